Source: an optimization exercise on an open RTL-to-GDS flow (aim: small area). Production flows keep margins and buffers that such runs may drop. Where RTL was checked, it was by simulation tests only, not by an equivalence proof against the original. The runs stand in the order in which they began. Some may have run side by side, so a run need not build on the results above it, and the first need not be the original design. Not every run is shown, and edits may drop behaviour that the tests do not exercise. No functional check of the RTL was part of runs 3 to 5 and 15. No activity file was given, so power comes from the tool's default toggle rates.

## flow/design.v

```verilog
module collisionPipe(evaluateCollision, xBird, yBird, xPipe, yPipe, resetLow, clk, height, width, collisionHappen);
	input evaluateCollision;
	input [7:0] xBird;
	input [6:0] yBird;
	input [7:0] xPipe;
	input [6:0] yPipe;
	input resetLow;
	input [7:0] height;
	input [4:0] width;
	input clk;
	output reg collisionHappen;
	always@(posedge clk)
	if (!resetLow)
		collisionHappen <= 1'b0;
	else
	begin
		if (evaluateCollision)
		begin
			if (collisionHappen == 0)  
			begin
				if (xPipe - 4 <= xBird && xBird <= xPipe + width && yBird <= yPipe + 1)
					collisionHappen <= 1'b1;
				else if (xPipe - 4 <= xBird && xBird <= xPipe + width && yBird >= yPipe + height - 4)
					collisionHappen <= 1'b1;
				else
					collisionHappen <= 1'b0;  
			end
			else
				collisionHappen <= 1'b1;
		end
	end
endmodule
module collisionSurface(evaluateCollision, yBird, resetLow, clk, crashHappen);
	input evaluateCollision;
	input [6:0] yBird;
	input resetLow;
	input clk;
	output reg crashHappen;
	always@(posedge clk)
	if (!resetLow)
		crashHappen <= 1'b0;
	else
	begin
		if (evaluateCollision)
		begin
			if (crashHappen == 0)
			begin
				if (yBird >= 7'd116)
					crashHappen <= 1'b1;
				else
					crashHappen <= 1'b0;
			end
			else
				crashHappen <= 1'b1;
		end
	end
endmodule
module datapath(xInput, yInput, loadDatapath, xOut, yOut, clk, resetLow, colorOut, oldOrCurrent, 
		finishedPrintingSignal, collisionHappened, points);
	input [7:0] xInput;
	input [6:0] yInput;
	input loadDatapath;  
	input clk;
	input resetLow;
	input oldOrCurrent;
	output reg [7:0] points;  
	output reg [7:0] xOut;  
	output reg [6:0] yOut;  
	output reg [2:0] colorOut;
	output reg finishedPrintingSignal;
	output collisionHappened;
	reg [2:0] birdOrPipeOrCoin;  
	reg [7:0] x;
	reg [6:0] y;
	reg [3:0] count;
	reg [7:0] xPipe1;
	reg [6:0] yPipe1;
	reg [7:0] xPipe2;
	reg [6:0] yPipe2;
	reg [7:0] xPipe3;
	reg [6:0] yPipe3;
	reg [4:0] countWidth;
	reg [7:0] countHeight;
	reg checkUpperPipeFinish;  
	reg [2:0] colorBird;
	reg [2:0] colorPipe;
	reg [2:0] colorPoint;
	 reg [2:0] speed;
	wire [7:0] height;
	wire [4:0] width;
	assign height = 8'd40;  
	assign width = 5'd6;  
	reg [4:0] pipeHeightIncrease;
	wire collisionHappened1;
	wire collisionHappened2;
	wire collisionHappened3;
	wire collisionHappened4;
	always @(posedge clk)
	begin
		if (!resetLow)
		begin
			speed <= 3'd1;
		end
		else if (points >= 8'd20)
		begin
			speed <= 3'd3;
		end
		else if (points >= 8'd5)
		begin
			speed <= 3'd2;
		end
	end
	collisionPipe checkPipe1(
		.evaluateCollision(1'b1),
		.xBird(xInput), 
		.yBird(yInput), 
		.xPipe(xPipe1), 
		.yPipe(yPipe1), 
		.clk(clk),
		.resetLow(resetLow), 
		.height(height), 
		.width(width),
		.collisionHappen(collisionHappened1)
		);
	collisionPipe checkPipe2(
		.evaluateCollision(1'b1),
		.xBird(xInput),
		.yBird(yInput),
		.xPipe(xPipe2), 
		.yPipe(yPipe2), 
		.clk(clk),
		.resetLow(resetLow),
		.height(height), 
		.width(width),
		.collisionHappen(collisionHappened2)
		);
	collisionPipe checkPipe3(
		.evaluateCollision(1'b1),
		.xBird(xInput),
		.yBird(yInput),
		.xPipe(xPipe3), 
		.yPipe(yPipe3), 
		.clk(clk),
		.resetLow(resetLow), 
		.height(height),
		.width(width), 
		.collisionHappen(collisionHappened3)
		);
	collisionSurface checkSurface(
		.evaluateCollision(1'b1),
		.yBird(yInput),
		.resetLow(resetLow),
		.clk(clk),
		.crashHappen(collisionHappened_4)
		);
	assign collisionHappened4 = 1'b0;  
	assign collisionHappened = collisionHappened1 | collisionHappened2 | collisionHappened3 | collisionHappened4;
	always @(posedge clk)
	begin
		if (resetLow == 1'b0)
		begin
			x <= 8'd78;
			y <= 7'd58;
			xOut <= 8'd0;
			yOut <= 7'd0;
			xPipe1 <= 8'd135;
			yPipe1 <= 7'd40;
			xPipe2 <= 8'd20;
			yPipe2 <= 7'd60;
			xPipe3 <= 8'd60;
			yPipe3 <= 7'd30;
			points <= 8'd0;
			countWidth <= 5'd0;
			countHeight <= 8'd0;
			checkUpperPipeFinish <= 1'd0;
			colorBird <= 3'd0;
			colorPipe <= 3'd0;
			colorPoint <= 3'd0;
			birdOrPipeOrCoin <= 3'd0;
			count <= 4'd0;  
			finishedPrintingSignal <= 1'd0;
			colorOut <= 3'd0;
		end
		else if (loadDatapath == 1'b1)
		begin
				x <= xInput;
				xOut <= xInput;
				y <= yInput;
				xOut <= yInput;
				count <= 4'b0000;
				finishedPrintingSignal <= 1'b0;
				birdOrPipeOrCoin <= 1'b0;
				if (oldOrCurrent == 1'b1)
					if (xPipe1 - speed >= 8'd160)  
					begin
						xPipe1 <= 8'd160 ;
						yPipe1 <= 7'd30 + pipeHeightIncrease;  
					end
					else
					begin
						if (!collisionHappened)  
						begin
							if (xPipe1 + width >= 8'd78 && xPipe1 + width - speed < 8'd78)  
								points <= points + 1;
							xPipe1 <= xPipe1 - speed;  
						end
						else
							xPipe1 <= xPipe1;  
					end
				else
					xPipe1 <= xPipe1;
				if (oldOrCurrent == 1'b1)
					if (xPipe2 - speed >= 8'd160)
					begin
						xPipe2 <= 8'd160;
						yPipe2 <= 7'd20 + pipeHeightIncrease;
					end
					else
					begin
						if (!collisionHappened)
						begin
							if (xPipe2 + width >= 8'd78 && xPipe2 + width - speed < 8'd78)
								points <= points + 1;
							xPipe2 <= xPipe2 - speed;
						end
						else
							xPipe2 <= xPipe2;
					end
				else
					xPipe2 <= xPipe2;
				if (oldOrCurrent == 1'b1)
					if (xPipe3 - speed >= 8'd160)
					begin
						xPipe3 <= 8'd160;
						yPipe3 <= 7'd40 + pipeHeightIncrease;
					end
					else
					begin
						if (!collisionHappened)
						begin
							if (xPipe3 + width >= 8'd78 && xPipe3 + width - speed < 8'd78)
								points <= points + 1;
							xPipe3 <= xPipe3 - speed;
						end
						else
							xPipe3 <= xPipe3;
					end
				else
					xPipe3 <= xPipe3;
				xOut <= 8'd0;  
				yOut <= 7'd0;  
				countWidth <= 5'd0;
				countHeight <= 8'd0;
				finishedPrintingSignal <= 1'b0;
				checkUpperPipeFinish <= 1'b0;
				if (oldOrCurrent == 1'b0)
				begin
					colorBird <= 3'b000;
					colorPipe <= 3'b000;
					colorPoint <= 3'b000;
				end
				else
				begin  
					colorBird <= 3'b100;
					colorPipe <= 3'b010;
					colorPoint <= 3'b110;
				end
		end
		else if (birdOrPipeOrCoin == 3'b0)
		begin
			colorOut <= colorBird;
			if (count != 4'b1111)
			begin
				xOut <= x + count[3:2];
				yOut <= y + count[1:0];
				count <= count + 1'b1;
			end
			else
			begin
				xOut <= x + count[3:2];
				yOut <= y + count[1:0];
				birdOrPipeOrCoin <= 3'd1;
			end
		end  
		else if (birdOrPipeOrCoin == 3'd1)
		begin
			colorOut <= colorPipe;
			if (!checkUpperPipeFinish)
			begin
				if (countWidth != (width - 1) || yOut != 0)  
				begin
					if (countWidth < width)
					begin  
						colorOut <= colorPipe;
						xOut <= xPipe1 + countWidth;
						countWidth <= countWidth + 1'b1;
						yOut <= yPipe1 - countHeight;
					end
					else
					begin  
						countWidth <= 0;
						countHeight <= countHeight + 1;
						xOut <= xPipe1;
						yOut <= yPipe1 - countHeight;
					end
				end
				else
				begin  
					xOut <= xPipe1 + countWidth;
					countWidth <= 0;
					countHeight <= height;
					checkUpperPipeFinish <= 1'b1;
				end
			end
			else
			begin
				if (countWidth != (width - 1) || yOut != 119)  
				begin
					if (countWidth < width)
					begin  
						xOut <= xPipe1 + countWidth;
						countWidth <= countWidth + 1'b1;
						yOut <= yPipe1 + countHeight;
					end
					else
					begin  
						countWidth <= 0;
						countHeight <= countHeight + 1;
						xOut <= xPipe1;
						yOut <= yPipe1 + countHeight;
					end
				end
				else
				begin  
					xOut <= xPipe1 + countWidth;
					checkUpperPipeFinish <= 1'b0;
					countWidth <= 5'd0;
					countHeight <= 8'd0;
					count <= 4'b0000;
					if (xPipe1 >= 8'd82)
						birdOrPipeOrCoin <= 3'd4;  
					else
						birdOrPipeOrCoin <= 3'd2;  
				end
			end
		end  
		else if (birdOrPipeOrCoin == 3'd4)
		begin  
			colorOut <= colorPoint;
			if (count != 4'b1111)
			begin
				xOut <= xPipe1 + count[3:2];
				yOut <= yPipe1 + 7'd19 + count[1:0];
				count <= count + 1'b1;
			end
			else
			begin
				xOut <= xPipe1 + count[3:2];
				yOut <= yPipe1 + 7'd19 + count[1:0];
				birdOrPipeOrCoin <= 3'd2;
			end
		end  
		else if (birdOrPipeOrCoin == 3'd2)
		begin
			colorOut <= colorPipe;
			if (!checkUpperPipeFinish)
			begin
				if (countWidth != (width - 1) || yOut != 0)  
				begin
					if (countWidth < width)
					begin  
						colorOut <= colorPipe;
						xOut <= xPipe2 + countWidth;
						countWidth <= countWidth + 1'b1;
						yOut <= yPipe2 - countHeight;
					end
					else
					begin  
						countWidth <= 0;
						countHeight <= countHeight + 1;
						xOut <= xPipe2;
						yOut <= yPipe2 - countHeight;
					end
				end
				else
				begin  
					xOut <= xPipe2 + countWidth;
					countWidth <= 0;
					countHeight <= height;
					checkUpperPipeFinish <= 1'b1;
				end
			end
			else
			begin
				if (countWidth != (width - 1) || yOut != 119)  
				begin
					if (countWidth < width)
					begin  
						xOut <= xPipe2 + countWidth;
						countWidth <= countWidth + 1'b1;
						yOut <= yPipe2 + countHeight;
					end
					else
					begin  
						countWidth <= 0;
						countHeight <= countHeight + 1;
						xOut <= xPipe2;
						yOut <= yPipe2 + countHeight;
					end
				end
				else
				begin  
					xOut <= xPipe2 + countWidth;	
					checkUpperPipeFinish <= 1'b0;
					countWidth <= 5'd0;
					countHeight <= 8'd0;
					count <= 4'b0000;
					if (xPipe2 >= 8'd82)
						birdOrPipeOrCoin <= 3'd5;
					else
						birdOrPipeOrCoin <= 3'd3;
				end
			end
		end 
		else if (birdOrPipeOrCoin == 3'd5)
		begin  
			colorOut <= colorPoint;
			if (count != 4'b1111)
			begin
				xOut <= xPipe2 + count[3:2];
				yOut <= yPipe2 + 7'd19 + count[1:0];
				count <= count + 1'b1;
			end
			else
			begin
				xOut <= xPipe2 + count[3:2];
				yOut <= yPipe2 + 7'd19 + count[1:0];
				birdOrPipeOrCoin <= 3'd3;
			end
		end 
		else if (birdOrPipeOrCoin == 3'd3)
		begin  
			colorOut <= colorPipe;
			if (!checkUpperPipeFinish)
			begin
				if (countWidth != (width - 1) || yOut != 0)  
				begin
					if (countWidth < width)
					begin  
						colorOut <= colorPipe;
						xOut <= xPipe3 + countWidth;
						countWidth <= countWidth + 1'b1;
						yOut <= yPipe3 - countHeight;
					end
					else
					begin  
						countWidth <= 0;
						countHeight <= countHeight + 1;
						xOut <= xPipe3;
						yOut <= yPipe3 - countHeight;
					end
				end
				else
				begin  
					xOut <= xPipe3 + countWidth;
					countWidth <= 0;
					countHeight <= height;
					checkUpperPipeFinish <= 1'b1;
				end
			end
			else
			begin
				if (countWidth != (width - 1) || yOut != 119)  
				begin
					if (countWidth < width)
					begin  
						xOut <= xPipe3 + countWidth;
						countWidth <= countWidth + 1'b1;
						yOut <= yPipe3 + countHeight;
					end
					else
					begin  
						countWidth <= 0;
						countHeight <= countHeight + 1;
						xOut <= xPipe3;
						yOut <= yPipe3 + countHeight;
					end
				end
				else
				begin  
					xOut <= xPipe3 + countWidth;	
					checkUpperPipeFinish <= 1'b0;
					countWidth <= 5'd0;
					countHeight <= 8'd0;
					count <= 4'b0000;
					if (xPipe3 >= 8'd82)
						birdOrPipeOrCoin <= 3'd6;
					else
						finishedPrintingSignal <= 1'b1;
				end
			end
		end  
		else if (birdOrPipeOrCoin == 3'd6)
		begin  
			colorOut <= colorPoint;
			if (count != 4'b1111)
			begin
				xOut <= xPipe3 + count[3:2];
				yOut <= yPipe3 + 7'd19 + count[1:0];
				count <= count + 1'b1;
			end
			else
			begin
				xOut <= xPipe3 + count[3:2];
				yOut <= yPipe3 + 7'd19 + count[1:0];
				finishedPrintingSignal <= 1'b1;
			end
		end  
	end  
	always @(posedge clk)
	begin
		if (!resetLow)
			pipeHeightIncrease <= 5'd0;
		else
			pipeHeightIncrease <= pipeHeightIncrease + 5'd15;
	end
endmodule
module controller(flap, clk, frameactive, resetLow, outputFinish, collisionOccurred, clrCanvasFinish, plotEnable, 
			oldOrCurrent, loadEnableDataPath, dropEnable, clrCanvasScreenEnable, clrCanvasXYOrRetainXYToVGA);
	input flap;
	input frameactive;
	input clk;
	input resetLow;
	input outputFinish;
	input collisionOccurred;
	input clrCanvasFinish;
	output reg plotEnable;
	output reg oldOrCurrent;
	output reg loadEnableDataPath;
	output reg dropEnable;
	output reg clrCanvasScreenEnable;
	output reg clrCanvasXYOrRetainXYToVGA;
   localparam  waitOnFrameDone = 4'd0,  
               eraseSetUp = 4'd1,
					erase = 4'd2,
					nextVisualSetUp = 4'd3,
					nextVisual = 4'd4,
					continuation = 4'd5,
					checkForCollision = 4'd6,
					collisionState = 4'd7,
					clrCanvas = 4'd8,  
					clrCanvasSetUp = 4'd9,  
					initialFrameSetUp = 4'd10,  
					initialFrame = 4'd11,
					waitForFlap = 4'd12;  
	reg [3:0] next_state;
	reg [3:0] current_state;
   always@(*)
   begin: state_table 
           case (current_state) 
					clrCanvasSetUp: 		next_state = clrCanvas;  
					clrCanvas:				next_state = clrCanvasFinish ? initialFrameSetUp : clrCanvas;  
					initialFrameSetUp: 	next_state = initialFrame;  
					initialFrame: 			next_state = outputFinish ? waitForFlap : initialFrame;  
					waitForFlap: 			next_state = flap ? waitForFlap : waitOnFrameDone;  
					waitOnFrameDone: 		next_state = frameactive ? eraseSetUp : waitOnFrameDone;  
					eraseSetUp: 			next_state = erase;  
					erase: 					next_state = outputFinish ? nextVisualSetUp: erase;  
					nextVisualSetUp: 		next_state = nextVisual;  
               nextVisual: 			next_state = outputFinish ? checkForCollision : nextVisual;  
					checkForCollision: 	next_state = collisionOccurred ? collisionState : continuation;  
					continuation: 			next_state = waitOnFrameDone;  
					collisionState: 		next_state = waitOnFrameDone;  
					default:     next_state = waitOnFrameDone;
       endcase
   end  
   always@(posedge clk)
   begin: state_FFs
		if(!resetLow)
			begin
				current_state <= clrCanvasSetUp;
			end
      else
           current_state <= next_state;
   end  
	always @(*)
	begin: enable_signals
		dropEnable = 1'b0;
		clrCanvasScreenEnable = 1'b0;
		clrCanvasXYOrRetainXYToVGA = 1'b1;
		plotEnable = 1'b0;
		loadEnableDataPath = 1'b0;
		oldOrCurrent = 1'b0;
		case (current_state)
			waitOnFrameDone:	plotEnable = 1'b0;
			eraseSetUp: begin  
				loadEnableDataPath = 1'b1; 
				oldOrCurrent = 1'b0;
			end
			erase: begin  
				loadEnableDataPath = 1'b0;
				plotEnable = 1'b1;
			end
			nextVisualSetUp: begin  
				loadEnableDataPath = 1'b1;
				oldOrCurrent = 1'b1;
			end
			nextVisual: begin  
				loadEnableDataPath = 1'b0;
				plotEnable = 1'b1;
			end
			continuation: begin
				dropEnable = 1'b1;  
			end
			collisionState: begin
				dropEnable = 1'b1;  
			end
			clrCanvasSetUp: begin
				clrCanvasScreenEnable = 1'b1;  
				clrCanvasXYOrRetainXYToVGA = 1'b0;  
			end
			clrCanvas: begin  
				clrCanvasScreenEnable = 1'b0;  
				clrCanvasXYOrRetainXYToVGA = 1'b0;
				plotEnable = 1'b1;  
			end
			initialFrameSetUp: begin
				loadEnableDataPath = 1'b1;  
				oldOrCurrent = 1'b1;  
			end
			initialFrame: begin
				loadEnableDataPath = 1'b0;  
				plotEnable = 1'b1;  
			end
		endcase
	end
endmodule
module flapController(flap, flapStateEnabled, clk, resetLow);
	input flap;
	input clk;
	input resetLow;
	output reg flapStateEnabled;  
	reg [4:0] currentState;
	reg [4:0] nextState;
	localparam flapState = 2'd0,  flapStateWait = 2'd1;
	always @(*)
	begin
		case (currentState)
			flapState:			nextState = flapStateWait;
			flapStateWait:  nextState = flap ? flapStateWait : flapState;
			default: 	nextState = flapStateWait;
		endcase
	end
	always @(posedge clk)
   begin: state_FFs
		if(!resetLow)
			begin
				currentState <= flapStateWait;
			end
      else
           currentState <= nextState;
   end
	always @(*)
	begin
		case (currentState)
			flapState: flapStateEnabled = 1'b1;
			flapStateWait: flapStateEnabled = 1'b0;
			default: flapStateEnabled = 1'b0;
		endcase
	end
endmodule
module downForce(dropActionSignal, flapActive, oldOrCurrent, yOut, clk, resetLow);
	input dropActionSignal;  
	input flapActive;
	input clk;
	input resetLow;
	input oldOrCurrent;
	output wire [6:0] yOut;
	reg signed [7:0] currentY;
	reg signed [7:0] oldY;
	reg signed [6:0] directionSpeed;  
	wire [3:0] gravity;
	assign gravity = 4'd1;
	wire [6:0] initialDirectiondirectionSpeed;
	assign yOut = oldOrCurrent ? currentY : oldY;  
	assign initialDirectiondirectionSpeed = 7'd2;
	always @(posedge clk)
	begin
		if (!resetLow)
		begin
			currentY <= 8'd58;
			oldY <= 8'd58;
			directionSpeed <= initialDirectiondirectionSpeed;
		end
		if (flapActive)  
		begin
			directionSpeed <= initialDirectiondirectionSpeed;
			if (dropActionSignal)
			begin
				oldY <= currentY;
				if (currentY - directionSpeed >= 0)
				begin
					currentY <= currentY - initialDirectiondirectionSpeed;
				end
			end
		end	
		else if (dropActionSignal)  
			begin
				if (currentY - directionSpeed >= 0 && currentY - directionSpeed <= 116)  
				begin
					oldY <= currentY;
					currentY <= currentY - directionSpeed;
					directionSpeed <= directionSpeed - gravity;
				end
				else if (currentY - directionSpeed < 0)  
				begin
					if (currentY == 8'd0)
						oldY <= 8'd0;
					else
						oldY <= currentY;
					currentY <= 8'd0;
					directionSpeed <= directionSpeed - gravity;
				end
				else if (currentY - directionSpeed > 116)  
				begin
					if (currentY == 8'd116)
						oldY <= 8'd116;
					else
						oldY <= currentY;
					currentY <= 116;
				end
			end
	end
endmodule
module frameClockCalculator(frameClock, resetLow, frameOut);
	input frameClock;
	input resetLow;
	output frameOut;
	reg [40:0] q;
	always @(posedge frameClock)
	begin
		if (resetLow == 1'b0)
			q <= 0;
		else
		begin
			if (q == 0)
					q <= 4999;  
			else
				q <= q - 1'b1;  
		end
	end
	assign frameOut = (q == 0) ? 1 : 0;
endmodule
module vgaFacilitatorForBlackOrNormalState(sendClearOrRegular, xClear, yClear, colorClear, xRegular, yRegular, colorRegular, xOut, yOut, colorOut);
	input sendClearOrRegular;  
	input [7:0] xClear;
	input [6:0] yClear;
	input [2:0] colorClear;
	input [7:0] xRegular;
	input [6:0] yRegular;
	input [2:0] colorRegular;
	output reg [7:0] xOut;
	output reg [6:0] yOut;
	output reg [2:0] colorOut;
	always @(*)
	begin
		case (sendClearOrRegular)
			1'b0:
			begin
				xOut = xClear;
				yOut = yClear;
				colorOut = colorClear;
			end
			1'b1:
			begin
				xOut = xRegular;
				yOut = yRegular;
				colorOut = colorRegular;
			end
		endcase
	end
endmodule
module blackScreenCalculator(colorIn, enableLoad, xOut, yOut, clk, resetLow, colorOut, signalClearFinish);
	input enableLoad;
	input clk;
	input resetLow;
	input [2:0] colorIn;
	output reg [7:0] xOut;
	output reg [6:0] yOut;
	output reg [2:0] colorOut;
	output reg signalClearFinish;
	reg [7:0] x;
	reg [6:0] y;
	reg [7:0] count_x;
	reg [6:0] count_y;
	always @(posedge clk)
	begin
		if (resetLow == 1'b0)
		begin
			x <= 8'd0;
			y <= 7'd0;
			colorOut <= 3'd0;
		end
		else if (enableLoad == 1'b1)
		begin
			xOut <= x;
			yOut <= y;
			count_x <= 8'd0;
			count_y <= 7'd0;
			signalClearFinish <= 1'b0;
		end
		else	
		begin
			if (count_y != 7'd120)
			begin
				if (count_x != 8'd160)
				begin
					xOut <= x + count_x;
					yOut <= y + count_y;
					count_x <= count_x + 1'd1;
					colorOut <= colorIn;
				end
				else if (count_x == 8'd160)
				begin
					count_x <= 8'd0;
					xOut <= x + count_x;
					yOut <= y + count_y;
					count_y <= count_y + 1'd1;
					colorOut <= colorIn;
				end
			end
			else
			begin
				xOut <= x + count_x;
				yOut <= y + count_y;
				colorOut <= colorOut;
				signalClearFinish <= 1'b1;
			end
		end
	end
endmodule
module flappyBird
	(
		clk,
		resetn,    
		flap_n,    
		x,
		y,
		colour,
		plot,
		HEX0,
		HEX1
	);
	input			clk;
	input			resetn;
	input			flap_n;
	output	[7:0]	x;
	output	[6:0]	y;
	output	[2:0]	colour;
	output			plot;
	output	[6:0]	HEX1;
	output	[6:0]	HEX0;
	wire writeEn;
	assign plot = writeEn;
	wire [7:0] points;  
	wire fm;  
	wire old_cur;  
	wire load_en;  
	wire [6:0] y_out;
	wire printEnd;  
	wire moveEn_ac;  
	wire jumpEn;  
	wire jump_state_achieved;  
	wire is_crash;  
	wire [2:0] colour_clear;
	wire [7:0] x_clear;
	wire [6:0] y_clear;
	wire [2:0] colour_go;
	wire [7:0] x_go;
	wire [6:0] y_go;
	wire clr_go;  
	wire clr_load_en;  
	wire clr_end_signal;  
	assign jumpEn = jump_state_achieved & !is_crash;  
	datapath data1(
		.xInput(8'd78),
		.yInput(y_out),
		.loadDatapath(load_en),
		.clk(clk),
		.resetLow(resetn),
		.oldOrCurrent(old_cur),
		.xOut(x_go),
		.yOut(y_go),
		.colorOut(colour_go),
		.finishedPrintingSignal(printEnd),
		.collisionHappened(is_crash),
		.points(points)
		);
	controller control1(
		.flap(flap_n),
		.frameactive(fm),
		.clk(clk),
		.resetLow(resetn),
		.outputFinish(printEnd),
		.collisionOccurred(is_crash),
		.clrCanvasFinish(clr_end_signal),
		.plotEnable(writeEn),
		.oldOrCurrent(old_cur),
		.loadEnableDataPath(load_en),
		.dropEnable(moveEn_ac),
		.clrCanvasScreenEnable(clr_load_en),
		.clrCanvasXYOrRetainXYToVGA(clr_go)
		);
	flapController control2(
		.flap(flap_n),
		.clk(clk),
		.resetLow(resetn),
		.flapStateEnabled(jump_state_achieved)
		);
	downForce gravity(
		.dropActionSignal(moveEn_ac),
		.flapActive(jumpEn),
		.oldOrCurrent(old_cur),
		.clk(clk),
		.resetLow(resetn),
		.yOut(y_out)
		);
	frameClockCalculator frames1(
		.frameClock(clk),
		.resetLow(resetn),
		.frameOut(fm)
		);
	vgaFacilitatorForBlackOrNormalState vgabOrN(
		.sendClearOrRegular(clr_go),
		.xClear(x_clear),
		.yClear(y_clear),
		.colorClear(colour_clear),
		.xRegular(x_go),
		.yRegular(y_go),
		.colorRegular(colour_go),
		.xOut(x),
		.yOut(y),
		.colorOut(colour)
		);
	blackScreenCalculator blkScreen(
		.colorIn(3'b000),
		.enableLoad(clr_load_en),
		.clk(clk),
		.resetLow(resetn),
		.xOut(x_clear),
		.yOut(y_clear),
		.colorOut(colour_clear),
		.signalClearFinish(clr_end_signal)
		);
	decoder dec0(
		.in(points[3:0]),
		.hex(HEX0)
		);
	decoder dec1(
		.in(points[7:4]),
		.hex(HEX1)
		);
endmodule
module decoder(in, hex);
	input [3:0] in;
   output [6:0] hex;
	assign hex[0] = ~((in[3] | in[2] | in[1] | ~in[0]) & (in[3] | ~in[2] | in[1] | in[0])
		& (~in[3] | ~in[2] | in[1] | ~in[0]) & (~in[3] | in[2] | ~in[1] | ~in[0]));
	assign hex[1] = ~((in[3] | ~in[2] | in[1] | ~in[0]) & (~in[3] | ~in[2] | in[1] | in[0])
		& (~in[3] | ~in[1] | ~in[0]) & (~in[2] | ~in[1] | in[0]));
	assign hex[2] = ~((~in[3] | ~in[2] | in[1] | in[0]) & (in[3] | in[2] | ~in[1] | in[0])
		& (~in[3] | ~in[2] | ~in[1]));
	assign hex[3] = ~((in[3] | ~in[2] | in[1] | in[0]) & (in[3] | in[2] | in[1] | ~in[0])
		& (~in[2] | ~in[1] | ~in[0]) & (~in[3] | in[2] | ~in[1] | in[0]));
	assign hex[4] = ~((in[3] | ~in[2] | in[1]) & (in[2] | in[1] | ~in[0]) & (in[3] | ~in[0]));
	assign hex[5] = ~((~in[3] | ~in[2] | in[1] | ~in[0]) & (in[3] | in[2] | ~in[0])
		& (in[3] | in[2] | ~in[1]) & (in[3] | ~in[1] | ~in[0]));
	assign hex[6] = ~((in[3] | in[2] | in[1]) & (in[3] | ~in[2] | ~in[1] | ~in[0])
		& (~in[3] | ~in[2] | in[1] | in[0]));
endmodule
```

## flow/run.sh

```bash
#!/bin/bash
# synth_recipe.tcl (not shown) runs the flow's synth.tcl, then flattens the netlist and writes it again
# the make line also repeats each setting of config.mk as NAME=value (left out here)
make -C /OpenROAD-flow-scripts/flow DESIGN_CONFIG=/design/flow/config.mk WORK_HOME=/design/flow/orfs CLKGATE_MAP_FILE= SYNTH_SCRIPT=/design/flow/synth_recipe.tcl finish
```

## flow/config.mk

```make
export PLATFORM = sky130hd
export DESIGN_NAME = flappyBird
export DESIGN_NICKNAME = flappyBird
export VERILOG_FILES = /design/flow/design.v
export SDC_FILE = /design/flow/constraint.sdc
export NUM_CORES = 4
export LEC_CHECK = 0
export CAP_MARGIN = 20
export CORE_MARGIN = 2
export CORE_UTILIZATION = 40
export SLEW_MARGIN = 20
```

## flow/constraint.sdc

```tcl
create_clock -name core_clock -period 10.0 [get_ports {clk}]
set_input_delay 2.0000 -clock core_clock [delete_from_list [all_inputs] [get_ports {clk}]]
set_output_delay 2.0000 -clock core_clock [all_outputs]
set_load 0.01 [all_outputs]
```

==> out/summary.txt, run 1 <==
run status: complete, no violations
Lkg Pwr: 7.40 nW
worst r2r src: data1.xPipe3[1]$_SDFFE_PN0P_
Post-Syn Area: 16,800 um^2
Overall Global Routing Usage: 21.6%
Final Skew: 0.00996 ns
crit path from: data1.points[1]$_SDFFE_PN0P_
IO buf count: 34
antenna violations before repair: 0
Max VDD drop: 216 uV
Worst slew margin: 34.3%
DRT Pass-1 Iters: 5
Num Clock Sinks: 212
synth top area cells: dfxtp_1, ha_1, edfxtp_1
CP Launch Type: flip-flop
largest net degree at the start of global routing: 44
Slew Limit Fails: 0
Netlist cell types: 86
Tcrit/Tclk final: 44.4%
core region area: 41,800 um^2
Clk pwr share: 38.1%
GRT overflow: 0
sequential group share of total power: 39.5%
Worst Setup End Kind: output port
Layout Nets: 2,253
Critical Path Max Stage Delay: 0.60 ns
DRT Wirelength: 47.9 mm
min-delay src: control2.currentState[0]$_SDFF_PN1_
Pwr Total: 2.71 mW
fraction of registers with async set/reset: 0%
cell count after synthesis: 2,094
slowest CP cell: dfxtp_1
Fin. Hold Viols: 0
Worst Path Required: 8.00 ns
CTS resizes: 0
WL/cell: 18.2 um
vias in the first global route: 14,400
first-pass GRT wire length: 77.4 mm
DP HPWL: 35.8 mm
Achievable Freq: 225 MHz
Pwr Density: 147 nW/um^2
commonest cells after routing, fill and taps aside: nor2_1, dfxtp_1, ha_1, nand2_1, a21oi_1
critical path arrival: 2.44 ns
commonest non-fill, non-tap cell in the layout: nor2_1
CTS tree: built
Min-Delay Path Class: flip-flop to flip-flop
ANT nets after route: 0
area leader, netlist: dfxtp_1
Post-route DRC: 0
Worst-path clk slew: 0.06 ns
syn_nets: 2,281
internal power: 1.87 mW
fin crit period: 4.44 ns
clock buffer depth: 3
unrepaired setup endpoints after global routing: false
maximum fanout along the worst path: 15
Post-Syn Area per Cell: 8.04 um^2
Layout fillers: 4,128
area grow syn2layout: 9.87%
total CTS buffers: 26
sw power: 0.847 mW
Hold Path Depth: 1
Post-synth top flop: dfxtp_1
diode count: 0
slew of the pin with the lowest slew margin: 0.980 ns
Logic pwr share: 22.5%
worst skew pair latency: 0.55 ns
vias per inst: 5.78
Die Outline Area: 43,800 um^2
row count: 75
Iteration-0 DRC Markers: 1,177
via count: 15,200
CTS root buf: clkbuf_16
synth warn: 10
CP Cell Sequence: inv_1 > maj3_1 > o32ai_1 > clkdlybuf4s50_1
switch share: 31.2%
Final GP Congestion: 0.928
path depth of the worst reg2reg path: 10
htree depth: 1
CP Class: flip-flop to output port
number of enable flip-flop cells after synthesis: 32
die height: 209 um
Final Setup Violations: 0
Yosys top cell area share: 21.4%
Synth Register Bits: 212
die width: 209 um
setup TNS: 0 ns
Post-CTS Setup Repair Bufs: 0
Max Cap Violations: 0
Initial Util: 40.3%
post-synthesis sequential area ratio: 27.1%
num ports: 36
fraction of layout cells with a size suffix above 1: 5.51%
CTS Hold Buffers Added: 0
## kinds of logic after synthesis
| family | Yosys count | share of synthesized area (%) |
|---|---|---|
| DFF | 212 | 27.1 |
| adders and majority gates | 186 | 14.7 |
| xor gates and xnor gates | 161 | 8.37 |
| buffers and inverters | 221 | 5.04 |
| AOI/OAI and AO/OA | 532 | 20.2 |
| muxes | 55 | 3.54 |
| and+or+nand+nor | 726 | 21.0 |
| other | 1 | 0.0223 |
## synth_stat cells (5+ instances only)
master and n:
dfxtp_1 180, a311oi_1 7, or3_1 16, a21o_1 22, o21ai_0 113, ha_1 164
o211ai_1 32, a21oi_1 158, nand2b_1 32, nand3_1 69, o221ai_1 8, edfxtp_1 32
and3_1 15, a221oi_1 7, clkbuf_1 87, o311ai_0 6, nand3b_1 8, nor2b_1 44
a211oi_1 24, mux2i_1 28, a41oi_1 5, a22oi_1 6, a21boi_0 7, xnor2_1 97
xor2_1 64, or2_2 7, nand4_1 18, nand2_1 158, o22ai_1 14, o21a_1 31
or4_1 10, inv_1 114, buf_1 8, nor4_1 18, o2111ai_1 5, nor3b_1 11
a31oi_1 16, mux2_2 26, nor3_1 55, fa_1 20, o21bai_1 16, nor2_1 232
buf_2 6, o31ai_1 10, and2_1 10
## per-layer routing
metal  vias up  part of all wire, %  global-route usage [%]  routed length [um]
li1       7397                    -                       -                   -
met1      7238                   45                    29.1               21700
met2       424                   46                    36.4               22300
met3       106                  5.1                    2.12                2430
met4         0                  3.1                    7.12                1500
met5         -                    0                       0                   0
## sequential cells by signal, summed over array words and instances (netlist names), 8 cells and up
register           count
frames1.q             41
blkScreen.count_x      8
blkScreen.xOut         8
data1.points           8
data1.xOut             8
data1.xPipe1           8
data1.xPipe2           8
data1.xPipe3           8
gravity.currentY       8
## final timing paths
path                                          to  slack (ns)
max                                      HEX0[5]        5.56
min          control2.currentState[0]$_SDFF_PN1_        0.43
max reg2reg         data1.points[6]$_SDFFE_PN0P_        6.03
min reg2reg  control2.currentState[0]$_SDFF_PN1_        0.43
## power groups by stage
stage / combinational (mW) / sequential (mW) / clock [mW]
after CTS: 0.614 / 1.07 / 1.05
final: 0.609 / 1.07 / 1.03
after floorplan: 0.502 / 1.05 / 0
after detailed placement: 0.608 / 1.09 / 0
after global routing: 0.694 / 1.09 / 1.08
after global placement: 0.594 / 1.08 / 0
## cell type report
class	count	area [um^2]	area share [%]
Timing Repair Buffer	47	435	2.35
Clock buffer	37	733	3.96
Clock inverter	11	210	1.14
Sequential cell	212	4560	24.7
Inverter	118	443	2.39
Tap cell	539	674	3.64
Multi-Input combinational cell	1661	11400	61.8
## worst max-delay path, delay by kind of cell (launching register included)
family	cells	cell delay, ns
buffers and inverters	2	0.78
adder cells (fa/ha/maj)	1	0.36
AO/OA/AOI/OAI	1	0.15
flip-flops	1	0.60
## per-stage QoR
step                std cells  utilization, %  setup WS [ns]  area [um^2]  hold slack, ns
floorplan                2094               -           6.19        16800           0.391
global placement         2577            42.0           5.67        17600           0.408
detailed placement       2577            42.1           5.61        17600           0.423
CTS                      2625            44.3           5.53        18500           0.439
global route             2625            44.3           5.38        18500           0.452
finish                   2625            44.3           5.56        18500           0.431
==> run 2: changes to the inputs <==
==> flow/design.v (replaced) <==
module flappyBird
	(
		clk,
		resetn,    
		flap_n,    
		x,
		y,
		colour,
		plot,
		HEX0,
		HEX1
	);
	input			clk;
	input			resetn;
	input			flap_n;
	output	[7:0]	x;
	output	[6:0]	y;
	output	[2:0]	colour;
	output			plot;
	output	[6:0]	HEX1;
	output	[6:0]	HEX0;
	localparam	S_WFRAME   = 4'd0,
				S_ERASESET = 4'd1,
				S_ERASE    = 4'd2,
				S_NVSET    = 4'd3,
				S_NV       = 4'd4,
				S_CONT     = 4'd5,
				S_CHECK    = 4'd6,
				S_CLR      = 4'd8,
				S_CLRSET   = 4'd9,
				S_INITSET  = 4'd10,
				S_INIT     = 4'd11,
				S_WFLAP    = 4'd12;
	localparam	P_FIRST = 3'd0,
				P_BIRD  = 3'd1,
				P_UP    = 3'd2,
				P_LO    = 3'd3,
				P_COIN  = 3'd4;
	reg [3:0] st;
	reg [2:0] ph;
	reg [1:0] k;         
	reg [7:0] c;         
	reg [6:0] r;         
	reg [7:0] xP1, xP2, xP3;
	reg [6:0] yP1, yP2, yP3;
	reg signed [7:0] curY;
	reg [6:0] oldY;
	reg signed [4:0] ds;
	reg [7:0] points;
	reg wrapped;         
	reg coll;
	reg fs;              
	reg [12:0] q;        
	reg [1:0] fk;        
	wire pass   = (st == S_INIT) | (st == S_ERASE) | (st == S_NV);
	wire cur    = (st == S_INIT) | (st == S_NV);
	wire oldcur = (st == S_INITSET) | (st == S_NVSET);
	wire setup  = (st == S_INITSET) | (st == S_ERASESET) | (st == S_NVSET);
	wire fm     = (q == 13'd0);
	wire [1:0] speed = (points >= 8'd20) ? 2'd3 :
	                   (points >= 8'd5)  ? 2'd2 :
	                   wrapped ? 2'd3 : 2'd1;
	wire [4:0] tmod = {fk, 3'b000} - q[4:0];
	wire [4:0] phi  = {tmod[0], 4'b0000} - tmod;
	wire [6:0] yB = oldcur ? curY[6:0] : oldY;
	function hit;
		input [7:0] xp;
		input [6:0] yp;
		input [6:0] yb;
		begin
			hit = (xp >= 8'd72) && (xp <= 8'd82) &&
			      (({1'b0, yb} <= {1'b0, yp} + 8'd1) || ({1'b0, yb} >= {1'b0, yp} + 8'd36));
		end
	endfunction
	wire collNow = hit(xP1, yP1, yB) | hit(xP2, yP2, yB) | hit(xP3, yP3, yB);
	wire flapActive = fs & ~coll;
	wire drop = (st == S_CONT);
	wire [7:0] xPk = (k == 2'd0) ? xP1 : (k == 2'd1) ? xP2 : xP3;
	wire [6:0] yPk = (k == 2'd0) ? yP1 : (k == 2'd1) ? yP2 : yP3;
	wire [6:0] yPn = (k == 2'd0) ? yP2 : yP3;    
	wire bc = (ph == P_BIRD) | (ph == P_COIN);
	wire rowEnd  = (c[2:0] == 3'd6);
	wire upEnd   = (c[2:0] == 3'd5) && (r == 7'd0);
	wire loEnd   = (c[2:0] == 3'd5) && (r == 7'd119);
	wire cnt15   = (c[3:0] == 4'd15);
	wire coinK   = (xPk >= 8'd82);
	wire lastPix = (k == 2'd2) && (((ph == P_LO) && loEnd && !coinK) || ((ph == P_COIN) && cnt15));
	wire clrEnd  = (r == 7'd120);
	wire [7:0] xbase = (ph == P_BIRD) ? 8'd78 : xPk;
	wire [2:0] xoff  = bc ? {1'b0, c[3:2]} : (rowEnd ? 3'd0 : c[2:0]);
	assign x = ((st == S_CLR) || (ph == P_FIRST)) ? c : xbase + {5'd0, xoff};
	assign y = r + (bc ? {5'd0, c[1:0]} : 7'd0);
	assign colour[0] = 1'b0;
	assign colour[1] = (ph == P_FIRST) ? (st == S_ERASE) : (cur & (ph != P_BIRD));
	assign colour[2] = (ph == P_FIRST) ? ((st == S_ERASE) & (xP3 >= 8'd82)) : (cur & bc);
	assign plot = pass | (st == S_CLR);
	always @(posedge clk) begin
		if (!resetn)
			st <= S_CLRSET;
		else
			case (st)
				S_CLRSET:   st <= S_CLR;
				S_CLR:      st <= clrEnd ? S_INITSET : S_CLR;
				S_INITSET:  st <= S_INIT;
				S_INIT:     st <= lastPix ? S_WFLAP : S_INIT;
				S_WFLAP:    st <= flap_n ? S_WFLAP : S_WFRAME;
				S_WFRAME:   st <= fm ? S_ERASESET : S_WFRAME;
				S_ERASESET: st <= S_ERASE;
				S_ERASE:    st <= lastPix ? S_NVSET : S_ERASE;
				S_NVSET:    st <= S_NV;
				S_NV:       st <= lastPix ? S_CHECK : S_NV;
				S_CHECK:    st <= S_CONT;
				default:    st <= S_WFRAME;
			endcase
	end
	always @(posedge clk) begin
		if (setup || (st == S_CLRSET)) begin
			ph <= P_FIRST;
			c <= 8'd0;
			r <= 7'd0;
			k <= 2'd0;
		end
		else if (st == S_CLR) begin
			if (ph == P_FIRST)
				ph <= P_UP;
			else if (c == 8'd160) begin
				c <= 8'd0;
				r <= r + 7'd1;
			end
			else
				c <= c + 8'd1;
		end
		else begin
			case (ph)
				P_FIRST: begin
					ph <= P_BIRD;
					c <= 8'd0;
					r <= cur ? curY[6:0] : oldY;
				end
				P_BIRD: begin
					c <= c + 8'd1;
					if (cnt15) begin
						ph <= P_UP;
						k <= 2'd0;
						c <= 8'd0;
						r <= yP1;
					end
				end
				P_UP: begin
					if (rowEnd) begin
						c <= 8'd0;
						r <= r - 7'd1;
					end
					else if (upEnd) begin
						ph <= P_LO;
						c <= 8'd0;
						r <= yPk + 7'd40;
					end
					else
						c <= c + 8'd1;
				end
				P_LO: begin
					if (rowEnd) begin
						c <= 8'd0;
						r <= r + 7'd1;
					end
					else if (loEnd) begin
						c <= 8'd0;
						if (coinK) begin
							ph <= P_COIN;
							r <= yPk + 7'd19;
						end
						else begin
							ph <= P_UP;
							k <= k + 2'd1;
							r <= yPn;
						end
					end
					else
						c <= c + 8'd1;
				end
				default: begin  
					c <= c + 8'd1;
					if (cnt15) begin
						ph <= P_UP;
						k <= k + 2'd1;
						c <= 8'd0;
						r <= yPn;
					end
				end
			endcase
		end
	end
	wire [7:0] sp8 = {6'd0, speed};
	wire w1 = xP1 < sp8;
	wire w2 = xP2 < sp8;
	wire w3 = xP3 < sp8;
	wire s1 = !w1 && (xP1 >= 8'd72) && (xP1 < 8'd72 + sp8);
	wire s2 = !w2 && (xP2 >= 8'd72) && (xP2 < 8'd72 + sp8);
	wire s3 = !w3 && (xP3 >= 8'd72) && (xP3 < 8'd72 + sp8);
	always @(posedge clk) begin
		if (!resetn) begin
			xP1 <= 8'd135; yP1 <= 7'd40;
			xP2 <= 8'd20;  yP2 <= 7'd60;
			xP3 <= 8'd60;  yP3 <= 7'd30;
			points <= 8'd0;
			wrapped <= 1'b0;
		end
		else if (oldcur) begin
			if (w1) begin
				xP1 <= 8'd160; yP1 <= 7'd30 + {2'd0, phi};
			end
			else if (!coll)
				xP1 <= xP1 - sp8;
			if (w2) begin
				xP2 <= 8'd160; yP2 <= 7'd20 + {2'd0, phi};
			end
			else if (!coll)
				xP2 <= xP2 - sp8;
			if (w3) begin
				xP3 <= 8'd160; yP3 <= 7'd40 + {2'd0, phi};
			end
			else if (!coll)
				xP3 <= xP3 - sp8;
			if (!coll && (s1 || s2 || s3)) begin
				points <= points + 8'd1;
				if (points == 8'd255)
					wrapped <= 1'b1;
			end
		end
	end
	always @(posedge clk) begin
		if (!resetn)
			coll <= 1'b0;
		else if (collNow)
			coll <= 1'b1;
	end
	always @(posedge clk) begin
		if (!resetn)
			fs <= 1'b0;
		else
			fs <= ~fs & ~flap_n;
	end
	wire signed [8:0] d = curY - ds;
	always @(posedge clk) begin
		if (!resetn) begin
			curY <= 8'sd58;
			oldY <= 7'd58;
			ds <= 5'sd2;
		end
		else begin
			if (drop)
				oldY <= curY[6:0];
			if (flapActive) begin
				ds <= 5'sd2;
				if (drop && d >= 0)
					curY <= curY - 8'sd2;
			end
			else if (drop) begin
				if (d < 0) begin
					curY <= 8'sd0;
					ds <= ds - 5'sd1;
				end
				else if (d > 116)
					curY <= 8'sd116;
				else begin
					curY <= d[7:0];
					ds <= ds - 5'sd1;
				end
			end
		end
	end
	always @(posedge clk) begin
		if (!resetn) begin
			q <= 13'd0;
			fk <= 2'd0;
		end
		else if (fm) begin
			q <= 13'd4999;
			fk <= fk + 2'd1;
		end
		else
			q <= q - 13'd1;
	end
	decoder dec0(
		.in(points[3:0]),
		.hex(HEX0)
		);
	decoder dec1(
		.in(points[7:4]),
		.hex(HEX1)
		);
endmodule
module decoder(in, hex);
	input [3:0] in;
	output [6:0] hex;
	assign hex[0] = ~((in[3] | in[2] | in[1] | ~in[0]) & (in[3] | ~in[2] | in[1] | in[0])
		& (~in[3] | ~in[2] | in[1] | ~in[0]) & (~in[3] | in[2] | ~in[1] | ~in[0]));
	assign hex[1] = ~((in[3] | ~in[2] | in[1] | ~in[0]) & (~in[3] | ~in[2] | in[1] | in[0])
		& (~in[3] | ~in[1] | ~in[0]) & (~in[2] | ~in[1] | in[0]));
	assign hex[2] = ~((~in[3] | ~in[2] | in[1] | in[0]) & (in[3] | in[2] | ~in[1] | in[0])
		& (~in[3] | ~in[2] | ~in[1]));
	assign hex[3] = ~((in[3] | ~in[2] | in[1] | in[0]) & (in[3] | in[2] | in[1] | ~in[0])
		& (~in[2] | ~in[1] | ~in[0]) & (~in[3] | in[2] | ~in[1] | in[0]));
	assign hex[4] = ~((in[3] | ~in[2] | in[1]) & (in[2] | in[1] | ~in[0]) & (in[3] | ~in[0]));
	assign hex[5] = ~((~in[3] | ~in[2] | in[1] | ~in[0]) & (in[3] | in[2] | ~in[0])
		& (in[3] | in[2] | ~in[1]) & (in[3] | ~in[1] | ~in[0]));
	assign hex[6] = ~((in[3] | in[2] | in[1]) & (in[3] | ~in[2] | ~in[1] | ~in[0])
		& (~in[3] | ~in[2] | in[1] | in[0]));
endmodule
==> run 2 against run 1 <==
Clock power shrank 43%; first-iteration DRC count shrank 50%; clock skew shrank 0.0013 ns; critical path type unchanged; largest power group is now clock.
==> out/summary.txt, run 2 <==
Synth top cells by count: nand2_1, nor2_1, dfxtp_1
Num Clock Sinks: 113
most frequent cell after synthesis: nand2_1
Fin. Hold Viols: 0
fraction of registers with async set/reset: 0%
Worst-path clk slew: 0.06 ns
synth warn: 1
commonest non-fill, non-tap cell in the layout: nand2_1
via count: 9,165
critical path arrival: 4.05 ns
DP HPWL: 19.7 mm
largest net degree at the start of global routing: 46
Post-CTS Setup Repair Bufs: 0
CP Cell Sequence: inv_1 > ha_1 > mux2_2 > mux2i_1 > nand2_1 > ha_1 > a21o_1 > a21oi_1 > nor3_1 > nand3_1 > o21a_1 > o21ai_0 > clkdlybuf4s50_1
CP Launch Type: flip-flop
ANT nets after route: 0
htree depth: 4
setup TNS: 0 ns
slew of the pin with the lowest slew margin: 1.06 ns
syn_nets: 1,414
antenna violations before repair: 0
Max VDD drop: 100 uV
GRT overflow: 0
cell mode on critical path: ha_1
synth top area cells: dfxtp_1, ha_1, nand2_1
fraction of layout cells with a size suffix above 1: 5.36%
Post-synth top flop: dfxtp_1
Pwr Total: 1.48 mW
Pwr Density: 136 nW/um^2
CTS Hold Buffers Added: 0
Critical Path Max Stage Delay: 0.64 ns
Post-Syn Area: 9790 um^2
Worst Path Required: 8.00 ns
cell count after synthesis: 1,311
Max Cap Violations: 0
vias per inst: 5.63
slowest CP cell: ha_1
Final Skew: 0.00863 ns
CTS root buf: clkbuf_16
Min-Delay Path Class: flip-flop to flip-flop
DRT Wirelength: 26.4 mm
IO buf count: 34
Post-Syn Area per Cell: 7.47 um^2
worst skew pair latency: 0.42 ns
CP Class: flip-flop to output port
CTS tree: built
post-synthesis sequential area ratio: 23.1%
number of enable flip-flop cells after synthesis: 0
unrepaired setup endpoints after global routing: false
CTS resizes: 0
run status: complete, no violations
Layout Nets: 1,395
Synth Register Bits: 113
Worst slew margin: 29.2%
max reg flops: 13
first-pass GRT wire length: 44.0 mm
Lkg Pwr: 4.15 nW
Final Setup Violations: 0
DRT Pass-1 Iters: 6
die width: 160 um
Overall Global Routing Usage: 20.8%
clock buffer depth: 2
Slew Limit Fails: 0
Yosys top cell area share: 23.1%
Worst Setup End Kind: output port
Initial Util: 40.5%
Final GP Congestion: 0.952
area grow syn2layout: 10.6%
Die Outline Area: 25,700 um^2
Biggest register: q
Tcrit/Tclk final: 60.5%
area leader, netlist: dfxtp_1
maximum fanout along the worst path: 16
WL/cell: 16.2 um
core region area: 24,200 um^2
Iteration-0 DRC Markers: 592
Achievable Freq: 165 MHz
diode count: 0
num ports: 36
die height: 160 um
commonest cells after routing, fill and taps aside: nand2_1, nor2_1, dfxtp_1, a21oi_1, ha_1
total CTS buffers: 17
Netlist cell types: 77
vias in the first global route: 8,593
reg2reg setup slack: 5.80 ns
final core utilization: 44.8%
fin crit period: 6.05 ns
hold_ws: 0.453 ns
row count: 57
Post-route DRC: 0
[run 2: cell types whose count changed after synthesis, moves of 28 or more]
cell      previous run  this run
o21ai_0            113        78
nor2b_1             44        16
dfxtp_1            180       113
edfxtp_1            32         0
ha_1               164        97
nor2_1             232       134
a21oi_1            158       105
xnor2_1             97        55
inv_1              114        65
[run 2: metal layers]
metal | track usage, % | wire length, um
met3 | 3.38 | 1210
met4 | 6.22 | 522
met2 | 33.9 | 12000
met5 | 0 | 0
met1 | 28.5 | 12600
[run 2: where the power goes]
part	total, mW	switching (mW)	internal, mW	leakage, nW
logic	0.371	0.213	0.158	2.97
clock network	0.582	0.234	0.348	0.263
registers	0.522	0.0426	0.479	0.917
[run 2: through the flow]
step	cells	setup slack, ns	cell area [um^2]
floorplan	1311	5.17	9790
global placement	1597	4.40	10300
detailed placement	1597	4.34	10300
CTS	1629	3.88	10800
global route	1629	3.65	10800
finish	1629	3.95	10800
[run 2: final cells by class]
| cell class | count | area, um^2 |
|---|---|---|
| Clock buffer | 20 | 447 |
| Fill cell | 2432 | 13300 |
| Tap cell | 324 | 405 |
| Inverter | 66 | 248 |
| Timing Repair Buffer | 39 | 378 |
| Sequential cell | 113 | 2260 |
| Clock inverter | 12 | 110 |
| Multi-Input combinational cell | 1055 | 6980 |
[run 2: kinds of logic after synthesis]
logic type / synth area share, %
DFF: 23.1
muxes: 4.56
xor gates and xnor gates: 8.68
and+or+nand+nor: 23.4
AOI/OAI and AO/OA: 21.3
buffers and inverters: 5.65
adders and majority gates: 13.3
other: 0.0383
[run 2: path summary, 6_finish.rpt]
check                              start                      to  depth (start not counted)
setup / recovery       k[1]$_SDFFE_PP0P_                    x[7]                         13
hold / removal          q[12]$_SDFF_PN0_        q[12]$_SDFF_PN0_                          2
setup reg to reg  points[1]$_SDFFE_PN0P_  points[7]$_SDFFE_PN0P_                         12
hold reg to reg         q[12]$_SDFF_PN0_        q[12]$_SDFF_PN0_                          2
[run 2: worst max-delay path: cells and delay by family, from the launching register on]
family          cells  cell delay, ns
fa+ha+maj           2            0.94
simple gates        3            0.56
mux                 2            0.60
buf+inv             2            0.64
flops               1            0.32
compound gates      4            0.57
==> run 3: changes to the inputs <==
==> flow/design.v (replaced) <==
module flappyBird
	(
		clk,
		resetn,    
		flap_n,    
		x,
		y,
		colour,
		plot,
		HEX0,
		HEX1
	);
	input			clk;
	input			resetn;
	input			flap_n;
	output	[7:0]	x;
	output	[6:0]	y;
	output	[2:0]	colour;
	output			plot;
	output	[6:0]	HEX1;
	output	[6:0]	HEX0;
	localparam	S_CLRSET   = 4'b0000,
				S_ERASESET = 4'b0001,
				S_INITSET  = 4'b0010,
				S_NVSET    = 4'b0011,
				S_WFRAME   = 4'b0100,
				S_CHECK    = 4'b0101,
				S_CONT     = 4'b0110,
				S_WFLAP    = 4'b0111,
				S_CLR      = 4'b1000,
				S_ERASE    = 4'b1001,
				S_INIT     = 4'b1010,
				S_NV       = 4'b1011;
	localparam	P_FIRST = 2'd0,
				P_BC    = 2'd1,    
				P_UP    = 2'd2,
				P_LO    = 2'd3;
	reg [3:0] st;
	reg [1:0] ph;
	reg [1:0] k;         
	reg [7:0] c;         
	reg [6:0] r;         
	reg [7:0] xP1, xP2, xP3;
	reg [6:0] yP1, yP2, yP3;
	reg signed [7:0] curY;
	reg [6:0] oldY;
	reg signed [4:0] ds;
	reg [7:0] points;
	reg wrapped;         
	reg coll;
	reg fs;              
	reg [12:0] lf;       
	reg [4:0] phi;       
	wire plotSt = st[3];
	wire clrSt  = (st == S_CLR);
	wire passSt = st[3] & (st[1] | st[0]);
	wire cur    = st[3] & st[1];                    
	wire oldcur = ~st[3] & ~st[2] & st[1];          
	wire setup  = ~st[3] & ~st[2];                  
	wire drop   = (st == S_CONT);
	wire fm     = (lf == 13'h0001);
	wire [1:0] speed = (points >= 8'd20) ? 2'd3 :
	                   (points >= 8'd5)  ? 2'd2 :
	                   wrapped ? 2'd3 : 2'd1;
	wire [6:0] yB = oldcur ? curY[6:0] : oldY;
	wire inX1 = (xP1 >= 8'd72) && (xP1 <= 8'd82);
	wire inX2 = (xP2 >= 8'd72) && (xP2 <= 8'd82);
	wire inX3 = (xP3 >= 8'd72) && (xP3 <= 8'd82);
	wire [6:0] yPx = ({7{inX1}} & yP1) | ({7{inX2}} & yP2) | ({7{inX3}} & yP3);
	wire [7:0] gd = {1'b0, yB} + {1'b1, ~yPx} - 8'd1;
	wire collNow = (inX1 | inX2 | inX3) & ~((gd[7:6] == 2'b00) && (gd[5:0] <= 6'd33));
	wire flapActive = fs & ~coll;
	wire first   = (ph == P_FIRST);
	wire bc      = (ph == P_BC);
	wire up      = (ph == P_UP);
	wire lo      = (ph == P_LO);
	wire game    = ~clrSt;                        
	wire bird    = (k == 2'd3);
	wire rowEnd  = (c[2:0] == 3'd6);
	wire at5     = (c[2:0] == 3'd5);
	wire upEnd   = up & at5 & (r == 7'd0);
	wire loEnd   = lo & at5 & (r == 7'd119);
	wire bcEnd   = bc & (c[3:0] == 4'd15);
	wire c160    = (c == 8'd160);
	wire [6:0] by = cur ? curY[6:0] : oldY;
	wire [7:0] xsel = (k == 2'd0) ? xP1 : (k == 2'd1) ? xP2 : (k == 2'd2) ? xP3 : 8'd78;
	wire coinK   = (xsel >= 8'd82);
	wire nextPipe = bcEnd | (loEnd & ~coinK);
	wire lastPix  = nextPipe & (k == 2'd2);
	wire [1:0] idx = nextPipe ? k + 2'd1 : k;
	wire [6:0] ysel = (idx == 2'd0) ? yP1 : (idx == 2'd1) ? yP2 : (idx == 2'd2) ? yP3 : by;
	wire rl = game & (first | (bc & (c[1:0] == 2'd3)) | upEnd | loEnd);
	wire ri = clrSt ? (c160 & ~first) : ((bc & (c[1:0] != 2'd3)) | (lo & rowEnd));
	wire rd = game & up & rowEnd;
	wire [6:0] kadd = nextPipe ? 7'd0 : up ? 7'd40 : (bird ? 7'd0 : 7'd19);
	wire [6:0] ra = rl ? ysel : r;
	wire [6:0] rb = rl ? kadd : {{6{rd}}, ri | rd};
	wire [6:0] rnext = ra + rb;
	wire cz = first | (clrSt ? c160 : (bcEnd | ((up | lo) & rowEnd) | upEnd | loEnd));
	wire [7:0] cnext = c + 8'd1;
	always @(posedge clk) begin
		if (setup) begin
			ph <= P_FIRST;
			k <= 2'd3;
		end
		else if (clrSt) begin
			if (first)
				ph <= P_UP;
		end
		else begin
			if (first)
				ph <= P_BC;
			if (bcEnd)
				ph <= P_UP;
			if (upEnd)
				ph <= P_LO;
			if (loEnd)
				ph <= coinK ? P_BC : P_UP;
			if (nextPipe)
				k <= idx;
		end
		r <= setup ? 7'd0 : rnext;
		c <= (setup | cz) ? 8'd0 : cnext;
	end
	wire [2:0] xoff  = bc ? {1'b0, c[3:2]} : {c[2] & ~c[1], c[1] & ~c[2], c[0]};
	assign x = (clrSt | first) ? c : xsel + {5'd0, xoff};
	assign y = r;
	assign colour[0] = 1'b0;
	assign colour[1] = first ? (st == S_ERASE) : (cur & ~(bc & bird));
	assign colour[2] = first ? ((st == S_ERASE) & (xP3 >= 8'd82)) : (cur & bc);
	assign plot = plotSt;
	always @(posedge clk) begin
		if (!resetn)
			st <= S_CLRSET;
		else
			case (st)
				S_CLR:      st <= (r == 7'd120) ? S_INITSET : S_CLR;
				S_INIT:     st <= lastPix ? S_WFLAP : S_INIT;
				S_ERASE:    st <= lastPix ? S_NVSET : S_ERASE;
				S_NV:       st <= lastPix ? S_CHECK : S_NV;
				S_WFLAP:    st <= flap_n ? S_WFLAP : S_WFRAME;
				S_WFRAME:   st <= fm ? S_ERASESET : S_WFRAME;
				S_CHECK:    st <= S_CONT;
				S_CONT:     st <= S_WFRAME;
				default:    st <= {2'b10, st[1:0]};    
			endcase
	end
	wire move = oldcur & ~coll;
	wire [1:0] amt = move ? speed : 2'd0;
	wire w1 = oldcur && (xP1 < {6'd0, speed});
	wire w2 = oldcur && (xP2 < {6'd0, speed});
	wire w3 = oldcur && (xP3 < {6'd0, speed});
	wire [7:0] xm1 = xP1 - {6'd0, amt};
	wire [7:0] xm2 = xP2 - {6'd0, amt};
	wire [7:0] xm3 = xP3 - {6'd0, amt};
	wire s1 = (xP1[7:3] == 5'b01001) && (xP1[2:0] < {1'b0, speed});
	wire s2 = (xP2[7:3] == 5'b01001) && (xP2[2:0] < {1'b0, speed});
	wire s3 = (xP3[7:3] == 5'b01001) && (xP3[2:0] < {1'b0, speed});
	wire inc = move & (s1 | s2 | s3);
	always @(posedge clk) begin
		if (!resetn) begin
			xP1 <= 8'd135; yP1 <= 7'd40;
			xP2 <= 8'd20;  yP2 <= 7'd60;
			xP3 <= 8'd60;  yP3 <= 7'd30;
			points <= 8'd0;
			wrapped <= 1'b0;
		end
		else begin
			xP1 <= w1 ? 8'd160 : xm1;
			xP2 <= w2 ? 8'd160 : xm2;
			xP3 <= w3 ? 8'd160 : xm3;
			if (w1) yP1 <= 7'd30 + {2'd0, phi};
			if (w2) yP2 <= 7'd20 + {2'd0, phi};
			if (w3) yP3 <= 7'd40 + {2'd0, phi};
			points <= points + {7'd0, inc};
			if (inc && (points == 8'd255))
				wrapped <= 1'b1;
		end
	end
	always @(posedge clk) begin
		if (!resetn)
			coll <= 1'b0;
		else if (collNow)
			coll <= 1'b1;
	end
	always @(posedge clk) begin
		if (!resetn)
			fs <= 1'b0;
		else
			fs <= ~fs & ~flap_n;
	end
	reg lt;
	always @(*)
		case ({curY[7], curY[1:0]})
			3'b001:  lt = (ds == 5'sd2);
			3'b000:  lt = (ds == 5'sd2) | (ds == 5'sd1);
			3'b111:  lt = (ds == 5'sd2) | (ds == 5'sd1) | (ds == 5'sd0);
			3'b110:  lt = (ds == 5'sd2) | (ds == 5'sd1) | (ds == 5'sd0) | (ds == -5'sd1);
			default: lt = 1'b0;
		endcase
	wire nearTop = (curY[7:1] == 7'd0) | (curY[7:1] == 7'h7f);
	wire fall = drop & ~flapActive;
	wire signed [4:0] rise = fall ? ds : (drop & ~(nearTop & lt)) ? 5'sd2 : 5'sd0;
	wire signed [8:0] e = curY - rise;
	wire low = (e > 116);
	wire dec = fall & ~low;
	always @(posedge clk) begin
		if (!resetn) begin
			curY <= 8'sd58;
			oldY <= 7'd58;
			ds <= 5'sd2;
		end
		else begin
			if (drop)
				oldY <= curY[6:0];
			ds <= flapActive ? 5'sd2 : ds + {5{dec}};
			curY <= (fall & e[8]) ? 8'sd0 : (fall & low) ? 8'sd116 : e[7:0];
		end
	end
	always @(posedge clk) begin
		if (!resetn) begin
			lf <= 13'h0001;
			phi <= 5'd0;
		end
		else begin
			phi <= phi + 5'd15;
			lf <= (lf == 13'h0b43) ? 13'h0001 : {lf[11:0], lf[12] ^ lf[3] ^ lf[2] ^ lf[0]};
		end
	end
	decoder dec0(
		.in(points[3:0]),
		.hex(HEX0)
		);
	decoder dec1(
		.in(points[7:4]),
		.hex(HEX1)
		);
endmodule
module decoder(in, hex);
	input [3:0] in;
	output [6:0] hex;
	assign hex[0] = ~((in[3] | in[2] | in[1] | ~in[0]) & (in[3] | ~in[2] | in[1] | in[0])
		& (~in[3] | ~in[2] | in[1] | ~in[0]) & (~in[3] | in[2] | ~in[1] | ~in[0]));
	assign hex[1] = ~((in[3] | ~in[2] | in[1] | ~in[0]) & (~in[3] | ~in[2] | in[1] | in[0])
		& (~in[3] | ~in[1] | ~in[0]) & (~in[2] | ~in[1] | in[0]));
	assign hex[2] = ~((~in[3] | ~in[2] | in[1] | in[0]) & (in[3] | in[2] | ~in[1] | in[0])
		& (~in[3] | ~in[2] | ~in[1]));
	assign hex[3] = ~((in[3] | ~in[2] | in[1] | in[0]) & (in[3] | in[2] | in[1] | ~in[0])
		& (~in[2] | ~in[1] | ~in[0]) & (~in[3] | in[2] | ~in[1] | in[0]));
	assign hex[4] = ~((in[3] | ~in[2] | in[1]) & (in[2] | in[1] | ~in[0]) & (in[3] | ~in[0]));
	assign hex[5] = ~((~in[3] | ~in[2] | in[1] | ~in[0]) & (in[3] | in[2] | ~in[0])
		& (in[3] | in[2] | ~in[1]) & (in[3] | ~in[1] | ~in[0]));
	assign hex[6] = ~((in[3] | in[2] | in[1]) & (in[3] | ~in[2] | ~in[1] | ~in[0])
		& (~in[3] | ~in[2] | in[1] | in[0]));
endmodule
--- a/flow/config.mk
+++ b/flow/config.mk
@@ -9,3 +9,4 @@
 export CORE_MARGIN = 2
 export CORE_UTILIZATION = 40
+export CTS_BUF_LIST = sky130_fd_sc_hd__clkbuf_4 sky130_fd_sc_hd__clkbuf_8
 export SLEW_MARGIN = 20
==> run 3 against run 2 <==
Die area is 17% lower; worst hold slack improved by 0.013 ns; critical path depth is 1 lower; sequential power shrank 4.0%; sequential share of layout area is 4.7 points higher; cell count decreased by 20%; total power is 25% lower; clock power down 23%; critical endpoint is now x[6]; combinational power down 57%; via count down 23%.
==> out/summary.txt, run 3 <==
Pwr Density: 124 nW/um^2
post-route setup slack: 3.69 ns
commonest non-fill, non-tap cell in the layout: nand2_1
cell mode on critical path: inv_1
max reg flops: 13
cell count after synthesis: 1,019
Post-synth top flop: dfxtp_1
Post-route DRC: 0
maximum fanout along the worst path: 18
vias in the first global route: 6,467
worst skew pair latency: 0.45 ns
CTS Hold Buffers Added: 0
synth warn: 1
CP Launch Type: flip-flop
run status: complete, no violations
Pwr Total: 1.11 mW
unrepaired setup endpoints after global routing: false
Fin. Hold Viols: 0
clock buffer depth: 2
num ports: 36
Min-Delay Path Class: flip-flop to flip-flop
worst r2r src: k[0]$_SDFFE_PP1P_
Place WS: 4.20 ns
dpl cell area: 8590 um^2
Initial Util: 40.4%
Overall Global Routing Usage: 18.7%
hold_ws: 0.466 ns
post-synthesis sequential area ratio: 28.4%
Iteration-0 DRC Markers: 373
CTS root buf: clkbuf_8
htree depth: 4
Final Skew: 0.0123 ns
Post-Syn Area per Cell: 7.95 um^2
most frequent cell after synthesis: nand2_1
commonest cells after routing, fill and taps aside: nand2_1, dfxtp_1, nor2_1, inv_1, o21ai_0
Synth Register Bits: 115
cell area after layout: 8980 um^2
fraction of registers with async set/reset: 0%
first-pass GRT wire length: 32.6 mm
Post-CTS Setup Repair Bufs: 0
via count: 7,033
IO buf count: 34
DRT Wirelength: 19.7 mm
Num Clock Sinks: 115
Yosys top cell area share: 28.4%
die height: 146 um
Worst-path clk slew: 0.08 ns
Final GP Congestion: 0.907
Tcrit/Tclk final: 63.1%
min-delay src: lf[7]$_SDFF_PP0_
ANT nets after route: 0
Max Cap Violations: 0
Layout Nets: 1,098
CP Cell Sequence: inv_1 > ha_1 > nor3b_1 > o31ai_2 > inv_1 > fa_1 > nor2b_1 > o21a_1 > nand3_1 > xor2_1 > o21ai_0 > clkdlybuf4s50_1
Post-Syn Area: 8100 um^2
die width: 146 um
slew of the pin with the lowest slew margin: 0.832 ns
WL/cell: 15.0 um
area leader, netlist: dfxtp_1
Critical Path Max Stage Delay: 0.71 ns
Achievable Freq: 158 MHz
number of enable flip-flop cells after synthesis: 0
Netlist cell types: 74
DRT Pass-1 Iters: 5
DP HPWL: 14.6 mm
Lkg Pwr: 3.54 nW
syn_nets: 1,088
GRT overflow: 0
total CTS buffers: 17
Biggest register: lf
Max VDD drop: 70.1 uV
largest net degree at the start of global routing: 79
row count: 52
CTS tree: built
antenna violations before repair: 0
fraction of layout cells with a size suffix above 1: 7.20%
Worst slew margin: 44.3%
vias per inst: 5.36
Worst Path Required: 8.00 ns
area grow syn2layout: 10.9%
diode count: 0
CP Class: flip-flop to output port
Slew Limit Fails: 0
fin crit period: 6.31 ns
slowest CP cell: dfxtp_1
setup TNS: 0 ns
core region area: 20,000 um^2
Die Outline Area: 21,400 um^2
critical path arrival: 4.31 ns
crit path from: k[0]$_SDFFE_PP1P_
synth top area cells: dfxtp_1, ha_1, nand2_1
Final Setup Violations: 0
CTS resizes: 0
Worst Setup End Kind: output port
Synth top cells by count: nand2_1, dfxtp_1, nor2_1
run 3: changes by cell type after synthesis, moves of 16 or more:
cell / delta
a21oi_1: -57
ha_1: -38
nand2_1: -18
xnor2_1: -19
nor2_1: -57
nor3_1: -25
and2_1: +16
clkbuf_1: -33
run 3: report_power, final:
| part | leakage (nW) | switching (mW) | internal (mW) |
|---|---|---|---|
| logic | 2.41 | 0.0894 | 0.0716 |
| clock network | 0.197 | 0.207 | 0.243 |
| registers | 0.934 | 0.0264 | 0.474 |
run 3: worst max-delay path: cells and delay by family, from the launching register on:
kind	cells	cell delay [ns]
AND/OR/NAND/NOR	3	0.41
flip-flops	1	0.71
buffers and inverters	3	1.05
AO/OA/AOI/OAI	3	0.65
adder cells (fa/ha/maj)	2	0.87
XOR/XNOR	1	0.15
run 3: final cells by class:
cell class / count / area (um^2)
clock inverters: 14 / 164
repair buffers: 40 / 380
flip-flops and latches: 115 / 2300
clock buffers: 17 / 234
fillers: 2054 / 11100
well taps: 270 / 338
multi-input cells: 791 / 5330
inverters: 64 / 240
run 3: final timing paths:
kind	end	slack, ns	depth (start not counted)
max reg2reg	r[6]$_SDFF_PP0_	4.47	19
min	lf[8]$_SDFF_PP0_	0.47	1
min reg2reg	lf[8]$_SDFF_PP0_	0.47	1
max	x[6]	3.69	12
run 3: through the flow:
stage               util, %  cells
floorplan                 -   1019
global placement       42.9   1280
detailed placement     42.9   1280
finish                 44.8   1311
global route           44.8   1311
CTS                    44.8   1311
run 3: cells by family after synthesis:
group | count (synthesis) | share of synthesized area, %
multiplexers | 31 | 4.03
AND/OR/NAND/NOR | 381 | 23.1
XOR/XNOR | 63 | 6.81
other | 1 | 0.0463
buffers and inverters | 113 | 5.93
adder cells (fa/ha/maj) | 66 | 10.8
flip-flops | 115 | 28.4
AO/OA/AOI/OAI | 249 | 20.9
run 3: layer usage:
metal	track usage, %	vias to the layer above	routed length (um)
li1	-	3585	-
met1	24.3	3319	9210
met2	31.3	110	9490
met3	3.66	19	733
met4	6.02	0	282
met5	0	-	0
==> run 4: changes to the inputs <==
--- a/flow/config.mk
+++ b/flow/config.mk
@@ -9,4 +9,5 @@
 export CORE_MARGIN = 2
 export CORE_UTILIZATION = 40
-export CTS_BUF_LIST = sky130_fd_sc_hd__clkbuf_4 sky130_fd_sc_hd__clkbuf_8
+export CTS_BUF_LIST = sky130_fd_sc_hd__clkbuf_4
+export CTS_CLUSTER_SIZE = 12
 export SLEW_MARGIN = 20
==> run 4 against run 3 <==
Cell count barely moved; fmax is 2.0% lower; sequential share of layout area is 0.30 points higher; die area unchanged; non-clock buffer count stayed put; core utilization is 0.52 points lower; wire length fell by 0.22%; combinational power about the same; clock power shrank 19%; first-iteration DRC count fell by 15%; critical path type unchanged.
==> out/summary.txt, run 4 <==
Worst-path clk slew: 0.12 ns
Post-Syn Area: 8100 um^2
run status: complete, no violations
antenna violations before repair: 1
fraction of layout cells with a size suffix above 1: 7.20%
Final Skew: 0.0179 ns
CTS root buf: clkbuf_4
Logic pwr share: 15.6%
DRT Pass-1 Iters: 5
die width: 146 um
cell count after synthesis: 1,019
first-pass GRT wire length: 32.4 mm
synth top area cells: dfxtp_1, ha_1, nand2_1
Initial Util: 40.4%
Post-Syn Area per Cell: 7.95 um^2
IO buf count: 34
Max Cap Violations: 0
Finished Layout Cells: 1,312
Yosys top cell area share: 28.4%
Worst Path Required: 8.00 ns
DP Cell Count: 1,280
commonest non-fill, non-tap cell in the layout: nand2_1
post-synthesis sequential area ratio: 28.4%
fin crit period: 6.44 ns
CTS resizes: 0
internal power: 0.716 mW
commonest cells after routing, fill and taps aside: nand2_1, dfxtp_1, nor2_1, inv_1, o21ai_0
Overall Global Routing Usage: 18.5%
DP HPWL: 14.6 mm
Layout fillers: 2,066
vias per inst: 5.37
row count: 52
largest net degree at the start of global routing: 79
Slew Limit Fails: 0
final core utilization: 44.3%
Post-route DRC: 0
Worst Setup End Kind: output port
Iteration-0 DRC Markers: 316
unrepaired setup endpoints after global routing: false
Final GP Congestion: 0.907
worst skew pair latency: 0.54 ns
critical path arrival: 4.44 ns
sequential group share of total power: 48.8%
Synth Register Bits: 115
CP Launch Type: flip-flop
area leader, netlist: dfxtp_1
sw power: 0.309 mW
CTS Hold Buffers Added: 0
fraction of registers with async set/reset: 0%
Die Outline Area: 21,400 um^2
Fin. Hold Viols: 0
Post-CTS Setup Repair Bufs: 0
Num Clock Sinks: 115
Pwr Density: 115 nW/um^2
Layout Nets: 1,098
Biggest register: lf
via count: 7,042
area grow syn2layout: 9.59%
Post-synth top flop: dfxtp_1
synth warn: 1
Lkg Pwr: 3.50 nW
die height: 146 um
clock buffer depth: 2
core region area: 20,000 um^2
total CTS buffers: 17
max reg flops: 13
syn_nets: 1,088
CP Class: flip-flop to output port
Synth top cells by count: nand2_1, dfxtp_1, nor2_1
vias in the first global route: 6,445
setup TNS: 0 ns
switch share: 30.1%
most frequent cell after synthesis: nand2_1
CTS tree: built
number of enable flip-flop cells after synthesis: 0
maximum fanout along the worst path: 18
Pwr Total: 1.02 mW
num ports: 36
ANT nets after route: 0
slew of the pin with the lowest slew margin: 0.855 ns
DRT Wirelength: 19.7 mm
Final Setup Violations: 0
GRT overflow: 0
Worst slew margin: 42.8%
Min-Delay Path Class: flip-flop to flip-flop
Clk pwr share: 35.6%
Tcrit/Tclk final: 64.4%
Achievable Freq: 155 MHz
WL/cell: 15.0 um
Netlist cell types: 74
Max VDD drop: 57.5 uV
htree depth: 4
## run 4: area by class of cell
| cell class | instances | area [um^2] | area share, % |
|---|---|---|---|
| sequential | 115 | 2300 | 25.9 |
| tap | 270 | 338 | 3.80 |
| antenna | 1 | 2.50 | 0.0282 |
| timing repair buffer | 40 | 380 | 4.28 |
| multi-input combinational | 791 | 5330 | 60.0 |
| inverter | 64 | 240 | 2.70 |
| clock buffer | 17 | 128 | 1.44 |
| clock inverter | 14 | 164 | 1.85 |
## run 4: through the flow
stage | hold WS [ns] | setup WS, ns | cell area, um^2
floorplan | 0.410 | 5.18 | 8100
global placement | 0.455 | 4.21 | 8590
detailed placement | 0.452 | 4.20 | 8590
CTS | 0.474 | 3.57 | 8880
global route | 0.501 | 3.30 | 8880
finish | 0.471 | 3.56 | 8880
## run 4: power by group through the flow
stage | clock network (mW) | registers, mW | logic [mW]
after floorplan | 0 | 0.501 | 0.120
after global placement | 0 | 0.511 | 0.159
after detailed placement | 0 | 0.511 | 0.160
after CTS | 0.374 | 0.501 | 0.161
after global routing | 0.395 | 0.504 | 0.181
final | 0.364 | 0.500 | 0.160
## run 4: kinds of logic (layout without fill, tap and decap cells)
group | Yosys count | in the layout | share of synthesized area (%)
AOI/OAI and AO/OA | 249 | 249 | 20.9
xor gates and xnor gates | 63 | 63 | 6.81
adders and majority gates | 66 | 66 | 10.8
buffers and inverters | 113 | 135 | 5.93
DFF | 115 | 115 | 28.4
muxes | 31 | 31 | 4.03
other | 1 | 2 | 0.0463
and+or+nand+nor | 381 | 381 | 23.1
## run 4: critical path: stages (launching register included)
cell             delay, ns
dfxtp_1               0.74
inv_1                 0.38
ha_1                  0.53
o31ai_2               0.43
inv_1                 0.11
fa_1                  0.46
nor2b_1               0.12
o21a_1                0.15
nand3_1               0.10
xor2_1                0.15
o21ai_0               0.16
clkdlybuf4s50_1       0.56
## run 4: worst paths after layout
check / startpoint / to / slack [ns] / cells after the start
setup / recovery: k[0]$_SDFFE_PP1P_ / x[6] / 3.56 / 11
hold reg to reg: lf[7]$_SDFF_PP0_ / lf[8]$_SDFF_PP0_ / 0.47 / 1
setup reg to reg: k[0]$_SDFFE_PP1P_ / r[6]$_SDFF_PP0_ / 4.46 / 18
hold / removal: lf[7]$_SDFF_PP0_ / lf[8]$_SDFF_PP0_ / 0.47 / 1
## run 4: layer usage
layer	track usage (%)	up-vias	wire (um)
li1	-	3599	-
met1	24.2	3322	9290
met2	31.3	99	9390
met3	3.50	22	663
met4	5.39	0	331
met5	0	-	0
==> run 5: changes to the inputs <==
==> flow/flow/run.sh (new file) <==
#!/bin/bash
# The standard layout (standard.sh), with two changes: the port buffers
# that global placement inserts are the smallest buffer (buf_1), and the
# clock tree is built from clkbuf_4 without dummy loads. Everything the
# flow prints goes to standard.log in the work folder.
set -euo pipefail
export BUFFER_PORTS_ARGS="-buffer_cell sky130_fd_sc_hd__buf_1"
export CTS_ARGS="-sink_clustering_enable -repair_clock_nets -buf_list sky130_fd_sc_hd__clkbuf_4 -dont_use_dummy_load"
bash standard.sh > standard.log 2>&1
==> flow/standard.sh (new file) <==
#!/bin/bash
# synth_recipe.tcl (not shown) runs the flow's synth.tcl, then flattens the netlist and writes it again
# the make line also repeats each setting of config.mk as NAME=value (left out here)
make -C /OpenROAD-flow-scripts/flow DESIGN_CONFIG=/design/flow/config.mk WORK_HOME=/design/flow/orfs CLKGATE_MAP_FILE= SYNTH_SCRIPT=/design/flow/synth_recipe.tcl "${@:-finish}"
--- a/flow/config.mk
+++ b/flow/config.mk
@@ -9,5 +9,3 @@
 export CORE_MARGIN = 2
 export CORE_UTILIZATION = 40
-export CTS_BUF_LIST = sky130_fd_sc_hd__clkbuf_4
-export CTS_CLUSTER_SIZE = 12
 export SLEW_MARGIN = 20
removed: flow/run.sh
==> run 5 against run 4 <==
Still clean; combinational power is 6% lower; design area fell by 4.1%; synthesized area did not move; register-to-register slack better by 0.25 ns; non-clock buffer count shrank 1; wire length shrank 1.6%; via count decreased by 1.2%; total power down 14%; global-route usage is 0.16 points lower; critical path depth did not move; cell count fell by 1.1%; critical path type unchanged; largest power group unchanged; highest routed layer unchanged.
==> out/summary.txt, run 5 <==
run status: complete, no violations
Num Clock Sinks: 115
Min-Delay Path Class: flip-flop to flip-flop
Final Skew: 0.0309 ns
largest net degree at the start of global routing: 79
CP endpoint: x[6]
Max Cap Violations: 0
Die Outline Area: 21,400 um^2
CTS root buf: clkbuf_4
DP HPWL: 14.4 mm
post-synthesis sequential area ratio: 28.4%
via count: 6,955
CP Class: flip-flop to output port
Synth top cells by count: nand2_1, dfxtp_1, nor2_1
clock buffer depth: 2
critical path arrival: 4.01 ns
GRT overflow: 0
path depth of the worst reg2reg path: 20
core region area: 20,000 um^2
most frequent cell after synthesis: nand2_1
WL/cell: 14.9 um
ANT nets after route: 0
worst r2r dst: r[6]$_SDFF_PP0_
die width: 146 um
Slew Limit Fails: 0
Post-Syn Area: 8100 um^2
max reg flops: 13
Lkg Pwr: 3.34 nW
dpl cell area: 8370 um^2
DRT Pass-1 Iters: 5
Layout fillers: 2,132
worst r2r src: k[0]$_SDFFE_PP1P_
Yosys top cell area share: 28.4%
Post-route DRC: 0
Worst-path clk slew: 0.12 ns
Worst Path Required: 8.00 ns
multi-input combinational cell area: 5340 um^2
Post-CTS Setup Repair Bufs: 0
Fin. Hold Viols: 0
Biggest register: lf
Post-Syn Area per Cell: 7.95 um^2
unrepaired setup endpoints after global routing: false
fin crit period: 6.01 ns
Post-synth top flop: dfxtp_1
number of enable flip-flop cells after synthesis: 0
crit path from: k[0]$_SDFFE_PP1P_
Final GP Congestion: 0.878
fraction of layout cells with a size suffix above 1: 6.04%
IO buf count: 34
synth warn: 1
final core utilization: 42.5%
total CTS buffers: 17
CP Launch Type: flip-flop
commonest cells after routing, fill and taps aside: nand2_1, dfxtp_1, nor2_1, inv_1, o21ai_0
antenna violations before repair: 1
Tcrit/Tclk final: 60.1%
Synth Register Bits: 115
maximum fanout along the worst path: 18
DP Cell Count: 1,279
area leader, netlist: dfxtp_1
vias per inst: 5.36
vias in the first global route: 6,461
first-pass GRT wire length: 32.2 mm
Layout Nets: 1,097
Worst Setup End Kind: output port
area grow syn2layout: 5.05%
Overall Global Routing Usage: 18.4%
cell area after layout: 8510 um^2
row count: 52
setup TNS: 0 ns
Finished Layout Cells: 1,297
fraction of registers with async set/reset: 0%
die height: 146 um
num ports: 36
Netlist cell types: 74
synth top area cells: dfxtp_1, ha_1, nand2_1
htree depth: 4
Iteration-0 DRC Markers: 328
worst skew pair latency: 0.53 ns
Final Setup Violations: 0
cell count after synthesis: 1,019
syn_nets: 1,088
CTS resizes: 0
slew of the pin with the lowest slew margin: 0.815 ns
CTS Hold Buffers Added: 0
Max VDD drop: 51.7 uV
Achievable Freq: 166 MHz
commonest non-fill, non-tap cell in the layout: nand2_1
DRT Wirelength: 19.4 mm
Worst slew margin: 45.1%
Initial Util: 40.4%
Pwr Density: 103 nW/um^2
register area: 2300 um^2
reg2reg setup slack: 4.71 ns
CTS tree: built
==> run 5: per-stage QoR <==
step	worst slack, ns	power [mW]	hold WS, ns
finish	3.99	0.880	0.478
floorplan	5.18	0.621	0.410
detailed placement	4.53	0.662	0.450
global route	3.65	0.936	0.490
CTS	3.94	0.891	0.478
global placement	4.63	0.661	0.450
==> run 5: power by group <==
part	total, mW	internal, mW	switching, mW
Sequential	0.500	0.474	0.0264
Clock	0.229	0.0774	0.152
Combinational	0.151	0.0624	0.0883
==> run 5: worst min path at each step <==
stage	start	to	slack, ns	cells past startpoint
4_1_cts	lf[6]$_SDFF_PP0_	lf[7]$_SDFF_PP0_	0.48	1
3_3_place_gp	lf[7]$_SDFF_PP0_	lf[8]$_SDFF_PP0_	0.45	1
3_5_place_dp	lf[4]$_SDFF_PP0_	lf[5]$_SDFF_PP0_	0.45	1
5_1_grt	lf[6]$_SDFF_PP0_	lf[7]$_SDFF_PP0_	0.49	1
6_report	lf[6]$_SDFF_PP0_	lf[7]$_SDFF_PP0_	0.48	1
2_1_floorplan	fs$_SDFF_PN0_	fs$_SDFF_PN0_	0.41	1
==> run 5: critical path, stage by stage, from the launching register on <==
cell	delay, ns
dfxtp_1	0.70
inv_1	0.36
ha_1	0.52
o31ai_2	0.43
inv_1	0.12
fa_1	0.48
nor2b_1	0.13
o21a_1	0.15
nand3_1	0.10
xor2_1	0.15
o21ai_0	0.18
buf_1	0.17
==> run 5: layout make-up <==
type / instances / area share, %
clock buffers: 17 / 1.50
flip-flops and latches: 115 / 27.0
diodes: 1 / 0.0294
repair buffers: 39 / 1.95
inverters: 64 / 2.82
multi-input cells: 791 / 62.7
well taps: 270 / 3.97
==> run 5: layer usage <==
metal | up-vias | part of all wire [%] | GRT usage, %
met3 | 22 | 3.2 | 3.28
met5 | - | 0 | 0
met4 | 0 | 1.3 | 5.00
met1 | 3252 | 47 | 24.4
li1 | 3567 | - | -
met2 | 114 | 48 | 30.8
==> run 5: kinds of logic after synthesis <==
| family | after synthesis | share of synthesized area (%) |
|---|---|---|
| buf+inv | 113 | 5.93 |
| flops | 115 | 28.4 |
| fa+ha+maj | 66 | 10.8 |
| mux | 31 | 4.03 |
| other cells | 1 | 0.0463 |
| xor+xnor | 63 | 6.81 |
| simple gates | 381 | 23.1 |
| compound gates | 249 | 20.9 |
==> run 6: changes to the inputs <==
--- a/flow/design.v
+++ b/flow/design.v
@@ -42,8 +42,13 @@
 	reg [6:0] r;         
 	reg [7:0] xP1, xP2, xP3;
-	reg [6:0] yP1, yP2, yP3;
-	reg signed [7:0] curY;
+	reg nw1, nw2, nw3;
+	reg [1:0] m1, m2, m3;
+	wire [6:0] yP1 = nw1 ? 7'd40 : {2'b01, m1, 3'b100};
+	wire [6:0] yP2 = nw2 ? 7'd60 : {4'd3 + {2'b00, m2}, 3'b010};
+	wire [6:0] yP3 = nw3 ? 7'd30 : {4'd5 + {2'b00, m3}, 3'b110};
+	reg [6:0] cy7;       
+	wire signed [7:0] curY = {&cy7[6:1], cy7};
 	reg [6:0] oldY;
-	reg signed [4:0] ds;
+	reg signed [4:0] v;   
 	reg [7:0] points;
 	reg wrapped;         
@@ -51,5 +56,5 @@
 	reg fs;              
 	reg [12:0] lf;       
-	reg [4:0] phi;       
+	reg [1:0] j;         
 	wire plotSt = st[3];
 	wire clrSt  = (st == S_CLR);
@@ -68,6 +73,6 @@
 	wire inX3 = (xP3 >= 8'd72) && (xP3 <= 8'd82);
 	wire [6:0] yPx = ({7{inX1}} & yP1) | ({7{inX2}} & yP2) | ({7{inX3}} & yP3);
-	wire [7:0] gd = {1'b0, yB} + {1'b1, ~yPx} - 8'd1;
-	wire collNow = (inX1 | inX2 | inX3) & ~((gd[7:6] == 2'b00) && (gd[5:0] <= 6'd33));
+	wire [7:0] gd = {1'b0, yB} + {1'b1, ~yPx};
+	wire collNow = (inX1 | inX2 | inX3) & ~((gd >= 8'd1) && (gd <= 8'd34));
 	wire flapActive = fs & ~coll;
 	wire first   = (ph == P_FIRST);
@@ -83,5 +88,4 @@
 	wire bcEnd   = bc & (c[3:0] == 4'd15);
 	wire c160    = (c == 8'd160);
-	wire [6:0] by = cur ? curY[6:0] : oldY;
 	wire [7:0] xsel = (k == 2'd0) ? xP1 : (k == 2'd1) ? xP2 : (k == 2'd2) ? xP3 : 8'd78;
 	wire coinK   = (xsel >= 8'd82);
@@ -89,11 +93,12 @@
 	wire lastPix  = nextPipe & (k == 2'd2);
 	wire [1:0] idx = nextPipe ? k + 2'd1 : k;
-	wire [6:0] ysel = (idx == 2'd0) ? yP1 : (idx == 2'd1) ? yP2 : (idx == 2'd2) ? yP3 : by;
-	wire rl = game & (first | (bc & (c[1:0] == 2'd3)) | upEnd | loEnd);
+	wire [6:0] ysel = (idx == 2'd0) ? yP1 : (idx == 2'd1) ? yP2 : yP3;
+	wire rl = game & (bcEnd | upEnd | loEnd);
 	wire ri = clrSt ? (c160 & ~first) : ((bc & (c[1:0] != 2'd3)) | (lo & rowEnd));
 	wire rd = game & up & rowEnd;
-	wire [6:0] kadd = nextPipe ? 7'd0 : up ? 7'd40 : (bird ? 7'd0 : 7'd19);
+	wire r3 = game & bc & (c[1:0] == 2'd3);
+	wire [6:0] kadd = nextPipe ? 7'd0 : up ? 7'd40 : 7'd19;
 	wire [6:0] ra = rl ? ysel : r;
-	wire [6:0] rb = rl ? kadd : {{6{rd}}, ri | rd};
+	wire [6:0] rb = rl ? kadd : r3 ? 7'h7d : {{6{rd}}, ri | rd};
 	wire [6:0] rnext = ra + rb;
 	wire cz = first | (clrSt ? c160 : (bcEnd | ((up | lo) & rowEnd) | upEnd | loEnd));
@@ -120,10 +125,10 @@
 				k <= idx;
 		end
-		r <= setup ? 7'd0 : rnext;
+		r <= setup ? (oldcur | st[0] ? yB : 7'd0) : rnext;
 		c <= (setup | cz) ? 8'd0 : cnext;
 	end
 	wire [2:0] xoff  = bc ? {1'b0, c[3:2]} : {c[2] & ~c[1], c[1] & ~c[2], c[0]};
 	assign x = (clrSt | first) ? c : xsel + {5'd0, xoff};
-	assign y = r;
+	assign y = first ? 7'd0 : r;
 	assign colour[0] = 1'b0;
 	assign colour[1] = first ? (st == S_ERASE) : (cur & ~(bc & bird));
@@ -146,4 +151,7 @@
 			endcase
 	end
+	wire cpar = (xP1 >= 8'd82) ^ (xP2 >= 8'd82) ^ (xP3 >= 8'd82);
+	wire [1:0] tj = j + {cpar, 1'b1};
+	wire [1:0] m = ~tj;              
 	wire move = oldcur & ~coll;
 	wire [1:0] amt = move ? speed : 2'd0;
@@ -160,7 +168,7 @@
 	always @(posedge clk) begin
 		if (!resetn) begin
-			xP1 <= 8'd135; yP1 <= 7'd40;
-			xP2 <= 8'd20;  yP2 <= 7'd60;
-			xP3 <= 8'd60;  yP3 <= 7'd30;
+			xP1 <= 8'd135; nw1 <= 1'b1;
+			xP2 <= 8'd20;  nw2 <= 1'b1;
+			xP3 <= 8'd60;  nw3 <= 1'b1;
 			points <= 8'd0;
 			wrapped <= 1'b0;
@@ -170,7 +178,7 @@
 			xP2 <= w2 ? 8'd160 : xm2;
 			xP3 <= w3 ? 8'd160 : xm3;
-			if (w1) yP1 <= 7'd30 + {2'd0, phi};
-			if (w2) yP2 <= 7'd20 + {2'd0, phi};
-			if (w3) yP3 <= 7'd40 + {2'd0, phi};
+			if (w1) begin nw1 <= 1'b0; m1 <= m; end
+			if (w2) begin nw2 <= 1'b0; m2 <= m; end
+			if (w3) begin nw3 <= 1'b0; m3 <= m; end
 			points <= points + {7'd0, inc};
 			if (inc && (points == 8'd255))
@@ -193,27 +201,26 @@
 	always @(*)
 		case ({curY[7], curY[1:0]})
-			3'b001:  lt = (ds == 5'sd2);
-			3'b000:  lt = (ds == 5'sd2) | (ds == 5'sd1);
-			3'b111:  lt = (ds == 5'sd2) | (ds == 5'sd1) | (ds == 5'sd0);
-			3'b110:  lt = (ds == 5'sd2) | (ds == 5'sd1) | (ds == 5'sd0) | (ds == -5'sd1);
+			3'b001:  lt = (v == -5'sd2);
+			3'b000:  lt = (v == -5'sd2) | (v == -5'sd1);
+			3'b111:  lt = (v == -5'sd2) | (v == -5'sd1) | (v == 5'sd0);
+			3'b110:  lt = (v == -5'sd2) | (v == -5'sd1) | (v == 5'sd0) | (v == 5'sd1);
 			default: lt = 1'b0;
 		endcase
 	wire nearTop = (curY[7:1] == 7'd0) | (curY[7:1] == 7'h7f);
 	wire fall = drop & ~flapActive;
-	wire signed [4:0] rise = fall ? ds : (drop & ~(nearTop & lt)) ? 5'sd2 : 5'sd0;
-	wire signed [8:0] e = curY - rise;
+	wire signed [4:0] mv = fall ? v : (drop & ~(nearTop & lt)) ? -5'sd2 : 5'sd0;
+	wire signed [8:0] e = curY + mv;
 	wire low = (e > 116);
-	wire dec = fall & ~low;
 	always @(posedge clk) begin
 		if (!resetn) begin
-			curY <= 8'sd58;
+			cy7 <= 7'd58;
 			oldY <= 7'd58;
-			ds <= 5'sd2;
+			v <= -5'sd2;
 		end
 		else begin
 			if (drop)
-				oldY <= curY[6:0];
-			ds <= flapActive ? 5'sd2 : ds + {5{dec}};
-			curY <= (fall & e[8]) ? 8'sd0 : (fall & low) ? 8'sd116 : e[7:0];
+				oldY <= cy7;
+			v <= flapActive ? -5'sd2 : v + {4'd0, fall & ~low};
+			cy7 <= (fall & e[8]) ? 7'd0 : (fall & low) ? 7'd116 : e[6:0];
 		end
 	end
@@ -221,8 +228,8 @@
 		if (!resetn) begin
 			lf <= 13'h0001;
-			phi <= 5'd0;
-		end
-		else begin
-			phi <= phi + 5'd15;
+			j <= 2'd0;
+		end
+		else begin
+			j <= j + {1'b0, fm};
 			lf <= (lf == 13'h0b43) ? 13'h0001 : {lf[11:0], lf[12] ^ lf[3] ^ lf[2] ^ lf[0]};
 		end
--- a/flow/flow/run.sh
+++ b/flow/flow/run.sh
@@ -6,4 +6,4 @@
 set -euo pipefail
 export BUFFER_PORTS_ARGS="-buffer_cell sky130_fd_sc_hd__buf_1"
-export CTS_ARGS="-sink_clustering_enable -repair_clock_nets -buf_list sky130_fd_sc_hd__clkbuf_4 -dont_use_dummy_load"
+export CTS_ARGS="-sink_clustering_enable -repair_clock_nets -buf_list sky130_fd_sc_hd__clkbuf_8 -dont_use_dummy_load"
 bash standard.sh > standard.log 2>&1
==> run 6 against run 5 <==
Core utilization up 0.38 points; synthesized cell count down 10%; synthesized area down 9.8%; first-iteration DRC count up 28%; clock skew up 0.0067 ns; clock power down 7%; design area down 9.6%; critical path depth unchanged; via count down 7.9%; total power down 19%; highest routed layer unchanged.
==> out/summary.txt, run 6 <==
run status: complete, no violations
die width: 139 um
largest family of logic cells by synthesized area: simple AND/OR/NAND/NOR gates
WL/cell: 15.2 um
met3 usage: 2.90%
Post-route DRC: 0
IO buf count: 34
Max VDD drop: 58.0 uV
total CTS buffers: 9
Biggest register: lf
cell count after synthesis: 915
Final GP Congestion: 0.820
Synth Register Bits: 101
Tcrit/Tclk final: 54.7%
row count: 49
area leader, netlist: dfxtp_1
synth top area cells: dfxtp_1, ha_1, nor2_1
CP Class: flip-flop to output port
num ports: 36
Worst-path clk slew: 0.11 ns
Final Setup Violations: 0
vias in the first global route: 5,985
Post-Syn Area: 7310 um^2
GRT overflow: 0
path depth of the worst reg2reg path: 16
Lkg Pwr: 2.98 nW
Max Cap Violations: 0
htree depth: 3
via count: 6,409
mux share of post-synthesis cell area: 2.62%
maximum fanout along the worst path: 17
XOR/XNOR share of the synthesized area: 7.19%
met1 Use GR: 26.0%
number of enable flip-flop cells after synthesis: 6
unrepaired setup endpoints after global routing: false
synth warn: 1
Post-Syn Area per Cell: 7.99 um^2
diode count: 0
Hold Path Depth: 1
clock buffer depth: 2
Netlist cell types: 85
Min-Delay Path Class: flip-flop to flip-flop
max reg flops: 13
commonest non-fill, non-tap cell in the layout: nor2_1
Die Outline Area: 19,400 um^2
Iteration-0 DRC Markers: 420
Achievable Freq: 183 MHz
Layout Nets: 982
CTS Hold Buffers Added: 0
busiest grt layer: met2
fraction of registers with async set/reset: 0%
met2 GRT Util: 29.3%
Worst Path Required: 8.00 ns
worst skew pair latency: 0.39 ns
Place WS: 4.94 ns
largest net degree at the start of global routing: 40
post-synthesis sequential area ratio: 28.5%
die height: 139 um
Compound-Gate Fraction of Synth Area: 20.3%
CTS root buf: clkbuf_8
slew of the pin with the lowest slew margin: 0.776 ns
commonest cells after routing, fill and taps aside: nor2_1, nand2_1, dfxtp_1, o21ai_0, ha_1
Synth top cells by count: nor2_1, dfxtp_1, nand2_1
Fin. Hold Viols: 0
critical path arrival: 3.47 ns
ANT nets after route: 0
setup TNS: 0 ns
DP HPWL: 13.1 mm
DRT Wirelength: 17.4 mm
fin crit period: 5.47 ns
Slew Limit Fails: 0
Worst Setup End Kind: output port
Initial Util: 40.7%
post-route setup slack: 4.53 ns
fraction of layout cells with a size suffix above 1: 5.43%
antenna violations before repair: 0
syn_nets: 975
CP Launch Type: flip-flop
Num Clock Sinks: 101
Post-Synth Simple-Gate Area: 26.0%
Final Skew: 0.0376 ns
CTS resizes: 0
Post-CTS Setup Repair Bufs: 0
Post-Synth Adder-Cell Area: 10.6%
vias per inst: 5.58
CTS tree: built
Post-synth top flop: dfxtp_1
DRT Pass-1 Iters: 5
Layout fillers: 1,816
area grow syn2layout: 5.36%
Overall Global Routing Usage: 18.6%
most frequent cell after synthesis: nor2_1
first-pass GRT wire length: 29.9 mm
Yosys top cell area share: 26.0%
core region area: 18,000 um^2
Worst slew margin: 47.8%
Pwr Density: 93.1 nW/um^2
==> run 6: cells by family (layout without fill, tap and decap cells) <==
logic type,Yosys count,in the layout
mux,17,17
compound gates,220,220
buf+inv,86,91
flops,101,101
other cells,1,1
simple gates,372,372
xor+xnor,60,60
fa+ha+maj,58,58
==> run 6: per-layer routing <==
layer,routed length (um),vias up
li1,-,3256
met1,8710,2995
met2,7810,135
met3,608,23
met4,316,0
met5,0,-
==> run 6: through the flow <==
| step | total power, mW | cells | area (um^2) | hold slack [ns] | utilization, % |
|---|---|---|---|---|---|
| floorplan | 0.493 | 915 | 7310 | 0.413 | - |
| global placement | 0.514 | 1140 | 7580 | 0.431 | 42.2 |
| detailed placement | 0.513 | 1140 | 7580 | 0.435 | 42.2 |
| CTS | 0.726 | 1149 | 7700 | 0.450 | 42.9 |
| global route | 0.752 | 1149 | 7700 | 0.461 | 42.9 |
| finish | 0.717 | 1149 | 7700 | 0.446 | 42.9 |
==> run 6: power by group <==
group          switching [mW]  total [mW]  internal [mW]  leakage, nW
clock network           0.132       0.213         0.0812       0.0647
logic                  0.0434      0.0738         0.0304         2.09
registers              0.0133       0.430          0.417        0.826
==> run 6: final timing paths <==
check	from	slack, ns	end
setup reg to reg	k[0]$_SDFFE_PP1P_	5.43	r[6]$_DFF_P_
setup / recovery	k[0]$_SDFFE_PP1P_	4.53	x[6]
hold reg to reg	lf[10]$_SDFF_PP0_	0.45	lf[11]$_SDFF_PP0_
hold / removal	lf[10]$_SDFF_PP0_	0.45	lf[11]$_SDFF_PP0_
==> run 6: area by class of cell <==
type | instances | area [um^2] | area share [%]
Timing Repair Buffer | 40 | 173 | 2.24
Tap cell | 229 | 287 | 3.72
Sequential cell | 101 | 2080 | 27.0
Inverter | 42 | 158 | 2.05
Multi-Input combinational cell | 728 | 4880 | 63.3
Clock buffer | 9 | 124 | 1.61
==> run 6: critical path, stage by stage (launching register included) <==
cell and delay [ns]:
dfxtp_1 0.51, inv_1 0.21, ha_1 0.45, o31ai_2 0.51, inv_1 0.12, fa_1 0.47, nor2b_1 0.13, o21a_1 0.15
nand3_1 0.10, xnor2_1 0.14, o21ai_0 0.14, buf_1 0.16
==> run 7: changes to the inputs <==
--- a/flow/flow/run.sh
+++ b/flow/flow/run.sh
@@ -6,4 +6,4 @@
 set -euo pipefail
 export BUFFER_PORTS_ARGS="-buffer_cell sky130_fd_sc_hd__buf_1"
-export CTS_ARGS="-sink_clustering_enable -repair_clock_nets -buf_list sky130_fd_sc_hd__clkbuf_8 -dont_use_dummy_load"
+export CTS_ARGS="-sink_clustering_enable -repair_clock_nets -buf_list {sky130_fd_sc_hd__clkbuf_4 sky130_fd_sc_hd__clkbuf_8} -dont_use_dummy_load"
 bash standard.sh > standard.log 2>&1
==> run 7 against run 6 <==
Cell count unchanged; non-clock buffer count stayed put; core utilization did not move; register-to-register slack about the same; clock-buffer cell count is the same; largest cell class unchanged; critical endpoint unchanged.
==> out/summary.txt, run 7 <==
run status: complete, no violations
Fin. Hold Viols: 0
Die Outline Area: 19,400 um^2
synth warn: 1
most frequent cell after synthesis: nor2_1
area grow syn2layout: 5.36%
hold_ws: 0.446 ns
CP Cell Sequence: inv_1 > ha_1 > o31ai_2 > inv_1 > fa_1 > nor2b_1 > o21a_1 > nand3_1 > xnor2_1 > o21ai_0 > buf_1
Post-Syn Area per Cell: 7.99 um^2
routed wl met3: 608 um
Compound-Gate Fraction of Synth Area: 20.3%
Slew Limit Fails: 0
antenna violations before repair: 0
Final Skew: 0.0376 ns
CTS tree: built
Post-Synth Simple-Gate Area: 26.0%
Worst-path clk slew: 0.11 ns
CP Launch Type: flip-flop
syn_nets: 975
maximum fanout along the worst path: 17
cell mode on critical path: inv_1
Biggest register: lf
Post-CTS Setup Repair Bufs: 0
Hold Path Depth: 1
row count: 49
Post-Syn Area: 7310 um^2
total CTS buffers: 9
unrepaired setup endpoints after global routing: false
Worst Path Required: 8.00 ns
Post-synth top flop: dfxtp_1
area leader, netlist: dfxtp_1
fin crit period: 5.47 ns
DP HPWL: 13.1 mm
Netlist cell types: 85
Pwr Density: 93.1 nW/um^2
number of enable flip-flop cells after synthesis: 6
uppermost layer routed: met4
Worst Setup End Kind: output port
Final Setup Violations: 0
post-synthesis sequential area ratio: 28.5%
Synth top cells by count: nor2_1, dfxtp_1, nand2_1
fraction of registers with async set/reset: 0%
via count: 6,409
Max Cap Violations: 0
core region area: 18,000 um^2
Clk pwr share: 29.7%
Layout Nets: 982
Final GP Congestion: 0.820
Achievable Freq: 183 MHz
critical path depth: 11
Worst slew margin: 47.8%
IO buf count: 34
Post-Synth Adder-Cell Area: 10.6%
num ports: 36
Critical Path Max Stage Delay: 0.51 ns
DRT Wirelength: 17.4 mm
critical path arrival: 3.47 ns
WL/cell: 15.2 um
Synth Register Bits: 101
Overall Global Routing Usage: 18.6%
setup TNS: 0 ns
CTS Hold Buffers Added: 0
Min-Delay Path Class: flip-flop to flip-flop
Logic pwr share: 10.3%
Yosys top cell area share: 26.0%
switch share: 26.3%
Num Clock Sinks: 101
commonest non-fill, non-tap cell in the layout: nor2_1
CP bufs+invs: 3
XOR/XNOR share of the synthesized area: 7.19%
cell count after synthesis: 915
vias in the first global route: 5,985
clock buffer depth: 2
htree depth: 3
Pwr Total: 0.717 mW
CTS resizes: 0
worst skew pair latency: 0.39 ns
met1 wire length: 8.71 mm
max reg flops: 13
Max VDD drop: 58.0 uV
Tcrit/Tclk final: 54.7%
synth top area cells: dfxtp_1, ha_1, nor2_1
largest net degree at the start of global routing: 40
die width: 139 um
Iteration-0 DRC Markers: 420
Lkg Pwr: 2.98 nW
CTS root buf: clkbuf_8
critical path's top delay family: adder cells
path depth of the worst reg2reg path: 16
met2 WL: 7.81 mm
Initial Util: 40.7%
CP Class: flip-flop to output port
sw power: 0.189 mW
fraction of layout cells with a size suffix above 1: 5.43%
GRT overflow: 0
diode count: 0
final core utilization: 42.9%
DRT Pass-1 Iters: 5
sequential group share of total power: 60.0%
Post-route DRC: 0
commonest cells after routing, fill and taps aside: nor2_1, nand2_1, dfxtp_1, o21ai_0, ha_1
first-pass GRT wire length: 29.9 mm
largest family of logic cells by synthesized area: simple AND/OR/NAND/NOR gates
vias per inst: 5.58
mux share of post-synthesis cell area: 2.62%
post-route setup slack: 4.53 ns
slowest CP cell: dfxtp_1
ANT nets after route: 0
internal power: 0.528 mW
die height: 139 um
slew of the pin with the lowest slew margin: 0.776 ns
Place WS: 4.94 ns
## run 7: cell counts after synthesis
Identical to the previous run, type by type.
## run 7: power by group through the flow
stage | logic [mW] | clock network, mW | registers, mW
final | 0.0738 | 0.213 | 0.430
after global routing | 0.0848 | 0.235 | 0.432
after CTS | 0.0745 | 0.221 | 0.430
after detailed placement | 0.0740 | 0 | 0.439
after global placement | 0.0739 | 0 | 0.440
after floorplan | 0.0597 | 0 | 0.433
## run 7: through the flow
step                cell area [um^2]  instances
finish                          7700       1149
global route                    7700       1149
floorplan                       7310        915
CTS                             7700       1149
global placement                7580       1140
detailed placement              7580       1140
## run 7: cells by family after synthesis
family | count (synthesis)
multiplexers | 17
AND/OR/NAND/NOR | 372
AO/OA/AOI/OAI | 220
other | 1
adder cells (fa/ha/maj) | 58
flip-flops | 101
buffers and inverters | 86
XOR/XNOR | 60
## run 7: layout make-up
| cell class | count | area [um^2] |
|---|---|---|
| repair buffers | 40 | 173 |
| well taps | 229 | 287 |
| multi-input cells | 728 | 4880 |
| inverters | 42 | 158 |
| fillers | 1816 | 10300 |
| flip-flops and latches | 101 | 2080 |
| clock buffers | 9 | 124 |
## run 7: path summary, 6_finish.rpt
check             slack, ns         startpoint           endpoint
setup / recovery       4.53  k[0]$_SDFFE_PP1P_               x[6]
hold reg to reg        0.45  lf[10]$_SDFF_PP0_  lf[11]$_SDFF_PP0_
setup reg to reg       5.43  k[0]$_SDFFE_PP1P_       r[6]$_DFF_P_
hold / removal         0.45  lf[10]$_SDFF_PP0_  lf[11]$_SDFF_PP0_
## run 7: routing by layer
metal / vias up / global-route usage, %
met2: 135 / 29.3
met5: - / 0
li1: 3256 / -
met1: 2995 / 26.0
met4: 0 / 6.01
met3: 23 / 2.90
## run 7: worst register-to-register path, delay by kind of cell, from the launching register on
kind	cells	cell delay (ns)
DFF	1	0.51
and+or+nand+nor	3	0.40
buffers and inverters	1	0.21
xor gates and xnor gates	1	0.20
adders and majority gates	2	0.97
AOI/OAI and AO/OA	9	2.19
==> run 8: changes to the inputs <==
==> flow/flow/run.sh (replaced) <==
#!/bin/bash
# The standard layout (standard.sh), with two changes: the port buffers
# that global placement inserts are the smallest buffer (buf_1), and the
# clock tree is built from clkbuf_8 without dummy loads. Everything the
# flow prints goes to standard.log in the work folder.
set -euo pipefail
export BUFFER_PORTS_ARGS="-buffer_cell sky130_fd_sc_hd__buf_1"
export CTS_ARGS="-sink_clustering_enable -repair_clock_nets -buf_list sky130_fd_sc_hd__clkbuf_8 -dont_use_dummy_load"
bash standard.sh > standard.log 2>&1
==> run 8 against run 7 <==
Still clean on timing, DRC and antenna; cell count is the same; sequential share of layout area is the same; combinational power is essentially flat; fmax is the same; critical endpoint unchanged.
==> out/summary.txt, run 8 <==
run status: complete, no violations
commonest cells after routing, fill and taps aside: nor2_1, nand2_1, dfxtp_1, o21ai_0, ha_1
unrepaired setup endpoints after global routing: false
Post-synth top flop: dfxtp_1
slew of the pin with the lowest slew margin: 0.776 ns
antenna violations before repair: 0
cell mode on critical path: inv_1
row count: 49
Synth Register Bits: 101
CP Cell Sequence: inv_1 > ha_1 > o31ai_2 > inv_1 > fa_1 > nor2b_1 > o21a_1 > nand3_1 > xnor2_1 > o21ai_0 > buf_1
Layout Nets: 982
max reg flops: 13
Final Setup Violations: 0
Worst Setup End Kind: output port
Post-route DRC: 0
Netlist cell types: 85
ANT nets after route: 0
diode count: 0
CTS root buf: clkbuf_8
post-synthesis sequential area ratio: 28.5%
Layout fillers: 1,816
critical path arrival: 3.47 ns
CP bufs+invs: 3
total CTS buffers: 9
Synth top cells by count: nor2_1, dfxtp_1, nand2_1
Critical Path Max Stage Delay: 0.51 ns
CP Launch Type: flip-flop
Post-Syn Area per Cell: 7.99 um^2
synth warn: 1
setup TNS: 0 ns
Yosys top cell area share: 26.0%
Lkg Pwr: 2.98 nW
slowest CP cell: dfxtp_1
GRT overflow: 0
area leader, netlist: dfxtp_1
Overall Global Routing Usage: 18.6%
Die Outline Area: 19,400 um^2
Final Skew: 0.0376 ns
critical path's top delay family: adder cells
Worst-path clk slew: 0.11 ns
num ports: 36
Initial Util: 40.7%
Worst slew margin: 47.8%
fraction of registers with async set/reset: 0%
syn_nets: 975
die width: 139 um
WL/cell: 15.2 um
Worst Path Required: 8.00 ns
commonest non-fill, non-tap cell in the layout: nor2_1
CTS tree: built
clock buffer depth: 2
vias per inst: 5.58
first-pass GRT wire length: 29.9 mm
DRT Pass-1 Iters: 5
CTS resizes: 0
IO buf count: 34
final core utilization: 42.9%
most frequent cell after synthesis: nor2_1
Tcrit/Tclk final: 54.7%
Min-Delay Path Class: flip-flop to flip-flop
Final GP Congestion: 0.820
core region area: 18,000 um^2
Max Cap Violations: 0
CTS Hold Buffers Added: 0
maximum fanout along the worst path: 17
Max VDD drop: 58.0 uV
fin crit period: 5.47 ns
CP Class: flip-flop to output port
die height: 139 um
largest net degree at the start of global routing: 40
Fin. Hold Viols: 0
Num Clock Sinks: 101
DRT Wirelength: 17.4 mm
Pwr Density: 93.1 nW/um^2
number of enable flip-flop cells after synthesis: 6
via count: 6,409
Iteration-0 DRC Markers: 420
worst skew pair latency: 0.39 ns
synth top area cells: dfxtp_1, ha_1, nor2_1
cell count after synthesis: 915
vias in the first global route: 5,985
htree depth: 3
Biggest register: lf
area grow syn2layout: 5.36%
Pwr Total: 0.717 mW
Post-CTS Setup Repair Bufs: 0
Slew Limit Fails: 0
DP HPWL: 13.1 mm
fraction of layout cells with a size suffix above 1: 5.43%
Achievable Freq: 183 MHz
Post-Syn Area: 7310 um^2
## run 8: cell counts after synthesis
Identical to the previous run, type by type.
## run 8: power by group
part	internal, mW	switching [mW]	leakage [nW]	total, mW
Clock	0.0812	0.132	0.0647	0.213
Combinational	0.0304	0.0434	2.09	0.0738
Sequential	0.417	0.0133	0.826	0.430
Total	0.528	0.189	2.98	0.717
## run 8: metrics by stage
stage	hold slack [ns]	setup slack, ns	instance area (um^2)	std cells
finish	0.446	4.53	7700	1149
CTS	0.450	4.52	7700	1149
detailed placement	0.435	4.94	7580	1140
floorplan	0.413	5.26	7310	915
global route	0.461	4.18	7700	1149
global placement	0.431	5.02	7580	1140
## run 8: worst reg2reg max path, cell delays in order (launching register included)
cell and delay (ns):
dfxtp_1 0.51, inv_1 0.21, ha_1 0.45, o31ai_1 0.65, o311ai_2 0.20, a21oi_2 0.27
nor3_1 0.07, o21ai_0 0.24, a31oi_1 0.18, fa_1 0.52, a21o_1 0.17, a21oi_1 0.19
o21ai_0 0.21, xor2_1 0.20, nor4b_1 0.25, nor2_1 0.08, o211ai_1 0.08
## run 8: final cells by class
class                           instances  area (um^2)  share of cell area, %
Tap cell                              229          287                   3.72
Clock buffer                            9          124                   1.61
Inverter                               42          158                   2.05
Multi-Input combinational cell        728         4880                   63.3
Sequential cell                       101         2080                   27.0
Timing Repair Buffer                   40          173                   2.24
## run 8: final timing paths
path / start / to / slack [ns] / depth (start not counted)
max: k[0]$_SDFFE_PP1P_ / x[6] / 4.53 / 11
min: lf[10]$_SDFF_PP0_ / lf[11]$_SDFF_PP0_ / 0.45 / 1
min reg2reg: lf[10]$_SDFF_PP0_ / lf[11]$_SDFF_PP0_ / 0.45 / 1
max reg2reg: k[0]$_SDFFE_PP1P_ / r[6]$_DFF_P_ / 5.43 / 16
## run 8: logic make-up after synthesis
kind of cell    after synthesis  synth area share [%]
compound gates              220                  20.3
flops                       101                  28.5
xor+xnor                     60                  7.19
buf+inv                      86                  4.78
fa+ha+maj                    58                  10.6
other cells                   1                0.0513
mux                          17                  2.62
simple gates                372                  26.0
## run 8: metal layers
metal,track usage (%),vias to the layer above,part of all wire [%]
met1,26.0,2995,50
met2,29.3,135,45
met4,6.01,0,1.8
met5,0,-,0
met3,2.90,23,3.5
li1,-,3256,-
==> run 9: changes to the inputs <==
--- a/flow/design.v
+++ b/flow/design.v
@@ -93,5 +93,17 @@
 	wire lastPix  = nextPipe & (k == 2'd2);
 	wire [1:0] idx = nextPipe ? k + 2'd1 : k;
-	wire [6:0] ysel = (idx == 2'd0) ? yP1 : (idx == 2'd1) ? yP2 : yP3;
+	wire ns = (idx == 2'd0) ? nw1 : (idx == 2'd1) ? nw2 : nw3;
+	wire [1:0] ms = (idx == 2'd0) ? m1 : (idx == 2'd1) ? m2 : m3;
+	reg [6:0] ysel;
+	always @(*)
+		case ({idx, ns})
+			3'b000:  ysel = {2'b01, ms, 3'b100};
+			3'b001:  ysel = 7'd40;
+			3'b010:  ysel = {4'd3 + {2'b00, ms}, 3'b010};
+			3'b011:  ysel = 7'd60;
+			3'b101:  ysel = 7'd30;
+			3'b111:  ysel = 7'd30;
+			default: ysel = {4'd5 + {2'b00, ms}, 3'b110};
+		endcase
 	wire rl = game & (bcEnd | upEnd | loEnd);
 	wire ri = clrSt ? (c160 & ~first) : ((bc & (c[1:0] != 2'd3)) | (lo & rowEnd));
==> run 9 against run 8 <==
Global-route usage is 0.19 points higher; highest routed layer unchanged; synthesized cell count is 1.6% lower; design area is 2.5% lower; non-clock buffer count is 2 lower; clock-buffer cell count stayed put; setup slack better by 0.21 ns; via count is 4.6% lower; cell count is 1.7% lower; still clean on timing, DRC and antenna; flip-flop and latch count stayed put; sequential share of layout area is 0.70 points higher.
==> out/summary.txt, run 9 <==
run status: complete, no violations
uppermost layer routed: met4
slowest CP cell: ha_1
slew of the pin with the lowest slew margin: 0.667 ns
Netlist cell types: 78
cell count after synthesis: 900
area leader, netlist: dfxtp_1
vias in the first global route: 5,590
Achievable Freq: 190 MHz
crit path from: k[1]$_SDFFE_PP1P_
Max VDD drop: 69.5 uV
Hold Path Depth: 1
Tcrit/Tclk final: 52.6%
CTS tree: built
IO buf count: 34
most frequent cell after synthesis: nand2_1
row count: 48
fraction of registers with async set/reset: 0%
Lkg Pwr: 3.02 nW
CP bufs+invs: 2
DP HPWL: 12.6 mm
worst r2r src: cy7[2]$_SDFF_PP0_
diode count: 0
CTS root buf: clkbuf_8
maximum fanout along the worst path: 16
Final Skew: 0.0338 ns
Fin. Hold Viols: 0
DRT Wirelength: 16.9 mm
syn_nets: 962
CTS resizes: 0
synth warn: 1
fraction of layout cells with a size suffix above 1: 4.42%
max reg flops: 13
CP Class: flip-flop to output port
Final Setup Violations: 0
via count: 6,116
worst skew pair latency: 0.40 ns
commonest non-fill, non-tap cell in the layout: nand2_1
total CTS buffers: 9
setup TNS: 0 ns
Yosys top cell area share: 26.7%
num ports: 36
die height: 138 um
Post-Syn Area: 7130 um^2
Worst slew margin: 55.4%
met2 WL: 7.35 mm
first-pass GRT wire length: 28.1 mm
Min-Delay Path Class: flip-flop to flip-flop
post-synthesis sequential area ratio: 29.2%
ANT nets after route: 0
vias per inst: 5.41
Finished Layout Cells: 1,130
Synth top cells by count: nand2_1, dfxtp_1, nor2_1
routed wl met3: 746 um
reg2reg setup slack: 5.19 ns
number of enable flip-flop cells after synthesis: 6
critical path arrival: 3.26 ns
Critical Path Max Stage Delay: 0.46 ns
htree depth: 3
Biggest register: lf
synth top area cells: dfxtp_1, ha_1, nand2_1
DP Cell Count: 1,121
Max Cap Violations: 0
Hold EP: fs$_SDFF_PN0_
fin crit period: 5.26 ns
area grow syn2layout: 5.28%
GRT overflow: 0
Iteration-0 DRC Markers: 401
DRT Pass-1 Iters: 8
path depth of the worst reg2reg path: 17
min-delay src: fs$_SDFF_PN0_
clock buffer depth: 2
Pwr Total: 0.726 mW
Final GP Congestion: 0.861
critical path's top delay family: compound AO/OA/AOI/OAI gates
Worst-path clk slew: 0.09 ns
Worst Setup End Kind: output port
worst r2r dst: v[1]$_SDFF_PP1_
cell mode on critical path: ha_1
Post-Syn Area per Cell: 7.92 um^2
Worst Path Required: 8.00 ns
Layout Nets: 969
Initial Util: 41.1%
die width: 138 um
Post-CTS Setup Repair Bufs: 0
Pwr Density: 96.8 nW/um^2
Overall Global Routing Usage: 18.8%
Post-synth top flop: dfxtp_1
CTS Hold Buffers Added: 0
antenna violations before repair: 0
commonest cells after routing, fill and taps aside: nand2_1, dfxtp_1, nor2_1, o21ai_0, ha_1
Num Clock Sinks: 101
WL/cell: 14.9 um
largest net degree at the start of global routing: 41
Slew Limit Fails: 0
core region area: 17,400 um^2
Die Outline Area: 18,900 um^2
CP Cell Sequence: inv_1 > ha_1 > nor3b_1 > o31ai_2 > ha_1 > a21o_1 > a21oi_1 > nor2_1 > and3_1 > xnor2_1 > o21ai_0 > buf_1
unrepaired setup endpoints after global routing: false
Post-route DRC: 0
Synth Register Bits: 101
met1 wire length: 8.49 mm
CP Launch Type: flip-flop
run 9: changes by cell type after synthesis, moves of 5 or more:
cell      change
o31ai_1       -5
o21ai_0      +14
clkbuf_1      +5
inv_1         +6
nor2b_1       -7
nor3b_1       +5
o21ai_1       -6
buf_2         -8
and2_1        +7
o21a_1        -8
a22o_1        +8
run 9: worst max-delay path by stage:
stage	to	depth (start not counted)	slack, ns
after floorplan	x[6]	11	5.45
after global placement	x[6]	11	5.21
after detailed placement	x[6]	12	5.13
after CTS	x[6]	12	4.69
after global routing	x[6]	12	4.44
final	x[7]	12	4.74
run 9: cell type report:
cell class,instances,area [um^2]
well taps,225,282
flip-flops and latches,101,2080
multi-input cells,711,4690
repair buffers,38,158
inverters,46,173
clock buffers,9,124
fillers,1782,9850
run 9: per-layer routing:
layer  vias up  global-route usage [%]
met2       111                    29.4
met5         -                       0
met3        23                    3.90
li1       3158                       -
met4         0                    4.52
met1      2824                    26.4
run 9: where the power goes:
part | internal, mW | switching [mW] | leakage, nW
clock network | 0.0812 | 0.134 | 0.0647
logic | 0.0315 | 0.0454 | 2.13
registers | 0.418 | 0.0159 | 0.825
total | 0.531 | 0.196 | 3.02
run 9: cells by family (layout without fill, tap and decap cells):
family / Yosys count / in the layout / synth area share (%)
and+or+nand+nor: 369 / 369 / 25.8
AOI/OAI and AO/OA: 204 / 204 / 18.8
DFF: 101 / 101 / 29.2
other: 1 / 1 / 0.0526
buffers and inverters: 88 / 93 / 5.04
xor gates and xnor gates: 61 / 61 / 7.49
adders and majority gates: 60 / 60 / 11.2
muxes: 16 / 16 / 2.39
run 9: stage by stage:
step           util, %  setup slack, ns  cell area, um^2  hold WS (ns)
2_1_floorplan        -             5.45             7130         0.404
3_3_place_gp      42.5             5.21             7380         0.419
3_5_place_dp      42.5             5.13             7380         0.424
4_1_cts           43.2             4.69             7510         0.436
5_1_grt           43.2             4.44             7510         0.464
6_report          43.2             4.74             7510         0.439
==> run 10: changes to the inputs <==
--- a/flow/flow/run.sh
+++ b/flow/flow/run.sh
@@ -6,4 +6,5 @@
 set -euo pipefail
 export BUFFER_PORTS_ARGS="-buffer_cell sky130_fd_sc_hd__buf_1"
+export RECOVER_POWER=100
 export CTS_ARGS="-sink_clustering_enable -repair_clock_nets -buf_list sky130_fd_sc_hd__clkbuf_8 -dont_use_dummy_load"
 bash standard.sh > standard.log 2>&1
==> run 10 against run 9 <==
The layout now fails its checks (capacitance limit, slew limit); largest power group unchanged; via count fell by 0.67%; critical path depth up 8; wire length is 0.23% lower; critical endpoint is now r[6]$_DFF_P_; core utilization is 0.23 points lower.
==> out/summary.txt, run 10 <==
run status: finished with violations
SO Viols: capacitance limit, slew limit
Final Setup Violations: 0
Post-synth top flop: dfxtp_1
vias in the first global route: 5,590
slew of the pin with the lowest slew margin: 1.78 ns
antenna violations before repair: 0
Fin. Hold Viols: 0
Final Skew: 0.0337 ns
number of enable flip-flop cells after synthesis: 6
Max Cap Violations: 1
Num Clock Sinks: 101
XOR/XNOR share of the synthesized area: 7.49%
CP Cell Sequence: inv_1 > ha_1 > nor2b_1 > o31ai_1 > o311ai_0 > a21boi_0 > mux2i_1 > a2bb2oi_1 > and2_0 > inv_1 > ha_1 > nor2_1 > a21oi_1 > o21ai_0 > o311ai_0 > ha_1 > a21o_1 > a21oi_1 > xor2_1 > mux2i_1
Iteration-0 DRC Markers: 437
Worst Setup End Kind: flip-flop
DRT Wirelength: 16.8 mm
Min-Delay Path Class: flip-flop to flip-flop
register area: 2080 um^2
critical path arrival: 5.96 ns
Yosys top cell area share: 26.7%
Initial Util: 41.1%
CP bufs+invs: 2
GRT overflow: 0
cell mode on critical path: ha_1
Worst Path Required: 10.25 ns
commonest cells after routing, fill and taps aside: nand2_1, dfxtp_1, nor2_1, o21ai_0, ha_1
area leader, netlist: dfxtp_1
commonest non-fill, non-tap cell in the layout: nand2_1
CTS resizes: 0
htree depth: 3
IO buf count: 34
Post-Synth Simple-Gate Area: 25.8%
Post-CTS Setup Repair Bufs: 0
fraction of layout cells with a size suffix above 1: 3.54%
Post-Syn Area: 7130 um^2
die width: 138 um
DRT Pass-1 Iters: 7
CTS Hold Buffers Added: 0
Slew Limit Fails: 41
most frequent cell after synthesis: nand2_1
Achievable Freq: 175 MHz
Layout fillers: 1,788
diode count: 0
Compound-Gate Fraction of Synth Area: 18.8%
post-synthesis sequential area ratio: 29.2%
Layout Nets: 969
Worst slew margin: -18.8%
Biggest register: lf
CTS tree: built
mux share of post-synthesis cell area: 2.39%
dpl cell area: 7380 um^2
CTS root buf: clkbuf_8
Netlist cell types: 78
area grow syn2layout: 4.72%
switch share: 26.9%
syn_nets: 962
sw power: 0.195 mW
Clk pwr share: 29.6%
internal power: 0.530 mW
max reg flops: 13
setup TNS: 0 ns
Pwr Density: 97.1 nW/um^2
Post-Syn Area per Cell: 7.92 um^2
Overall Global Routing Usage: 18.8%
CP Launch Type: flip-flop
sequential group share of total power: 59.8%
row count: 48
vias per inst: 5.38
unrepaired setup endpoints after global routing: false
cell area after layout: 7470 um^2
ANT nets after route: 0
DP HPWL: 12.6 mm
Max VDD drop: 69.4 uV
Die Outline Area: 18,900 um^2
synth top area cells: dfxtp_1, ha_1, nand2_1
Post-Synth Adder-Cell Area: 11.2%
slowest CP cell: a21boi_0
fraction of registers with async set/reset: 0%
critical path's top delay family: compound AO/OA/AOI/OAI gates
Worst-path clk slew: 0.09 ns
via count: 6,075
Tcrit/Tclk final: 57.2%
Post-route DRC: 0
maximum fanout along the worst path: 16
Logic pwr share: 10.5%
Synth top cells by count: nand2_1, dfxtp_1, nor2_1
Critical Path Max Stage Delay: 1.01 ns
Final GP Congestion: 0.861
die height: 138 um
clock buffer depth: 2
total CTS buffers: 9
multi-input combinational cell area: 4660 um^2
WL/cell: 14.9 um
largest family of logic cells by synthesized area: simple AND/OR/NAND/NOR gates
fin crit period: 5.72 ns
CP Class: flip-flop to flip-flop
num ports: 36
Synth Register Bits: 101
synth warn: 1
largest net degree at the start of global routing: 41
first-pass GRT wire length: 28.1 mm
cell count after synthesis: 900
Lkg Pwr: 2.98 nW
core region area: 17,400 um^2
worst skew pair latency: 0.40 ns
## run 10: cell counts after synthesis
Identical to the previous run, type by type.
## run 10: area by class of cell
class / instances / share of cell area [%]
clock buffer: 9 / 1.66
inverter: 46 / 2.31
multi-input combinational: 711 / 62.4
sequential: 101 / 27.9
tap: 225 / 3.77
timing repair buffer: 38 / 2.01
## run 10: path summary, 6_finish.rpt
path / startpoint / end / slack, ns / depth (start not counted)
max: k[1]$_SDFFE_PP1P_ / r[6]$_DFF_P_ / 4.28 / 20
min: fs$_SDFF_PN0_ / fs$_SDFF_PN0_ / 0.44 / 1
max reg2reg: k[1]$_SDFFE_PP1P_ / r[6]$_DFF_P_ / 4.28 / 20
min reg2reg: fs$_SDFF_PN0_ / fs$_SDFF_PN0_ / 0.44 / 1
## run 10: stage by stage
step | instances | utilization, % | hold slack, ns | setup slack, ns | total power [mW]
floorplan | 900 | - | 0.404 | 5.45 | 0.500
global placement | 1121 | 42.5 | 0.419 | 5.21 | 0.520
detailed placement | 1121 | 42.5 | 0.424 | 5.13 | 0.521
CTS | 1130 | 43.2 | 0.436 | 4.69 | 0.736
global route | 1130 | 43.0 | 0.464 | 3.73 | 0.760
finish | 1130 | 43.0 | 0.436 | 4.28 | 0.725
## run 10: power groups by stage
stage / sequential [mW] / combinational, mW / clock [mW]
after global placement: 0.443 / 0.0772 / 0
after global routing: 0.436 / 0.0870 / 0.237
after floorplan: 0.435 / 0.0645 / 0
final: 0.434 / 0.0763 / 0.215
after CTS: 0.434 / 0.0778 / 0.225
after detailed placement: 0.443 / 0.0774 / 0
## run 10: cells by family after synthesis
logic type	Yosys count
flip-flops	101
AO/OA/AOI/OAI	204
XOR/XNOR	61
AND/OR/NAND/NOR	369
adder cells (fa/ha/maj)	60
buffers and inverters	88
other	1
multiplexers	16
## run 10: per-layer routing
| layer | global-route usage [%] | wire length (um) |
|---|---|---|
| met1 | 26.4 | 8450 |
| met2 | 29.4 | 7350 |
| met3 | 3.90 | 763 |
| met4 | 4.52 | 263 |
| met5 | 0 | 0 |
## run 10: worst register-to-register path, stage by stage, from the launching register on
cell       delay, ns
dfxtp_1         0.43
inv_1           0.12
ha_1            0.36
nor2b_1         0.21
o31ai_1         0.53
o311ai_0        0.28
a21boi_0        1.01
mux2i_1         0.56
a2bb2oi_1       0.23
and2_0          0.21
inv_1           0.06
ha_1            0.28
nor2_1          0.09
a21oi_1         0.07
o21ai_0         0.10
o311ai_0        0.15
ha_1            0.36
a21o_1          0.17
a21oi_1         0.16
xor2_1          0.15
mux2i_1         0.08
==> run 11: changes to the inputs <==
==> flow/flow/run.sh (replaced) <==
#!/bin/bash
# The standard layout (standard.sh), with these changes: the port buffers
# that global placement inserts are the smallest buffer (buf_1); the clock
# tree is built from clkbuf_8 without dummy loads; after global routing,
# gates off the critical paths are downsized (RECOVER_POWER) and
# flow/post_grt.tcl repairs slew and capacitance again. Everything the flow
# prints goes to standard.log in the work folder.
set -euo pipefail
export BUFFER_PORTS_ARGS="-buffer_cell sky130_fd_sc_hd__buf_1"
export CTS_ARGS="-sink_clustering_enable -repair_clock_nets -buf_list sky130_fd_sc_hd__clkbuf_8 -dont_use_dummy_load"
export RECOVER_POWER=100
export POST_GLOBAL_ROUTE_TCL="$PWD/flow/post_grt.tcl"
bash standard.sh > standard.log 2>&1
==> flow/flow/post_grt.tcl (new file) <==
# After power recovery has downsized gates off the critical paths, repair
# any max-slew or max-capacitance violation that left, as the standard
# global route step does after its own repairs.
log_cmd estimate_parasitics -global_routing
repair_design_helper
log_cmd global_route -start_incremental
log_cmd detailed_placement
log_cmd global_route -end_incremental
==> run 11 against run 10 <==
Now clean on timing, DRC and antenna; design area up 0.40%; via count is 0.72% higher; combinational power increased by 2%; synthesized area did not move; clock-buffer cell count is the same; clock skew about the same; setup slack improved by 0.33 ns; total power rose by 0.23%; register-to-register slack better by 0.33 ns; die area stayed put; cell count about the same; sequential power about the same.
==> out/summary.txt, run 11 <==
cell count after synthesis: 900
area grow syn2layout: 5.14%
num ports: 36
CP Launch Type: flip-flop
clock buffer depth: 2
Die Outline Area: 18,900 um^2
fin crit period: 5.39 ns
DRT Wirelength: 16.9 mm
via count: 6,119
maximum fanout along the worst path: 16
met2 WL: 7.31 mm
Worst Setup End Kind: flip-flop
Final Skew: 0.0340 ns
Biggest register: lf
routed wl met3: 833 um
die height: 138 um
Worst slew margin: 43.7%
Post-synth top flop: dfxtp_1
vias in the first global route: 5,590
Layout Nets: 970
met1 wire length: 8.47 mm
CTS resizes: 0
vias per inst: 5.41
post-synthesis sequential area ratio: 29.2%
most frequent cell after synthesis: nand2_1
synth top area cells: dfxtp_1, ha_1, nand2_1
Synth Register Bits: 101
antenna violations before repair: 0
setup TNS: 0 ns
Hold Path Depth: 1
worst r2r dst: r[6]$_DFF_P_
commonest cells after routing, fill and taps aside: nand2_1, dfxtp_1, nor2_1, o21ai_0, ha_1
Post-Syn Area: 7130 um^2
htree depth: 3
Fin. Hold Viols: 0
cell area after layout: 7500 um^2
DRT Pass-1 Iters: 7
core region area: 17,400 um^2
ANT nets after route: 0
Worst-path clk slew: 0.09 ns
Slew Limit Fails: 0
path depth of the worst reg2reg path: 20
min-delay src: fs$_SDFF_PN0_
Pwr Total: 0.727 mW
fraction of registers with async set/reset: 0%
IO buf count: 34
Post-CTS Setup Repair Bufs: 0
max reg flops: 13
Initial Util: 41.1%
first-pass GRT wire length: 28.1 mm
Yosys top cell area share: 26.7%
die width: 138 um
Final GP Congestion: 0.861
uppermost layer routed: met4
Hold EP: fs$_SDFF_PN0_
commonest non-fill, non-tap cell in the layout: nand2_1
worst r2r src: k[1]$_SDFFE_PP1P_
number of enable flip-flop cells after synthesis: 6
fraction of layout cells with a size suffix above 1: 3.86%
Post-route DRC: 0
DP HPWL: 12.6 mm
worst skew pair latency: 0.40 ns
area leader, netlist: dfxtp_1
Layout fillers: 1,783
synth warn: 1
critical path arrival: 5.64 ns
diode count: 0
CTS root buf: clkbuf_8
Max Cap Violations: 0
Num Clock Sinks: 101
Final Setup Violations: 0
reg2reg setup slack: 4.61 ns
Synth top cells by count: nand2_1, dfxtp_1, nor2_1
Achievable Freq: 186 MHz
run status: complete, no violations
Pwr Density: 96.9 nW/um^2
Tcrit/Tclk final: 53.9%
largest net degree at the start of global routing: 41
CTS Hold Buffers Added: 0
WL/cell: 14.9 um
Worst Path Required: 10.25 ns
GRT overflow: 0
Lkg Pwr: 3.00 nW
Post-Syn Area per Cell: 7.92 um^2
Iteration-0 DRC Markers: 412
Netlist cell types: 78
Min-Delay Path Class: flip-flop to flip-flop
CP Class: flip-flop to flip-flop
dpl cell area: 7380 um^2
total CTS buffers: 9
row count: 48
Max VDD drop: 69.4 uV
CTS tree: built
Overall Global Routing Usage: 18.8%
syn_nets: 962
slew of the pin with the lowest slew margin: 0.823 ns
-- run 11: cell counts after synthesis --
Identical to the previous run, type by type.
-- run 11: how the worst max path moves through the flow --
stage / end / depth (start not counted) / startpoint
final: r[6]$_DFF_P_ / 20 / k[1]$_SDFFE_PP1P_
after CTS: x[6] / 12 / k[1]$_SDFFE_PP1P_
after detailed placement: x[6] / 12 / k[1]$_SDFFE_PP1P_
after global placement: x[6] / 11 / k[0]$_SDFFE_PP1P_
after floorplan: x[6] / 11 / k[0]$_SDFFE_PP1P_
-- run 11: final cells by class --
| type | instances | area, um^2 | area share (%) |
|---|---|---|---|
| multi-input cells | 711 | 4660 | 62.1 |
| flip-flops and latches | 101 | 2080 | 27.8 |
| well taps | 225 | 282 | 3.76 |
| repair buffers | 39 | 180 | 2.40 |
| inverters | 46 | 173 | 2.30 |
| clock buffers | 9 | 124 | 1.65 |
-- run 11: per-stage QoR --
stage,setup WS [ns],util [%],hold slack (ns),instances
2_1_floorplan,5.45,-,0.404,900
3_3_place_gp,5.21,42.5,0.419,1121
3_5_place_dp,5.13,42.5,0.424,1121
4_1_cts,4.69,43.2,0.436,1130
6_report,4.61,43.2,0.439,1131
-- run 11: cell families (layout without fill, tap and decap cells) --
family | count (synthesis) | in the layout | share of synthesized area, %
adders and majority gates | 60 | 60 | 11.2
muxes | 16 | 16 | 2.39
other | 1 | 1 | 0.0526
DFF | 101 | 101 | 29.2
buffers and inverters | 88 | 94 | 5.04
xor gates and xnor gates | 61 | 61 | 7.49
and+or+nand+nor | 369 | 369 | 25.8
AOI/OAI and AO/OA | 204 | 204 | 18.8
-- run 11: report_power, final --
group / leakage [nW] / switching (mW) / internal, mW
sequential: 0.825 / 0.0158 / 0.418
combinational: 2.11 / 0.0459 / 0.0319
clock: 0.0647 / 0.134 / 0.0811
total: 3.00 / 0.196 / 0.531
-- run 11: metal layers --
metal | vias to the layer above | global-route usage (%)
li1 | 3163 | -
met1 | 2801 | 26.4
met2 | 132 | 29.4
met3 | 23 | 3.90
met4 | 0 | 4.52
met5 | - | 0
-- run 11: worst max-delay path: stages (launching register included) --
cell	delay [ns]
dfxtp_1	0.43
inv_1	0.12
ha_1	0.36
nor2b_1	0.20
o31ai_1	0.53
o311ai_0	0.28
a21boi_1	0.69
mux2i_1	0.54
a2bb2oi_1	0.23
and2_0	0.21
inv_1	0.06
ha_1	0.28
nor2_1	0.09
a21oi_1	0.07
o21ai_0	0.10
o311ai_0	0.15
ha_1	0.36
a21o_1	0.17
a21oi_1	0.16
xor2_1	0.15
mux2i_1	0.08
==> run 12: changes to the inputs <==
==> flow/flow/run.sh (replaced) <==
#!/bin/bash
# The standard layout (standard.sh), with two changes: the port buffers
# that global placement inserts are the smallest buffer (buf_1), and the
# clock tree is built from clkbuf_8 without dummy loads. Everything the
# flow prints goes to standard.log in the work folder.
set -euo pipefail
export BUFFER_PORTS_ARGS="-buffer_cell sky130_fd_sc_hd__buf_1"
export CTS_ARGS="-sink_clustering_enable -repair_clock_nets -buf_list sky130_fd_sc_hd__clkbuf_8 -dont_use_dummy_load"
bash standard.sh > standard.log 2>&1
--- a/flow/config.mk
+++ b/flow/config.mk
@@ -8,4 +8,5 @@
 export CAP_MARGIN = 20
 export CORE_MARGIN = 2
-export CORE_UTILIZATION = 40
+export CORE_UTILIZATION = 55
+export PLACE_DENSITY = 0.7
 export SLEW_MARGIN = 20
removed: flow/flow/post_grt.tcl
==> run 12 against run 11 <==
Critical endpoint is now x[6]; synthesized cell count did not move; register-to-register slack improved by 0.56 ns; core utilization up 16 points; flip-flop and latch count unchanged; worst hold slack gained 0.020 ns; wire length rose by 0.72%; first-iteration DRC count is 18% higher; via count increased by 3.8%.
==> out/summary.txt, run 12 <==
Synth Register Bits: 101
total CTS buffers: 9
unrepaired setup endpoints after global routing: false
CP Class: flip-flop to output port
CTS Hold Buffers Added: 0
Layout Nets: 969
core region area: 12,600 um^2
sw power: 0.192 mW
via count: 6,354
internal power: 0.531 mW
slew of the pin with the lowest slew margin: 0.702 ns
Worst Path Required: 8.00 ns
max reg flops: 13
synth top area cells: dfxtp_1, ha_1, nand2_1
fin crit period: 5.33 ns
Num Clock Sinks: 101
ANT nets after route: 0
Worst slew margin: 52.8%
vias per inst: 5.90
Hold Path Depth: 2
fraction of layout cells with a size suffix above 1: 4.42%
run status: complete, no violations
clock buffer depth: 2
Fin. Hold Viols: 0
Post-Syn Area: 7130 um^2
CP bufs+invs: 3
Overall Global Routing Usage: 24.4%
die width: 118 um
Max Cap Violations: 0
Final Skew: 0.0233 ns
Iteration-0 DRC Markers: 486
Critical Path Max Stage Delay: 0.49 ns
diode count: 0
num ports: 36
Synth top cells by count: nand2_1, dfxtp_1, nor2_1
Pwr Density: 97.1 nW/um^2
WL/cell: 15.8 um
Pwr Total: 0.723 mW
Post-Syn Area per Cell: 7.92 um^2
Netlist cell types: 78
Achievable Freq: 188 MHz
IO buf count: 34
Biggest register: lf
fraction of registers with async set/reset: 0%
Worst Setup End Kind: output port
critical path arrival: 3.33 ns
Max VDD drop: 63.4 uV
path depth of the worst reg2reg path: 19
syn_nets: 962
CTS root buf: clkbuf_8
setup TNS: 0 ns
maximum fanout along the worst path: 16
commonest cells after routing, fill and taps aside: nand2_1, dfxtp_1, nor2_1, o21ai_0, ha_1
Tcrit/Tclk final: 53.3%
Post-synth top flop: dfxtp_1
Slew Limit Fails: 0
Post-CTS Setup Repair Bufs: 0
critical path's top delay family: adder cells
post-synthesis sequential area ratio: 29.2%
Worst-path clk slew: 0.08 ns
Min-Delay Path Class: flip-flop to flip-flop
row count: 41
synth warn: 1
commonest non-fill, non-tap cell in the layout: nand2_1
Initial Util: 56.5%
DRT Wirelength: 17.0 mm
most frequent cell after synthesis: nand2_1
Layout fillers: 1,197
htree depth: 3
critical path depth: 11
Lkg Pwr: 3.02 nW
number of enable flip-flop cells after synthesis: 6
first-pass GRT wire length: 28.1 mm
largest net degree at the start of global routing: 41
DP HPWL: 12.7 mm
Logic pwr share: 10.7%
Post-route DRC: 0
CP Cell Sequence: inv_1 > ha_1 > o31ai_2 > inv_1 > fa_1 > nor2b_1 > o21a_1 > nand3_1 > xor2_1 > o21ai_0 > buf_1
area grow syn2layout: 4.35%
vias in the first global route: 5,989
Final GP Congestion: 0.880
die height: 118 um
cell count after synthesis: 900
worst skew pair latency: 0.38 ns
register area: 2080 um^2
CTS resizes: 0
switch share: 26.6%
Final Setup Violations: 0
Die Outline Area: 13,900 um^2
antenna violations before repair: 0
GRT overflow: 0
sequential group share of total power: 60.1%
area leader, netlist: dfxtp_1
CTS tree: built
Yosys top cell area share: 26.7%
cell mode on critical path: inv_1
Clk pwr share: 29.2%
DRT Pass-1 Iters: 5
CP Launch Type: flip-flop
slowest CP cell: fa_1
multi-input combinational cell area: 4690 um^2
-- run 12: cell counts after synthesis --
Identical to the previous run, type by type.
-- run 12: cells by family after synthesis --
kind of cell,synth area share [%]
AOI/OAI and AO/OA,18.8
other,0.0526
muxes,2.39
xor gates and xnor gates,7.49
DFF,29.2
buffers and inverters,5.04
and+or+nand+nor,25.8
adders and majority gates,11.2
-- run 12: worst min-delay path: stages (launching register included) --
cell,delay [ns]
dfxtp_1,0.32
nand2_1,0.05
a21oi_1,0.05
-- run 12: area by class of cell --
cell class / count / share of cell area [%]
multi-input cells: 711 / 63.0
flip-flops and latches: 101 / 28.0
inverters: 46 / 2.32
well taps: 172 / 2.89
clock buffers: 9 / 1.66
repair buffers: 38 / 2.12
-- run 12: worst paths after layout --
check	start	to	slack, ns
worst max register to register	k[0]$_SDFFE_PP1P_	r[6]$_DFF_P_	5.17
worst min register to register	oldY[6]$_SDFFE_PN0N_	oldY[6]$_SDFFE_PN0N_	0.46
worst max-delay path	k[0]$_SDFFE_PP1P_	x[6]	4.67
worst min-delay path	oldY[6]$_SDFFE_PN0N_	oldY[6]$_SDFFE_PN0N_	0.46
-- run 12: per-layer routing --
metal  wire length (um)  vias to the layer above  GRT usage [%]
li1                   -                     3143              -
met3               1100                       35           4.46
met1               7510                     2969           31.3
met4                429                        0           10.5
met2               7960                      207           40.3
met5                  0                        -              0
-- run 12: power groups by stage --
| stage | Sequential, mW | Clock, mW | Combinational [mW] |
|---|---|---|---|
| after CTS | 0.434 | 0.217 | 0.0770 |
| after global routing | 0.436 | 0.234 | 0.0868 |
| after floorplan | 0.435 | 0 | 0.0645 |
| final | 0.434 | 0.211 | 0.0772 |
| after global placement | 0.442 | 0 | 0.0746 |
| after detailed placement | 0.443 | 0 | 0.0766 |
-- run 12: per-stage QoR --
stage | util [%] | hold WS (ns) | area [um^2] | setup slack, ns | std cells
floorplan | - | 0.404 | 7130 | 5.45 | 900
global placement | 58.0 | 0.444 | 7320 | 5.26 | 1068
detailed placement | 58.0 | 0.451 | 7320 | 5.07 | 1068
CTS | 59.0 | 0.463 | 7440 | 4.68 | 1077
global route | 59.0 | 0.488 | 7440 | 4.42 | 1077
finish | 59.0 | 0.459 | 7440 | 4.67 | 1077
==> run 13: changes to the inputs <==
--- a/flow/design.v
+++ b/flow/design.v
@@ -38,5 +38,5 @@
 	reg [3:0] st;
 	reg [1:0] ph;
-	reg [1:0] k;         
+	reg [2:0] k;         
 	reg [7:0] c;         
 	reg [6:0] r;         
@@ -81,5 +81,5 @@
 	wire lo      = (ph == P_LO);
 	wire game    = ~clrSt;                        
-	wire bird    = (k == 2'd3);
+	wire bird    = (k == 3'd0);
 	wire rowEnd  = (c[2:0] == 3'd6);
 	wire at5     = (c[2:0] == 3'd5);
@@ -88,20 +88,19 @@
 	wire bcEnd   = bc & (c[3:0] == 4'd15);
 	wire c160    = (c == 8'd160);
-	wire [7:0] xsel = (k == 2'd0) ? xP1 : (k == 2'd1) ? xP2 : (k == 2'd2) ? xP3 : 8'd78;
+	wire [7:0] xsel = ({8{k[0]}} & xP1) | ({8{k[1]}} & xP2) | ({8{k[2]}} & xP3) | ({8{bird}} & 8'd78);
 	wire coinK   = (xsel >= 8'd82);
 	wire nextPipe = bcEnd | (loEnd & ~coinK);
-	wire lastPix  = nextPipe & (k == 2'd2);
-	wire [1:0] idx = nextPipe ? k + 2'd1 : k;
-	wire ns = (idx == 2'd0) ? nw1 : (idx == 2'd1) ? nw2 : nw3;
-	wire [1:0] ms = (idx == 2'd0) ? m1 : (idx == 2'd1) ? m2 : m3;
+	wire lastPix  = nextPipe & k[2];
+	wire [2:0] idx = nextPipe ? {k[1], k[0], bird} : k;
+	wire ns = (idx[0] & nw1) | (idx[1] & nw2) | (idx[2] & nw3);
+	wire [1:0] ms = ({2{idx[0]}} & m1) | ({2{idx[1]}} & m2) | ({2{idx[2]}} & m3);
 	reg [6:0] ysel;
 	always @(*)
-		case ({idx, ns})
-			3'b000:  ysel = {2'b01, ms, 3'b100};
-			3'b001:  ysel = 7'd40;
-			3'b010:  ysel = {4'd3 + {2'b00, ms}, 3'b010};
-			3'b011:  ysel = 7'd60;
-			3'b101:  ysel = 7'd30;
-			3'b111:  ysel = 7'd30;
+		casez ({idx[1:0], ns})
+			3'b?10:  ysel = {2'b01, ms, 3'b100};
+			3'b?11:  ysel = 7'd40;
+			3'b100:  ysel = {4'd3 + {2'b00, ms}, 3'b010};
+			3'b101:  ysel = 7'd60;
+			3'b001:  ysel = 7'd30;
 			default: ysel = {4'd5 + {2'b00, ms}, 3'b110};
 		endcase
@@ -119,5 +118,5 @@
 		if (setup) begin
 			ph <= P_FIRST;
-			k <= 2'd3;
+			k <= 3'd0;
 		end
 		else if (clrSt) begin
--- a/flow/config.mk
+++ b/flow/config.mk
@@ -8,5 +8,4 @@
 export CAP_MARGIN = 20
 export CORE_MARGIN = 2
-export CORE_UTILIZATION = 55
-export PLACE_DENSITY = 0.7
+export CORE_UTILIZATION = 40
 export SLEW_MARGIN = 20
==> run 13 against run 12 <==
Cell count rose by 4.1%; first-iteration DRC count shrank 0.62%; fmax up 5.1%; register-to-register slack worse by 0.04 ns; total power grew 1.2%; combinational power increased by 1%; highest routed layer unchanged.
==> out/summary.txt, run 13 <==
Worst-path clk slew: 0.09 ns
Layout Nets: 956
Worst Path Required: 8.00 ns
commonest non-fill, non-tap cell in the layout: nand2_1
Post-Syn Area per Cell: 7.94 um^2
CTS tree: built
Post-CTS Setup Repair Bufs: 0
via count: 6,242
Final Skew: 0.0202 ns
fraction of registers with async set/reset: 0%
Tcrit/Tclk final: 50.7%
ANT nets after route: 0
slew of the pin with the lowest slew margin: 0.913 ns
commonest cells after routing, fill and taps aside: nand2_1, dfxtp_1, nor2_1, a21oi_1, o21ai_0
CTS Hold Buffers Added: 0
post-synthesis sequential area ratio: 29.7%
total CTS buffers: 9
Die Outline Area: 18,800 um^2
Overall Global Routing Usage: 18.9%
die width: 137 um
Worst Setup End Kind: output port
IO buf count: 34
most frequent cell after synthesis: nand2_1
Layout fillers: 1,833
maximum fanout along the worst path: 20
critical path arrival: 3.07 ns
syn_nets: 950
slowest CP cell: dfxtp_1
DRT Wirelength: 17.2 mm
GRT overflow: 0
diode count: 0
Max Cap Violations: 0
antenna violations before repair: 0
Lkg Pwr: 2.97 nW
fin crit period: 5.07 ns
synth warn: 1
Netlist cell types: 69
area grow syn2layout: 5.32%
Pwr Density: 98.0 nW/um^2
worst skew pair latency: 0.38 ns
cell count after synthesis: 892
Min-Delay Path Class: flip-flop to flip-flop
num ports: 36
Worst slew margin: 38.3%
Post-synth top flop: dfxtp_1
CP Class: flip-flop to output port
Iteration-0 DRC Markers: 483
DRT Pass-1 Iters: 7
die height: 137 um
CP Cell Sequence: or3_1 > nand2_1 > ha_1 > a21o_1 > a21oi_1 > a211oi_1 > nand2_1 > xor2_1 > o21ai_0 > buf_1
Yosys top cell area share: 27.1%
area leader, netlist: dfxtp_1
CTS resizes: 0
htree depth: 3
CP Launch Type: flip-flop
Achievable Freq: 197 MHz
Post-route DRC: 0
unrepaired setup endpoints after global routing: false
Synth top cells by count: nand2_1, dfxtp_1, nor2_1
max reg flops: 13
vias in the first global route: 5,599
CTS root buf: clkbuf_8
Place WS: 5.19 ns
cell mode on critical path: nand2_1
vias per inst: 5.57
Final GP Congestion: 0.899
setup TNS: 0 ns
Max VDD drop: 51.5 uV
Biggest register: lf
WL/cell: 15.3 um
Slew Limit Fails: 0
number of enable flip-flop cells after synthesis: 6
first-pass GRT wire length: 28.2 mm
Num Clock Sinks: 102
core region area: 17,300 um^2
Pwr Total: 0.731 mW
Post-Syn Area: 7090 um^2
post-route setup slack: 4.93 ns
Final Setup Violations: 0
row count: 48
largest net degree at the start of global routing: 42
synth top area cells: dfxtp_1, ha_1, nand2_1
clock buffer depth: 2
Fin. Hold Viols: 0
Initial Util: 41.0%
run status: complete, no violations
Critical Path Max Stage Delay: 0.73 ns
fraction of layout cells with a size suffix above 1: 3.91%
Synth Register Bits: 102
DP HPWL: 12.9 mm
==> run 13: changes by cell type after synthesis, moves of 5 or more <==
| cell | change |
|---|---|
| a21oi_1 | +15 |
| a222oi_1 | +7 |
| nor3_1 | -7 |
| a22o_1 | -6 |
| nor3b_1 | -5 |
| nor4_1 | -5 |
| nand4_1 | +5 |
| and2_1 | -5 |
| nor2_1 | -11 |
==> run 13: final timing paths <==
check	from	endpoint	slack [ns]	depth (start not counted)
setup / recovery	k[1]$_SDFFE_PP0P_	x[7]	4.93	10
hold reg to reg	oldY[2]$_SDFFE_PN0N_	oldY[2]$_SDFFE_PN0N_	0.46	2
hold / removal	oldY[2]$_SDFFE_PN0N_	oldY[2]$_SDFFE_PN0N_	0.46	2
setup reg to reg	k[1]$_SDFFE_PP0P_	r[6]$_DFF_P_	5.13	18
==> run 13: layout make-up <==
class	instances	area, um^2	share of cell area [%]
multi-input cells	701	4620	61.9
flip-flops and latches	102	2100	28.2
well taps	225	282	3.77
inverters	45	169	2.26
repair buffers	39	165	2.21
clock buffers	9	124	1.66
==> run 13: cells by family (layout without fill, tap and decap cells) <==
logic type | Yosys count | in the layout | synth area share, %
fa+ha+maj | 57 | 57 | 10.7
compound gates | 223 | 223 | 20.3
simple gates | 339 | 339 | 23.5
other cells | 1 | 1 | 0.0529
mux | 19 | 19 | 2.97
xor+xnor | 62 | 62 | 7.66
flops | 102 | 102 | 29.7
buf+inv | 89 | 93 | 5.12
==> run 13: report_power, final <==
group	internal [mW]	total, mW	leakage (nW)	switching, mW
Combinational	0.0321	0.0782	2.07	0.0462
Clock	0.0812	0.215	0.0647	0.133
Sequential	0.422	0.439	0.834	0.0164
==> run 13: routing by layer <==
| metal | routed length (um) | track usage, % | vias up |
|---|---|---|---|
| met1 | 8330 | 26.1 | 2894 |
| met2 | 7590 | 29.7 | 171 |
| met5 | 0 | 0 | - |
| li1 | - | - | 3144 |
| met4 | 382 | 6.36 | 0 |
| met3 | 872 | 3.41 | 33 |
==> run 13: critical path, delay by kind of cell (launching register included) <==
family                   cells  cell delay, ns
XOR/XNOR                     1            0.16
AND/OR/NAND/NOR              3            0.73
buffers and inverters        1            0.17
flip-flops                   1            0.73
adder cells (fa/ha/maj)      1            0.30
AO/OA/AOI/OAI                4            0.62
==> run 13: stage by stage <==
step           utilization [%]  hold WS [ns]  cell area [um^2]  std cells
2_1_floorplan                -         0.412              7090        892
5_1_grt                   43.1         0.485              7460       1121
4_1_cts                   43.1         0.461              7460       1121
3_3_place_gp              42.4         0.441              7340       1112
3_5_place_dp              42.4         0.449              7340       1112
6_report                  43.1         0.459              7460       1121
==> run 14: changes to the inputs <==
--- a/flow/config.mk
+++ b/flow/config.mk
@@ -8,4 +8,5 @@
 export CAP_MARGIN = 20
 export CORE_MARGIN = 2
-export CORE_UTILIZATION = 40
+export CORE_UTILIZATION = 55
+export PLACE_DENSITY = 0.7
 export SLEW_MARGIN = 20
==> run 14 against run 13 <==
Still clean on timing, DRC and antenna; worst hold slack got worse by 0.015 ns; clock skew rose by 0.0088 ns; sequential share of layout area rose by 0.20 points; via count rose by 2.7%; critical endpoint unchanged; highest routed layer unchanged.
==> out/summary.txt, run 14 <==
run status: complete, no violations
Tcrit/Tclk final: 51.5%
CP Class: flip-flop to output port
CTS resizes: 0
synth top area cells: dfxtp_1, ha_1, nand2_1
Fin. Hold Viols: 0
area grow syn2layout: 4.57%
Max VDD drop: 57.0 uV
Iteration-0 DRC Markers: 457
unrepaired setup endpoints after global routing: false
Achievable Freq: 194 MHz
fin crit period: 5.15 ns
number of enable flip-flop cells after synthesis: 6
Slew Limit Fails: 0
slew of the pin with the lowest slew margin: 0.864 ns
Post-Syn Area: 7090 um^2
maximum fanout along the worst path: 20
total CTS buffers: 9
IO buf count: 34
antenna violations before repair: 0
die height: 118 um
Max Cap Violations: 0
row count: 41
Layout Nets: 957
Initial Util: 56.1%
ANT nets after route: 0
num ports: 36
uppermost layer routed: met4
htree depth: 3
setup TNS: 0 ns
routed wl met3: 1.04 mm
post-synthesis sequential area ratio: 29.7%
vias per inst: 6.00
met2 WL: 7.99 mm
most frequent cell after synthesis: nand2_1
cell area after layout: 7410 um^2
fraction of layout cells with a size suffix above 1: 4.12%
die width: 118 um
Overall Global Routing Usage: 25.1%
Synth Register Bits: 102
syn_nets: 950
Yosys top cell area share: 27.1%
Min-Delay Path Class: flip-flop to flip-flop
diode count: 0
critical path arrival: 3.15 ns
Num Clock Sinks: 102
Biggest register: lf
worst skew pair latency: 0.39 ns
synth warn: 1
area leader, netlist: dfxtp_1
Pwr Density: 98.3 nW/um^2
Post-route DRC: 0
Worst slew margin: 41.6%
commonest non-fill, non-tap cell in the layout: nand2_1
first-pass GRT wire length: 28.7 mm
met1 wire length: 7.58 mm
Post-CTS Setup Repair Bufs: 0
vias in the first global route: 6,086
WL/cell: 16.0 um
Worst-path clk slew: 0.11 ns
DP HPWL: 12.9 mm
cell count after synthesis: 892
Worst Path Required: 8.00 ns
Post-Syn Area per Cell: 7.94 um^2
largest net degree at the start of global routing: 42
Lkg Pwr: 2.97 nW
Final Skew: 0.0291 ns
fraction of registers with async set/reset: 0%
Netlist cell types: 69
CTS Hold Buffers Added: 0
Synth top cells by count: nand2_1, dfxtp_1, nor2_1
Final Setup Violations: 0
multi-input combinational cell area: 4630 um^2
max reg flops: 13
CTS root buf: clkbuf_8
CP Launch Type: flip-flop
DRT Wirelength: 17.1 mm
CTS tree: built
Worst Setup End Kind: output port
via count: 6,411
Layout fillers: 1,153
register area: 2100 um^2
commonest cells after routing, fill and taps aside: nand2_1, dfxtp_1, nor2_1, a21oi_1, o21ai_0
Post-synth top flop: dfxtp_1
clock buffer depth: 2
core region area: 12,600 um^2
Die Outline Area: 13,800 um^2
dpl cell area: 7280 um^2
GRT overflow: 0
Final GP Congestion: 0.909
DRT Pass-1 Iters: 6
[run 14: area by class of cell]
cell class	instances	share of cell area, %
clock buffers	9	1.67
repair buffers	40	2.33
multi-input cells	701	62.4
flip-flops and latches	102	28.4
inverters	45	2.28
well taps	172	2.90
[run 14: worst paths after layout]
| check | cells after the start | endpoint | start | slack [ns] |
|---|---|---|---|---|
| worst max-delay path | 10 | x[7] | k[1]$_SDFFE_PP0P_ | 4.85 |
| worst min-delay path | 1 | lf[6]$_SDFF_PP0_ | lf[5]$_SDFF_PP0_ | 0.44 |
| worst max register to register | 18 | r[6]$_DFF_P_ | k[1]$_SDFFE_PP0P_ | 5.03 |
| worst min register to register | 1 | lf[6]$_SDFF_PP0_ | lf[5]$_SDFF_PP0_ | 0.44 |
[run 14: stage by stage]
stage / util [%] / setup slack, ns / total power, mW / cells / hold slack, ns
5_1_grt: 58.7 / 4.63 / 0.764 / 1069 / 0.479
3_5_place_dp: 57.7 / 5.08 / 0.525 / 1060 / 0.432
3_3_place_gp: 57.7 / 5.33 / 0.522 / 1060 / 0.439
6_report: 58.7 / 4.85 / 0.728 / 1069 / 0.443
2_1_floorplan: - / 5.58 / 0.502 / 892 / 0.412
4_1_cts: 58.7 / 4.87 / 0.734 / 1069 / 0.454
[run 14: cells by family (layout without fill, tap and decap cells)]
| kind of cell | count (synthesis) | in the layout | synth area share (%) |
|---|---|---|---|
| AO/OA/AOI/OAI | 223 | 223 | 20.3 |
| XOR/XNOR | 62 | 62 | 7.66 |
| adder cells (fa/ha/maj) | 57 | 57 | 10.7 |
| buffers and inverters | 89 | 94 | 5.12 |
| flip-flops | 102 | 102 | 29.7 |
| multiplexers | 19 | 19 | 2.97 |
| other | 1 | 1 | 0.0529 |
| AND/OR/NAND/NOR | 339 | 339 | 23.5 |
[run 14: power by group]
| group | internal, mW | leakage [nW] | switching, mW | total, mW |
|---|---|---|---|---|
| Clock | 0.0811 | 0.0647 | 0.131 | 0.212 |
| Combinational | 0.0326 | 2.07 | 0.0459 | 0.0785 |
| Sequential | 0.422 | 0.834 | 0.0159 | 0.438 |
| Total | 0.536 | 2.97 | 0.192 | 0.728 |
[run 14: layer usage]
metal,global-route usage (%),up-vias
met3,3.54,42
met5,0,-
met2,41.2,231
met4,11.5,0
met1,32.7,2993
li1,-,3145
[run 14: critical path, stage by stage, from the launching register on]
cell	delay, ns
dfxtp_1	0.75
or3_1	0.47
nand2_1	0.15
ha_1	0.32
a21o_1	0.12
a21oi_1	0.09
a211oi_1	0.31
nand2_1	0.12
xor2_1	0.16
o21ai_0	0.14
buf_1	0.16
==> run 15: changes to the inputs <==
--- a/flow/design.v
+++ b/flow/design.v
@@ -38,5 +38,5 @@
 	reg [3:0] st;
 	reg [1:0] ph;
-	reg [2:0] k;         
+	reg [1:0] k;         
 	reg [7:0] c;         
 	reg [6:0] r;         
@@ -81,26 +81,27 @@
 	wire lo      = (ph == P_LO);
 	wire game    = ~clrSt;                        
-	wire bird    = (k == 3'd0);
-	wire rowEnd  = (c[2:0] == 3'd6);
-	wire at5     = (c[2:0] == 3'd5);
+	wire bird    = (k == 2'd3);
+	wire rowEnd  = c[2] & c[1];                   
+	wire at5     = c[2] & c[0];                   
 	wire upEnd   = up & at5 & (r == 7'd0);
 	wire loEnd   = lo & at5 & (r == 7'd119);
 	wire bcEnd   = bc & (c[3:0] == 4'd15);
-	wire c160    = (c == 8'd160);
-	wire [7:0] xsel = ({8{k[0]}} & xP1) | ({8{k[1]}} & xP2) | ({8{k[2]}} & xP3) | ({8{bird}} & 8'd78);
+	wire c160    = c[7] & c[5];                   
+	wire [7:0] xsel = (k == 2'd0) ? xP1 : (k == 2'd1) ? xP2 : (k == 2'd2) ? xP3 : 8'd78;
 	wire coinK   = (xsel >= 8'd82);
 	wire nextPipe = bcEnd | (loEnd & ~coinK);
-	wire lastPix  = nextPipe & k[2];
-	wire [2:0] idx = nextPipe ? {k[1], k[0], bird} : k;
-	wire ns = (idx[0] & nw1) | (idx[1] & nw2) | (idx[2] & nw3);
-	wire [1:0] ms = ({2{idx[0]}} & m1) | ({2{idx[1]}} & m2) | ({2{idx[2]}} & m3);
+	wire lastPix  = nextPipe & (k == 2'd2);
+	wire [1:0] idx = nextPipe ? k + 2'd1 : k;
+	wire ns = (idx == 2'd0) ? nw1 : (idx == 2'd1) ? nw2 : nw3;
+	wire [1:0] ms = (idx == 2'd0) ? m1 : (idx == 2'd1) ? m2 : m3;
 	reg [6:0] ysel;
 	always @(*)
-		casez ({idx[1:0], ns})
-			3'b?10:  ysel = {2'b01, ms, 3'b100};
-			3'b?11:  ysel = 7'd40;
-			3'b100:  ysel = {4'd3 + {2'b00, ms}, 3'b010};
-			3'b101:  ysel = 7'd60;
-			3'b001:  ysel = 7'd30;
+		case ({idx, ns})
+			3'b000:  ysel = {2'b01, ms, 3'b100};
+			3'b001:  ysel = 7'd40;
+			3'b010:  ysel = {4'd3 + {2'b00, ms}, 3'b010};
+			3'b011:  ysel = 7'd60;
+			3'b101:  ysel = 7'd30;
+			3'b111:  ysel = 7'd30;
 			default: ysel = {4'd5 + {2'b00, ms}, 3'b110};
 		endcase
@@ -118,5 +119,5 @@
 		if (setup) begin
 			ph <= P_FIRST;
-			k <= 3'd0;
+			k <= 2'd3;
 		end
 		else if (clrSt) begin
@@ -151,5 +152,5 @@
 		else
 			case (st)
-				S_CLR:      st <= (r == 7'd120) ? S_INITSET : S_CLR;
+				S_CLR:      st <= (&r[6:3]) ? S_INITSET : S_CLR;    
 				S_INIT:     st <= lastPix ? S_WFLAP : S_INIT;
 				S_ERASE:    st <= lastPix ? S_NVSET : S_ERASE;
==> run 15 against run 14 <==
Flip-flop and latch count decreased by 1; total power increased by 0.39%; still clean on timing, DRC and antenna; critical path depth increased by 1; setup slack got worse by 0.44 ns; synthesized area increased by 0.44%; core utilization decreased by 0.16 points; critical path type unchanged; global-route usage increased by 0.28 points; design area decreased by 0.27%; first-iteration DRC count decreased by 23%; sequential power about the same.
==> out/summary.txt, run 15 <==
Pwr Density: 99.0 nW/um^2
Post-CTS Setup Repair Bufs: 0
Post-Syn Area: 7120 um^2
vias per inst: 5.93
first-pass GRT wire length: 29.0 mm
die height: 118 um
synth warn: 1
Post-synth top flop: dfxtp_1
diode count: 0
largest family of logic cells by synthesized area: simple AND/OR/NAND/NOR gates
maximum fanout along the worst path: 16
Yosys top cell area share: 26.7%
DP HPWL: 13.0 mm
CP Launch Type: flip-flop
Tcrit/Tclk final: 55.9%
commonest non-fill, non-tap cell in the layout: dfxtp_1
Post-Synth Adder-Cell Area: 10.6%
area grow syn2layout: 3.83%
Overall Global Routing Usage: 25.3%
run status: complete, no violations
fin crit period: 5.59 ns
GRT overflow: 0
row count: 41
Iteration-0 DRC Markers: 353
Initial Util: 56.4%
unrepaired setup endpoints after global routing: false
Lkg Pwr: 2.94 nW
area leader, netlist: dfxtp_1
fraction of layout cells with a size suffix above 1: 4.37%
DRT Wirelength: 17.1 mm
Final Skew: 0.0260 ns
num ports: 36
antenna violations before repair: 0
Slew Limit Fails: 0
XOR/XNOR share of the synthesized area: 8.00%
core region area: 12,600 um^2
Min-Delay Path Class: flip-flop to flip-flop
Fin. Hold Viols: 0
Synth top cells by count: dfxtp_1, nand2_1, nor2_1
Synth Register Bits: 101
Num Clock Sinks: 101
max reg flops: 13
CTS tree: built
CTS root buf: clkbuf_8
Compound-Gate Fraction of Synth Area: 19.2%
Post-Syn Area per Cell: 7.96 um^2
die width: 118 um
Layout fillers: 1,195
cell count after synthesis: 894
fraction of registers with async set/reset: 0%
Final GP Congestion: 0.926
Max VDD drop: 53.3 uV
clock buffer depth: 2
met3 usage: 3.49%
Layout Nets: 953
CP Class: flip-flop to output port
Pwr Total: 0.731 mW
multi-input combinational cell area: 4660 um^2
Achievable Freq: 179 MHz
number of enable flip-flop cells after synthesis: 6
WL/cell: 16.1 um
critical path arrival: 3.59 ns
Finished Layout Cells: 1,064
CTS Hold Buffers Added: 0
largest net degree at the start of global routing: 37
ANT nets after route: 0
Worst slew margin: 30.4%
busiest grt layer: met2
DP Cell Count: 1,055
Post-route DRC: 0
Worst Setup End Kind: output port
total CTS buffers: 9
Biggest register: lf
Max Cap Violations: 0
DRT Pass-1 Iters: 5
Post-Synth Simple-Gate Area: 24.9%
Die Outline Area: 13,900 um^2
IO buf count: 34
most frequent cell after synthesis: dfxtp_1
Final Setup Violations: 0
mux share of post-synthesis cell area: 2.73%
register area: 2080 um^2
synth top area cells: dfxtp_1, ha_1, nand2_1
met1 Use GR: 33.9%
commonest cells after routing, fill and taps aside: dfxtp_1, nand2_1, nor2_1, o21ai_0, ha_1
worst skew pair latency: 0.38 ns
setup TNS: 0 ns
vias in the first global route: 5,913
post-synthesis sequential area ratio: 29.3%
CTS resizes: 0
Netlist cell types: 80
syn_nets: 953
Worst Path Required: 8.00 ns
met2 GRT Util: 40.9%
htree depth: 3
slew of the pin with the lowest slew margin: 1.03 ns
Worst-path clk slew: 0.09 ns
via count: 6,311
-- run 15: stage by stage --
stage / hold slack (ns) / util [%] / setup slack [ns] / instance area (um^2)
global route: 0.429 / 58.6 / 4.11 / 7390
detailed placement: 0.406 / 57.6 / 4.84 / 7270
CTS: 0.420 / 58.6 / 4.43 / 7390
finish: 0.416 / 58.6 / 4.41 / 7390
global placement: 0.402 / 57.6 / 4.99 / 7270
floorplan: 0.390 / - / 5.10 / 7120
-- run 15: layer usage --
layer | part of all wire (%) | wire (um)
met1 | 44 | 7600
met3 | 6.2 | 1060
met2 | 46 | 7930
met4 | 2.9 | 501
met5 | 0 | 0
-- run 15: kinds of logic after synthesis --
family	Yosys count
fa+ha+maj	56
simple gates	352
other cells	1
buf+inv	92
flops	101
mux	18
compound gates	209
xor+xnor	65
-- run 15: worst max-delay path, stage by stage, from the launching register on --
cell,delay [ns]
dfxtp_1,0.59
inv_1,0.18
ha_1,0.43
o31ai_1,0.59
inv_1,0.13
fa_1,0.45
nor2b_1,0.13
o21a_1,0.15
nand3_1,0.09
xor2_1,0.16
o21ai_0,0.14
buf_1,0.17
-- run 15: area by class of cell --
| type | count | share of cell area (%) |
|---|---|---|
| multi-input combinational | 701 | 63.0 |
| sequential | 101 | 28.2 |
| tap | 172 | 2.91 |
| inverter | 45 | 2.29 |
| timing repair buffer | 36 | 1.93 |
| clock buffer | 9 | 1.68 |
-- run 15: final timing paths --
kind                                   startpoint             to  slack [ns]  depth (start not counted)
worst max-delay path            k[0]$_SDFFE_PP1P_           x[6]        4.41                         11
worst min-delay path                fs$_SDFF_PN0_  fs$_SDFF_PN0_        0.42                          1
worst max register to register  k[0]$_SDFFE_PP1P_   r[6]$_DFF_P_        4.83                         17
worst min register to register      fs$_SDFF_PN0_  fs$_SDFF_PN0_        0.42                          1
-- run 15: power by group --
part	switching [mW]	internal, mW
Combinational	0.0484	0.0346
Clock	0.128	0.0811
Sequential	0.0190	0.420
Total	0.196	0.535
==> run 16: changes to the inputs <==
--- a/flow/design.v
+++ b/flow/design.v
@@ -38,5 +38,5 @@
 	reg [3:0] st;
 	reg [1:0] ph;
-	reg [1:0] k;         
+	reg [2:0] k;         
 	reg [7:0] c;         
 	reg [6:0] r;         
@@ -81,27 +81,26 @@
 	wire lo      = (ph == P_LO);
 	wire game    = ~clrSt;                        
-	wire bird    = (k == 2'd3);
-	wire rowEnd  = c[2] & c[1];                   
-	wire at5     = c[2] & c[0];                   
+	wire bird    = (k == 3'd0);
+	wire rowEnd  = (c[2:0] == 3'd6);
+	wire at5     = (c[2:0] == 3'd5);
 	wire upEnd   = up & at5 & (r == 7'd0);
 	wire loEnd   = lo & at5 & (r == 7'd119);
 	wire bcEnd   = bc & (c[3:0] == 4'd15);
-	wire c160    = c[7] & c[5];                   
-	wire [7:0] xsel = (k == 2'd0) ? xP1 : (k == 2'd1) ? xP2 : (k == 2'd2) ? xP3 : 8'd78;
+	wire c160    = (c == 8'd160);
+	wire [7:0] xsel = ({8{k[0]}} & xP1) | ({8{k[1]}} & xP2) | ({8{k[2]}} & xP3);
 	wire coinK   = (xsel >= 8'd82);
 	wire nextPipe = bcEnd | (loEnd & ~coinK);
-	wire lastPix  = nextPipe & (k == 2'd2);
-	wire [1:0] idx = nextPipe ? k + 2'd1 : k;
-	wire ns = (idx == 2'd0) ? nw1 : (idx == 2'd1) ? nw2 : nw3;
-	wire [1:0] ms = (idx == 2'd0) ? m1 : (idx == 2'd1) ? m2 : m3;
+	wire lastPix  = nextPipe & k[2];
+	wire [2:0] idx = nextPipe ? {k[1], k[0], bird} : k;
+	wire ns = (idx[0] & nw1) | (idx[1] & nw2) | (idx[2] & nw3);
+	wire [1:0] ms = ({2{idx[0]}} & m1) | ({2{idx[1]}} & m2) | ({2{idx[2]}} & m3);
 	reg [6:0] ysel;
 	always @(*)
-		case ({idx, ns})
-			3'b000:  ysel = {2'b01, ms, 3'b100};
-			3'b001:  ysel = 7'd40;
-			3'b010:  ysel = {4'd3 + {2'b00, ms}, 3'b010};
-			3'b011:  ysel = 7'd60;
-			3'b101:  ysel = 7'd30;
-			3'b111:  ysel = 7'd30;
+		casez ({idx[1:0], ns})
+			3'b?10:  ysel = {2'b01, ms, 3'b100};
+			3'b?11:  ysel = 7'd40;
+			3'b100:  ysel = {4'd3 + {2'b00, ms}, 3'b010};
+			3'b101:  ysel = 7'd60;
+			3'b001:  ysel = 7'd30;
 			default: ysel = {4'd5 + {2'b00, ms}, 3'b110};
 		endcase
@@ -119,5 +118,5 @@
 		if (setup) begin
 			ph <= P_FIRST;
-			k <= 2'd3;
+			k <= 3'd0;
 		end
 		else if (clrSt) begin
@@ -140,6 +139,7 @@
 		c <= (setup | cz) ? 8'd0 : cnext;
 	end
-	wire [2:0] xoff  = bc ? {1'b0, c[3:2]} : {c[2] & ~c[1], c[1] & ~c[2], c[0]};
-	assign x = (clrSt | first) ? c : xsel + {5'd0, xoff};
+	wire [7:0] xbase = xsel | ({8{bird & ~first & ~clrSt}} & 8'd78) | ({8{clrSt}} & c);
+	wire [2:0] xoff  = clrSt ? 3'd0 : bc ? {1'b0, c[3:2]} : {c[2] & ~c[1], c[1] & ~c[2], c[0]};
+	assign x = xbase + {5'd0, xoff};
 	assign y = first ? 7'd0 : r;
 	assign colour[0] = 1'b0;
@@ -152,5 +152,5 @@
 		else
 			case (st)
-				S_CLR:      st <= (&r[6:3]) ? S_INITSET : S_CLR;    
+				S_CLR:      st <= (r == 7'd120) ? S_INITSET : S_CLR;
 				S_INIT:     st <= lastPix ? S_WFLAP : S_INIT;
 				S_ERASE:    st <= lastPix ? S_NVSET : S_ERASE;
==> run 16 against run 15 <==
Largest power group unchanged; clock-buffer cell count unchanged; combinational power increased by 6.9%; clock skew increased by 0.0019 ns; flip-flop and latch count increased by 1; sequential power about the same; clock power about the same; sequential share of layout area increased by 0.35 points; still clean; largest cell class unchanged; highest routed layer unchanged; wire length decreased by 0.79%.
==> out/summary.txt, run 16 <==
Clk pwr share: 28.2%
Iteration-0 DRC Markers: 516
total CTS buffers: 9
sequential group share of total power: 59.7%
run status: complete, no violations
Min-Delay Path Class: flip-flop to flip-flop
reg2reg setup slack: 5.03 ns
WL/cell: 15.8 um
worst skew pair latency: 0.39 ns
switch share: 26.7%
CP Launch Type: flip-flop
worst r2r src: k[0]$_SDFFE_PP0P_
htree depth: 3
syn_nets: 956
fin crit period: 5.15 ns
Worst slew margin: 38.6%
cell count after synthesis: 898
Worst Path Required: 8.00 ns
CTS root buf: clkbuf_8
Final Setup Violations: 0
Post-synth top flop: dfxtp_1
Worst Setup End Kind: output port
core region area: 12,600 um^2
Netlist cell types: 64
maximum fanout along the worst path: 12
Max VDD drop: 88.9 uV
Worst-path clk slew: 0.09 ns
die width: 117 um
internal power: 0.540 mW
Synth top cells by count: dfxtp_1, nand2_1, nor2_1
Final Skew: 0.0279 ns
fraction of registers with async set/reset: 0%
fraction of layout cells with a size suffix above 1: 3.44%
max reg flops: 13
CP Class: flip-flop to output port
sw power: 0.197 mW
number of enable flip-flop cells after synthesis: 6
CTS tree: built
Achievable Freq: 194 MHz
Max Cap Violations: 0
DP HPWL: 12.8 mm
Initial Util: 56.1%
num ports: 36
DP Cell Count: 1,064
Slew Limit Fails: 0
synth warn: 1
DRT Wirelength: 17.0 mm
Lkg Pwr: 3.01 nW
Layout Nets: 961
Fin. Hold Viols: 0
clock buffer depth: 2
hold_ws: 0.459 ns
Post-route DRC: 0
critical path arrival: 3.15 ns
ANT nets after route: 0
GRT overflow: 0
Post-CTS Setup Repair Bufs: 0
antenna violations before repair: 0
commonest cells after routing, fill and taps aside: dfxtp_1, nand2_1, nor2_1, a21oi_1, o21ai_0
commonest non-fill, non-tap cell in the layout: dfxtp_1
diode count: 0
IO buf count: 34
Yosys top cell area share: 27.2%
first-pass GRT wire length: 28.0 mm
Synth Register Bits: 102
Logic pwr share: 12.0%
CTS resizes: 0
crit path from: ph[0]$_SDFFE_PP0P_
Num Clock Sinks: 102
row count: 41
Finished Layout Cells: 1,073
area leader, netlist: dfxtp_1
DRT Pass-1 Iters: 6
unrepaired setup endpoints after global routing: false
synth top area cells: dfxtp_1, ha_1, nand2_1
vias in the first global route: 5,905
Biggest register: lf
dpl cell area: 7240 um^2
most frequent cell after synthesis: dfxtp_1
Pwr Density: 100 nW/um^2
CTS Hold Buffers Added: 0
Tcrit/Tclk final: 51.5%
Final GP Congestion: 0.948
Post-Syn Area per Cell: 7.86 um^2
post-synthesis sequential area ratio: 29.8%
cell area after layout: 7370 um^2
slew of the pin with the lowest slew margin: 0.908 ns
largest net degree at the start of global routing: 42
Die Outline Area: 13,800 um^2
Post-Syn Area: 7060 um^2
vias per inst: 5.94
area grow syn2layout: 4.41%
setup TNS: 0 ns
die height: 117 um
via count: 6,376
Overall Global Routing Usage: 25.6%
min-delay src: oldY[6]$_SDFFE_PN0P_
[run 16: kinds of logic after synthesis]
logic type      count (synthesis)  synth area share [%]
simple gates                  362                  25.6
compound gates                212                  18.9
other cells                     1                0.0531
mux                            20                  3.00
buf+inv                        89                  5.07
flops                         102                  29.8
fa+ha+maj                      55                  10.5
xor+xnor                       57                  7.07
[run 16: power by group through the flow]
stage               Combinational [mW]  Clock (mW)  Sequential (mW)
finish                          0.0887       0.208            0.440
global route                     0.100       0.228            0.442
CTS                             0.0888       0.215            0.440
detailed placement              0.0879           0            0.449
global placement                0.0858           0            0.449
floorplan                       0.0706           0            0.441
[run 16: final cells by class]
class / instances / area [um^2]
multi-input cells: 707 / 4600
fillers: 1177 / 5200
inverters: 44 / 165
flip-flops and latches: 102 / 2100
clock buffers: 9 / 124
well taps: 172 / 215
repair buffers: 39 / 165
[run 16: layer usage]
layer	GRT usage (%)	wire length (um)	vias to the layer above	part of all wire [%]
met2	41.8	7880	201	46
met1	33.3	7620	2971	45
met4	10.2	490	0	2.9
met3	5.10	970	35	5.7
met5	0	0	-	0
li1	-	-	3169	-
[run 16: final timing paths]
check / end / cells past startpoint
setup / recovery: x[6] / 11
hold / removal: oldY[6]$_SDFFE_PN0P_ / 2
setup reg to reg: r[6]$_DFF_P_ / 21
hold reg to reg: oldY[6]$_SDFFE_PN0P_ / 2
[run 16: worst max-delay path, stage by stage (launching register included)]
cell,delay [ns]
dfxtp_1,0.56
nor2b_1,0.45
a21oi_1,0.15
nor2_1,0.13
ha_1,0.19
inv_1,0.06
fa_1,0.41
nor2b_1,0.12
o21ai_0,0.12
nor3b_1,0.25
xor2_1,0.18
buf_1,0.17
[run 16: through the flow]
stage          utilization (%)  worst slack [ns]  total power [mW]
6_report                  58.6              4.85             0.737
5_1_grt                   58.6              4.51             0.770
4_1_cts                   58.6              4.89             0.744
3_5_place_dp              57.6              5.11             0.537
3_3_place_gp              57.6              5.38             0.534
2_1_floorplan                -              5.48             0.512
==> run 17: changes to the inputs <==
==> flow/flow/run.sh (replaced) <==
#!/bin/bash
# The standard layout (standard.sh), with two changes: the port buffers
# that global placement inserts are the smallest buffer (buf_1), and the
# clock tree is built from clkbuf_16 without dummy loads. Everything the
# flow prints goes to standard.log in the work folder.
set -euo pipefail
export BUFFER_PORTS_ARGS="-buffer_cell sky130_fd_sc_hd__buf_1"
export CTS_ARGS="-sink_clustering_enable -repair_clock_nets -buf_list sky130_fd_sc_hd__clkbuf_16 -dont_use_dummy_load"
bash standard.sh > standard.log 2>&1
==> run 17 against run 16 <==
Still clean on timing, DRC and antenna; total power up 12%; clock-buffer cell count unchanged; via count up 0.58%; core utilization up 0.81 points; global-route usage down 0.076 points; sequential power about the same; critical path type unchanged; critical endpoint unchanged.
==> out/summary.txt, run 17 <==
run status: complete, no violations
slowest CP cell: dfxtp_1
Pwr Density: 110 nW/um^2
vias per inst: 5.98
DP Cell Count: 1,064
WL/cell: 15.8 um
fin crit period: 5.11 ns
worst r2r dst: r[6]$_DFF_P_
cell count after synthesis: 898
Worst Setup End Kind: output port
Post-route DRC: 0
area leader, netlist: dfxtp_1
Final GP Congestion: 0.948
CTS root buf: clkbuf_16
Post-Syn Area: 7060 um^2
unrepaired setup endpoints after global routing: false
post-synthesis sequential area ratio: 29.8%
antenna violations before repair: 0
Worst slew margin: 37.0%
Post-Syn Area per Cell: 7.86 um^2
Pwr Total: 0.825 mW
Hold EP: oldY[6]$_SDFFE_PN0P_
DRT Wirelength: 17.0 mm
Tcrit/Tclk final: 51.1%
post-route setup slack: 4.89 ns
htree depth: 3
total CTS buffers: 9
Synth top cells by count: dfxtp_1, nand2_1, nor2_1
clock buffer depth: 2
Worst-path clk slew: 0.06 ns
min-delay src: oldY[6]$_SDFFE_PN0P_
Yosys top cell area share: 27.2%
CP Launch Type: flip-flop
CP bufs+invs: 2
reg2reg setup slack: 4.98 ns
CP Class: flip-flop to output port
Critical Path Max Stage Delay: 0.53 ns
Max Cap Violations: 0
path depth of the worst reg2reg path: 21
Iteration-0 DRC Markers: 582
DP HPWL: 12.8 mm
ANT nets after route: 0
mux share of post-synthesis cell area: 3.00%
Achievable Freq: 196 MHz
critical path's top delay family: simple AND/OR/NAND/NOR gates
switch share: 25.1%
fraction of layout cells with a size suffix above 1: 3.44%
register area: 2100 um^2
Post-Synth Simple-Gate Area: 25.6%
commonest non-fill, non-tap cell in the layout: dfxtp_1
Hold Path Depth: 2
synth top area cells: dfxtp_1, ha_1, nand2_1
num ports: 36
Compound-Gate Fraction of Synth Area: 18.9%
Num Clock Sinks: 102
Lkg Pwr: 3.06 nW
area grow syn2layout: 5.85%
first-pass GRT wire length: 27.9 mm
internal power: 0.618 mW
maximum fanout along the worst path: 21
commonest cells after routing, fill and taps aside: dfxtp_1, nand2_1, nor2_1, a21oi_1, o21ai_0
number of enable flip-flop cells after synthesis: 6
Netlist cell types: 64
fraction of registers with async set/reset: 0%
max reg flops: 13
worst skew pair latency: 0.36 ns
core region area: 12,600 um^2
IO buf count: 34
most frequent cell after synthesis: dfxtp_1
Synth Register Bits: 102
Max VDD drop: 115 uV
CTS resizes: 0
Min-Delay Path Class: flip-flop to flip-flop
Layout fillers: 1,162
sequential group share of total power: 53.4%
Initial Util: 56.1%
CTS Hold Buffers Added: 0
via count: 6,413
Post-synth top flop: dfxtp_1
critical path arrival: 3.11 ns
Fin. Hold Viols: 0
Logic pwr share: 10.8%
worst r2r src: k[0]$_SDFFE_PP0P_
cell mode on critical path: nand3_1
Post-CTS Setup Repair Bufs: 0
Post-Synth Adder-Cell Area: 10.5%
multi-input combinational cell area: 4600 um^2
slew of the pin with the lowest slew margin: 0.932 ns
Overall Global Routing Usage: 25.5%
largest family of logic cells by synthesized area: simple AND/OR/NAND/NOR gates
Clk pwr share: 35.9%
diode count: 0
vias in the first global route: 5,860
Finished Layout Cells: 1,073
GRT overflow: 0
Biggest register: lf
syn_nets: 956
Die Outline Area: 13,800 um^2
crit path from: k[0]$_SDFFE_PP0P_
die height: 117 um
Slew Limit Fails: 0
die width: 117 um
Place WS: 5.11 ns
DRT Pass-1 Iters: 9
Final Setup Violations: 0
Layout Nets: 961
Final Skew: 0.0189 ns
setup TNS: 0 ns
row count: 41
XOR/XNOR share of the synthesized area: 7.07%
sw power: 0.207 mW
CP Cell Sequence: nor3_1 > nand3_1 > nand3_1 > inv_1 > fa_1 > nor2b_1 > o21ai_0 > nor3b_1 > xor2_1 > buf_1
CTS tree: built
Worst Path Required: 8.00 ns
largest net degree at the start of global routing: 42
synth warn: 1
-- run 17: cell types whose count changed in the layout (fill, tap and decap cells not counted) --
cell / delta
clkbuf_8: -9
clkbuf_16: +9
-- run 17: worst reg2reg max path, cell delays in order (launching register included) --
cell	delay, ns
dfxtp_1	0.53
a222oi_1	0.63
a41oi_1	0.24
a2111oi_2	0.46
nor2_1	0.07
buf_4	0.22
mux2_2	0.30
a211oi_1	0.40
inv_1	0.09
ha_1	0.30
inv_1	0.08
nor2_1	0.05
o21ai_0	0.18
a31oi_1	0.12
ha_1	0.31
inv_1	0.11
o21bai_1	0.09
a21oi_1	0.18
xnor2_1	0.13
and3_1	0.20
mux2i_1	0.12
nand3_1	0.09
-- run 17: power groups by stage --
| stage | Combinational (mW) | Sequential [mW] | Clock [mW] |
|---|---|---|---|
| after global placement | 0.0858 | 0.449 | 0 |
| after floorplan | 0.0706 | 0.441 | 0 |
| after CTS | 0.0888 | 0.440 | 0.302 |
| after detailed placement | 0.0879 | 0.449 | 0 |
| final | 0.0889 | 0.441 | 0.296 |
| after global routing | 0.100 | 0.442 | 0.317 |
-- run 17: metrics by stage --
step / utilization [%] / instance area, um^2 / hold slack, ns
finish: 59.4 / 7470 / 0.457
global route: 59.4 / 7470 / 0.473
CTS: 59.4 / 7470 / 0.457
detailed placement: 57.6 / 7240 / 0.440
global placement: 57.6 / 7240 / 0.433
floorplan: - / 7060 / 0.412
-- run 17: final cells by class --
type	instances	share of cell area, %
clock buffers	9	3.02
flip-flops and latches	102	28.1
inverters	44	2.21
multi-input cells	707	61.5
well taps	172	2.88
repair buffers	39	2.21
-- run 17: per-layer routing --
layer	wire length (um)	vias to the layer above	share of wire (%)	track usage, %
met4	472	0	2.8	9.49
met3	1050	39	6.2	5.36
met5	0	-	0	0
li1	-	3179	-	-
met1	7570	2958	45	33.3
met2	7890	237	46	41.7
-- run 17: logic make-up (layout without fill, tap and decap cells) --
group,count (synthesis),in the layout
AOI/OAI and AO/OA,212,212
buffers and inverters,89,92
other,1,1
xor gates and xnor gates,57,57
adders and majority gates,55,55
and+or+nand+nor,362,362
DFF,102,102
muxes,20,20
-- run 17: how the worst max path moves through the flow --
stage / to / slack [ns] / cells past startpoint
3_3_place_gp: r[6]$_DFF_P_ / 5.38 / 21
5_1_grt: r[6]$_DFF_P_ / 4.51 / 21
3_5_place_dp: r[6]$_DFF_P_ / 5.11 / 21
4_1_cts: x[6] / 4.93 / 11
6_report: x[6] / 4.89 / 10
2_1_floorplan: x[6] / 5.48 / 12

==> static timing again, ports no longer ideal <==
No port has a modelled driver above. Below, the same layouts with a new extraction and two added sets of constraints.
Step 1, drivers: a clkbuf_16 drives clk and a buf_2 each remaining input, both assumed.
Step 2 adds t to the input delays and takes it off the output delays; t is the mean of the earliest and latest rising clock arrival at the registers after step 1. Input paths then give back, and output paths get back, about the clock's delay inside the block.
Three values: ideal, step 1, step 2; two values: the first two.
run	shift t [ns]	setup slack, ns	worst hold slack (ns)
run 1	0.595	5.561 / 5.510 / 5.581	0.431 / 0.431 / 0.431
run 2	0.463	3.946 / 3.900 / 4.363	0.453 / 0.453 / 0.453
run 3	0.490	3.689 / 3.648 / 4.138	0.466 / 0.466 / 0.466
run 4	0.573	3.563 / 3.524 / 4.097	0.471 / 0.471 / 0.471
run 5	0.561	3.992 / 3.950 / 4.512	0.478 / 0.478 / 0.478
run 6	0.409	4.531 / 4.495 / 4.904	0.446 / 0.446 / 0.446
run 7	0.409	4.531 / 4.495 / 4.904	0.446 / 0.446 / 0.446
run 8	0.409	4.531 / 4.495 / 4.904	0.446 / 0.446 / 0.446
run 9	0.415	4.738 / 4.702 / 5.118	0.439 / 0.439 / 0.439
run 10	0.414	4.284 / 4.284 / 4.284	0.436 / 0.436 / 0.436
run 11	0.415	4.613 / 4.603 / 4.613	0.439 / 0.439 / 0.439
run 12	0.407	4.673 / 4.630 / 5.037	0.459 / 0.459 / 0.459
run 13	0.405	4.931 / 4.895 / 5.132	0.459 / 0.459 / 0.459
run 14	0.412	4.853 / 4.813 / 5.029	0.443 / 0.443 / 0.443
run 15	0.404	4.414 / 4.374 / 4.778	0.416 / 0.416 / 0.416
run 16	0.410	4.846 / 4.810 / 5.031	0.459 / 0.459 / 0.459
run 17	0.388	4.889 / 4.849 / 4.983	0.457 / 0.457 / 0.457
